This design comes from an exercise in tuning for small area on the open sky130 flow, not from production work. RTL that was checked went through simulation tests only; none was proved equivalent to the original. The runs stand in the order in which they began. Some may have run side by side, so a run need not build on the results above it, and the first need not be the original design. The series may have gaps, and a smaller design here may also do less where the tests do not look. For runs 3 to 11, 13, 14 and 18, only the layout was checked, not whether the RTL still works. No driver is modelled on the clock port, so clocking that relies on it looks cheaper here than on a real chip. No activity file was given, so power comes from the tool's default toggle rates.

File: flow/design.v
module DataGen(
input             i_clk,
input             i_rst,
input             i_buffon_up,
input             i_buffon_down,
input             i_buffon_left,
input             i_buffon_right,
input      [5:0]  i_color,
output reg [8:0]  o_x,
output reg [7:0]  o_y,
output reg [5:0]  o_data,
output reg        o_done
);
reg done;
reg [8:0]  x_min;
reg [8:0]  x_max;
reg [7:0]  y_min;
reg [7:0]  y_max;
reg [15:0] color_count;
always @(posedge i_clk)
begin
    if(i_rst)
    begin
        o_x     <= 0;
        o_y     <= 0;
		  o_done  <= 0;
    end
    else
    begin 
	 o_x <= (o_x+1) % 400;  
	 if(o_x == 0)
	 o_y <= (o_y+1) % 225;
	 if((o_x == 399) && (o_y == 224))
	 o_done <= 1;
	end			
end
always @(posedge i_clk)
begin
    if(i_rst)
	 begin
	     o_data  <=  6'b111_111;
	 end
	 else
	 begin
	    if(o_x > x_min & o_x < x_max & o_y > y_min & o_y < y_max)
          o_data <= i_color[0]?color_count[15:10]:i_color;
       else
          o_data <= 6'b000000;
	 end
end
always @(posedge i_clk)
begin
    if(i_rst)
	 begin
	     x_min  <=  100;
	     x_max  <=  150;
	     y_min  <=  100;
	     y_max  <=  150;
	 end
	 else
	 begin
		  if(i_buffon_left)
		  begin
		      if(x_min >= 1)
				begin
				    x_min <= x_min - 1;
				    x_max <= x_max - 1;
				end	 
		  end
		  if(i_buffon_right)
		  begin
		      if(x_max <= 398)
				begin
				    x_min <= x_min + 1;
				    x_max <= x_max + 1;
				end	 
		  end
		  if(i_buffon_up)
		  begin
		      if(y_min >= 1)
				begin
				    y_min <= y_min - 1;
				    y_max <= y_max - 1;
				end	 
		  end
		  if(i_buffon_down)
		  begin
		      if(y_max <= 223)
				begin
				    y_min <= y_min + 1;
				    y_max <= y_max + 1;
				end	 
		  end
	 end
end
always @(posedge i_clk)
begin
if(i_rst)
color_count <= 0;
else if(i_color[0])
color_count <= color_count+1;
end
endmodule
module FBCtl(
output        o_rdy,
input         i_enc,
input         i_rst,
input         i_vsync,
output [15:0] o_data,
input         i_clk,
input  [8:0]  i_x,
input  [7:0]  i_y,
input  [5:0]  i_data,
input         i_done,
output        o_fb_we,
output [16:0] o_fb_waddr,
output [5:0]  o_fb_wdata,
output [16:0] o_fb_raddr,
input  [5:0]  i_fb_rdata
);
reg [16:0] rd_addr;
reg [16:0] wr_addr;
reg        frame_buffer_wr_en;
wire[5:0] buff_data;
reg [5:0]  wr_data;
reg [10:0] X;
reg [9:0]  Y;
assign o_rdy   = i_done;
assign o_data     = {buff_data[4],{2{buff_data[5:4]}},{3{buff_data[3:2]}},buff_data[0],{2{buff_data[1:0]}}};
assign o_fb_we    = frame_buffer_wr_en;
assign o_fb_waddr = wr_addr;
assign o_fb_wdata = wr_data;
assign o_fb_raddr = rd_addr;
assign buff_data  = i_fb_rdata;
always @(posedge i_clk)
begin
    if(i_rst|i_vsync)
    begin
        X <= 0;
		  Y <= 0;
    end
    else
    begin
        if(i_enc)
	     begin
		      if (X == 1599)
            begin
                X  <= 0;
                if(Y == 899)
                    Y  <= 0;
                else
                    Y  <= Y + 1;    
            end
            else
                X <= X + 1;
		  rd_addr <= X[10:2]+400*Y[9:2];
		  end		
    end
end
always @(posedge i_clk)
begin
    if(i_rst)
    begin
        frame_buffer_wr_en <= 1'b0;
        wr_addr <= 0;
    end
    else
    begin
        frame_buffer_wr_en <= 1'b1;
        wr_addr  <= i_x + 400*i_y;
		  wr_data  <= i_data;	  
    end
end
endmodule
module debouncer(
input    i_clk,
input    i_rst,
input    i_button,
output   o_pulse
);
reg [9:0] counter;
always @(posedge i_clk)
begin
    if(i_rst)
	     counter <= 0;
    else if(i_button)
	     counter <= counter +1'b1;
end
assign o_pulse = (counter ==100) ? 1'b1 : 1'b0;
endmodule
module lab3_pixgen(
    input         clk,
    input         rst,
    input  [5:0]  color,
    input         btn_left,
    input         btn_right,
    input         btn_up,
    input         btn_down,
    input         enc,
    input         vsync,
    input  [5:0]  fb_rdata,
    output        rdy,
    output        fb_we,
    output [16:0] fb_waddr,
    output [5:0]  fb_wdata,
    output [16:0] fb_raddr,
    output [15:0] rgb
);
wire [8:0]  w_x_coordinate;
wire [7:0]  w_y_coordinate;
wire [5:0]  w_video_data;
wire        w_done;
wire        left_pulse, right_pulse, up_pulse, down_pulse;
FBCtl Inst_FBCtl(
    .o_rdy(rdy),
    .i_enc(enc),
    .i_vsync(vsync),
    .i_rst(rst),
    .o_data(rgb),
    .i_clk(clk),
    .i_x(w_x_coordinate),
    .i_y(w_y_coordinate),
    .i_data(w_video_data),
    .i_done(w_done),
    .o_fb_we(fb_we),
    .o_fb_waddr(fb_waddr),
    .o_fb_wdata(fb_wdata),
    .o_fb_raddr(fb_raddr),
    .i_fb_rdata(fb_rdata)
);
DataGen Inst_DataGen(
    .i_clk(clk),
    .i_rst(rst),
    .i_color(color),
    .i_buffon_up(up_pulse),
    .i_buffon_down(down_pulse),
    .i_buffon_left(left_pulse),
    .i_buffon_right(right_pulse),
    .o_x(w_x_coordinate),
    .o_y(w_y_coordinate),
    .o_data(w_video_data),
    .o_done(w_done)
);
debouncer d1(.i_clk(clk), .i_rst(rst), .i_button(btn_left),  .o_pulse(left_pulse));
debouncer d2(.i_clk(clk), .i_rst(rst), .i_button(btn_right), .o_pulse(right_pulse));
debouncer d3(.i_clk(clk), .i_rst(rst), .i_button(btn_up),    .o_pulse(up_pulse));
debouncer d4(.i_clk(clk), .i_rst(rst), .i_button(btn_down),  .o_pulse(down_pulse));
endmodule
File: flow/run.sh
#!/bin/bash
# synth_recipe.tcl (not shown) runs the flow's synth.tcl, then flattens the netlist and writes it again
# the make line also repeats each setting of config.mk as NAME=value (left out here)
make -C /OpenROAD-flow-scripts/flow DESIGN_CONFIG=/design/flow/config.mk WORK_HOME=/design/flow/orfs CLKGATE_MAP_FILE= SYNTH_SCRIPT=/design/flow/synth_recipe.tcl finish
File: flow/config.mk
export PLATFORM = sky130hd
export DESIGN_NAME = lab3_pixgen
export DESIGN_NICKNAME = lab3_pixgen
export VERILOG_FILES = /design/flow/design.v
export SDC_FILE = /design/flow/constraint.sdc
export NUM_CORES = 4
export LEC_CHECK = 0
export CAP_MARGIN = 20
export CORE_MARGIN = 2
export CORE_UTILIZATION = 40
export SLEW_MARGIN = 20
File: flow/constraint.sdc
create_clock -name core_clock -period 5.0 [get_ports {clk}]
set_input_delay 1.0000 -clock core_clock [delete_from_list [all_inputs] [get_ports {clk}]]
set_output_delay 1.0000 -clock core_clock [all_outputs]
set_load 0.01 [all_outputs]
==> impl_metrics.json, run 1 <==
{
  "outcome": "complete, no violations",
  "fp.dieH_um": 171,
  "yosys.area_share.simple_pct": 19.6,
  "hold_violations": 0,
  "slowest_stage": "dfxtp_1",
  "final_max_slew_viol_count": 0,
  "synth_top_area_share_pct": 27.6,
  "maxCapViolCount": 0,
  "core_mm2": 0.0271,
  "yosys_warnings": 3,
  "cts_resized": 0,
  "ys_types": 76,
  "crit_path_start_kind": "flop",
  "grt_max_degree": 82,
  "rows": 60,
  "timing.final.crit_share_pct": 80.2,
  "rr_startpoint": "Inst_DataGen.o_y[0]",
  "post_drt_via_cell_ratio": 5.01,
  "cts_made_buffers": 17,
  "gr-total-overflow": 0,
  "irDropWorstVdd_mv": 0.220,
  "io_buffers": 55,
  "place_congestion": 0.830,
  "cts_tree": "done",
  "max-slew-margin-rel_pct": 34.4,
  "period_minus_slack_ns": 4.01,
  "synthTopCellsByArea": "dfxtp_1 (28%), ha_1 (15%), xnor2_1 (6.7%), edfxtp_1 (6.2%), nor2_1 (5.6%)",
  "drc_errors": 0,
  "ys_ff_latch": 176,
  "yosys.area.top_type": "dfxtp_1",
  "final_util_pct": 45.9,
  "path_cells": "ha_1, xor2_1, inv_1, ha_1, nor3_1, nand3_4, nand2_1, xnor2_1, ha_1, o2111ai_2, a31oi_4, nor2b_2, xor2_1, a211oi_2",
  "preCtsSetupSlack_ns": 1.08,
  "start_util_pct": 40.9,
  "post_cts_buffers": 0,
  "clockBufferDepth": 2,
  "grt_antenna_before_repair": 0,
  "postRouteAntennaNets": 0,
  "ys_seq_area_share_pct": 33.8,
  "critPathArrivalTime_ns": 4.35,
  "via_count": 8358,
  "synth_top_family_by_area": "simple AND/OR/NAND/NOR gates",
  "p_leak_uw": 0.00530,
  "synth_edf_count": 23,
  "total_power_uw": 3440,
  "seq_area_mm2": 0.00375,
  "drt-pass1-iter-count": 4,
  "synth_compound_area_share_pct": 10.9,
  "fin_cells": 1668,
  "clk_latency_ns": 0.43,
  "post_drt_wl_per_cell_um": 13.1,
  "syn_avg_cell_area_um2": 8.83,
  "worstPathRequired_ns": 5.34,
  "min_path_type": "flop to flop",
  "p_per_area_mw_per_mm2": 276,
  "cts_root_buffer": "clkbuf_16",
  "setup_slack_ns": 0.990,
  "syn_area_mm2": 0.0111,
  "htree_num_levels": 4,
  "routed_wl_um": 21800,
  "grt_pass1_wl_um": 37300,
  "fmaxAchievable_ghz": 0.249,
  "clock_skew_ns": 0.0144,
  "cp_slowest_stage_delay_ns": 0.63,
  "crit_path_end_kind": "flop",
  "synthAdderAreaFrac_pct": 16.9,
  "setup-tns-final_ns": 0,
  "grt_pass1_vias": 8055,
  "io_pins": 78,
  "startpoint": "Inst_DataGen.o_y[0]",
  "cts.sinks": 176,
  "crit_fanout": 12,
  "synth_cells": 1256,
  "hpwlAfterDp_um": 15900,
  "drtIter0Drc": 293,
  "place_inst": 1636,
  "final_nets": 1448,
  "path_class": "flop to flop",
  "n_antenna_cell": 0,
  "fp.dieArea_mm2": 0.0291,
  "holdCritStartpoint": "Inst_DataGen.o_data[3]",
  "drive_above_1_share_pct": 4.40,
  "hold_buffers": 0,
  "multiInputGateArea_mm2": 0.00669,
  "crit_top_cell": "ha_1",
  "die_x_um": 171,
  "path_clk_slew_ns": 0.07,
  "setup-violations-final": 0,
  "synthMuxAreaShare_pct": 1.36,
  "syn_nets": 1421,
  "track_usage_pct": 15.5,
  "rsz0062_at_grt": "false",
  "num-fill-cells": 2631,
  "synth_xor_area_share_pct": 11.5,
  "async_flop_share_pct": 0,
  "synth-main-ff-cell": "dfxtp_1",
  "worst_slew_pin_slew_ns": 0.982,
  "areaGrowthSynthToFinish_pct": 12.1
}
-- metrics by stage --
stage | area (um^2) | hold WS, ns
final | 12400 | 0.403
after global routing | 12400 | 0.417
after CTS | 12400 | 0.404
after detailed placement | 11900 | 0.389
after global placement | 11900 | 0.388
after floorplan | 11100 | 0.386
-- logic make-up (layout without fill, tap and decap cells) --
logic type	after synthesis	count (layout)
fa+ha+maj	145	145
xor+xnor	146	146
buf+inv	157	197
flops	176	176
simple gates	437	437
compound gates	180	180
mux	15	15
-- final cells by class --
class	instances	area share, %
Multi-Input combinational cell	923	53.8
Tap cell	372	3.74
Timing Repair Buffer	57	4.53
Clock inverter	15	1.12
Inverter	108	3.26
Clock buffer	17	3.42
Sequential cell	176	30.2
-- power by group --
group	leakage, uW	internal, uW	switching (uW)
sequential	0.00146	1480	55.4
combinational	0.00355	269	328
clock	0.000280	693	610
-- critical path: cells and delay by family (launching register included) --
family | cells | cell delay (ns)
compound gates | 3 | 0.69
buf+inv | 1 | 0.15
flops | 1 | 0.63
simple gates | 4 | 0.85
fa+ha+maj | 3 | 0.88
xor+xnor | 3 | 0.71
-- registers in the layout (all words and copies together), names as in the netlist --
| register | count |
|---|---|
| Inst_DataGen.color_count | 16 |
| Inst_DataGen.o_data | 6 |
| Inst_DataGen.o_done | 1 |
| Inst_DataGen.o_x | 9 |
| Inst_DataGen.o_y | 8 |
| Inst_DataGen.x_max | 9 |
| Inst_DataGen.x_min | 9 |
| Inst_DataGen.y_max | 8 |
| Inst_DataGen.y_min | 8 |
| Inst_FBCtl.X | 11 |
| Inst_FBCtl.Y | 10 |
| Inst_FBCtl.frame_buffer_wr_en | 1 |
| Inst_FBCtl.rd_addr | 17 |
| Inst_FBCtl.wr_addr | 17 |
| Inst_FBCtl.wr_data | 6 |
| d1.counter | 10 |
| d2.counter | 10 |
| d3.counter | 10 |
| d4.counter | 10 |
-- per-layer routing --
metal  global-route usage [%]  share of wire (%)
met1                     20.0                 49
met2                     26.7                 47
met3                     3.05                2.4
met4                     3.98                1.2
met5                        0                  0
-- worst paths after layout --
path | endpoint | slack (ns) | cells past startpoint
max | Inst_DataGen.o_y[2] | 0.99 | 14
min | Inst_FBCtl.wr_data[3] | 0.40 | 0
max reg2reg | Inst_DataGen.o_y[2] | 0.99 | 14
min reg2reg | Inst_FBCtl.wr_data[3] | 0.40 | 0
-- placed cells by master, fill, tap and decap left out, types with 7 or more instances in the layout --
master,synthesis,routed
a21o_1,21,21
mux2i_1,14,14
nand3_1,40,40
o21ai_0,37,37
nand2_1,81,81
ha_1,137,137
nor3_1,24,24
xnor2_1,85,85
clkbuf_16,0,17
or3_1,7,7
nor2b_1,16,16
inv_1,108,108
clkdlybuf4s50_1,0,54
xor2_1,61,61
nand4_1,32,32
a31oi_1,8,8
a21oi_1,46,46
dfxtp_1,153,153
and3_1,17,17
edfxtp_1,23,23
nor2_1,165,165
fa_1,8,8
-- Yosys cell counts (all sizes together) (8+ instances only) --
cell type / instances
a21oi: 47
xor2: 61
a31oi: 10
ha: 137
clkbuf: 26
edfxtp: 23
a21o: 21
mux2i: 14
nor2: 166
nor3: 26
nand4: 33
buf: 23
nand2: 81
and3: 17
dfxtp: 153
a211oi: 8
nor2b: 18
o21ai: 38
nand3: 41
xnor2: 85
inv: 108
fa: 8
==> inputs of run 2 (changes only) <==
==> flow/design.v (replaced) <==
module DataGen(
input             i_clk,
input             i_rst,
input             i_first,
input             i_buffon_up,
input             i_buffon_down,
input             i_buffon_left,
input             i_buffon_right,
input      [5:0]  i_color,
output reg [8:0]  o_px,
output reg [7:0]  o_py,
output reg [5:0]  o_data,
output reg        o_done
);
reg [8:0]  x_min;
reg [7:0]  y_min;
reg [15:0] color_count;
wire       x_wrap = (o_px == 9'd399);
wire       y_step = (o_px == 9'd0);
wire [8:0] x = (i_first | x_wrap) ? 9'd0 : o_px + 9'd1;
wire [7:0] y = (i_first | (y_step & (o_py == 8'd224))) ? 8'd0 : o_py + y_step;
wire [9:0] dx = {1'b0, x} - {1'b0, x_min} - 10'd1;
wire [8:0] dy = {1'b0, y} - {1'b0, y_min} - 9'd1;
wire       in_rect = (dx < 10'd49) & (dy < 9'd49);
always @(posedge i_clk) begin
    o_px <= x;
    o_py <= y;
    if (i_rst) begin
        o_done <= 1'b0;
        o_data <= 6'b111111;
    end else begin
        if (x == 9'd399 && y == 8'd224)
            o_done <= 1'b1;
        o_data <= in_rect ? (i_color[0] ? color_count[15:10] : i_color) : 6'd0;
    end
end
always @(posedge i_clk) begin
    if (i_rst) begin
        x_min <= 9'd100;
        y_min <= 8'd100;
    end else begin
        if (i_buffon_right & (x_min <= 9'd348))
            x_min <= x_min + 9'd1;
        else if (i_buffon_left & (x_min != 9'd0))
            x_min <= x_min - 9'd1;
        if (i_buffon_down & (y_min <= 8'd173))
            y_min <= y_min + 8'd1;
        else if (i_buffon_up & (y_min != 8'd0))
            y_min <= y_min - 8'd1;
    end
end
always @(posedge i_clk)
    if (i_rst)
        color_count <= 16'd0;
    else
        color_count <= color_count + i_color[0];
endmodule
module FBCtl(
output        o_rdy,
input         i_enc,
input         i_rst,
input         i_vsync,
output [15:0] o_data,
input         i_clk,
input  [8:0]  i_px,
input  [7:0]  i_py,
input  [5:0]  i_data,
input         i_done,
output        o_fb_we,
output [16:0] o_fb_waddr,
output [5:0]  o_fb_wdata,
output [16:0] o_fb_raddr,
input  [5:0]  i_fb_rdata
);
reg        we;
reg [5:0]  wr_data;
reg [10:0] PX;
reg [9:0]  PY;
reg        z;
assign o_rdy      = i_done;
assign o_data     = {i_fb_rdata[4],{2{i_fb_rdata[5:4]}},{3{i_fb_rdata[3:2]}},i_fb_rdata[0],{2{i_fb_rdata[1:0]}}};
assign o_fb_we    = we;
assign o_fb_waddr = i_px + 17'd400 * i_py;
assign o_fb_wdata = wr_data;
assign o_fb_raddr = PX[10:2] + 17'd400 * PY[9:2];
wire        x_wrap = (PX == 11'd1599);
wire [10:0] X = (z | x_wrap) ? 11'd0 : PX + 11'd1;
wire [9:0]  Y = (z | (x_wrap & (PY == 10'd899))) ? 10'd0 : PY + x_wrap;
always @(posedge i_clk) begin
    if (i_rst | i_vsync)
        z <= 1'b1;
    else if (i_enc) begin
        z  <= 1'b0;
        PX <= X;
        PY <= Y;
    end
end
always @(posedge i_clk) begin
    we      <= ~i_rst;
    wr_data <= i_data;
end
endmodule
module debouncer(
input    i_clk,
input    i_rst,
input    i_button,
output   o_pulse
);
reg [9:0] counter;
always @(posedge i_clk)
    if (i_rst)
        counter <= 0;
    else
        counter <= counter + i_button;
assign o_pulse = (counter == 10'd100);
endmodule
module lab3_pixgen(
    input         clk,
    input         rst,
    input  [5:0]  color,
    input         btn_left,
    input         btn_right,
    input         btn_up,
    input         btn_down,
    input         enc,
    input         vsync,
    input  [5:0]  fb_rdata,
    output        rdy,
    output        fb_we,
    output [16:0] fb_waddr,
    output [5:0]  fb_wdata,
    output [16:0] fb_raddr,
    output [15:0] rgb
);
wire [8:0]  w_px;
wire [7:0]  w_py;
wire [5:0]  w_video_data;
wire        w_done;
wire        left_pulse, right_pulse, up_pulse, down_pulse;
FBCtl Inst_FBCtl(
    .o_rdy(rdy),
    .i_enc(enc),
    .i_vsync(vsync),
    .i_rst(rst),
    .o_data(rgb),
    .i_clk(clk),
    .i_px(w_px),
    .i_py(w_py),
    .i_data(w_video_data),
    .i_done(w_done),
    .o_fb_we(fb_we),
    .o_fb_waddr(fb_waddr),
    .o_fb_wdata(fb_wdata),
    .o_fb_raddr(fb_raddr),
    .i_fb_rdata(fb_rdata)
);
DataGen Inst_DataGen(
    .i_clk(clk),
    .i_rst(rst),
    .i_first(~fb_we),
    .i_color(color),
    .i_buffon_up(up_pulse),
    .i_buffon_down(down_pulse),
    .i_buffon_left(left_pulse),
    .i_buffon_right(right_pulse),
    .o_px(w_px),
    .o_py(w_py),
    .o_data(w_video_data),
    .o_done(w_done)
);
debouncer d1(.i_clk(clk), .i_rst(rst), .i_button(btn_left),  .o_pulse(left_pulse));
debouncer d2(.i_clk(clk), .i_rst(rst), .i_button(btn_right), .o_pulse(right_pulse));
debouncer d3(.i_clk(clk), .i_rst(rst), .i_button(btn_up),    .o_pulse(up_pulse));
debouncer d4(.i_clk(clk), .i_rst(rst), .i_button(btn_down),  .o_pulse(down_pulse));
endmodule
==> impl_metrics.json, run 2 <==
{
  "syn_area_mm2": 0.00896,
  "path_clk_slew_ns": 0.06,
  "fin_cells": 1370,
  "hpwlAfterDp_um": 13200,
  "grt_antenna_before_repair": 0,
  "place_congestion": 0.794,
  "crit_path_start_kind": "flop",
  "worst_slew_pin_slew_ns": 0.980,
  "fp.dieH_um": 154,
  "hold_violations": 0,
  "mostFrequentLayoutCell": "nor2_1",
  "seq_power_share_pct": 40.7,
  "synth_top_area_share_pct": 23.5,
  "gr-total-overflow": 0,
  "p_clk_share_pct": 46.1,
  "cts_root_buffer": "clkbuf_16",
  "io_buffers": 55,
  "htree_num_levels": 4,
  "final_cell_mix": "nor2_1 (146), ha_1 (121), dfxtp_1 (103), inv_1 (94), xnor2_1 (65)",
  "grtUsageMet1_pct": 20.4,
  "n_antenna_cell": 0,
  "p_leak_uw": 0.00443,
  "synth-main-ff-cell": "dfxtp_1",
  "max-slew-margin-rel_pct": 34.7,
  "rows": 54,
  "drive_above_1_share_pct": 7.16,
  "total_power_uw": 2650,
  "crit_fanout": 4,
  "fp.dieArea_mm2": 0.0236,
  "critPathArrivalTime_ns": 3.84,
  "period_minus_slack_ns": 4.84,
  "yosys_warnings": 3,
  "ys_ff_latch": 126,
  "grt_pass1_vias": 6491,
  "p_per_area_mw_per_mm2": 255,
  "rr_startpoint": "Inst_DataGen.o_px[5]",
  "top_regs": "Inst_DataGen.color_count x16, Inst_FBCtl.PX x11",
  "grt_max_degree": 45,
  "crit_path_end_kind": "primary output",
  "start_util_pct": 40.9,
  "irDropWorstVdd_mv": 0.227,
  "worst-r2r-setup-slack_ns": 0.83,
  "power_frac_comb_pct": 13.2,
  "post_drt_via_cell_ratio": 5.06,
  "clockBufferDepth": 2,
  "path_class": "flop to primary output",
  "timing.final.crit_share_pct": 96.9,
  "p_sw_share_pct": 24.5,
  "areaGrowthSynthToFinish_pct": 15.7,
  "worstReg2RegEnd": "Inst_DataGen.o_data[0]",
  "ys_top_cells_by_count": "nor2_1 (147), ha_1 (122), dfxtp_1 (105), inv_1 (95), xnor2_1 (65)",
  "post_drt_wl_per_cell_um": 12.6,
  "cts.sinks": 126,
  "drt-pass1-iter-count": 6,
  "routed_wl_um": 17200,
  "outcome": "complete, no violations",
  "clk_latency_ns": 0.41,
  "top_register": "Inst_DataGen.color_count",
  "yosys.area.top_type": "dfxtp_1",
  "async_flop_share_pct": 0,
  "ys_seq_area_share_pct": 30.5,
  "grt_pass1_wl_um": 29400,
  "grt_use_met3_pct": 2.59,
  "yosysMostFrequentCell": "nor2_1",
  "top_usage_layer": "met2",
  "track_usage_pct": 14.7,
  "whs_path_depth": 0,
  "ys_types": 62,
  "via_count": 6929,
  "drtIter0Drc": 237,
  "die_x_um": 154,
  "place_inst": 1332,
  "min_path_type": "flop to flop",
  "syn_nets": 1186,
  "intPower_uw": 2000,
  "hold_end": "Inst_FBCtl.wr_data[3]",
  "drc_errors": 0,
  "setup-violations-final": 0,
  "synth_edf_count": 21,
  "syn_avg_cell_area_um2": 8.68,
  "whs_ns": 0.330,
  "largest_reg_flops": 16,
  "final_max_slew_viol_count": 0,
  "final_nets": 1231,
  "postRouteAntennaNets": 0,
  "synthTopCellsByArea": "dfxtp_1 (23%), ha_1 (17%), edfxtp_1 (7.0%), xnor2_1 (6.4%), nor2_1 (6.2%)",
  "reg2reg_depth": 13,
  "io_pins": 78,
  "met2_usage_pct": 23.7,
  "cts_tree": "done",
  "worstPathRequired_ns": 4.00,
  "core_mm2": 0.0219,
  "synth_cells": 1032,
  "num-fill-cells": 2159,
  "fmaxAchievable_ghz": 0.206,
  "p_switching_uw": 647,
  "clock_skew_ns": 0.00998,
  "holdCritStartpoint": "Inst_DataGen.o_data[3]",
  "maxCapViolCount": 0,
  "cts_made_buffers": 17
}
[run 2: cell count changes in the layout (fill, tap and decap cells not counted), moves of 10 or more]
| cell | before | now |
|---|---|---|
| nand4_1 | 32 | 16 |
| dfxtp_1 | 153 | 103 |
| buf_4 | 3 | 16 |
| nor2_1 | 165 | 146 |
| nor4_1 | 2 | 12 |
| a21o_1 | 21 | 10 |
| inv_1 | 108 | 94 |
| ha_1 | 137 | 121 |
| o21ai_0 | 37 | 22 |
| nand2_1 | 81 | 42 |
| xnor2_1 | 85 | 65 |
[run 2: layout make-up]
| cell class | count | area, um^2 | area share, % |
|---|---|---|---|
| well taps | 280 | 350 | 3.38 |
| clock inverters | 12 | 130 | 1.26 |
| repair buffers | 71 | 646 | 6.23 |
| clock buffers | 20 | 458 | 4.42 |
| flip-flops and latches | 126 | 2740 | 26.4 |
| inverters | 95 | 357 | 3.44 |
| multi-input cells | 766 | 5690 | 54.9 |
[run 2: power groups by stage]
stage | Sequential (uW) | Clock, uW | Combinational (uW)
final | 1080 | 1220 | 350
after global routing | 1080 | 1300 | 393
after detailed placement | 1100 | 0 | 341
after global placement | 1100 | 0 | 340
after CTS | 1080 | 1250 | 345
after floorplan | 1090 | 0 | 229
[run 2: kinds of logic after synthesis]
logic type | synth area share, %
buffers and inverters | 6.98
AOI/OAI and AO/OA | 11.4
xor gates and xnor gates | 11.9
DFF | 30.5
and+or+nand+nor | 18.4
muxes | 1.01
adders and majority gates | 19.7
[run 2: critical path, cell delays in order (launching register included)]
cell and delay, ns:
dfxtp_2 0.36, inv_1 0.07, ha_1 0.28, ha_1 0.28, inv_1 0.05, fa_1 0.49
inv_1 0.04, ha_1 0.33, nor2b_1 0.16, o31a_1 0.28, nor3_2 0.25, buf_4 0.15
o21bai_1 0.06, a21oi_1 0.18, xor2_1 0.19, xnor2_1 0.13, clkbuf_2 0.15
[run 2: how the worst max path moves through the flow]
stage	from	endpoint	slack, ns	depth (start not counted)
6_report	Inst_DataGen.o_py[3]	fb_waddr[16]	0.16	16
5_1_grt	Inst_DataGen.o_py[3]	fb_waddr[16]	-0.02	16
3_5_place_dp	Inst_FBCtl.PY[4]	fb_raddr[16]	0.07	15
2_1_floorplan	Inst_DataGen.o_py[2]	fb_waddr[16]	0.71	14
4_1_cts	Inst_FBCtl.PY[4]	fb_raddr[16]	-0.02	15
3_3_place_gp	Inst_FBCtl.PY[5]	fb_raddr[16]	0.12	15
[run 2: stage by stage]
stage	TNS (ns)	utilization [%]	area (um^2)	worst slack (ns)
after CTS	-0.0185	47.1	10300	-0.0185
after global routing	-0.0197	47.4	10400	-0.0197
after global placement	0	44.1	9660	0.117
after detailed placement	0	44.1	9660	0.0684
final	0	47.4	10400	0.155
after floorplan	0	-	8960	0.710
[run 2: metal layers]
layer	wire (um)	share of wire [%]	up-vias
met4	165	0.96	0
met1	8890	52	3184
li1	-	-	3647
met2	7670	45	82
met5	0	0	-
met3	465	2.7	16
[run 2: what timing repair did]
action / 4_1_cts / 5_1_grt
gates resized for setup: 15 / 21
buffers inserted: 3 / 3
hold buffers: 0 / 0
pin swaps: 1 / 5
setup endpoints to repair: 7 / 8
==> inputs of run 3 (changes only) <==
==> flow/design.v (replaced) <==
module lab3_pixgen(
    input         clk,
    input         rst,
    input  [5:0]  color,
    input         btn_left,
    input         btn_right,
    input         btn_up,
    input         btn_down,
    input         enc,
    input         vsync,
    input  [5:0]  fb_rdata,
    output        rdy,
    output        fb_we,
    output [16:0] fb_waddr,
    output [5:0]  fb_wdata,
    output [16:0] fb_raddr,
    output [15:0] rgb
);
reg  [9:0] cnt_l, cnt_r, cnt_u, cnt_d;
wire       left_pulse  = (cnt_l == 10'd100);
wire       right_pulse = (cnt_r == 10'd100);
wire       up_pulse    = (cnt_u == 10'd100);
wire       down_pulse  = (cnt_d == 10'd100);
always @(posedge clk) begin
    if (rst) begin
        cnt_l <= 10'd0;
        cnt_r <= 10'd0;
        cnt_u <= 10'd0;
        cnt_d <= 10'd0;
    end else begin
        cnt_l <= cnt_l + btn_left;
        cnt_r <= cnt_r + btn_right;
        cnt_u <= cnt_u + btn_up;
        cnt_d <= cnt_d + btn_down;
    end
end
reg  [8:0]  px;
reg  [7:0]  py;
reg         we;
reg         done;
reg  [5:0]  data;
reg  [5:0]  wdata;
reg  [8:0]  x_min;
reg  [7:0]  y_min;
reg  [15:0] cc;
wire       x_wrap = (px == 9'd399);
wire       y_step = (px == 9'd0);
wire [8:0] x = (~we | x_wrap) ? 9'd0 : px + 9'd1;
wire [7:0] y = (~we | (y_step & (py == 8'd224))) ? 8'd0 : py + y_step;
wire [9:0] dx = {1'b0, x} - {1'b0, x_min} - 10'd1;
wire [8:0] dy = {1'b0, y} - {1'b0, y_min} - 9'd1;
wire       in_rect = (dx < 10'd49) & (dy < 9'd49);
always @(posedge clk) begin
    px    <= x;
    py    <= y;
    we    <= ~rst;
    wdata <= data;
    if (rst) begin
        done <= 1'b0;
        data <= 6'b111111;
    end else begin
        if (x == 9'd399 && y == 8'd224)
            done <= 1'b1;
        data <= in_rect ? (color[0] ? cc[15:10] : color) : 6'd0;
    end
end
always @(posedge clk) begin
    if (rst) begin
        x_min <= 9'd100;
        y_min <= 8'd100;
    end else begin
        if (right_pulse & (x_min <= 9'd348))
            x_min <= x_min + 9'd1;
        else if (left_pulse & (x_min != 9'd0))
            x_min <= x_min - 9'd1;
        if (down_pulse & (y_min <= 8'd173))
            y_min <= y_min + 8'd1;
        else if (up_pulse & (y_min != 8'd0))
            y_min <= y_min - 8'd1;
    end
end
always @(posedge clk)
    if (rst)
        cc <= 16'd0;
    else
        cc <= cc + color[0];
reg [10:0] PX;
reg [9:0]  PY;
reg        z;
wire        X_wrap = (PX == 11'd1599);
wire [10:0] X = (z | X_wrap) ? 11'd0 : PX + 11'd1;
wire [9:0]  Y = (z | (X_wrap & (PY == 10'd899))) ? 10'd0 : PY + X_wrap;
always @(posedge clk) begin
    if (rst | vsync)
        z <= 1'b1;
    else if (enc) begin
        z  <= 1'b0;
        PX <= X;
        PY <= Y;
    end
end
assign rdy      = done;
assign fb_we    = we;
assign fb_waddr = px + 17'd400 * py;
assign fb_wdata = wdata;
assign fb_raddr = PX[10:2] + 17'd400 * PY[9:2];
assign rgb      = {fb_rdata[4], {2{fb_rdata[5:4]}}, {3{fb_rdata[3:2]}}, fb_rdata[0], {2{fb_rdata[1:0]}}};
endmodule
==> flow/flow/run.sh (new file) <==
#!/bin/bash
# Own layout flow: the standard layout, with a synthesis script that
# maps all logic with ABC (no half/full adder cell extraction) using an
# area-oriented ABC script. Registers are inferred and mapped exactly as in
# the standard synthesis. Tool output goes to flow_make.log (make) and to
# ORFS's own per-step logs under orfs/logs/.
set -euo pipefail
W=$PWD
sed "s#@FLOWDIR@#$W/flow#g" flow/synth.tcl > my_synth.tcl
sed "s#SYNTH_SCRIPT=[^ ]*#SYNTH_SCRIPT=$W/my_synth.tcl#" standard.sh > my_standard.sh
bash my_standard.sh finish > flow_make.log 2>&1
==> flow/flow/area.abc (new file) <==
strash
&get -n
&deepsyn -T 30
&put
&get -n
&dch -f
&nf -R 1000
&put
==> flow/flow/synth.tcl (new file) <==
# The standard synthesis script (synth_recipe.tcl), with two steps replaced:
# no extraction of half/full adder cells, and the final ABC mapping run
# with flow/area.abc instead of ORFS's speed script.
proc synth {args} { yosys synth -nofsm -noshare {*}$args }
proc extract_fa {args} { puts "extract_fa skipped" }
proc abc {args} {
  set i [lsearch -exact $args -script]
  if { $i >= 0 } {
    set args [lreplace $args $i [expr { $i + 1 }] -script @FLOWDIR@/area.abc]
  }
  yosys abc {*}$args
}
source $::env(SCRIPTS_DIR)/synth.tcl
# left out here: clear keep_hierarchy, flatten, clean up, hide names made inside functions, write 1_2_yosys.v
==> flow/standard.sh (new file) <==
#!/bin/bash
# synth_recipe.tcl (not shown) runs the flow's synth.tcl, then flattens the netlist and writes it again
# the make line also repeats each setting of config.mk as NAME=value (left out here)
make -C /OpenROAD-flow-scripts/flow DESIGN_CONFIG=/design/flow/config.mk WORK_HOME=/design/flow/orfs CLKGATE_MAP_FILE= SYNTH_SCRIPT=/design/flow/synth_recipe.tcl "${@:-finish}"
removed: flow/run.sh
==> impl_metrics.json, run 3 <==
{
  "final_util_pct": 50.5,
  "n_antenna_cell": 0,
  "mostFrequentLayoutCell": "dfxtp_1",
  "synth_cells": 790,
  "period_minus_slack_ns": 4.81,
  "intPower_uw": 1870,
  "worst_slew_pin_slew_ns": 0.948,
  "cp_slowest_stage_delay_ns": 0.45,
  "p_clk_share_pct": 45.7,
  "drive_above_1_share_pct": 10.1,
  "track_usage_pct": 16.2,
  "wl_met3_um": 408,
  "fp.dieH_um": 132,
  "slowest_stage": "edfxtp_1",
  "place_congestion": 0.802,
  "wl_met1_um": 6560,
  "grt_antenna_before_repair": 0,
  "critPathArrivalTime_ns": 3.81,
  "drtIter0Drc": 250,
  "final_cell_mix": "dfxtp_1 (103), a21oi_1 (93), nor2_1 (89), o21ai_0 (61), nor3_1 (48)",
  "start_util_pct": 41.0,
  "post_drt_via_cell_ratio": 5.20,
  "clk_latency_ns": 0.41,
  "setup-violations-final": 0,
  "p_sw_share_pct": 24.0,
  "outcome": "complete, no violations",
  "synthTopCellsByArea": "dfxtp_1 (32%), edfxtp_1 (9.7%), a21oi_1 (7.2%), xnor2_1 (7.0%), nor2_1 (5.4%)",
  "final_nets": 888,
  "cts_tree": "done",
  "clockBufferDepth": 2,
  "num-fill-cells": 1504,
  "wl_met2_um": 6720,
  "cts_made_buffers": 17,
  "hpwlAfterDp_um": 9900,
  "grt_pass1_vias": 5280,
  "rr_startpoint": "py[4]",
  "yosysMostFrequentCell": "dfxtp_1",
  "hold_violations": 0,
  "cp_num_buf_inv": 1,
  "fin_cells": 1096,
  "multiInputGateArea_mm2": 0.00364,
  "maxCapViolCount": 0,
  "top_register": "cc",
  "rows": 46,
  "p_per_area_mw_per_mm2": 307,
  "holdCritStartpoint": "data[5]",
  "path_class": "flop to primary output",
  "final_max_slew_viol_count": 0,
  "whs_path_depth": 0,
  "min_path_type": "flop to flop",
  "ys_ff_latch": 126,
  "largest_reg_flops": 16,
  "path_cells": "xor2_2, a21oi_2, maj3_2, xnor2_2, nand2b_1, a21o_1, and3_1, o21ai_2, and2_4, nor3_2, o21ai_0, nand2_1, nand2b_4, o21ai_1, xnor2_1, and2_1, a21boi_2, clkdlybuf4s15_2",
  "postRouteAntennaNets": 0,
  "ys_types": 46,
  "highest_layer": "met4",
  "power_frac_comb_pct": 10.8,
  "drt-pass1-iter-count": 4,
  "routed_wl_um": 13900,
  "synth-main-ff-cell": "dfxtp_1",
  "synth_edf_count": 21,
  "seq_area_mm2": 0.00274,
  "irDropWorstVdd_mv": 0.265,
  "worstReg2RegEnd": "data[5]",
  "gr-total-overflow": 0,
  "cts_root_buffer": "clkbuf_16",
  "timing.final.crit_share_pct": 96.1,
  "fmaxAchievable_ghz": 0.208,
  "areaGrowthSynthToFinish_pct": 23.1,
  "crit_path_start_kind": "flop",
  "grt_max_degree": 36,
  "rsz0062_at_grt": "true",
  "path_clk_slew_ns": 0.06,
  "htree_num_levels": 4,
  "top_regs": "cc x16, PX x11",
  "syn_avg_cell_area_um2": 8.27,
  "io_pins": 78,
  "cts.sinks": 126,
  "seq_power_share_pct": 43.5,
  "grt_pass1_wl_um": 23400,
  "crit_path_end_kind": "primary output",
  "synth_top_area_share_pct": 32.2,
  "post_drt_wl_per_cell_um": 12.7,
  "setup-tns-final_ns": 0,
  "reg2reg_depth": 28,
  "worst-r2r-setup-slack_ns": 0.47,
  "fp.dieArea_mm2": 0.0174,
  "yosys_warnings": 1,
  "drc_errors": 0,
  "io_buffers": 55,
  "syn_nets": 810,
  "core_mm2": 0.0159,
  "worstPathRequired_ns": 4.00,
  "ys_top_cells_by_count": "dfxtp_1 (105), a21oi_1 (94), nor2_1 (94), o21ai_0 (68), xnor2_1 (52)",
  "async_flop_share_pct": 0,
  "total_power_uw": 2470,
  "hold_end": "wdata[5]",
  "place_inst": 1060,
  "die_x_um": 132,
  "clock_skew_ns": 0.00784,
  "ys_seq_area_share_pct": 41.8,
  "cp_top_family": "simple AND/OR/NAND/NOR gates",
  "p_switching_uw": 593,
  "whs_ns": 0.326,
  "via_count": 5696,
  "syn_area_mm2": 0.00653,
  "max-slew-margin-rel_pct": 36.4,
  "p_leak_uw": 0.00313,
  "crit_fanout": 5,
  "yosys.area.top_type": "dfxtp_1"
}
-- run 3: cell types whose count changed in the layout (fill, tap and decap cells not counted), sizes merged, moves of 31 or more --
cell	change
inv	-98
xor2	-35
ha	-122
nor2	-53
nand3	-31
o21ai	+42
a21oi	+45
-- run 3: routing by layer --
metal / vias to the layer above / track usage, %
li1: 2956 / -
met1: 2657 / 20.1
met2: 68 / 27.3
met3: 15 / 3.34
met4: 0 / 6.94
met5: - / 0
-- run 3: worst reg2reg max path, delay by kind of cell (launching register included) --
kind                       cells  cell delay [ns]
xor gates and xnor gates       2             0.32
adders and majority gates      2             0.57
and+or+nand+nor               11             1.25
DFF                            1             0.33
AOI/OAI and AO/OA              9             1.37
buffers and inverters          4             0.59
-- run 3: worst max path at each step --
stage / from / to / slack [ns] / depth (start not counted)
detailed placement: py[4] / fb_waddr[15] / -0.08 / 22
global placement: py[4] / fb_waddr[15] / 0.09 / 22
floorplan: py[0] / data[1] / 0.17 / 26
finish: PY[3] / fb_raddr[16] / 0.19 / 18
CTS: PX[7] / fb_raddr[16] / 0.01 / 19
global route: PX[7] / fb_raddr[16] / -0.09 / 19
-- run 3: cell families (layout without fill, tap and decap cells) --
group / Yosys count / in the layout / share of synthesized area [%]
AO/OA/AOI/OAI: 207 / 207 / 17.9
multiplexers: 3 / 3 / 0.460
AND/OR/NAND/NOR: 322 / 322 / 24.6
flip-flops: 126 / 126 / 41.8
XOR/XNOR: 74 / 74 / 9.92
buffers and inverters: 52 / 142 / 4.37
adder cells (fa/ha/maj): 6 / 6 / 0.919
-- run 3: repair_timing --
action | in CTS | in global routing
pin swaps | 7 | 14
resized for setup | 28 | 28
hold buffers | 0 | 0
setup buffers | 3 | 2
endpoints found under the setup margin | 8 | 14
cloned | 0 | 0
-- run 3: power groups by stage --
stage	sequential (uW)	clock [uW]	combinational, uW
after floorplan	1090	0	146
after global placement	1090	0	249
after detailed placement	1090	0	253
after CTS	1070	1150	259
after global routing	1080	1200	292
final	1070	1130	266
-- run 3: through the flow --
step	cell area, um^2	setup WS (ns)
detailed placement	7350	-0.0781
finish	8040	0.194
global route	8040	-0.0918
floorplan	6530	0.170
global placement	7350	0.0875
CTS	7970	0.0120
-- run 3: area by class of cell --
| class | count | area share, % |
|---|---|---|
| Clock inverter | 13 | 1.49 |
| Clock buffer | 18 | 5.34 |
| Timing Repair Buffer | 83 | 9.30 |
| Multi-Input combinational cell | 612 | 45.2 |
| Inverter | 28 | 1.31 |
| Sequential cell | 126 | 34.0 |
| Tap cell | 216 | 3.36 |
==> inputs of run 4 (changes only) <==
==> flow/flow/run.sh (replaced) <==
#!/bin/bash
# Own layout flow: the standard layout (standard.sh), with
#  - a synthesis script (flow/synth.tcl) that maps all logic with ABC using
#    flow/area.abc, without extracting half/full adder cells; registers are
#    inferred and mapped exactly as in the standard synthesis;
#  - extra make settings from flow/make_args (one VAR=value per line).
# make's output goes to flow_make.log; ORFS writes each step's log under
# orfs/logs/.
set -euo pipefail
W=$PWD
sed "s#@FLOWDIR@#$W/flow#g" flow/synth.tcl > my_synth.tcl
sed "s#SYNTH_SCRIPT=[^ ]*#SYNTH_SCRIPT=$W/my_synth.tcl#" standard.sh > my_standard.sh
ARGS=()
if [[ -f flow/make_args ]]; then
  while IFS= read -r l; do
    [[ -z "$l" || "$l" == \#* ]] || ARGS+=("$l")
  done < flow/make_args
fi
bash my_standard.sh "${ARGS[@]}" finish > flow_make.log 2>&1
--- a/flow/config.mk
+++ b/flow/config.mk
@@ -9,3 +9,4 @@
 export CORE_MARGIN = 2
 export CORE_UTILIZATION = 40
+export CTS_BUF_LIST = sky130_fd_sc_hd__clkbuf_4
 export SLEW_MARGIN = 20
==> impl_metrics.json, run 4 <==
{
  "critPathArrivalTime_ns": 3.81,
  "path_clk_slew_ns": 0.12,
  "ys_types": 46,
  "async_flop_share_pct": 0,
  "final_max_slew_viol_count": 0,
  "synthTopCellsByArea": "dfxtp_1 (32%), edfxtp_1 (9.7%), a21oi_1 (7.2%), xnor2_1 (7.0%), nor2_1 (5.4%)",
  "worst_slew_pin_slew_ns": 0.912,
  "syn_nets": 810,
  "drc_errors": 0,
  "p_leak_uw": 0.00304,
  "post_drt_wl_per_cell_um": 12.6,
  "setup-violations-final": 0,
  "htree_num_levels": 4,
  "mostFrequentLayoutCell": "dfxtp_1",
  "core_mm2": 0.0159,
  "fp.dieH_um": 132,
  "grt_pass1_wl_um": 23500,
  "grt_max_degree": 36,
  "syn_avg_cell_area_um2": 8.27,
  "final_util_pct": 49.5,
  "worstPathRequired_ns": 4.00,
  "top_register": "cc",
  "synth_cells": 790,
  "clockBufferDepth": 2,
  "timing.final.crit_share_pct": 96.1,
  "p_per_area_mw_per_mm2": 252,
  "power_frac_comb_pct": 14.2,
  "cts_tree": "done",
  "fmaxAchievable_ghz": 0.208,
  "total_power_uw": 1990,
  "die_x_um": 132,
  "areaGrowthSynthToFinish_pct": 20.8,
  "maxCapViolCount": 0,
  "ys_top_cells_by_count": "dfxtp_1 (105), a21oi_1 (94), nor2_1 (94), o21ai_0 (68), xnor2_1 (52)",
  "setup-tns-final_ns": 0,
  "synth_top_area_share_pct": 32.2,
  "place_congestion": 0.802,
  "drtIter0Drc": 262,
  "crit_top_cell": "xnor2_2",
  "slowest_stage": "dfxtp_4",
  "grt_antenna_before_repair": 0,
  "largest_reg_flops": 16,
  "gr-total-overflow": 0,
  "cts.sinks": 126,
  "drt-pass1-iter-count": 4,
  "drive_above_1_share_pct": 12.7,
  "synth-main-ff-cell": "dfxtp_1",
  "crit_fanout": 4,
  "max-slew-margin-rel_pct": 38.8,
  "n_antenna_cell": 0,
  "p_sw_share_pct": 27.0,
  "io_buffers": 55,
  "syn_area_mm2": 0.00653,
  "synth_edf_count": 21,
  "p_clk_share_pct": 31.9,
  "clk_latency_ns": 0.53,
  "post_drt_via_cell_ratio": 5.19,
  "outcome": "complete, no violations",
  "cts_made_buffers": 17,
  "place_inst": 1060,
  "path_cells": "buf_4, nand2b_4, nand3_2, buf_4, or3_4, nand2_2, xnor2_2, nor2_1, maj3_2, nor2_4, xnor2_1, a21oi_1, o21ai_1, nand2_1, xnor2_2, xnor2_2, o21ai_1, and2_1, o22ai_1, a21oi_1, buf_2",
  "rsz0062_at_grt": "true",
  "io_pins": 78,
  "postRouteAntennaNets": 0,
  "min_path_type": "flop to flop",
  "final_cell_mix": "dfxtp_1 (102), a21oi_1 (93), nor2_1 (87), o21ai_0 (59), nor3_1 (48)",
  "yosys.area.top_type": "dfxtp_1",
  "hpwlAfterDp_um": 9900,
  "hold_violations": 0,
  "routed_wl_um": 13900,
  "final_nets": 897,
  "crit_path_end_kind": "primary output",
  "start_util_pct": 41.0,
  "clock_skew_ns": 0.0155,
  "cts_root_buffer": "clkbuf_4",
  "rows": 46,
  "p_switching_uw": 537,
  "via_count": 5735,
  "intPower_uw": 1450,
  "ys_seq_area_share_pct": 41.8,
  "fin_cells": 1105,
  "period_minus_slack_ns": 4.81,
  "top_regs": "cc x16, PX x11",
  "preCtsSetupSlack_ns": -0.0781,
  "path_class": "flop to primary output",
  "ys_ff_latch": 126,
  "yosys_warnings": 1,
  "fp.dieArea_mm2": 0.0174,
  "seq_power_share_pct": 53.9,
  "grt_pass1_vias": 5291,
  "yosysMostFrequentCell": "dfxtp_1",
  "cp_slowest_stage_delay_ns": 0.37,
  "irDropWorstVdd_mv": 0.177,
  "setup_slack_ns": 0.194,
  "track_usage_pct": 16.2,
  "crit_path_start_kind": "flop"
}
## run 4: cell families (layout without fill, tap and decap cells)
group                    after synthesis  count (layout)  share of synthesized area [%]
buffers and inverters                 52             151                           4.37
AND/OR/NAND/NOR                      322             322                           24.6
adder cells (fa/ha/maj)                6               6                          0.919
AO/OA/AOI/OAI                        207             207                           17.9
multiplexers                           3               3                          0.460
XOR/XNOR                              74              74                           9.92
flip-flops                           126             126                           41.8
## run 4: power by group through the flow
stage	logic, uW	clock network, uW	registers [uW]
finish	282	635	1070
global route	308	708	1080
CTS	263	661	1070
detailed placement	253	0	1090
global placement	249	0	1090
floorplan	146	0	1090
## run 4: per-stage QoR
step	hold WS, ns	cell area [um^2]
final	0.340	7890
after global routing	0.350	7890
after CTS	0.342	7720
after detailed placement	0.312	7350
after global placement	0.321	7350
after floorplan	0.310	6530
## run 4: final timing paths
path / to / depth (start not counted) / slack [ns] / startpoint
worst min-delay path: wdata[5] / 0 / 0.34 / data[5]
worst max register to register: data[0] / 27 / 0.45 / py[1]
worst max-delay path: fb_waddr[15] / 21 / 0.19 / py[1]
worst min register to register: wdata[5] / 0 / 0.34 / data[5]
## run 4: critical path, delay by kind of cell, from the launching register on
family / cells / cell delay [ns]
and+or+nand+nor: 8 / 1.05
xor gates and xnor gates: 4 / 0.55
AOI/OAI and AO/OA: 5 / 0.53
DFF: 1 / 0.37
buffers and inverters: 3 / 0.44
adders and majority gates: 1 / 0.33
## run 4: timing repair
action	4_1_cts	5_1_grt
hold buffers	0	0
endpoints found under the setup margin	8	15
pin swaps	8	31
setup buffers	7	7
gates resized for setup	39	44
## run 4: final cells by class
type | instances | area, um^2
clock buffers | 18 | 135
clock inverters | 13 | 120
fillers | 1526 | 8050
inverters | 28 | 105
multi-input cells | 612 | 3720
flip-flops and latches | 126 | 2740
well taps | 216 | 270
repair buffers | 92 | 801
## run 4: metal layers
metal / share of wire (%) / vias to the layer above / global-route usage [%] / wire length [um]
li1: - / 2982 / - / -
met1: 47 / 2679 / 20.0 / 6550
met3: 2.6 / 13 / 3.84 / 362
met2: 49 / 61 / 27.7 / 6880
met5: 0 / - / 0 / 0
met4: 1.1 / 0 / 5.86 / 153
==> inputs of run 5 (changes only) <==
==> flow/flow/make_args (new file) <==
BUFFER_PORTS_ARGS=-buffer_cell sky130_fd_sc_hd__buf_1
--- a/flow/config.mk
+++ b/flow/config.mk
@@ -9,4 +9,3 @@
 export CORE_MARGIN = 2
 export CORE_UTILIZATION = 40
-export CTS_BUF_LIST = sky130_fd_sc_hd__clkbuf_4
 export SLEW_MARGIN = 20
==> impl_metrics.json, run 5 <==
{
  "period_minus_slack_ns": 4.72,
  "start_util_pct": 41.0,
  "ys_ff_latch": 126,
  "core_mm2": 0.0159,
  "cp_slowest_stage_delay_ns": 0.33,
  "clock_skew_ns": 0.00857,
  "path_clk_slew_ns": 0.06,
  "startpoint": "py[0]",
  "post_drt_wl_per_cell_um": 12.2,
  "top_register": "cc",
  "syn_nets": 810,
  "place_congestion": 0.770,
  "largest_reg_flops": 16,
  "p_switching_uw": 579,
  "p_sw_share_pct": 22.7,
  "die_x_um": 132,
  "place_inst": 1051,
  "syn_avg_cell_area_um2": 8.27,
  "cts_made_buffers": 17,
  "crit_fanout": 3,
  "areaGrowthSynthToFinish_pct": 19.2,
  "fp.dieArea_mm2": 0.0174,
  "yosys.area.top_type": "dfxtp_1",
  "async_flop_share_pct": 0,
  "crit_top_cell": "xnor2_2",
  "timing.final.crit_share_pct": 94.5,
  "synth_top_area_share_pct": 32.2,
  "io_pins": 78,
  "via_count": 5573,
  "grt_antenna_before_repair": 0,
  "crit_path_end_kind": "primary output",
  "syn_area_mm2": 0.00653,
  "io_buffers": 55,
  "setup-violations-final": 0,
  "irDropWorstVdd_mv": 0.234,
  "cts_tree": "done",
  "post_drt_via_cell_ratio": 5.09,
  "yosysMostFrequentCell": "dfxtp_1",
  "grt_pass1_vias": 4920,
  "p_clk_share_pct": 49.1,
  "max-slew-margin-rel_pct": 37.8,
  "final_util_pct": 48.8,
  "gr-total-overflow": 0,
  "rr_startpoint": "py[0]",
  "top_regs": "cc x16, PX x11",
  "yosys_warnings": 1,
  "path_class": "flop to primary output",
  "fmaxAchievable_ghz": 0.212,
  "final_max_slew_viol_count": 0,
  "grt_max_degree": 49,
  "clk_latency_ns": 0.41,
  "cts_root_buffer": "clkbuf_16",
  "drtIter0Drc": 258,
  "routed_wl_um": 13400,
  "final_nets": 887,
  "synth_edf_count": 21,
  "critPathArrivalTime_ns": 3.72,
  "crit_path_start_kind": "flop",
  "htree_num_levels": 4,
  "rows": 46,
  "worstPathRequired_ns": 4.00,
  "min_path_type": "flop to flop",
  "p_leak_uw": 0.00300,
  "synth_cells": 790,
  "ys_seq_area_share_pct": 41.8,
  "drc_errors": 0,
  "drt-pass1-iter-count": 4,
  "clockBufferDepth": 2,
  "num-fill-cells": 1591,
  "synth-main-ff-cell": "dfxtp_1",
  "seq_power_share_pct": 42.1,
  "ys_types": 46,
  "p_per_area_mw_per_mm2": 328,
  "drive_above_1_share_pct": 10.1,
  "maxCapViolCount": 0,
  "final_cell_mix": "dfxtp_1 (102), a21oi_1 (92), nor2_1 (92), o21ai_0 (61), buf_1 (51)",
  "worst_slew_pin_slew_ns": 0.928,
  "power_frac_comb_pct": 8.8,
  "mostFrequentLayoutCell": "dfxtp_1",
  "reg2reg_depth": 27,
  "postRouteAntennaNets": 0,
  "hold_violations": 0,
  "intPower_uw": 1970,
  "slowest_stage": "maj3_2",
  "holdCritStartpoint": "data[3]",
  "n_antenna_cell": 0,
  "cts.sinks": 126,
  "fp.dieH_um": 132,
  "path_cells": "clkinv_1, nor2_2, nand2_1, nand3_2, o21ai_2, maj3_2, nand2_2, nand2_2, xnor2_2, nor2_1, maj3_2, nor2_4, xnor2_2, a21oi_1, o21ai_1, nand2_1, xnor2_2, xnor2_1, o21ai_1, and2_1, o22ai_1, a21oi_1, buf_2",
  "fin_cells": 1095,
  "hpwlAfterDp_um": 9210,
  "outcome": "complete, no violations",
  "synthTopCellsByArea": "dfxtp_1 (32%), edfxtp_1 (9.7%), a21oi_1 (7.2%), xnor2_1 (7.0%), nor2_1 (5.4%)",
  "whs_path_depth": 0,
  "track_usage_pct": 15.6,
  "ys_top_cells_by_count": "dfxtp_1 (105), a21oi_1 (94), nor2_1 (94), o21ai_0 (68), xnor2_1 (52)",
  "grt_pass1_wl_um": 22400
}
-- run 5: cell counts after synthesis --
No cell type changed its count.
-- run 5: per-layer routing --
| layer | GRT usage (%) | share of wire, % |
|---|---|---|
| met2 | 25.0 | 46 |
| met1 | 20.5 | 51 |
| met4 | 6.04 | 1.2 |
| met5 | 0 | 0 |
| met3 | 3.42 | 2.4 |
-- run 5: final timing paths --
path	endpoint	slack [ns]
setup / recovery	fb_waddr[15]	0.28
setup reg to reg	data[4]	0.43
hold / removal	wdata[3]	0.32
hold reg to reg	wdata[3]	0.32
-- run 5: final cells by class --
type,instances,area [um^2],share of cell area (%)
Tap cell,216,270,3.47
Sequential cell,126,2740,35.1
Timing Repair Buffer,82,418,5.37
Inverter,28,105,1.35
Multi-Input combinational cell,612,3650,46.8
Clock buffer,23,512,6.57
Clock inverter,8,100,1.29
-- run 5: metrics by stage --
stage | setup TNS, ns | worst slack (ns) | instance area, um^2 | hold WS, ns | power (uW)
global placement | 0 | 0.199 | 6940 | 0.314 | 1290
global route | -0.0488 | -0.0400 | 7790 | 0.328 | 2650
floorplan | 0 | 0.170 | 6530 | 0.310 | 1240
CTS | 0 | 0.00177 | 7610 | 0.327 | 2560
finish | 0 | 0.277 | 7790 | 0.325 | 2550
detailed placement | 0 | 0.145 | 6940 | 0.313 | 1290
-- run 5: timing repair --
| action | CTS | global route |
|---|---|---|
| resized for setup | 12 | 36 |
| pin swaps | 2 | 22 |
| setup buffers | 4 | 9 |
| endpoints found under the setup margin | 4 | 12 |
| hold buffers | 0 | 0 |
-- run 5: worst max-delay path: cells and delay by family, from the launching register on --
| kind | cells | cell delay, ns |
|---|---|---|
| AO/OA/AOI/OAI | 6 | 0.55 |
| XOR/XNOR | 4 | 0.61 |
| adder cells (fa/ha/maj) | 2 | 0.64 |
| buffers and inverters | 2 | 0.25 |
| flip-flops | 1 | 0.32 |
| AND/OR/NAND/NOR | 9 | 0.94 |
-- run 5: power groups by stage --
stage	clock network (uW)	logic, uW	registers (uW)
6_report	1250	225	1070
5_1_grt	1330	252	1080
4_1_cts	1280	204	1070
3_5_place_dp	0	200	1090
3_3_place_gp	0	198	1090
2_1_floorplan	0	146	1090
-- run 5: cell families after synthesis --
kind of cell	count (synthesis)	synth area share, %
AO/OA/AOI/OAI	207	17.9
XOR/XNOR	74	9.92
adder cells (fa/ha/maj)	6	0.919
buffers and inverters	52	4.37
flip-flops	126	41.8
multiplexers	3	0.460
AND/OR/NAND/NOR	322	24.6
==> inputs of run 6 (changes only) <==
==> flow/flow/make_args (replaced) <==
BUFFER_PORTS_ARGS=-buffer_cell sky130_fd_sc_hd__buf_1
MIN_BUF_CELL_AND_PORTS=sky130_fd_sc_hd__buf_1 A X
CTS_ARGS=-sink_clustering_enable -repair_clock_nets -dont_use_dummy_load -sink_clustering_size 30 -buf_list sky130_fd_sc_hd__clkbuf_8
==> impl_metrics.json, run 6 <==
{
  "path_class": "flop to primary output",
  "synth-main-ff-cell": "dfxtp_1",
  "grt_antenna_before_repair": 0,
  "maxCapViolCount": 0,
  "clockBufferDepth": 2,
  "cts_made_buffers": 17,
  "cts.sinks": 126,
  "crit_path_start_kind": "flop",
  "path_clk_slew_ns": 0.08,
  "synthTopCellsByArea": "dfxtp_1 (33%), edfxtp_1 (9.8%), a21oi_1 (7.3%), xnor2_1 (7.1%), nor2_1 (5.5%)",
  "rows": 46,
  "preCtsSetupSlack_ns": 0.165,
  "clock_skew_ns": 0.0313,
  "hpwlAfterDp_um": 9080,
  "p_clk_share_pct": 32.6,
  "setup_slack_ns": 0.213,
  "p_sw_share_pct": 24.5,
  "setup-tns-final_ns": 0,
  "start_util_pct": 40.7,
  "crit_path_end_kind": "primary output",
  "drt-pass1-iter-count": 5,
  "fp.dieArea_mm2": 0.0171,
  "worstPathRequired_ns": 4.00,
  "routed_wl_um": 12900,
  "largest_reg_flops": 16,
  "htree_num_levels": 4,
  "num-fill-cells": 1564,
  "yosys.area.top_type": "dfxtp_1",
  "areaGrowthSynthToFinish_pct": 14.4,
  "fmaxAchievable_ghz": 0.209,
  "fin_cells": 1079,
  "synth_cells": 790,
  "syn_nets": 810,
  "via_count": 5513,
  "min_path_type": "flop to flop",
  "seq_power_share_pct": 56.0,
  "crit_end": "fb_waddr[15]",
  "grt_max_degree": 49,
  "place_inst": 1054,
  "outcome": "complete, no violations",
  "final_util_pct": 46.6,
  "p_switching_uw": 469,
  "top_register": "cc",
  "worst_slew_pin_slew_ns": 0.652,
  "gr-total-overflow": 0,
  "worst-r2r-setup-slack_ns": 0.47,
  "final_cell_mix": "dfxtp_1 (102), a21oi_1 (93), nor2_1 (92), o21ai_0 (62), buf_1 (51)",
  "worstReg2RegEnd": "data[2]",
  "die_x_um": 131,
  "fp.dieH_um": 131,
  "yosys_warnings": 1,
  "crit_fanout": 3,
  "cts_root_buffer": "clkbuf_8",
  "irDropWorstVdd_mv": 0.214,
  "timing.final.crit_share_pct": 95.7,
  "n_antenna_cell": 0,
  "ys_top_cells_by_count": "dfxtp_1 (105), a21oi_1 (94), nor2_1 (94), o21ai_0 (68), xnor2_1 (52)",
  "syn_area_mm2": 0.00644,
  "reg2reg_depth": 26,
  "period_minus_slack_ns": 4.79,
  "power_frac_comb_pct": 11.4,
  "ys_ff_latch": 126,
  "p_per_area_mw_per_mm2": 260,
  "max-slew-margin-rel_pct": 55.9,
  "p_leak_uw": 0.00280,
  "syn_avg_cell_area_um2": 8.15,
  "top_regs": "cc x16, PX x11",
  "mostFrequentLayoutCell": "dfxtp_1",
  "post_drt_via_cell_ratio": 5.11,
  "core_mm2": 0.0158,
  "yosysMostFrequentCell": "dfxtp_1",
  "startpoint": "py[1]",
  "total_power_uw": 1920,
  "post_drt_wl_per_cell_um": 12.0,
  "cts_tree": "done",
  "io_pins": 78,
  "synth_edf_count": 21,
  "drtIter0Drc": 281,
  "critPathArrivalTime_ns": 3.79,
  "drc_errors": 0,
  "synth_top_area_share_pct": 32.6,
  "drive_above_1_share_pct": 8.34,
  "async_flop_share_pct": 0,
  "rr_startpoint": "py[1]",
  "place_congestion": 0.773,
  "grt_pass1_wl_um": 21200,
  "clk_latency_ns": 0.43,
  "track_usage_pct": 15.4,
  "ys_seq_area_share_pct": 42.4,
  "intPower_uw": 1450,
  "ys_types": 46,
  "io_buffers": 55,
  "final_nets": 885,
  "setup-violations-final": 0,
  "postRouteAntennaNets": 0,
  "grt_pass1_vias": 4820,
  "final_max_slew_viol_count": 0,
  "hold_violations": 0
}
run 6: changes by cell type after synthesis:
cell   before  now
buf_4      24    0
buf_1       0   24
run 6: through the flow:
stage	hold slack, ns	area, um^2
2_1_floorplan	0.310	6440
3_3_place_gp	0.312	6960
3_5_place_dp	0.312	6960
4_1_cts	0.324	7260
5_1_grt	0.334	7370
6_report	0.317	7370
run 6: layout make-up:
cell class              instances  area (um^2)  share of cell area [%]
inverters                      28          105                    1.43
multi-input cells             612         3620                    49.1
well taps                     216          270                    3.67
clock buffers                  17          234                    3.17
repair buffers                 80          403                    5.47
flip-flops and latches        126         2740                    37.2
run 6: routing by layer:
metal,track usage (%),wire length [um],share of wire [%],vias up
li1,-,-,-,2945
met1,20.1,6550,51,2498
met2,25.0,5860,45,54
met3,3.87,378,2.9,16
met4,4.69,151,1.2,0
met5,0,0,0,-
run 6: power by group through the flow:
stage               clock network, uW  registers [uW]  logic [uW]
floorplan                           0            1090         139
global placement                    0            1090         199
CTS                               652            1070         204
global route                      691            1080         247
finish                            624            1070         219
detailed placement                  0            1090         200
run 6: worst min-delay path by stage:
stage                  from        to  slack [ns]  cells after the start
floorplan           data[0]  wdata[0]        0.31                      0
global placement    data[5]  wdata[5]        0.31                      0
detailed placement  data[0]  wdata[0]        0.31                      0
CTS                 data[2]  wdata[2]        0.32                      0
global route        data[2]  wdata[2]        0.33                      0
finish              data[2]  wdata[2]        0.32                      0
run 6: what timing repair did:
item,4_1_cts,5_1_grt
cloned,0,0
gates resized for setup,12,30
setup endpoints to repair,4,12
hold endpoints to repair,0,0
hold buffers,0,0
pin swaps,1,20
setup buffers,4,4
run 6: worst max-delay path: stages (launching register included):
cell and delay, ns:
dfxtp_4 0.36, xnor2_2 0.18, nand2_1 0.08, nand3_2 0.08
o21ai_2 0.07, maj3_2 0.30, nand2_1 0.09, nand2_2 0.07
xnor2_2 0.15, nor2_1 0.06, maj3_2 0.34, nor2_4 0.13
xnor2_1 0.12, a21oi_1 0.07, o21ai_1 0.11, nand2_1 0.10
xnor2_1 0.20, xnor2_1 0.17, o21ai_1 0.12, and2_1 0.18
o22ai_1 0.16, a21oi_1 0.06, buf_2 0.14
run 6: cells by family (layout without fill, tap and decap cells):
group,count (synthesis),count (layout),share of synthesized area (%)
AOI/OAI and AO/OA,207,207,18.1
xor gates and xnor gates,74,74,10.1
adders and majority gates,6,6,0.932
buffers and inverters,52,125,3.03
DFF,126,126,42.4
muxes,3,3,0.466
and+or+nand+nor,322,322,25.0
==> inputs of run 7 (changes only) <==
--- a/flow/config.mk
+++ b/flow/config.mk
@@ -8,4 +8,4 @@
 export CAP_MARGIN = 20
 export CORE_MARGIN = 2
-export CORE_UTILIZATION = 40
+export CORE_UTILIZATION = 65
 export SLEW_MARGIN = 20
removed: flow/flow/make_args
==> impl_metrics.json, run 7 <==
{
  "setup_slack_ns": 0.0985,
  "yosys.area.top_type": "dfxtp_1",
  "drc_errors": 0,
  "yosys_warnings": 1,
  "setup-tns-final_ns": 0,
  "grt_pass1_vias": 5667,
  "start_util_pct": 66.8,
  "worst-r2r-setup-slack_ns": 0.19,
  "areaGrowthSynthToFinish_pct": 23.8,
  "ys_ff_latch": 126,
  "htree_num_levels": 4,
  "synthTopCellsByArea": "dfxtp_1 (32%), edfxtp_1 (9.7%), a21oi_1 (7.2%), xnor2_1 (7.0%), nor2_1 (5.4%)",
  "cts.sinks": 126,
  "path_class": "flop to primary output",
  "crit_path_start_kind": "flop",
  "worstPathRequired_ns": 4.00,
  "synth-main-ff-cell": "dfxtp_1",
  "place_congestion": 0.824,
  "drt-pass1-iter-count": 5,
  "fp.dieArea_mm2": 0.0109,
  "hold_violations": 0,
  "mostFrequentLayoutCell": "dfxtp_1",
  "crit_fanout": 3,
  "cts_made_buffers": 17,
  "final_nets": 898,
  "seq_area_mm2": 0.00274,
  "critPathArrivalTime_ns": 3.90,
  "irDropWorstVdd_mv": 0.253,
  "synth_cells": 790,
  "top_regs": "cc x16, PX x11",
  "grt_antenna_before_repair": 0,
  "worst_slew_pin_slew_ns": 0.877,
  "reg2reg_depth": 26,
  "drtIter0Drc": 324,
  "whs_ns": 0.327,
  "preCtsSetupSlack_ns": -0.126,
  "hpwlAfterDp_um": 9460,
  "path_clk_slew_ns": 0.05,
  "fmaxAchievable_ghz": 0.204,
  "via_count": 5996,
  "track_usage_pct": 26.7,
  "drive_above_1_share_pct": 12.5,
  "clock_skew_ns": 0.00809,
  "crit_path_end_kind": "primary output",
  "async_flop_share_pct": 0,
  "clockBufferDepth": 2,
  "syn_nets": 810,
  "num-fill-cells": 593,
  "final_cell_mix": "dfxtp_1 (102), a21oi_1 (91), nor2_1 (88), o21ai_0 (62), nor3_1 (48)",
  "worstReg2RegEnd": "data[1]",
  "io_buffers": 55,
  "grt_pass1_wl_um": 24300,
  "dpl_cell_area_mm2": 0.00722,
  "synth_edf_count": 21,
  "fp.dieH_um": 104,
  "startpoint": "py[4]",
  "post_drt_wl_per_cell_um": 14.6,
  "n_antenna_cell": 0,
  "gr-total-overflow": 0,
  "syn_avg_cell_area_um2": 8.27,
  "multiInputGateArea_mm2": 0.00369,
  "clk_latency_ns": 0.51,
  "final_util_pct": 82.8,
  "post_drt_via_cell_ratio": 5.86,
  "min_path_type": "flop to flop",
  "whs_path_depth": 0,
  "maxCapViolCount": 0,
  "fin_area_mm2": 0.00809,
  "p_per_area_mw_per_mm2": 308,
  "die_x_um": 104,
  "final_max_slew_viol_count": 0,
  "routed_wl_um": 14900,
  "rows": 36,
  "timing.final.crit_share_pct": 98.0,
  "synth_top_area_share_pct": 32.2,
  "grt_max_degree": 49,
  "syn_area_mm2": 0.00653,
  "largest_reg_flops": 16,
  "core_mm2": 0.00977,
  "hold_end": "wdata[2]",
  "ys_top_cells_by_count": "dfxtp_1 (105), a21oi_1 (94), nor2_1 (94), o21ai_0 (68), xnor2_1 (52)",
  "ys_types": 46,
  "max-slew-margin-rel_pct": 41.2,
  "rr_startpoint": "py[3]",
  "outcome": "complete, no violations",
  "period_minus_slack_ns": 4.90,
  "p_leak_uw": 0.00322,
  "cts_tree": "done",
  "ys_seq_area_share_pct": 41.8,
  "cts_root_buffer": "clkbuf_8",
  "yosysMostFrequentCell": "dfxtp_1",
  "postRouteAntennaNets": 0,
  "holdCritStartpoint": "data[2]",
  "setup-violations-final": 0,
  "rsz0062_at_grt": "true",
  "io_pins": 78,
  "top_register": "cc"
}
run 7: changes by cell type in the layout (fill, tap and decap cells not counted), moves of 4 or more:
cell             previous run  this run
nor2_1                     92        88
clkbuf_1                    0         4
buf_4                      24        37
buf_1                      51         0
clkbuf_16                   0        18
clkbuf_8                   17         6
clkdlybuf4s50_1             0        45
run 7: routing by layer:
layer / track usage [%] / vias up / part of all wire (%)
li1: - / 2993 / -
met5: 0 / - / 0
met4: 9.17 / 0 / 1.6
met2: 49.4 / 137 / 52
met3: 5.33 / 29 / 3.8
met1: 30.7 / 2837 / 42
run 7: report_power, final:
group          total, uW  switching, uW  internal [uW]
Sequential          1070           21.2           1050
Clock               1140            411            732
Combinational        278            134            144
run 7: area by class of cell:
cell class,count,share of cell area (%)
multi-input combinational,612,45.7
sequential,126,33.8
timing repair buffer,93,10.1
clock buffer,28,6.77
tap,133,2.06
inverter,28,1.30
clock inverter,3,0.232
run 7: kinds of logic after synthesis:
family                   synth area share, %
AND/OR/NAND/NOR                         24.6
AO/OA/AOI/OAI                           17.9
flip-flops                              41.8
XOR/XNOR                                9.92
buffers and inverters                   4.37
adder cells (fa/ha/maj)                0.919
multiplexers                           0.460
run 7: metrics by stage:
step / std cells / power [uW]
2_1_floorplan: 790 / 1240
3_3_place_gp: 974 / 1330
3_5_place_dp: 974 / 1340
4_1_cts: 1018 / 2480
5_1_grt: 1023 / 2570
6_report: 1023 / 2490
run 7: worst max path at each step:
| stage | slack [ns] | depth (start not counted) | endpoint |
|---|---|---|---|
| after floorplan | 0.17 | 26 | data[1] |
| after global placement | 0.09 | 22 | fb_waddr[15] |
| after detailed placement | -0.13 | 18 | fb_raddr[16] |
| after CTS | -0.12 | 19 | fb_raddr[16] |
| after global routing | -0.16 | 22 | fb_waddr[14] |
| final | 0.1 | 23 | fb_waddr[14] |
run 7: critical path, cell delays in order, from the launching register on:
cell and delay (ns):
dfxtp_2 0.34, xnor2_2 0.18, nand2_1 0.08, nand3_2 0.10, o21ai_2 0.08, maj3_2 0.32
nand2_2 0.09, nand2_2 0.07, xnor2_2 0.18, nor2_1 0.08, maj3_2 0.36, nor2_4 0.18
buf_6 0.11, buf_4 0.08, buf_4 0.10, nand2_1 0.05, nand2_2 0.10, xnor2_2 0.09
xnor2_2 0.15, o21ai_2 0.16, nand2_1 0.08, o21ai_1 0.10, xnor2_1 0.14, buf_2 0.16
run 7: timing repair:
action / in CTS / in global routing
pin swaps: 6 / 21
setup endpoints to repair: 14 / 16
hold buffers: 0 / 0
resized for setup: 27 / 47
setup buffers: 13 / 5
==> inputs of run 8 (changes only) <==
==> flow/design.v (replaced) <==
module lab3_pixgen(
    input         clk,
    input         rst,
    input  [5:0]  color,
    input         btn_left,
    input         btn_right,
    input         btn_up,
    input         btn_down,
    input         enc,
    input         vsync,
    input  [5:0]  fb_rdata,
    output        rdy,
    output        fb_we,
    output [16:0] fb_waddr,
    output [5:0]  fb_wdata,
    output [16:0] fb_raddr,
    output [15:0] rgb
);
reg  [9:0] cnt_l, cnt_r, cnt_u, cnt_d;
wire       left_pulse  = (cnt_l == 10'd100);
wire       right_pulse = (cnt_r == 10'd100);
wire       up_pulse    = (cnt_u == 10'd100);
wire       down_pulse  = (cnt_d == 10'd100);
always @(posedge clk) begin
    if (rst) begin
        cnt_l <= 10'd0;
        cnt_r <= 10'd0;
        cnt_u <= 10'd0;
        cnt_d <= 10'd0;
    end else begin
        cnt_l <= cnt_l + btn_left;
        cnt_r <= cnt_r + btn_right;
        cnt_u <= cnt_u + btn_up;
        cnt_d <= cnt_d + btn_down;
    end
end
reg  [8:0] x_min;
reg  [7:0] y_min;
wire x_inc = right_pulse & (x_min <= 9'd348);
wire x_dec = ~x_inc & left_pulse & (x_min != 9'd0);
wire y_inc = down_pulse & (y_min <= 8'd173);
wire y_dec = ~y_inc & up_pulse & (y_min != 8'd0);
always @(posedge clk) begin
    if (rst) begin
        x_min <= 9'd100;
        y_min <= 8'd100;
    end else begin
        x_min <= x_min + {{8{x_dec}}, x_inc | x_dec};
        y_min <= y_min + {{7{y_dec}}, y_inc | y_dec};
    end
end
reg [15:0] cc;
always @(posedge clk)
    if (rst)
        cc <= 16'd0;
    else
        cc <= cc + color[0];
reg  [8:0] px;
reg  [7:0] py;
reg        we;
reg        done;
reg  [5:0] data;
reg  [5:0] wdata;
wire       x_wrap = (px == 9'd399);
wire       y_step = (px == 9'd0);
wire [8:0] x = (~we | x_wrap) ? 9'd0 : px + 9'd1;
wire [7:0] y = (~we | (y_step & (py == 8'd224))) ? 8'd0 : py + y_step;
wire [8:0] dx = px - x_min;
wire [7:0] dy = py + ~y_min + y_step;
wire       in_rect = we & (dx < 9'd49) & (dy < 8'd49);
always @(posedge clk) begin
    px    <= x;
    py    <= y;
    we    <= ~rst;
    wdata <= data;
    if (rst) begin
        done <= 1'b0;
        data <= 6'b111111;
    end else begin
        if (we & (px == 9'd398) & (py == 8'd224))
            done <= 1'b1;
        data <= in_rect ? (color[0] ? cc[15:10] : color) : 6'd0;
    end
end
reg [10:0] PX;
reg [1:0]  Yl;
reg [12:0] T;
reg        z;
wire        X_wrap  = (PX == 11'd1599);
wire        Yl_wrap = X_wrap & (Yl == 2'd3);
wire        Y_wrap  = Yl_wrap & (T == 13'd5624);
wire        c16     = (PX[5:0] == 6'd63);
wire [10:0] X   = (z | X_wrap) ? 11'd0 : PX + 11'd1;
wire [1:0]  Yln = (z | Yl_wrap) ? 2'd0 : Yl + X_wrap;
wire [12:0] Tn  = (z | Y_wrap) ? 13'd0 : T + ((X_wrap & ~Yl_wrap) ? -13'd24 : {12'd0, c16});
always @(posedge clk) begin
    if (rst | vsync)
        z <= 1'b1;
    else if (enc) begin
        z  <= 1'b0;
        PX <= X;
        Yl <= Yln;
        T  <= Tn;
    end
end
assign rdy      = done;
assign fb_we    = we;
assign fb_waddr = px + 17'd400 * py;
assign fb_wdata = wdata;
assign fb_raddr = {T, PX[5:2]};
assign rgb      = {fb_rdata[4], {2{fb_rdata[5:4]}}, {3{fb_rdata[3:2]}}, fb_rdata[0], {2{fb_rdata[1:0]}}};
endmodule
==> flow/flow/make_args (new file) <==
BUFFER_PORTS_ARGS=-buffer_cell sky130_fd_sc_hd__buf_1
MIN_BUF_CELL_AND_PORTS=sky130_fd_sc_hd__buf_1 A X
CTS_ARGS=-sink_clustering_enable -repair_clock_nets -dont_use_dummy_load -sink_clustering_size 30 -buf_list sky130_fd_sc_hd__clkbuf_8
--- a/flow/config.mk
+++ b/flow/config.mk
@@ -8,4 +8,4 @@
 export CAP_MARGIN = 20
 export CORE_MARGIN = 2
-export CORE_UTILIZATION = 65
+export CORE_UTILIZATION = 40
 export SLEW_MARGIN = 20
==> impl_metrics.json, run 8 <==
{
  "via_count": 5399,
  "syn_avg_cell_area_um2": 8.52,
  "yosys.area.top_type": "dfxtp_1",
  "p_switching_uw": 460,
  "synth-main-ff-cell": "dfxtp_1",
  "irDropWorstVdd_mv": 0.136,
  "place_congestion": 0.773,
  "clock_skew_ns": 0.0293,
  "drc_errors": 0,
  "post_drt_via_cell_ratio": 5.41,
  "mostFrequentLayoutCell": "dfxtp_1",
  "met2_usage_pct": 26.6,
  "final_max_slew_viol_count": 0,
  "fmaxAchievable_ghz": 0.214,
  "n_antenna_cell": 0,
  "ys_types": 48,
  "max-slew-margin-rel_pct": 42.4,
  "clockBufferDepth": 2,
  "worstPathRequired_ns": 4.00,
  "crit_path_end_kind": "primary output",
  "synthTopCellsByArea": "dfxtp_1 (34%), edfxtp_1 (12%), a21oi_1 (7.0%), o21ai_0 (5.0%), xnor2_1 (4.8%)",
  "hold_buffers": 0,
  "crit_path_start_kind": "flop",
  "synth_cells": 734,
  "grt_max_degree": 44,
  "clk_latency_ns": 0.45,
  "critPathArrivalTime_ns": 3.67,
  "largest_reg_flops": 16,
  "outcome": "complete, no violations",
  "path_class": "flop to primary output",
  "hold_violations": 0,
  "cts_made_buffers": 17,
  "ys_seq_area_share_pct": 46.1,
  "hpwlAfterDp_um": 9220,
  "synth_top_family_by_area": "simple AND/OR/NAND/NOR gates",
  "async_flop_share_pct": 0,
  "p_per_area_mw_per_mm2": 276,
  "fp.dieH_um": 129,
  "ys_ff_latch": 131,
  "top_usage_layer": "met2",
  "synth_compound_area_share_pct": 18.8,
  "path_clk_slew_ns": 0.06,
  "intPower_uw": 1460,
  "syn_area_mm2": 0.00625,
  "yosysMostFrequentCell": "dfxtp_1",
  "io_pins": 78,
  "syn_nets": 754,
  "top_register": "cc",
  "grt_antenna_before_repair": 0,
  "post_drt_wl_per_cell_um": 13.2,
  "grt_use_met3_pct": 3.51,
  "whs_ns": 0.328,
  "min_path_type": "flop to flop",
  "cts_tree": "done",
  "period_minus_slack_ns": 4.67,
  "cts.sinks": 131,
  "routed_wl_um": 13200,
  "postRouteAntennaNets": 0,
  "total_power_uw": 1920,
  "synth_xor_area_share_pct": 6.72,
  "fp.dieArea_mm2": 0.0167,
  "final_nets": 809,
  "worst_slew_pin_slew_ns": 0.854,
  "final_util_pct": 45.8,
  "final_cell_mix": "dfxtp_1 (100), a21oi_1 (87), nor2_1 (76), o21ai_0 (61), nor3_1 (55)",
  "p_leak_uw": 0.00250,
  "htree_num_levels": 4,
  "synth_edf_count": 26,
  "yosys_warnings": 1,
  "start_util_pct": 41.0,
  "rows": 45,
  "die_x_um": 129,
  "synth_top_area_share_pct": 33.6,
  "setup-violations-final": 0,
  "track_usage_pct": 16.3,
  "crit_fanout": 8,
  "power_frac_comb_pct": 8.2,
  "areaGrowthSynthToFinish_pct": 11.6,
  "core_mm2": 0.0153,
  "synthMuxAreaShare_pct": 0.660,
  "ys_top_cells_by_count": "dfxtp_1 (105), a21oi_1 (88), nor2_1 (76), o21ai_0 (62), nor3_1 (57)",
  "timing.final.crit_share_pct": 93.3,
  "cts_root_buffer": "clkbuf_8",
  "maxCapViolCount": 0,
  "drtIter0Drc": 222,
  "grt_pass1_wl_um": 22100,
  "io_buffers": 55,
  "grt_pass1_vias": 4915,
  "gr-total-overflow": 0,
  "p_clk_share_pct": 33.3,
  "setup-tns-final_ns": 0,
  "top_regs": "cc x16, T x13, PX x11",
  "grtUsageMet1_pct": 20.8,
  "drt-pass1-iter-count": 5,
  "synthAdderAreaFrac_pct": 0.160,
  "seq_power_share_pct": 58.5,
  "p_sw_share_pct": 23.9,
  "yosys.area_share.simple_pct": 25.1,
  "drive_above_1_share_pct": 4.45
}
## run 8: cell count changes in the layout (fill, tap and decap cells not counted), sizes merged, moves of 10 or more
cell	previous run	this run
buf	42	59
clkbuf	28	18
clkdlybuf4s50	45	0
clkinv	30	18
nor2	94	76
xnor2	52	34
## run 8: power groups by stage
stage | combinational (uW) | clock [uW] | sequential [uW]
floorplan | 107 | 0 | 1150
global placement | 150 | 0 | 1150
detailed placement | 154 | 0 | 1150
CTS | 154 | 663 | 1130
global route | 180 | 706 | 1130
finish | 159 | 640 | 1130
## run 8: repair_timing
| item | in CTS | in global routing |
|---|---|---|
| buffers inserted | 0 | 1 |
| setup endpoints to repair | 2 | 3 |
| pin swaps | 0 | 3 |
| resized for setup | 3 | 12 |
## run 8: path summary, 6_finish.rpt
kind | slack (ns) | cells past startpoint | from | end
setup / recovery | 0.33 | 17 | px[4] | fb_waddr[15]
setup reg to reg | 1.31 | 13 | py[4] | py[6]
hold reg to reg | 0.33 | 0 | data[3] | wdata[3]
hold / removal | 0.33 | 0 | data[3] | wdata[3]
## run 8: layer usage
layer	routed length (um)	part of all wire, %
met1	6420	49
met2	6050	46
met3	554	4.2
met4	197	1.5
met5	0	0
## run 8: cells by family after synthesis
group | Yosys count
buf+inv | 42
simple gates | 304
fa+ha+maj | 1
mux | 4
flops | 131
compound gates | 204
xor+xnor | 48
## run 8: final cells by class
| class | instances | area, um^2 |
|---|---|---|
| fillers | 1469 | 8280 |
| multi-input cells | 561 | 3260 |
| flip-flops and latches | 131 | 2890 |
| repair buffers | 60 | 265 |
| well taps | 211 | 264 |
| clock buffers | 17 | 234 |
| inverters | 18 | 67.6 |
## run 8: stage by stage
| step | std cells | area (um^2) | setup WS (ns) |
|---|---|---|---|
| global route | 998 | 6980 | -0.00451 |
| global placement | 979 | 6660 | 0.561 |
| CTS | 996 | 6910 | 0.111 |
| finish | 998 | 6980 | 0.334 |
| floorplan | 734 | 6250 | 0.724 |
| detailed placement | 979 | 6660 | 0.426 |
## run 8: critical path, cell delays in order, from the launching register on
cell	delay, ns
dfxtp_2	0.41
nand2_1	0.10
o21ai_1	0.20
nor2b_2	0.19
o21ai_0	0.10
a211oi_1	0.32
a21oi_1	0.09
xnor2_1	0.17
buf_4	0.15
a21oi_1	0.12
o21ai_0	0.11
nand2b_2	0.24
nor3_4	0.26
a31oi_4	0.15
a21oi_2	0.19
nor2_1	0.07
a22o_1	0.24
buf_1	0.12
==> inputs of run 9 (changes only) <==
--- a/flow/design.v
+++ b/flow/design.v
@@ -62,8 +62,12 @@
 reg  [5:0] data;
 reg  [5:0] wdata;
+reg  [12:0] Tw;
 wire       x_wrap = (px == 9'd399);
 wire       y_step = (px == 9'd0);
 wire [8:0] x = (~we | x_wrap) ? 9'd0 : px + 9'd1;
-wire [7:0] y = (~we | (y_step & (py == 8'd224))) ? 8'd0 : py + y_step;
+wire       y_wrap = y_step & (py == 8'd224);
+wire [7:0] y = (~we | y_wrap) ? 8'd0 : py + y_step;
+wire [12:0] Twn = (~we | y_wrap) ? 13'd0 :
+                  Tw + (x_wrap ? -13'd24 : y_step ? 13'd25 : {12'd0, &px[3:0]});
 wire [8:0] dx = px - x_min;
 wire [7:0] dy = py + ~y_min + y_step;
@@ -72,4 +76,5 @@
     px    <= x;
     py    <= y;
+    Tw    <= Twn;
     we    <= ~rst;
     wdata <= data;
@@ -106,5 +111,5 @@
 assign rdy      = done;
 assign fb_we    = we;
-assign fb_waddr = px + 17'd400 * py;
+assign fb_waddr = {Tw, px[3:0]};
 assign fb_wdata = wdata;
 assign fb_raddr = {T, PX[5:2]};
==> impl_metrics.json, run 9 <==
{
  "outcome": "complete, no violations",
  "synth_top_area_share_pct": 37.2,
  "cp_top_family": "simple AND/OR/NAND/NOR gates",
  "syn_nets": 748,
  "grt_use_met3_pct": 4.63,
  "cp_slowest_stage_delay_ns": 0.36,
  "routed_wl_um": 13100,
  "synth_edf_count": 26,
  "syn_area_mm2": 0.00634,
  "top_usage_layer": "met2",
  "setup-tns-final_ns": 0,
  "grtUsageMet1_pct": 20.0,
  "final_cell_mix": "dfxtp_1 (118), a21oi_1 (107), nor2_1 (71), o21ai_0 (66), nor3_1 (56)",
  "slowest_stage": "dfxtp_1",
  "gr-total-overflow": 0,
  "track_usage_pct": 16.0,
  "path_class": "flop to flop",
  "final_nets": 802,
  "place_inst": 979,
  "setup-violations-final": 0,
  "drc_errors": 0,
  "timing.final.crit_share_pct": 72.0,
  "clk_latency_ns": 0.45,
  "rows": 46,
  "hpwlAfterDp_um": 9340,
  "io_buffers": 55,
  "fmaxAchievable_ghz": 0.278,
  "irDropWorstVdd_mv": 0.146,
  "crit_path_start_kind": "flop",
  "cts.sinks": 144,
  "yosys.area_share.simple_pct": 24.2,
  "top_register": "cc",
  "syn_avg_cell_area_um2": 8.72,
  "path_clk_slew_ns": 0.07,
  "clockBufferDepth": 2,
  "place_congestion": 0.813,
  "grt_pass1_wl_um": 21900,
  "n_antenna_cell": 0,
  "core_mm2": 0.0157,
  "clock_skew_ns": 0.0332,
  "drive_above_1_share_pct": 2.82,
  "fin_area_mm2": 0.00700,
  "mostFrequentLayoutCell": "dfxtp_1",
  "min_path_type": "flop to flop",
  "yosys.area.top_type": "dfxtp_1",
  "whs_ns": 0.331,
  "fp.dieH_um": 130,
  "fin_cells": 996,
  "critPathArrivalTime_ns": 3.96,
  "period_minus_slack_ns": 3.60,
  "grt_pass1_vias": 4923,
  "grt_antenna_before_repair": 0,
  "yosysMostFrequentCell": "dfxtp_1",
  "htree_num_levels": 4,
  "max-slew-margin-rel_pct": 39.7,
  "synth_compound_area_share_pct": 20.9,
  "grt_max_degree": 46,
  "synth_top_family_by_area": "simple AND/OR/NAND/NOR gates",
  "post_cts_buffers": 0,
  "cts_tree": "done",
  "postRouteAntennaNets": 0,
  "post_drt_via_cell_ratio": 5.42,
  "cts_root_buffer": "clkbuf_8",
  "synthMuxAreaShare_pct": 0.316,
  "top_regs": "cc x16, T x13, Tw x13",
  "ys_seq_area_share_pct": 49.5,
  "ys_top_cells_by_count": "dfxtp_1 (118), a21oi_1 (107), nor2_1 (71), o21ai_0 (67), nor3_1 (56)",
  "post_drt_wl_per_cell_um": 13.1,
  "ys_types": 49,
  "start_util_pct": 40.4,
  "crit_top_cell": "nor2_1",
  "hold_violations": 0,
  "final_max_slew_viol_count": 0,
  "maxCapViolCount": 0,
  "fp.dieArea_mm2": 0.0169,
  "synth-main-ff-cell": "dfxtp_1",
  "path_cells": "nor2_1, nand3_1, nor4_1, nand2_1, clkinv_1, a21oi_1, and3_1, and2_0, o211ai_1, o21ai_0, nor3_1, nand2b_1, nor2_1, nor2_1, a21oi_1, nand3_1, mux2i_1, nor2_1, a211oi_1",
  "cts_resized": 0,
  "worst_slew_pin_slew_ns": 0.892,
  "dpl_cell_area_mm2": 0.00676,
  "die_x_um": 130,
  "rsz0062_at_grt": "false",
  "via_count": 5397,
  "async_flop_share_pct": 0,
  "synthTopCellsByArea": "dfxtp_1 (37%), edfxtp_1 (12%), a21oi_1 (8.4%), o21ai_0 (5.3%), nor3_1 (4.4%)",
  "crit_path_end_kind": "flop",
  "met2_usage_pct": 26.1,
  "preCtsSetupSlack_ns": 1.38,
  "crit_fanout": 7,
  "cts_made_buffers": 17,
  "drt-pass1-iter-count": 4,
  "drtIter0Drc": 231,
  "synthAdderAreaFrac_pct": 0,
  "yosys_warnings": 1,
  "p_leak_uw": 0.00254,
  "io_pins": 78,
  "ys_ff_latch": 144,
  "setup_slack_ns": 1.40,
  "synth_xor_area_share_pct": 2.76,
  "areaGrowthSynthToFinish_pct": 10.3,
  "worstPathRequired_ns": 5.36,
  "cp_num_buf_inv": 1,
  "num-fill-cells": 1508,
  "largest_reg_flops": 16,
  "p_per_area_mw_per_mm2": 294,
  "hold_buffers": 0,
  "synth_cells": 728
}
run 9: cell families after synthesis:
group	Yosys count
AND/OR/NAND/NOR	293
XOR/XNOR	20
AO/OA/AOI/OAI	231
buffers and inverters	38
multiplexers	2
flip-flops	144
run 9: through the flow:
step	utilization [%]	total power, uW
after floorplan	-	1380
after global placement	43.0	1420
after detailed placement	43.0	1430
after CTS	44.5	2090
after global routing	44.5	2150
final	44.5	2060
run 9: report_power, final:
part / switching, uW / internal, uW / leakage [uW]
clock: 361 / 299 / 0.000122
combinational: 89.2 / 57.6 / 0.00121
sequential: 36.8 / 1220 / 0.00121
total: 487 / 1570 / 0.00254
run 9: path summary, 6_finish.rpt:
| check | slack [ns] | cells after the start | start | endpoint |
|---|---|---|---|---|
| max reg2reg | 1.40 | 19 | px[6] | Tw[12] |
| max | 1.40 | 19 | px[6] | Tw[12] |
| min reg2reg | 0.33 | 0 | data[0] | wdata[0] |
| min | 0.33 | 0 | data[0] | wdata[0] |
run 9: final cells by class:
class	count	area (um^2)	share of cell area (%)
Clock buffer	17	234	3.34
Inverter	14	52.6	0.751
Multi-Input combinational cell	546	3060	43.7
Sequential cell	144	3140	44.9
Tap cell	216	270	3.86
Timing Repair Buffer	59	238	3.40
run 9: metal layers:
layer	wire length [um]	vias up
li1	-	2777
met1	6240	2477
met2	6050	122
met3	547	21
met4	214	0
met5	0	-
==> inputs of run 10 (changes only) <==
--- a/flow/config.mk
+++ b/flow/config.mk
@@ -8,4 +8,4 @@
 export CAP_MARGIN = 20
 export CORE_MARGIN = 2
-export CORE_UTILIZATION = 40
+export CORE_UTILIZATION = 70
 export SLEW_MARGIN = 20
==> impl_metrics.json, run 10 <==
{
  "cts_tree": "done",
  "drc_errors": 0,
  "ys_ff_latch": 144,
  "path_class": "flop to flop",
  "n_antenna_cell": 0,
  "core_mm2": 0.00876,
  "cts_root_buffer": "clkbuf_8",
  "yosysMostFrequentCell": "dfxtp_1",
  "yosys_warnings": 1,
  "setup-violations-final": 0,
  "synth_top_family_by_area": "simple AND/OR/NAND/NOR gates",
  "syn_avg_cell_area_um2": 8.72,
  "synthMuxAreaShare_pct": 0.316,
  "fmaxAchievable_ghz": 0.270,
  "hold_end": "wdata[5]",
  "hpwlAfterDp_um": 8980,
  "rr_startpoint": "PX[0]",
  "clock_skew_ns": 0.0303,
  "io_buffers": 55,
  "die_x_um": 99.2,
  "maxCapViolCount": 0,
  "post_drt_via_cell_ratio": 6.19,
  "holdCritStartpoint": "data[5]",
  "rsz0062_at_grt": "false",
  "ys_top_cells_by_count": "dfxtp_1 (118), a21oi_1 (107), nor2_1 (71), o21ai_0 (67), nor3_1 (56)",
  "clockBufferDepth": 2,
  "largest_reg_flops": 16,
  "drive_above_1_share_pct": 2.82,
  "drtIter0Drc": 222,
  "whs_path_depth": 0,
  "p_leak_uw": 0.00254,
  "grt_max_degree": 26,
  "synth_cells": 728,
  "setup-tns-final_ns": 0,
  "cts.sinks": 144,
  "p_per_area_mw_per_mm2": 299,
  "final_cell_mix": "dfxtp_1 (118), a21oi_1 (107), nor2_1 (71), o21ai_0 (66), nor3_1 (56)",
  "synth_xor_area_share_pct": 2.76,
  "fp.dieArea_mm2": 0.00984,
  "synth_top_area_share_pct": 37.2,
  "top_regs": "cc x16, T x13, Tw x13",
  "ys_types": 49,
  "crit_path_start_kind": "flop",
  "drt-pass1-iter-count": 5,
  "areaGrowthSynthToFinish_pct": 8.14,
  "yosys.area_share.simple_pct": 24.2,
  "cts_resized": 0,
  "syn_area_mm2": 0.00634,
  "grt_pass1_vias": 5026,
  "worst-r2r-setup-slack_ns": 1.30,
  "worstPathRequired_ns": 5.17,
  "htree_num_levels": 4,
  "clk_latency_ns": 0.43,
  "top_register": "cc",
  "post_cts_buffers": 0,
  "grt_pass1_wl_um": 21400,
  "path_clk_slew_ns": 0.08,
  "synthAdderAreaFrac_pct": 0,
  "place_congestion": 0.843,
  "cts_made_buffers": 17,
  "synth_compound_area_share_pct": 20.9,
  "io_pins": 78,
  "syn_nets": 748,
  "async_flop_share_pct": 0,
  "min_path_type": "flop to flop",
  "worst_slew_pin_slew_ns": 0.916,
  "crit_path_end_kind": "flop",
  "rows": 34,
  "final_max_slew_viol_count": 0,
  "synth_edf_count": 26,
  "mostFrequentLayoutCell": "dfxtp_1",
  "crit_fanout": 8,
  "synthTopCellsByArea": "dfxtp_1 (37%), edfxtp_1 (12%), a21oi_1 (8.4%), o21ai_0 (5.3%), nor3_1 (4.4%)",
  "routed_wl_um": 12700,
  "via_count": 5501,
  "timing.final.crit_share_pct": 74.0,
  "hold_buffers": 0,
  "outcome": "complete, no violations",
  "whs_ns": 0.314,
  "grt_antenna_before_repair": 0,
  "reg2reg_depth": 14,
  "worstReg2RegEnd": "T[12]",
  "yosys.area.top_type": "dfxtp_1",
  "ys_seq_area_share_pct": 49.5,
  "track_usage_pct": 26.3,
  "postRouteAntennaNets": 0,
  "final_nets": 802,
  "irDropWorstVdd_mv": 0.194,
  "num-fill-cells": 636,
  "hold_violations": 0,
  "critPathArrivalTime_ns": 3.87,
  "synth-main-ff-cell": "dfxtp_1",
  "start_util_pct": 72.4,
  "max-slew-margin-rel_pct": 38.1,
  "gr-total-overflow": 0,
  "period_minus_slack_ns": 3.70,
  "fp.dieH_um": 99.2,
  "post_drt_wl_per_cell_um": 14.3
}
-- run 10: per-stage QoR --
| stage | total power [uW] | setup slack (ns) | instances | util [%] | cell area [um^2] |
|---|---|---|---|---|---|
| after global placement | 1410 | 1.56 | 871 | 75.6 | 6630 |
| after global routing | 2130 | 0.948 | 888 | 78.3 | 6860 |
| after detailed placement | 1420 | 1.40 | 871 | 75.6 | 6630 |
| final | 2050 | 1.30 | 888 | 78.3 | 6860 |
| after floorplan | 1380 | 1.84 | 728 | - | 6340 |
| after CTS | 2060 | 1.36 | 888 | 78.3 | 6860 |
-- run 10: logic make-up (layout without fill, tap and decap cells) --
kind of cell,Yosys count,count (layout)
buffers and inverters,38,90
DFF,144,144
muxes,2,2
and+or+nand+nor,293,293
AOI/OAI and AO/OA,231,231
xor gates and xnor gates,20,20
-- run 10: layout make-up --
type	instances	area, um^2	share of cell area, %
flip-flops and latches	144	3140	45.8
clock buffers	17	234	3.41
well taps	108	135	1.97
repair buffers	59	238	3.46
multi-input cells	546	3060	44.6
inverters	14	52.6	0.766
-- run 10: worst max-delay path by stage --
stage / startpoint / to / slack, ns / cells after the start
2_1_floorplan: PX[0] / T[12] / 1.84 / 14
3_3_place_gp: color[0] / cc[15] / 1.56 / 12
3_5_place_dp: PX[0] / T[12] / 1.40 / 14
4_1_cts: PX[0] / T[12] / 1.36 / 14
5_1_grt: px[6] / Tw[12] / 0.95 / 19
6_report: PX[0] / T[12] / 1.30 / 14
-- run 10: worst max-delay path, cell delays in order (launching register included) --
cell	delay [ns]
edfxtp_1	0.45
and3_1	0.26
and3_1	0.22
and2_0	0.28
and4_1	0.31
nand2_1	0.15
and3_1	0.26
and3_1	0.23
and2_0	0.25
and3_1	0.25
and3_1	0.19
nand3_1	0.10
mux2i_1	0.22
a21oi_1	0.11
o21a_1	0.15
-- run 10: layer usage --
| metal | routed length (um) | track usage [%] |
|---|---|---|
| met5 | 0 | 0 |
| met4 | 146 | 9.17 |
| met3 | 581 | 5.48 |
| met2 | 6390 | 46.7 |
| met1 | 5580 | 31.8 |
-- run 10: report_power, final --
group,switching [uW],internal [uW],total [uW]
Clock,353,299,652
Combinational,87.9,57.6,145
Sequential,36.8,1220,1250
Total,477,1570,2050
==> inputs of run 11 (changes only) <==
--- a/flow/config.mk
+++ b/flow/config.mk
@@ -8,4 +8,5 @@
 export CAP_MARGIN = 20
 export CORE_MARGIN = 2
-export CORE_UTILIZATION = 70
+export CORE_UTILIZATION = 60
+export GPL_TIMING_DRIVEN = 0
 export SLEW_MARGIN = 20
==> impl_metrics.json, run 11 <==
{
  "max-slew-margin-rel_pct": 32.3,
  "slowest_stage": "nor4_1",
  "synth_top_family_by_area": "simple AND/OR/NAND/NOR gates",
  "cts.sinks": 144,
  "clock_skew_ns": 0.0204,
  "setup-tns-final_ns": 0,
  "hpwlAfterDp_um": 9050,
  "post_drt_via_cell_ratio": 5.87,
  "hold_violations": 0,
  "top_register": "cc",
  "n_antenna_cell": 0,
  "cts_resized": 0,
  "crit_path_end_kind": "flop",
  "core_mm2": 0.0103,
  "irDropWorstVdd_mv": 0.199,
  "io_buffers": 71,
  "period_minus_slack_ns": 3.78,
  "crit_fanout": 5,
  "hold_buffers": 0,
  "post_cts_buffers": 0,
  "async_flop_share_pct": 0,
  "synthTopCellsByArea": "dfxtp_1 (37%), edfxtp_1 (12%), a21oi_1 (8.4%), o21ai_0 (5.3%), nor3_1 (4.4%)",
  "timing.final.crit_share_pct": 75.7,
  "synthAdderAreaFrac_pct": 0,
  "min_path_type": "flop to flop",
  "maxCapViolCount": 0,
  "ys_types": 49,
  "largest_reg_flops": 16,
  "synth_top_area_share_pct": 37.2,
  "synthMuxAreaShare_pct": 0.316,
  "die_x_um": 107,
  "post_drt_wl_per_cell_um": 13.6,
  "crit_path_start_kind": "flop",
  "critPathArrivalTime_ns": 4.13,
  "syn_area_mm2": 0.00634,
  "postRouteAntennaNets": 0,
  "yosys.area_share.simple_pct": 24.2,
  "mostFrequentLayoutCell": "dfxtp_1",
  "p_per_area_mw_per_mm2": 293,
  "start_util_pct": 61.7,
  "htree_num_levels": 4,
  "clockBufferDepth": 2,
  "crit_top_cell": "nor2_1",
  "final_cell_mix": "dfxtp_1 (118), a21oi_1 (107), buf_1 (94), nor2_1 (71), o21ai_0 (66)",
  "areaGrowthSynthToFinish_pct": 11.6,
  "path_class": "flop to flop",
  "drive_above_1_share_pct": 2.69,
  "io_pins": 78,
  "path_cells": "clkinv_1, nor4_1, nand2_1, clkinv_1, a21oi_1, and3_1, and2_0, o211ai_1, o21ai_0, nor3_1, nand2b_1, nor2_1, nor2_1, a21oi_1, nand3_1, mux2i_1, nor2_1, a211oi_1",
  "p_leak_uw": 0.00260,
  "synth_compound_area_share_pct": 20.9,
  "fmaxAchievable_ghz": 0.264,
  "synth_cells": 728,
  "total_power_uw": 2070,
  "outcome": "complete, no violations",
  "setup-violations-final": 0,
  "cts_tree": "done",
  "yosysMostFrequentCell": "dfxtp_1",
  "drtIter0Drc": 332,
  "syn_avg_cell_area_um2": 8.72,
  "drc_errors": 0,
  "fp.dieH_um": 107,
  "yosys_warnings": 1,
  "ys_top_cells_by_count": "dfxtp_1 (118), a21oi_1 (107), nor2_1 (71), o21ai_0 (67), nor3_1 (56)",
  "clk_latency_ns": 0.42,
  "rows": 37,
  "grt_max_degree": 38,
  "cts_root_buffer": "clkbuf_8",
  "via_count": 5606,
  "final_max_slew_viol_count": 0,
  "worstPathRequired_ns": 5.34,
  "final_nets": 841,
  "fp.dieArea_mm2": 0.0114,
  "top_regs": "cc x16, T x13, Tw x13",
  "drt-pass1-iter-count": 5,
  "yosys.area.top_type": "dfxtp_1",
  "track_usage_pct": 23.6,
  "ys_ff_latch": 144,
  "synth_edf_count": 26,
  "path_clk_slew_ns": 0.08,
  "grt_antenna_before_repair": 0,
  "place_congestion": 0.815,
  "grt_pass1_wl_um": 22000,
  "gr-total-overflow": 0,
  "cp_slowest_stage_delay_ns": 0.50,
  "synth_xor_area_share_pct": 2.76,
  "ys_seq_area_share_pct": 49.5,
  "syn_nets": 748,
  "grt_pass1_vias": 5091,
  "rsz0062_at_grt": "false",
  "routed_wl_um": 13000,
  "cts_made_buffers": 17,
  "synth-main-ff-cell": "dfxtp_1",
  "worst_slew_pin_slew_ns": 1.00
}
[run 11: final timing paths]
check | start | endpoint | slack, ns | cells after the start
setup / recovery | px[2] | Tw[12] | 1.22 | 18
hold reg to reg | data[3] | wdata[3] | 0.32 | 0
setup reg to reg | px[2] | Tw[12] | 1.22 | 18
hold / removal | data[3] | wdata[3] | 0.32 | 0
[run 11: final cells by class]
cell class | count | area (um^2)
buffer | 24 | 90.1
sequential | 144 | 3140
multi-input combinational | 546 | 3060
inverter | 14 | 52.6
fill | 864 | 3200
tap | 136 | 170
timing repair buffer | 74 | 327
clock buffer | 17 | 234
[run 11: per-layer routing]
metal  GRT usage (%)  part of all wire (%)  vias to the layer above
met2            41.2                    49                      127
met1            29.4                    46                     2620
met3            5.11                   4.3                        7
met4            6.86                  0.65                        0
li1                -                     -                     2852
met5               0                     0                        -
[run 11: worst max-delay path, delay by kind of cell, from the launching register on]
kind                   cells  cell delay [ns]
AO/OA/AOI/OAI              5             0.90
buffers and inverters      2             0.26
flip-flops                 1             0.40
multiplexers               1             0.19
AND/OR/NAND/NOR           10             1.97
[run 11: power by group]
| part | total (uW) | switching (uW) | internal [uW] |
|---|---|---|---|
| combinational | 163 | 96.4 | 66.1 |
| clock | 657 | 357 | 300 |
| sequential | 1250 | 37.5 | 1220 |
| total | 2070 | 491 | 1580 |
[run 11: logic make-up (layout without fill, tap and decap cells)]
family | Yosys count | count (layout)
multiplexers | 2 | 2
buffers and inverters | 38 | 129
XOR/XNOR | 20 | 20
flip-flops | 144 | 144
AO/OA/AOI/OAI | 231 | 231
AND/OR/NAND/NOR | 293 | 293
[run 11: metrics by stage]
| stage | std cells | cell area (um^2) | utilization, % | hold slack (ns) | setup slack, ns |
|---|---|---|---|---|---|
| 5_1_grt | 955 | 7080 | 68.9 | 0.327 | 0.623 |
| 3_3_place_gp | 935 | 6780 | 66.0 | 0.313 | 0.375 |
| 3_5_place_dp | 938 | 6850 | 66.6 | 0.313 | 1.22 |
| 6_report | 955 | 7080 | 68.9 | 0.325 | 1.22 |
| 4_1_cts | 955 | 7080 | 68.9 | 0.328 | 1.18 |
| 2_1_floorplan | 728 | 6340 | - | 0.310 | 1.84 |
==> inputs of run 12 (changes only) <==
--- a/flow/design.v
+++ b/flow/design.v
@@ -37,8 +37,21 @@
 reg  [8:0] x_min;
 reg  [7:0] y_min;
-wire x_inc = right_pulse & (x_min <= 9'd348);
+wire x_inc = right_pulse & (x_min != 9'd349);
 wire x_dec = ~x_inc & left_pulse & (x_min != 9'd0);
-wire y_inc = down_pulse & (y_min <= 8'd173);
+wire y_inc = down_pulse & (y_min != 8'd174);
 wire y_dec = ~y_inc & up_pulse & (y_min != 8'd0);
+wire [8:0] x_tog;
+wire [7:0] y_tog;
+assign x_tog[0] = x_inc | x_dec;
+assign y_tog[0] = y_inc | y_dec;
+genvar i;
+generate
+    for (i = 1; i < 9; i = i + 1) begin : g_xt
+        assign x_tog[i] = x_tog[i-1] & (x_min[i-1] ^ x_dec);
+    end
+    for (i = 1; i < 8; i = i + 1) begin : g_yt
+        assign y_tog[i] = y_tog[i-1] & (y_min[i-1] ^ y_dec);
+    end
+endgenerate
 always @(posedge clk) begin
     if (rst) begin
@@ -46,6 +59,6 @@
         y_min <= 8'd100;
     end else begin
-        x_min <= x_min + {{8{x_dec}}, x_inc | x_dec};
-        y_min <= y_min + {{7{y_dec}}, y_inc | y_dec};
+        x_min <= x_min ^ x_tog;
+        y_min <= y_min ^ y_tog;
     end
 end
@@ -92,20 +105,15 @@
 reg [12:0] T;
 reg        z;
+wire        en      = enc & ~vsync & ~rst;
 wire        X_wrap  = (PX == 11'd1599);
 wire        Yl_wrap = X_wrap & (Yl == 2'd3);
 wire        Y_wrap  = Yl_wrap & (T == 13'd5624);
 wire        c16     = (PX[5:0] == 6'd63);
-wire [10:0] X   = (z | X_wrap) ? 11'd0 : PX + 11'd1;
-wire [1:0]  Yln = (z | Yl_wrap) ? 2'd0 : Yl + X_wrap;
-wire [12:0] Tn  = (z | Y_wrap) ? 13'd0 : T + ((X_wrap & ~Yl_wrap) ? -13'd24 : {12'd0, c16});
 always @(posedge clk) begin
-    if (rst | vsync)
-        z <= 1'b1;
-    else if (enc) begin
-        z  <= 1'b0;
-        PX <= X;
-        Yl <= Yln;
-        T  <= Tn;
-    end
+    z  <= rst | vsync | (z & ~enc);
+    PX <= (en & (z | X_wrap)) ? 11'd0 : PX + en;
+    Yl <= (en & (z | Yl_wrap)) ? 2'd0 : Yl + (en & X_wrap);
+    T  <= (en & (z | Y_wrap)) ? 13'd0 :
+          T + (~en ? 13'd0 : (X_wrap & ~Yl_wrap) ? -13'd24 : {12'd0, c16});
 end
 assign rdy      = done;
--- a/flow/config.mk
+++ b/flow/config.mk
@@ -8,5 +8,4 @@
 export CAP_MARGIN = 20
 export CORE_MARGIN = 2
-export CORE_UTILIZATION = 60
-export GPL_TIMING_DRIVEN = 0
+export CORE_UTILIZATION = 40
 export SLEW_MARGIN = 20
==> impl_metrics.json, run 12 <==
{
  "slowest_stage": "and3_1",
  "irDropWorstVdd_mv": 0.175,
  "path_cells": "clkbuf_2, nor2_1, and3_1, and2_0, and3_1, and3_1, a21oi_1, and3_1, nand2_1, and3_1, and2_0, nand4_1, nor2_1, a21oi_1, nor2b_1, o21ai_0, nor2_1, nor2_1, a211oi_1",
  "fmaxAchievable_ghz": 0.243,
  "yosys.area.top_type": "dfxtp_1",
  "final_cell_mix": "dfxtp_1 (144), a21oi_1 (100), nor2_1 (78), o21ai_0 (64), nor3_1 (57)",
  "num-fill-cells": 1444,
  "p_per_area_mw_per_mm2": 299,
  "synth_edf_count": 0,
  "min_path_type": "flop to flop",
  "ys_ff_latch": 144,
  "post_cts_buffers": 0,
  "fin_area_mm2": 0.00662,
  "async_flop_share_pct": 0,
  "p_sw_share_pct": 23.3,
  "cts.sinks": 144,
  "power_frac_comb_pct": 5.5,
  "hold_violations": 0,
  "setup-tns-final_ns": 0,
  "ys_top_cells_by_count": "dfxtp_1 (144), a21oi_1 (100), nor2_1 (78), o21ai_0 (65), nor3_1 (57)",
  "fp.dieH_um": 127,
  "crit_top_cell": "and3_1",
  "worst_slew_pin_slew_ns": 0.776,
  "grt_pass1_vias": 4834,
  "seq_area_mm2": 0.00288,
  "syn_nets": 748,
  "gr-total-overflow": 0,
  "grt_antenna_before_repair": 1,
  "max-slew-margin-rel_pct": 47.8,
  "die_x_um": 127,
  "crit_path_end_kind": "flop",
  "synth_cells": 728,
  "grt_pass1_wl_um": 21200,
  "fp.dieArea_mm2": 0.0160,
  "final_util_pct": 45.4,
  "drtIter0Drc": 269,
  "cts_resized": 0,
  "via_count": 5198,
  "total_power_uw": 1980,
  "p_clk_share_pct": 33.6,
  "syn_area_mm2": 0.00602,
  "rsz0062_at_grt": "false",
  "mostFrequentLayoutCell": "dfxtp_1",
  "outcome": "complete, no violations",
  "hpwlAfterDp_um": 8660,
  "place_congestion": 0.797,
  "worstPathRequired_ns": 5.35,
  "post_drt_via_cell_ratio": 5.40,
  "clock_skew_ns": 0.0207,
  "post_drt_wl_per_cell_um": 12.9,
  "critPathArrivalTime_ns": 4.46,
  "final_max_slew_viol_count": 0,
  "seq_power_share_pct": 60.9,
  "synth-main-ff-cell": "dfxtp_1",
  "path_clk_slew_ns": 0.07,
  "p_switching_uw": 462,
  "period_minus_slack_ns": 4.11,
  "clk_latency_ns": 0.43,
  "drt-pass1-iter-count": 4,
  "synth_top_area_share_pct": 47.9,
  "io_buffers": 55,
  "postRouteAntennaNets": 0,
  "drc_errors": 0,
  "maxCapViolCount": 0,
  "ys_seq_area_share_pct": 47.9,
  "syn_avg_cell_area_um2": 8.27,
  "routed_wl_um": 12400,
  "yosys_warnings": 1,
  "crit_fanout": 7,
  "yosysMostFrequentCell": "dfxtp_1",
  "largest_reg_flops": 16,
  "final_nets": 800,
  "ys_types": 42,
  "n_antenna_cell": 0,
  "crit_path_start_kind": "input pin",
  "cts_root_buffer": "clkbuf_8",
  "start_util_pct": 41.2,
  "cts_tree": "done",
  "track_usage_pct": 15.9,
  "synthTopCellsByArea": "dfxtp_1 (48%), a21oi_1 (8.3%), o21ai_0 (5.4%), nor2_1 (4.9%), nor3_1 (4.7%)",
  "htree_num_levels": 4,
  "rows": 44,
  "clockBufferDepth": 2,
  "areaGrowthSynthToFinish_pct": 10.0,
  "multiInputGateArea_mm2": 0.00300,
  "path_class": "input pin to flop",
  "cp_slowest_stage_delay_ns": 0.29,
  "io_pins": 78,
  "setup-violations-final": 0,
  "intPower_uw": 1520,
  "drive_above_1_share_pct": 2.83,
  "cts_made_buffers": 17,
  "dpl_cell_area_mm2": 0.00638,
  "top_regs": "cc x16, T x13, Tw x13",
  "timing.final.crit_share_pct": 82.3,
  "grt_max_degree": 42,
  "hold_buffers": 0,
  "core_mm2": 0.0146,
  "p_leak_uw": 0.00251,
  "top_register": "cc"
}
[run 12: logic make-up after synthesis]
family | synth area share, %
buf+inv | 2.37
simple gates | 26.9
compound gates | 18.2
mux | 0.499
flops | 47.9
xor+xnor | 4.08
[run 12: worst paths after layout]
kind,slack (ns),start,end,depth (start not counted)
max reg2reg,1.53,PX[0],T[12],17
min reg2reg,0.32,data[0],wdata[0],0
max,0.89,rst,T[12],19
min,0.32,data[0],wdata[0],0
[run 12: worst max-delay path, delay by kind of cell]
family                 cells  cell delay, ns
and+or+nand+nor           14            2.87
buffers and inverters      1            0.09
AOI/OAI and AO/OA          4            0.52
[run 12: metal layers]
layer  routed length [um]  GRT usage [%]
met4                  185           5.43
met5                   12              0
met1                 5900           19.3
met2                 5720           26.2
met3                  539           5.40
[run 12: metrics by stage]
step,cells,hold WS [ns],setup slack (ns)
floorplan,728,0.310,1.04
global placement,945,0.311,0.600
detailed placement,945,0.313,0.470
CTS,962,0.322,0.925
global route,962,0.335,0.416
finish,962,0.319,0.886
[run 12: power by group through the flow]
| stage | registers [uW] | logic, uW | clock network [uW] |
|---|---|---|---|
| after CTS | 1210 | 110 | 699 |
| final | 1210 | 109 | 665 |
| after global placement | 1230 | 107 | 0 |
| after floorplan | 1230 | 77.8 | 0 |
| after detailed placement | 1230 | 110 | 0 |
| after global routing | 1210 | 125 | 739 |
[run 12: cell type report]
| class | instances | area share (%) |
|---|---|---|
| Clock buffer | 17 | 3.53 |
| Tap cell | 184 | 3.48 |
| Multi-Input combinational cell | 546 | 45.3 |
| Inverter | 14 | 0.794 |
| Sequential cell | 144 | 43.5 |
| Timing Repair Buffer | 57 | 3.36 |
==> inputs of run 13 (changes only) <==
--- a/flow/design.v
+++ b/flow/design.v
@@ -75,5 +75,4 @@
 reg  [5:0] data;
 reg  [5:0] wdata;
-reg  [12:0] Tw;
 wire       x_wrap = (px == 9'd399);
 wire       y_step = (px == 9'd0);
@@ -81,6 +80,4 @@
 wire       y_wrap = y_step & (py == 8'd224);
 wire [7:0] y = (~we | y_wrap) ? 8'd0 : py + y_step;
-wire [12:0] Twn = (~we | y_wrap) ? 13'd0 :
-                  Tw + (x_wrap ? -13'd24 : y_step ? 13'd25 : {12'd0, &px[3:0]});
 wire [8:0] dx = px - x_min;
 wire [7:0] dy = py + ~y_min + y_step;
@@ -89,5 +86,4 @@
     px    <= x;
     py    <= y;
-    Tw    <= Twn;
     we    <= ~rst;
     wdata <= data;
@@ -119,5 +115,5 @@
 assign rdy      = done;
 assign fb_we    = we;
-assign fb_waddr = {Tw, px[3:0]};
+assign fb_waddr = {{py, 4'b0} + {py, 3'b0} + py + px[8:4], px[3:0]};
 assign fb_wdata = wdata;
 assign fb_raddr = {T, PX[5:2]};
==> impl_metrics.json, run 13 <==
{
  "hold_end": "wdata[5]",
  "whs_path_depth": 0,
  "place_inst": 960,
  "cts_tree": "done",
  "synth_cells": 741,
  "via_count": 5322,
  "path_clk_slew_ns": 0.08,
  "async_flop_share_pct": 0,
  "top_register": "cc",
  "drive_above_1_share_pct": 6.37,
  "seq_area_mm2": 0.00263,
  "rows": 44,
  "top_regs": "cc x16, T x13, PX x11",
  "ys_types": 45,
  "fin_area_mm2": 0.00672,
  "yosysMostFrequentCell": "dfxtp_1",
  "maxCapViolCount": 0,
  "fmaxAchievable_ghz": 0.209,
  "fp.dieArea_mm2": 0.0158,
  "seq_power_share_pct": 58.9,
  "grt_antenna_before_repair": 0,
  "intPower_uw": 1410,
  "p_clk_share_pct": 34.5,
  "htree_num_levels": 4,
  "cts.sinks": 131,
  "irDropWorstVdd_mv": 0.138,
  "rsz0062_at_grt": "true",
  "p_sw_share_pct": 23.0,
  "drc_errors": 0,
  "syn_area_mm2": 0.00594,
  "areaGrowthSynthToFinish_pct": 13.0,
  "ys_top_cells_by_count": "dfxtp_1 (131), a21oi_1 (91), nor2_1 (74), o21ai_0 (69), nand2_1 (54)",
  "power_frac_comb_pct": 6.6,
  "worstReg2RegEnd": "T[12]",
  "crit_fanout": 8,
  "mostFrequentLayoutCell": "dfxtp_1",
  "syn_nets": 761,
  "path_class": "flop to primary output",
  "synth_top_area_share_pct": 44.1,
  "grt_pass1_wl_um": 21900,
  "outcome": "complete, no violations",
  "critPathArrivalTime_ns": 3.79,
  "fin_cells": 985,
  "min_path_type": "flop to flop",
  "cts_made_buffers": 17,
  "n_antenna_cell": 0,
  "core_mm2": 0.0145,
  "io_buffers": 54,
  "start_util_pct": 40.9,
  "io_pins": 78,
  "dpl_cell_area_mm2": 0.00633,
  "crit_path_end_kind": "primary output",
  "post_drt_wl_per_cell_um": 13.2,
  "syn_avg_cell_area_um2": 8.02,
  "hpwlAfterDp_um": 9150,
  "timing.final.crit_share_pct": 95.8,
  "clk_latency_ns": 0.44,
  "drtIter0Drc": 261,
  "p_leak_uw": 0.00252,
  "hold_violations": 0,
  "final_max_slew_viol_count": 0,
  "place_congestion": 0.848,
  "p_per_area_mw_per_mm2": 274,
  "setup-violations-final": 0,
  "num-fill-cells": 1429,
  "routed_wl_um": 13000,
  "post_drt_via_cell_ratio": 5.40,
  "final_util_pct": 46.2,
  "synthTopCellsByArea": "dfxtp_1 (44%), a21oi_1 (7.7%), o21ai_0 (5.8%), nor2_1 (4.7%), nor3_1 (4.4%)",
  "yosys_warnings": 1,
  "worst_slew_pin_slew_ns": 0.879,
  "clockBufferDepth": 2,
  "grt_pass1_vias": 4946,
  "max-slew-margin-rel_pct": 40.8,
  "grt_max_degree": 42,
  "ys_seq_area_share_pct": 44.1,
  "yosys.area.top_type": "dfxtp_1",
  "postRouteAntennaNets": 0,
  "multiInputGateArea_mm2": 0.00322,
  "worstPathRequired_ns": 4.00,
  "synth-main-ff-cell": "dfxtp_1",
  "ys_ff_latch": 131,
  "p_switching_uw": 423,
  "reg2reg_depth": 17,
  "crit_path_start_kind": "flop",
  "largest_reg_flops": 16,
  "gr-total-overflow": 0,
  "rr_startpoint": "PX[0]",
  "cts_root_buffer": "clkbuf_8",
  "period_minus_slack_ns": 4.79,
  "clock_skew_ns": 0.0291,
  "total_power_uw": 1840,
  "worst-r2r-setup-slack_ns": 1.33,
  "drt-pass1-iter-count": 5,
  "die_x_um": 126,
  "fp.dieH_um": 126,
  "final_cell_mix": "dfxtp_1 (129), a21oi_1 (88), nor2_1 (72), o21ai_0 (66), nand2_1 (52)",
  "holdCritStartpoint": "data[5]",
  "synth_edf_count": 0,
  "setup-tns-final_ns": 0,
  "track_usage_pct": 16.5,
  "final_nets": 823
}
[run 13: per-layer routing]
metal	vias to the layer above	track usage [%]	part of all wire (%)	wire (um)
li1	2747	-	-	-
met1	2442	20.7	46	6030
met2	114	27.5	48	6200
met3	19	4.12	4.3	559
met4	0	5.88	1.4	184
met5	-	0	0	0
[run 13: kinds of logic (layout without fill, tap and decap cells)]
group | count (synthesis) | count (layout) | share of synthesized area (%)
and+or+nand+nor | 319 | 319 | 27.4
AOI/OAI and AO/OA | 201 | 201 | 18.9
DFF | 131 | 131 | 44.1
buffers and inverters | 44 | 104 | 2.78
adders and majority gates | 1 | 1 | 0.168
muxes | 1 | 1 | 0.168
xor gates and xnor gates | 43 | 43 | 6.34
other | 1 | 1 | 0.0631
[run 13: how the worst max path moves through the flow]
stage | startpoint | end | slack (ns)
2_1_floorplan | py[1] | fb_waddr[14] | 0.50
3_3_place_gp | py[1] | fb_waddr[15] | 0.45
3_5_place_dp | py[1] | fb_waddr[15] | 0.14
4_1_cts | px[5] | fb_waddr[14] | 0.003
5_1_grt | py[1] | fb_waddr[15] | -0.11
6_report | px[5] | fb_waddr[14] | 0.21
[run 13: metrics by stage]
step	worst slack [ns]	hold slack (ns)
global placement	0.446	0.314
detailed placement	0.144	0.318
CTS	0.00345	0.336
global route	-0.105	0.331
floorplan	0.498	0.310
finish	0.209	0.332
[run 13: power groups by stage]
stage          clock network, uW  logic [uW]  registers, uW
2_1_floorplan                  0        74.5           1110
3_3_place_gp                   0         106           1100
3_5_place_dp                   0         109           1100
4_1_cts                      662         113           1080
5_1_grt                      707         136           1080
6_report                     634         122           1080
[run 13: layout make-up]
class                   count  area share (%)
clock buffers              17            3.48
inverters                  19            1.06
multi-input cells         566            48.0
flip-flops and latches    131            39.1
well taps                 184            3.43
repair buffers             68            4.94
[run 13: worst max-delay path, stage by stage, from the launching register on]
cell	delay (ns)
dfxtp_1	0.32
buf_4	0.16
nor2_1	0.13
a21oi_2	0.05
nor2b_1	0.14
a21oi_2	0.23
nand2_2	0.10
nand3_2	0.11
o21ai_2	0.08
o311ai_2	0.26
and3_1	0.25
nor2_2	0.06
maj3_2	0.32
nor2_1	0.13
a41oi_2	0.07
and3_4	0.24
or3_1	0.35
nand2_1	0.10
xnor2_1	0.11
clkbuf_2	0.14
[run 13: repair_timing]
item                       4_1_cts  5_1_grt
hold buffers                     0        0
setup buffers                    2        5
pin swaps                        3        4
setup endpoints to repair        3        3
gates resized for setup          6       18
==> inputs of run 14 (changes only) <==
--- a/flow/design.v
+++ b/flow/design.v
@@ -18,8 +18,12 @@
 );
 reg  [9:0] cnt_l, cnt_r, cnt_u, cnt_d;
-wire       left_pulse  = (cnt_l == 10'd100);
-wire       right_pulse = (cnt_r == 10'd100);
-wire       up_pulse    = (cnt_u == 10'd100);
-wire       down_pulse  = (cnt_d == 10'd100);
+function [9:0] db_next;
+    input [9:0] c;
+    db_next = {c[8:0], c[9] ^ c[6] ^ (c[8:0] == 9'd0)};
+endfunction
+wire       left_pulse  = (cnt_l == 10'd778);
+wire       right_pulse = (cnt_r == 10'd778);
+wire       up_pulse    = (cnt_u == 10'd778);
+wire       down_pulse  = (cnt_d == 10'd778);
 always @(posedge clk) begin
     if (rst) begin
@@ -29,8 +33,8 @@
         cnt_d <= 10'd0;
     end else begin
-        cnt_l <= cnt_l + btn_left;
-        cnt_r <= cnt_r + btn_right;
-        cnt_u <= cnt_u + btn_up;
-        cnt_d <= cnt_d + btn_down;
+        if (btn_left)  cnt_l <= db_next(cnt_l);
+        if (btn_right) cnt_r <= db_next(cnt_r);
+        if (btn_up)    cnt_u <= db_next(cnt_u);
+        if (btn_down)  cnt_d <= db_next(cnt_d);
     end
 end
@@ -75,4 +79,5 @@
 reg  [5:0] data;
 reg  [5:0] wdata;
+reg  [12:0] Tw;
 wire       x_wrap = (px == 9'd399);
 wire       y_step = (px == 9'd0);
@@ -80,4 +85,6 @@
 wire       y_wrap = y_step & (py == 8'd224);
 wire [7:0] y = (~we | y_wrap) ? 8'd0 : py + y_step;
+wire [12:0] Twn = (~we | y_wrap) ? 13'd0 :
+                  Tw + (x_wrap ? -13'd24 : y_step ? 13'd25 : {12'd0, &px[3:0]});
 wire [8:0] dx = px - x_min;
 wire [7:0] dy = py + ~y_min + y_step;
@@ -86,4 +93,5 @@
     px    <= x;
     py    <= y;
+    Tw    <= Twn;
     we    <= ~rst;
     wdata <= data;
@@ -115,5 +123,5 @@
 assign rdy      = done;
 assign fb_we    = we;
-assign fb_waddr = {{py, 4'b0} + {py, 3'b0} + py + px[8:4], px[3:0]};
+assign fb_waddr = {Tw, px[3:0]};
 assign fb_wdata = wdata;
 assign fb_raddr = {T, PX[5:2]};
==> impl_metrics.json, run 14 <==
{
  "outcome": "complete, no violations",
  "cts_tree": "done",
  "ys_seq_area_share_pct": 48.3,
  "hold_buffers": 0,
  "final_nets": 764,
  "via_count": 4975,
  "drive_above_1_share_pct": 2.70,
  "n_antenna_cell": 0,
  "final_util_pct": 45.2,
  "clk_latency_ns": 0.44,
  "fp.dieH_um": 126,
  "p_sw_share_pct": 22.7,
  "p_clk_share_pct": 33.0,
  "ys_top_cells_by_count": "dfxtp_1 (144), nor2_1 (81), a21oi_1 (65), o21ai_0 (46), nor3_1 (41)",
  "die_x_um": 126,
  "track_usage_pct": 15.6,
  "drc_errors": 0,
  "io_pins": 78,
  "crit_path_start_kind": "input pin",
  "grt_antenna_before_repair": 0,
  "hold_violations": 0,
  "maxCapViolCount": 0,
  "post_drt_via_cell_ratio": 5.37,
  "clockBufferDepth": 2,
  "gr-total-overflow": 0,
  "fmaxAchievable_ghz": 0.244,
  "postRouteAntennaNets": 0,
  "crit_fanout": 8,
  "yosysMostFrequentCell": "dfxtp_1",
  "irDropWorstVdd_mv": 0.149,
  "p_switching_uw": 448,
  "min_path_type": "flop to flop",
  "grt_pass1_wl_um": 20800,
  "cts_root_buffer": "clkbuf_8",
  "final_cell_mix": "dfxtp_1 (144), nor2_1 (81), a21oi_1 (65), buf_1 (55), o21ai_0 (45)",
  "syn_nets": 711,
  "worst-r2r-setup-slack_ns": 1.16,
  "mostFrequentLayoutCell": "dfxtp_1",
  "syn_avg_cell_area_um2": 8.64,
  "intPower_uw": 1520,
  "period_minus_slack_ns": 4.11,
  "top_regs": "cc x16, T x13, Tw x13",
  "worstPathRequired_ns": 5.35,
  "power_frac_comb_pct": 5.8,
  "rsz0062_at_grt": "false",
  "synth_top_area_share_pct": 48.3,
  "setup-violations-final": 0,
  "synth_cells": 691,
  "grt_max_degree": 32,
  "post_drt_wl_per_cell_um": 13.0,
  "place_congestion": 0.828,
  "setup_slack_ns": 0.894,
  "cts.sinks": 144,
  "htree_num_levels": 4,
  "hpwlAfterDp_um": 8560,
  "synthTopCellsByArea": "dfxtp_1 (48%), a21oi_1 (5.4%), a22o_1 (5.3%), nor2_1 (5.1%), o21ai_0 (3.9%)",
  "drtIter0Drc": 187,
  "timing.final.crit_share_pct": 82.1,
  "ys_ff_latch": 144,
  "yosys.area.top_type": "dfxtp_1",
  "p_per_area_mw_per_mm2": 300,
  "io_buffers": 55,
  "rows": 44,
  "cts_resized": 0,
  "syn_area_mm2": 0.00597,
  "total_power_uw": 1970,
  "start_util_pct": 41.1,
  "whs_ns": 0.321,
  "fp.dieArea_mm2": 0.0159,
  "clock_skew_ns": 0.0290,
  "p_leak_uw": 0.00257,
  "core_mm2": 0.0145,
  "crit_path_end_kind": "flop",
  "ys_types": 47,
  "routed_wl_um": 12100,
  "yosys_warnings": 1,
  "seq_power_share_pct": 61.1,
  "final_max_slew_viol_count": 0,
  "setup-tns-final_ns": 0,
  "drt-pass1-iter-count": 4,
  "path_class": "input pin to flop",
  "critPathArrivalTime_ns": 4.45,
  "synth-main-ff-cell": "dfxtp_1",
  "post_cts_buffers": 0,
  "cts_made_buffers": 17,
  "async_flop_share_pct": 0,
  "synth_edf_count": 0,
  "preCtsSetupSlack_ns": 0.469,
  "max-slew-margin-rel_pct": 44.6,
  "largest_reg_flops": 16,
  "grt_pass1_vias": 4630,
  "top_register": "cc",
  "path_clk_slew_ns": 0.07,
  "worst_slew_pin_slew_ns": 0.820,
  "areaGrowthSynthToFinish_pct": 10.1
}
[run 14: cell count changes in the layout (fill, tap and decap cells not counted), sizes merged, moves of 9 or more]
cell	delta
a22o	+34
a21oi	-26
o21ai	-23
nand2	-17
and3	-13
dfxtp	+13
nor3	-11
nand2b	-9
[run 14: path summary, 6_finish.rpt]
path / start / end / cells past startpoint
max: rst / T[12] / 17
min: data[3] / wdata[3] / 0
max reg2reg: px[3] / Tw[12] / 18
min reg2reg: data[3] / wdata[3] / 0
[run 14: kinds of logic (layout without fill, tap and decap cells)]
kind of cell,after synthesis,after routing,synth area share [%]
mux,1,1,0.168
buf+inv,48,99,3.02
fa+ha+maj,1,1,0.168
flops,144,144,48.3
simple gates,267,267,22.1
xor+xnor,35,35,5.13
compound gates,195,195,21.1
[run 14: worst max-delay path, stage by stage]
cell and delay [ns]:
buf_1 0.08, nor2_1 0.21, and3_1 0.24, and2_0 0.25, and3_1 0.24, and3_1 0.32, a21oi_1 0.14, and3_1 0.24
nand2_1 0.12, and3_1 0.23, and3_1 0.23, and3_1 0.23, nand3_1 0.11, a21oi_1 0.25, and2_0 0.24, a21oi_1 0.09
a311oi_1 0.24
[run 14: metal layers]
metal | track usage [%] | vias up | share of wire [%]
met2 | 25.4 | 87 | 47
met3 | 4.29 | 13 | 3.8
met5 | 0 | - | 0
li1 | - | 2585 | -
met4 | 6.85 | 0 | 1.5
met1 | 19.3 | 2290 | 48
[run 14: power groups by stage]
stage,registers (uW),clock network [uW],logic (uW)
finish,1200,650,115
global route,1210,726,131
CTS,1200,681,116
detailed placement,1230,0,116
global placement,1230,0,112
floorplan,1230,0,84.4
[run 14: cell type report]
type                    instances  area [um^2]
flip-flops and latches        144         2880
repair buffers                 58          229
fillers                      1433         7960
well taps                     184          230
clock buffers                  17          234
multi-input cells             499         2910
inverters                      24         90.1
[run 14: stage by stage]
step / cells / area (um^2)
4_1_cts: 926 / 6570
5_1_grt: 926 / 6570
2_1_floorplan: 691 / 5970
3_3_place_gp: 909 / 6340
3_5_place_dp: 909 / 6340
6_report: 926 / 6570
==> inputs of run 15 (changes only) <==
--- a/flow/design.v
+++ b/flow/design.v
@@ -41,7 +41,7 @@
 reg  [8:0] x_min;
 reg  [7:0] y_min;
-wire x_inc = right_pulse & (x_min != 9'd349);
+wire x_inc = right_pulse & ~(x_min[8] & x_min[6] & (&x_min[4:2]) & x_min[0]);    
 wire x_dec = ~x_inc & left_pulse & (x_min != 9'd0);
-wire y_inc = down_pulse & (y_min != 8'd174);
+wire y_inc = down_pulse & ~(y_min[7] & y_min[5] & (&y_min[3:1]));                
 wire y_dec = ~y_inc & up_pulse & (y_min != 8'd0);
 wire [8:0] x_tog;
@@ -80,8 +80,8 @@
 reg  [5:0] wdata;
 reg  [12:0] Tw;
-wire       x_wrap = (px == 9'd399);
+wire       x_wrap = px[8] & px[7] & (&px[3:0]);                
 wire       y_step = (px == 9'd0);
 wire [8:0] x = (~we | x_wrap) ? 9'd0 : px + 9'd1;
-wire       y_wrap = y_step & (py == 8'd224);
+wire       y_wrap = y_step & (&py[7:5]);                        
 wire [7:0] y = (~we | y_wrap) ? 8'd0 : py + y_step;
 wire [12:0] Twn = (~we | y_wrap) ? 13'd0 :
@@ -100,5 +100,5 @@
         data <= 6'b111111;
     end else begin
-        if (we & (px == 9'd398) & (py == 8'd224))
+        if (we & px[8] & px[7] & (&px[3:1]) & ~px[0] & (&py[7:5]))    
             done <= 1'b1;
         data <= in_rect ? (color[0] ? cc[15:10] : color) : 6'd0;
@@ -110,8 +110,8 @@
 reg        z;
 wire        en      = enc & ~vsync & ~rst;
-wire        X_wrap  = (PX == 11'd1599);
+wire        c16     = &PX[5:0];
+wire        X_wrap  = PX[10] & PX[9] & c16;                     
 wire        Yl_wrap = X_wrap & (Yl == 2'd3);
-wire        Y_wrap  = Yl_wrap & (T == 13'd5624);
-wire        c16     = (PX[5:0] == 6'd63);
+wire        Y_wrap  = Yl_wrap & T[12] & T[10] & (&T[8:5]);      
 always @(posedge clk) begin
     z  <= rst | vsync | (z & ~enc);
==> flow/flow/area.abc (replaced) <==
strash
&get -n
&deepsyn -I 3 -J 200
&put
&get -n
&dch -f
&nf -R 1000
&put
==> impl_metrics.json, run 15 <==
{
  "outcome": "complete, no violations",
  "ys_ff_latch": 144,
  "crit_top_cell": "and3_1",
  "post_drt_wl_per_cell_um": 12.7,
  "path_clk_slew_ns": 0.08,
  "path_class": "input pin to flop",
  "drtIter0Drc": 229,
  "mostFrequentLayoutCell": "dfxtp_1",
  "final_nets": 742,
  "worstReg2RegEnd": "T[12]",
  "hold_end": "wdata[1]",
  "final_cell_mix": "dfxtp_1 (144), a21oi_1 (72), nor2_1 (68), buf_1 (55), o21ai_0 (42)",
  "hold_buffers": 0,
  "clk_latency_ns": 0.44,
  "cts_resized": 0,
  "setup-violations-final": 0,
  "setup-tns-final_ns": 0,
  "grt_max_degree": 34,
  "clock_skew_ns": 0.0247,
  "p_sw_share_pct": 23.2,
  "post_cts_buffers": 0,
  "p_switching_uw": 461,
  "power_frac_comb_pct": 6.1,
  "num-fill-cells": 1417,
  "max-slew-margin-rel_pct": 57.5,
  "synth_xor_area_share_pct": 3.16,
  "clockBufferDepth": 2,
  "crit_path_end_kind": "flop",
  "fp.dieArea_mm2": 0.0155,
  "critPathArrivalTime_ns": 4.96,
  "min_path_type": "flop to flop",
  "cts_made_buffers": 17,
  "postRouteAntennaNets": 0,
  "top_register": "cc",
  "synth_edf_count": 0,
  "core_mm2": 0.0144,
  "async_flop_share_pct": 0,
  "maxCapViolCount": 0,
  "final_max_slew_viol_count": 0,
  "cp_top_family": "simple AND/OR/NAND/NOR gates",
  "synthAdderAreaFrac_pct": 0,
  "synth_top_family_by_area": "compound AO/OA/AOI/OAI gates",
  "intPower_uw": 1520,
  "worst_slew_pin_slew_ns": 0.637,
  "synth_compound_area_share_pct": 22.7,
  "grt_pass1_vias": 4357,
  "areaGrowthSynthToFinish_pct": 10.4,
  "ys_types": 42,
  "hold_violations": 0,
  "synth-main-ff-cell": "dfxtp_1",
  "grt_antenna_before_repair": 0,
  "post_drt_via_cell_ratio": 5.37,
  "crit_fanout": 6,
  "largest_reg_flops": 16,
  "slowest_stage": "or3_1",
  "yosys.area_share.simple_pct": 21.5,
  "cts_root_buffer": "clkbuf_8",
  "p_leak_uw": 0.00243,
  "rows": 44,
  "holdCritStartpoint": "data[1]",
  "synthTopCellsByArea": "dfxtp_1 (50%), a21oi_1 (6.2%), a22o_1 (5.4%), nor2_1 (4.4%), o21ai_0 (3.7%)",
  "top_regs": "cc x16, T x13, Tw x13",
  "cts.sinks": 144,
  "grt_pass1_wl_um": 19600,
  "gr-total-overflow": 0,
  "fin_cells": 904,
  "syn_area_mm2": 0.00582,
  "period_minus_slack_ns": 4.57,
  "track_usage_pct": 15.1,
  "cp_slowest_stage_delay_ns": 0.34,
  "yosys_warnings": 1,
  "place_congestion": 0.798,
  "rsz0062_at_grt": "false",
  "irDropWorstVdd_mv": 0.159,
  "routed_wl_um": 11500,
  "p_per_area_mw_per_mm2": 309,
  "synthMuxAreaShare_pct": 0,
  "place_inst": 887,
  "syn_avg_cell_area_um2": 8.70,
  "htree_num_levels": 4,
  "io_buffers": 55,
  "via_count": 4853,
  "yosysMostFrequentCell": "dfxtp_1",
  "fp.dieH_um": 125,
  "synth_cells": 669,
  "total_power_uw": 1990,
  "crit_path_start_kind": "input pin",
  "start_util_pct": 40.5,
  "timing.final.crit_share_pct": 91.4,
  "multiInputGateArea_mm2": 0.00276,
  "drive_above_1_share_pct": 2.78,
  "seq_area_mm2": 0.00288,
  "fmaxAchievable_ghz": 0.219,
  "path_cells": "buf_1, nor2_1, and3_1, and2_0, and3_1, and3_1, nand3_1, a21oi_1, nor2b_1, and2_0, and3_1, o21a_1, nand2_1, and3b_1, nor2b_1, nand2_1, or3_1, nor2_1, o21ai_0, a21oi_1, o21a_1",
  "io_pins": 78,
  "n_antenna_cell": 0,
  "worst-r2r-setup-slack_ns": 1.11,
  "worst-path-stages": 21,
  "cts_tree": "done",
  "synth_top_area_share_pct": 49.5,
  "syn_nets": 689,
  "p_clk_share_pct": 33.4,
  "worstPathRequired_ns": 5.39,
  "drc_errors": 0,
  "seq_power_share_pct": 60.6,
  "reg2reg_depth": 19,
  "yosys.area.top_type": "dfxtp_1",
  "ys_top_cells_by_count": "dfxtp_1 (144), a21oi_1 (72), nor2_1 (68), o21ai_0 (43), nand2_1 (38)",
  "die_x_um": 125,
  "hpwlAfterDp_um": 8120,
  "cp_num_buf_inv": 1,
  "ys_seq_area_share_pct": 49.5,
  "drt-pass1-iter-count": 6,
  "whs_path_depth": 0,
  "whs_ns": 0.322,
  "rr_startpoint": "PX[0]"
}
==> run 15: cell types whose count changed after synthesis, moves of 4 or more <==
cell     previous run  this run
nor2_1             81        68
xor2_1             13         4
a21oi_1            65        72
o21a_1              9        14
xnor2_1            22        17
nand3_1            15        19
nor3_1             41        37
nor4_1             10         6
==> run 15: routing by layer <==
layer	vias to the layer above	global-route usage [%]	wire length (um)
met5	-	0	0
met4	0	7.40	284
met3	33	3.87	515
met2	70	23.9	5110
met1	2239	19.3	5610
li1	2511	-	-
==> run 15: logic make-up (layout without fill, tap and decap cells) <==
| group | after synthesis | in the layout |
|---|---|---|
| flip-flops | 144 | 144 |
| XOR/XNOR | 21 | 21 |
| AND/OR/NAND/NOR | 251 | 251 |
| AO/OA/AOI/OAI | 206 | 206 |
| buffers and inverters | 47 | 98 |
==> run 15: layout make-up <==
| class | count | share of cell area [%] |
|---|---|---|
| clock buffer | 17 | 3.64 |
| multi-input combinational | 478 | 43.0 |
| timing repair buffer | 58 | 3.57 |
| sequential | 144 | 44.9 |
| tap | 184 | 3.58 |
| inverter | 23 | 1.34 |
==> run 15: metrics by stage <==
stage | setup WS [ns] | utilization, % | instance area [um^2]
CTS | 0.447 | 44.7 | 6420
global route | 0.0185 | 44.7 | 6420
floorplan | 0.399 | - | 5820
global placement | 0.149 | 43.1 | 6190
finish | 0.428 | 44.7 | 6420
detailed placement | 0.00546 | 43.1 | 6190
==> run 15: how the worst max path moves through the flow <==
stage	start	end	slack, ns
2_1_floorplan	rst	T[12]	0.40
3_3_place_gp	rst	T[12]	0.15
3_5_place_dp	rst	T[12]	0.005
4_1_cts	rst	T[12]	0.45
5_1_grt	rst	T[12]	0.02
6_report	rst	T[12]	0.43
==> run 15: power by group through the flow <==
stage | Combinational, uW | Sequential, uW | Clock, uW
after floorplan | 89.1 | 1230 | 0
after global placement | 118 | 1230 | 0
after detailed placement | 121 | 1230 | 0
after CTS | 122 | 1200 | 690
after global routing | 138 | 1210 | 728
final | 121 | 1200 | 662
==> inputs of run 16 (changes only) <==
--- a/flow/flow/run.sh
+++ b/flow/flow/run.sh
@@ -4,5 +4,6 @@
 #    flow/area.abc, without extracting half/full adder cells; registers are
 #    inferred and mapped exactly as in the standard synthesis;
-#  - extra make settings from flow/make_args (one VAR=value per line).
+#  - extra make settings from flow/make_args (one VAR=value per line;
+#    @FLOWDIR@ stands for this flow folder).
 # make's output goes to flow_make.log; ORFS writes each step's log under
 # orfs/logs/.
@@ -14,5 +15,5 @@
 if [[ -f flow/make_args ]]; then
   while IFS= read -r l; do
-    [[ -z "$l" || "$l" == \#* ]] || ARGS+=("$l")
+    [[ -z "$l" || "$l" == \#* ]] || ARGS+=("${l//@FLOWDIR@/$W/flow}")
   done < flow/make_args
 fi
==> flow/flow/make_args (replaced) <==
BUFFER_PORTS_ARGS=-buffer_cell sky130_fd_sc_hd__buf_1
MIN_BUF_CELL_AND_PORTS=sky130_fd_sc_hd__buf_1 A X
CTS_ARGS=-sink_clustering_enable -repair_clock_nets -dont_use_dummy_load -sink_clustering_size 30 -root_buf sky130_fd_sc_hd__clkbuf_16 -buf_list sky130_fd_sc_hd__clkbuf_4
POST_CTS_TCL=@FLOWDIR@/post_cts.tcl
==> flow/flow/post_cts.tcl (new file) <==
estimate_parasitics -placement
set block [ord::get_db_block]
set up 0
foreach inst [$block getInsts] {
  if {[[$inst getMaster] getName] ne "sky130_fd_sc_hd__clkbuf_4"} { continue }
  set net [[$inst findITerm X] getNet]
  if {$net eq "NULL"} { continue }
  set mx 0
  foreach it [$net getITerms] {
    if {[$it isInputSignal]} {
      set s [get_property [get_pins "[[$it getInst] getName]/[[$it getMTerm] getName]"] slew_max]
      if {$s > $mx} { set mx $s }
    }
  }
  if {$mx > 0.095} {
    replace_cell [get_cells [$inst getName]] sky130_fd_sc_hd__clkbuf_8
    incr up
  }
  puts "post_cts: [$inst getName] max clock pin slew $mx"
}
puts "post_cts: upsized $up leaf buffers"
if {$up > 0} {
  detailed_placement
  check_placement -verbose
  estimate_parasitics -placement
}
==> impl_metrics.json, run 16 <==
{
  "outcome": "complete, no violations",
  "grt_antenna_before_repair": 0,
  "met2_usage_pct": 23.8,
  "final_cell_mix": "dfxtp_1 (144), a21oi_1 (72), nor2_1 (67), buf_1 (55), o21ai_0 (42)",
  "p_per_area_mw_per_mm2": 303,
  "fin_cells": 904,
  "grt_use_met3_pct": 4.64,
  "areaGrowthSynthToFinish_pct": 9.87,
  "rows": 44,
  "clk_latency_ns": 0.37,
  "synthTopCellsByArea": "dfxtp_1 (50%), a21oi_1 (6.2%), a22o_1 (5.4%), nor2_1 (4.4%), o21ai_0 (3.7%)",
  "startpoint": "rst",
  "critPathArrivalTime_ns": 4.89,
  "clock_skew_ns": 0.0282,
  "setup-violations-final": 0,
  "drt-pass1-iter-count": 5,
  "grt_max_degree": 34,
  "p_sw_share_pct": 23.3,
  "top_register": "cc",
  "syn_nets": 689,
  "die_x_um": 125,
  "largest_reg_flops": 16,
  "yosysMostFrequentCell": "dfxtp_1",
  "top_usage_layer": "met2",
  "yosys_warnings": 1,
  "reg2reg_depth": 19,
  "p_leak_uw": 0.00241,
  "drc_errors": 0,
  "gr-total-overflow": 0,
  "place_congestion": 0.798,
  "start_util_pct": 40.5,
  "yosys.area.top_type": "dfxtp_1",
  "fp.dieArea_mm2": 0.0155,
  "drtIter0Drc": 218,
  "p_clk_share_pct": 31.8,
  "io_buffers": 55,
  "hold_end": "wdata[1]",
  "syn_area_mm2": 0.00582,
  "worstReg2RegEnd": "T[12]",
  "post_drt_via_cell_ratio": 5.36,
  "async_flop_share_pct": 0,
  "final_nets": 742,
  "worst-r2r-setup-slack_ns": 1.15,
  "maxCapViolCount": 0,
  "intPower_uw": 1490,
  "p_switching_uw": 451,
  "crit_fanout": 6,
  "grtUsageMet1_pct": 19.4,
  "grt_pass1_vias": 4357,
  "place_inst": 887,
  "track_usage_pct": 15.1,
  "hold_violations": 0,
  "synth_cells": 669,
  "power_frac_comb_pct": 6.2,
  "max-slew-margin-rel_pct": 58.0,
  "io_pins": 78,
  "crit_path_start_kind": "input pin",
  "n_antenna_cell": 0,
  "worstPathRequired_ns": 5.30,
  "routed_wl_um": 11500,
  "top_regs": "cc x16, T x13, Tw x13",
  "fmaxAchievable_ghz": 0.218,
  "ys_types": 42,
  "holdCritStartpoint": "data[1]",
  "ys_top_cells_by_count": "dfxtp_1 (144), a21oi_1 (72), nor2_1 (68), o21ai_0 (43), nand2_1 (38)",
  "final_max_slew_viol_count": 0,
  "whs_path_depth": 0,
  "path_class": "input pin to flop",
  "worst_slew_pin_slew_ns": 0.629,
  "path_clk_slew_ns": 0.08,
  "postRouteAntennaNets": 0,
  "fp.dieH_um": 125,
  "crit_path_end_kind": "flop",
  "final_util_pct": 44.5,
  "synth_edf_count": 0,
  "irDropWorstVdd_mv": 0.171,
  "syn_avg_cell_area_um2": 8.70,
  "setup-tns-final_ns": 0,
  "post_drt_wl_per_cell_um": 12.8,
  "core_mm2": 0.0144,
  "min_path_type": "flop to flop",
  "rsz0062_at_grt": "false",
  "cts_tree": "done",
  "synth_top_area_share_pct": 49.5,
  "whs_ns": 0.322,
  "timing.final.crit_share_pct": 91.8,
  "num-fill-cells": 1412,
  "drive_above_1_share_pct": 3.06,
  "seq_power_share_pct": 62.0,
  "hpwlAfterDp_um": 8120,
  "rr_startpoint": "PX[0]",
  "period_minus_slack_ns": 4.59,
  "via_count": 4845,
  "ys_ff_latch": 144,
  "cts.sinks": 144,
  "synth-main-ff-cell": "dfxtp_1",
  "grt_pass1_wl_um": 19600,
  "ys_seq_area_share_pct": 49.5,
  "mostFrequentLayoutCell": "dfxtp_1"
}
## run 16: cell counts after synthesis
No cell type changed its count.
## run 16: cell families (layout without fill, tap and decap cells)
| group | Yosys count | after routing | share of synthesized area, % |
|---|---|---|---|
| and+or+nand+nor | 251 | 251 | 21.5 |
| AOI/OAI and AO/OA | 206 | 206 | 22.7 |
| DFF | 144 | 144 | 49.5 |
| buffers and inverters | 47 | 98 | 3.03 |
| xor gates and xnor gates | 21 | 21 | 3.16 |
## run 16: worst max-delay path, stage by stage
cell and delay [ns]:
buf_1 0.17, nor2_2 0.22, and3_1 0.22, and2_0 0.24, and3_1 0.24, and3_2 0.26
nand3_1 0.16, a21oi_1 0.19, nor2b_1 0.08, and2_0 0.21, and3_1 0.24, o21a_1 0.20
nand2_1 0.13, and3b_1 0.21, nor2b_1 0.18, nand2_1 0.10, or3_1 0.34, nor2_1 0.09
o21ai_0 0.10, a21oi_1 0.16, o21a_1 0.13
## run 16: layout make-up
class | count | area [um^2] | area share, %
repair buffers | 58 | 229 | 3.58
clock buffers | 17 | 201 | 3.15
multi-input cells | 478 | 2760 | 43.2
well taps | 184 | 230 | 3.60
inverters | 23 | 86.3 | 1.35
flip-flops and latches | 144 | 2880 | 45.1
## run 16: how the worst max path moves through the flow
stage,cells after the start,endpoint
2_1_floorplan,20,T[12]
3_3_place_gp,21,T[12]
3_5_place_dp,21,T[12]
5_1_grt,21,T[12]
6_report,21,T[12]
## run 16: routing by layer
layer	part of all wire (%)	vias up	wire, um
met2	44	91	5120
li1	-	2512	-
met1	49	2213	5690
met5	0	-	0
met4	2.0	0	228
met3	4.3	29	497
## run 16: per-stage QoR
stage / power [uW] / setup WS [ns] / cell area, um^2
finish: 1940 / 0.411 / 6390
global route: 2030 / 0.0548 / 6390
detailed placement: 1350 / 0.00546 / 6190
global placement: 1340 / 0.149 / 6190
floorplan: 1320 / 0.399 / 5820
## run 16: power groups by stage
| stage | Combinational, uW | Clock, uW | Sequential (uW) |
|---|---|---|---|
| after global routing | 139 | 684 | 1210 |
| after detailed placement | 121 | 0 | 1230 |
| after floorplan | 89.1 | 0 | 1230 |
| after global placement | 118 | 0 | 1230 |
| final | 121 | 616 | 1200 |
==> inputs of run 17 (changes only) <==
--- a/flow/config.mk
+++ b/flow/config.mk
@@ -8,4 +8,4 @@
 export CAP_MARGIN = 20
 export CORE_MARGIN = 2
-export CORE_UTILIZATION = 40
+export CORE_UTILIZATION = 70
 export SLEW_MARGIN = 20
==> impl_metrics.json, run 17 <==
{
  "dpl_cell_area_mm2": 0.00609,
  "start_util_pct": 71.5,
  "fp.dieH_um": 95.2,
  "synth-main-ff-cell": "dfxtp_1",
  "holdCritStartpoint": "data[5]",
  "largest_reg_flops": 16,
  "max-slew-margin-rel_pct": 57.3,
  "areaGrowthSynthToFinish_pct": 7.96,
  "min_path_type": "flop to flop",
  "drt-pass1-iter-count": 4,
  "path_clk_slew_ns": 0.09,
  "crit_fanout": 6,
  "mostFrequentLayoutCell": "dfxtp_1",
  "cts.sinks": 144,
  "place_inst": 808,
  "rsz0062_at_grt": "false",
  "io_buffers": 55,
  "top_register": "cc",
  "timing.final.crit_share_pct": 93.0,
  "grt_use_met3_pct": 6.72,
  "final_max_slew_viol_count": 0,
  "n_antenna_cell": 0,
  "outcome": "complete, no violations",
  "top_regs": "cc x16, T x13, Tw x13",
  "fin_area_mm2": 0.00628,
  "seq_area_mm2": 0.00288,
  "final_cell_mix": "dfxtp_1 (144), a21oi_1 (72), nor2_1 (67), buf_1 (55), o21ai_0 (42)",
  "postRouteAntennaNets": 0,
  "grt_pass1_wl_um": 18200,
  "routed_wl_um": 10900,
  "p_per_area_mw_per_mm2": 302,
  "fin_cells": 825,
  "grt_antenna_before_repair": 0,
  "async_flop_share_pct": 0,
  "ys_seq_area_share_pct": 49.5,
  "drc_errors": 0,
  "syn_avg_cell_area_um2": 8.70,
  "hold_end": "wdata[5]",
  "core_mm2": 0.00813,
  "worst-r2r-setup-slack_ns": 1.10,
  "clock_skew_ns": 0.0266,
  "syn_nets": 689,
  "num-fill-cells": 608,
  "final_nets": 742,
  "gr-total-overflow": 0,
  "yosysMostFrequentCell": "dfxtp_1",
  "path_class": "input pin to flop",
  "yosys.area.top_type": "dfxtp_1",
  "cts_tree": "done",
  "multiInputGateArea_mm2": 0.00276,
  "period_minus_slack_ns": 4.65,
  "top_usage_layer": "met2",
  "synth_top_area_share_pct": 49.5,
  "crit_path_end_kind": "flop",
  "place_congestion": 0.858,
  "fmaxAchievable_ghz": 0.215,
  "startpoint": "rst",
  "critPathArrivalTime_ns": 4.93,
  "clk_latency_ns": 0.35,
  "die_x_um": 95.2,
  "via_count": 4914,
  "grtUsageMet1_pct": 31.1,
  "hold_violations": 0,
  "worstReg2RegEnd": "T[12]",
  "grt_pass1_vias": 4259,
  "hpwlAfterDp_um": 7720,
  "p_leak_uw": 0.00241,
  "grt_max_degree": 34,
  "fp.dieArea_mm2": 0.00906,
  "ys_ff_latch": 144,
  "synth_cells": 669,
  "synth_edf_count": 0,
  "irDropWorstVdd_mv": 0.191,
  "worst_slew_pin_slew_ns": 0.639,
  "drive_above_1_share_pct": 3.06,
  "met2_usage_pct": 43.1,
  "worstPathRequired_ns": 5.28,
  "io_pins": 78,
  "crit_path_start_kind": "input pin",
  "post_drt_wl_per_cell_um": 13.3,
  "post_drt_via_cell_ratio": 5.96,
  "syn_area_mm2": 0.00582,
  "rows": 33,
  "ys_top_cells_by_count": "dfxtp_1 (144), a21oi_1 (72), nor2_1 (68), o21ai_0 (43), nand2_1 (38)",
  "rr_startpoint": "PX[0]",
  "yosys_warnings": 1,
  "reg2reg_depth": 19,
  "track_usage_pct": 25.0,
  "synthTopCellsByArea": "dfxtp_1 (50%), a21oi_1 (6.2%), a22o_1 (5.4%), nor2_1 (4.4%), o21ai_0 (3.7%)",
  "whs_path_depth": 0,
  "setup-violations-final": 0,
  "drtIter0Drc": 205,
  "ys_types": 42,
  "maxCapViolCount": 0
}
==> run 17: cell counts after synthesis <==
No cell type changed its count.
==> run 17: metal layers <==
layer	part of all wire [%]	wire, um
met2	50	5470
met5	0	0
met4	0.77	84
met3	3.8	418
met1	45	4980
==> run 17: cell type report <==
cell class,instances,area share (%)
sequential,144,45.9
multi-input combinational,478,44.0
timing repair buffer,58,3.64
clock buffer,17,3.01
tap,105,2.09
inverter,23,1.37
==> run 17: through the flow <==
step	utilization [%]	setup TNS (ns)	worst slack [ns]	hold WS, ns	total power (uW)
2_1_floorplan	-	0	0.399	0.310	1320
3_3_place_gp	74.9	0	0.165	0.313	1340
3_5_place_dp	74.9	-0.0698	-0.0561	0.315	1350
5_1_grt	77.2	0	0.0175	0.310	1990
6_report	77.2	0	0.350	0.305	1900
==> run 17: critical path, cell delays in order <==
cell     delay [ns]
buf_1          0.17
nor2_2         0.22
and3_1         0.23
and2_1         0.22
and3_1         0.24
and3_2         0.26
nand3_1        0.14
a21oi_1        0.20
nor2b_1        0.08
and2_0         0.22
and3_1         0.24
o21a_1         0.21
nand2_1        0.15
and3b_1        0.23
nor2b_1        0.19
nand2_1        0.10
or3_1          0.34
nor2_1         0.09
o21ai_0        0.10
a21oi_1        0.16
o21a_1         0.13
==> run 17: logic make-up (layout without fill, tap and decap cells) <==
family	Yosys count	in the layout	share of synthesized area [%]
compound gates	206	206	22.7
xor+xnor	21	21	3.16
buf+inv	47	98	3.03
flops	144	144	49.5
simple gates	251	251	21.5
==> run 17: how the worst max path moves through the flow <==
stage          slack [ns]  depth (start not counted)    end
2_1_floorplan        0.40                         20  T[12]
3_3_place_gp         0.16                         21  T[12]
3_5_place_dp        -0.06                         21  T[12]
5_1_grt              0.02                         21  T[12]
6_report             0.35                         21  T[12]
==> run 17: report_power, final <==
group / internal [uW] / total, uW / switching (uW) / leakage (uW)
combinational: 48.0 / 121 / 73.4 / 0.00114
clock: 245 / 572 / 327 / 0.000104
sequential: 1180 / 1200 / 25.5 / 0.00117
==> inputs of run 18 (changes only) <==
--- a/flow/design.v
+++ b/flow/design.v
@@ -74,5 +74,5 @@
         cc <= cc + color[0];
 reg  [8:0] px;
-reg  [7:0] py;
+reg  [7:0] Dy;       
 reg        we;
 reg        done;
@@ -83,14 +83,16 @@
 wire       y_step = (px == 9'd0);
 wire [8:0] x = (~we | x_wrap) ? 9'd0 : px + 9'd1;
-wire       y_wrap = y_step & (&py[7:5]);                        
-wire [7:0] y = (~we | y_wrap) ? 8'd0 : py + y_step;
+wire       y_wrap = y_step & Tw[12] & Tw[10] & (&Tw[8:5]);     
+wire [7:0] Dyn = ~we ? 8'd156 :
+                 Dy + (y_step ? (y_wrap ? 8'd32 : 8'd1) : 8'd0)
+                    - {{7{y_dec}}, y_inc | y_dec};
 wire [12:0] Twn = (~we | y_wrap) ? 13'd0 :
                   Tw + (x_wrap ? -13'd24 : y_step ? 13'd25 : {12'd0, &px[3:0]});
 wire [8:0] dx = px - x_min;
-wire [7:0] dy = py + ~y_min + y_step;
+wire [7:0] dy = Dy - {7'd0, ~y_step};
 wire       in_rect = we & (dx < 9'd49) & (dy < 8'd49);
 always @(posedge clk) begin
     px    <= x;
-    py    <= y;
+    Dy    <= Dyn;
     Tw    <= Twn;
     we    <= ~rst;
@@ -100,5 +102,5 @@
         data <= 6'b111111;
     end else begin
-        if (we & px[8] & px[7] & (&px[3:1]) & ~px[0] & (&py[7:5]))    
+        if (we & (&px[3:1]) & ~px[0] & Tw[12] & Tw[10] & (&Tw[8:3]))    
             done <= 1'b1;
         data <= in_rect ? (color[0] ? cc[15:10] : color) : 6'd0;
--- a/flow/config.mk
+++ b/flow/config.mk
@@ -8,4 +8,4 @@
 export CAP_MARGIN = 20
 export CORE_MARGIN = 2
-export CORE_UTILIZATION = 70
+export CORE_UTILIZATION = 40
 export SLEW_MARGIN = 20
==> impl_metrics.json, run 18 <==
{
  "outcome": "complete, no violations",
  "intPower_uw": 1510,
  "cts_tree": "done",
  "rsz0062_at_grt": "false",
  "seq_power_share_pct": 61.6,
  "p_per_area_mw_per_mm2": 312,
  "synth_top_family_by_area": "compound AO/OA/AOI/OAI gates",
  "p_leak_uw": 0.00240,
  "fin_cells": 891,
  "fp.dieH_um": 124,
  "top_register": "cc",
  "multiInputGateArea_mm2": 0.00277,
  "yosys.area.top_type": "dfxtp_1",
  "synth_cells": 656,
  "hold_violations": 0,
  "io_pins": 78,
  "total_power_uw": 1990,
  "syn_avg_cell_area_um2": 8.80,
  "final_util_pct": 45.7,
  "critPathArrivalTime_ns": 5.00,
  "drive_above_1_share_pct": 3.94,
  "crit_fanout": 5,
  "fmaxAchievable_ghz": 0.213,
  "setup-violations-final": 0,
  "routed_wl_um": 11600,
  "max-slew-margin-rel_pct": 54.9,
  "period_minus_slack_ns": 4.69,
  "via_count": 4848,
  "worstPathRequired_ns": 5.31,
  "gr-total-overflow": 0,
  "n_antenna_cell": 0,
  "min_path_type": "flop to flop",
  "fin_area_mm2": 0.00639,
  "crit_path_end_kind": "flop",
  "yosys_warnings": 1,
  "synth_compound_area_share_pct": 22.0,
  "place_congestion": 0.830,
  "maxCapViolCount": 0,
  "track_usage_pct": 15.5,
  "top_regs": "cc x16, T x13, Tw x13",
  "synthAdderAreaFrac_pct": 0,
  "drt-pass1-iter-count": 4,
  "synthTopCellsByArea": "dfxtp_1 (50%), a21oi_1 (5.9%), a22o_1 (5.5%), o21ai_0 (4.9%), nor2_1 (4.2%)",
  "timing.final.crit_share_pct": 93.8,
  "final_cell_mix": "dfxtp_1 (144), a21oi_1 (66), nor2_1 (64), o21ai_0 (57), buf_1 (55)",
  "fp.dieArea_mm2": 0.0154,
  "preCtsSetupSlack_ns": -0.0853,
  "synth_xor_area_share_pct": 3.64,
  "synth_edf_count": 0,
  "irDropWorstVdd_mv": 0.164,
  "clock_skew_ns": 0.0288,
  "ys_types": 43,
  "p_switching_uw": 482,
  "synth_top_area_share_pct": 49.9,
  "mostFrequentLayoutCell": "dfxtp_1",
  "post_drt_via_cell_ratio": 5.44,
  "ys_top_cells_by_count": "dfxtp_1 (144), a21oi_1 (68), nor2_1 (64), o21ai_0 (57), nand2_1 (38)",
  "syn_area_mm2": 0.00577,
  "seq_area_mm2": 0.00288,
  "final_max_slew_viol_count": 0,
  "async_flop_share_pct": 0,
  "largest_reg_flops": 16,
  "synthMuxAreaShare_pct": 0.564,
  "die_x_um": 124,
  "grt_pass1_vias": 4288,
  "power_frac_comb_pct": 7.7,
  "setup_slack_ns": 0.309,
  "clk_latency_ns": 0.37,
  "dpl_cell_area_mm2": 0.00618,
  "p_sw_share_pct": 24.2,
  "cts.sinks": 144,
  "grt_antenna_before_repair": 0,
  "num-fill-cells": 1393,
  "post_drt_wl_per_cell_um": 13.0,
  "start_util_pct": 41.3,
  "path_class": "input pin to flop",
  "ys_ff_latch": 144,
  "hpwlAfterDp_um": 8200,
  "worst_slew_pin_slew_ns": 0.675,
  "grt_pass1_wl_um": 19000,
  "grt_max_degree": 29,
  "final_nets": 733,
  "drc_errors": 0,
  "drtIter0Drc": 255,
  "crit_path_start_kind": "input pin",
  "ys_seq_area_share_pct": 49.9,
  "path_clk_slew_ns": 0.09,
  "core_mm2": 0.0140,
  "p_clk_share_pct": 30.7,
  "rows": 43,
  "yosys.area_share.simple_pct": 21.3,
  "place_inst": 874,
  "areaGrowthSynthToFinish_pct": 10.7,
  "io_buffers": 55,
  "postRouteAntennaNets": 0,
  "syn_nets": 676,
  "synth-main-ff-cell": "dfxtp_1",
  "yosysMostFrequentCell": "dfxtp_1"
}
==> run 18: changes by cell type in the layout (fill, tap and decap cells not counted), moves of 4 or more <==
cell      before  now
nor4_1         6   10
a21oi_1       72   66
o21a_1        14    5
and3_1        24   19
and2_0        13   18
clkinv_1      23   14
buf_4          3    7
o22ai_1        4    0
or3_1          5   11
o21ai_0       42   57
==> run 18: kinds of logic (layout without fill, tap and decap cells) <==
group                     after synthesis  in the layout
and+or+nand+nor                       245            245
AOI/OAI and AO/OA                     202            202
DFF                                   144            144
buffers and inverters                  38             93
xor gates and xnor gates               24             24
muxes                                   3              3
==> run 18: cell type report <==
cell class	instances	share of cell area, %
clock buffer	17	3.15
inverter	14	0.822
tap	180	3.52
multi-input combinational	474	43.4
timing repair buffer	62	4.05
sequential	144	45.1
==> run 18: final timing paths <==
path                               from        to  slack [ns]  depth (start not counted)
worst max-delay path                rst     T[12]        0.31                         22
worst max register to register    PX[0]     T[12]        1.00                         20
worst min-delay path            data[0]  wdata[0]        0.33                          0
worst min register to register  data[0]  wdata[0]        0.33                          0
==> run 18: per-stage QoR <==
stage	hold slack (ns)	setup TNS (ns)
floorplan	0.310	0
global placement	0.312	0
detailed placement	0.316	-0.106
global route	0.339	0
finish	0.329	0
==> run 18: metal layers <==
| layer | wire, um | vias to the layer above | GRT usage (%) |
|---|---|---|---|
| met1 | 5720 | 2252 | 19.6 |
| met5 | 0 | - | 0 |
| met3 | 470 | 13 | 4.21 |
| met4 | 185 | 0 | 6.53 |
| met2 | 5230 | 97 | 25.1 |
| li1 | - | 2486 | - |
==> run 18: power groups by stage <==
stage / logic (uW) / registers, uW / clock network [uW]
after floorplan: 108 / 1250 / 0
after global placement: 149 / 1250 / 0
after detailed placement: 154 / 1250 / 0
after global routing: 175 / 1230 / 684
final: 154 / 1230 / 612
==> run 18: critical path: stages <==
cell	delay, ns
buf_1	0.16
nor2_1	0.17
and3_1	0.21
and2_0	0.16
and3_1	0.18
and3_1	0.21
nand3_1	0.17
a21oi_2	0.16
nor2b_1	0.07
and2_0	0.17
and3_1	0.21
o21a_1	0.20
and2_0	0.22
or3b_1	0.45
or3_1	0.36
nor2_1	0.10
nor2_1	0.06
a21oi_2	0.17
nor3b_4	0.24
mux2_1	0.17
o21bai_1	0.06
a21oi_1	0.10

static timing again, ports no longer ideal:
Ports are ideal in the flow. The routed layouts listed here were re-timed in OpenROAD. Step 1: set_driving_cell puts a clkbuf_16 on clk and a buf_2 on each other input, an assumption about the parent block. Step 2, shift: input delay + t, output delay - t, t = (earliest + latest rising clock arrival at the registers) / 2. This alone moves slack from input paths to output paths. a / b / c = no drivers / after step 1 / after step 2; a / b = the first two.
| run | t (ns) | setup slack, ns | worst register clock-pin slew, ns |
|---|---|---|---|
| run 1 | 0.472 | 0.990 / 0.990 / 0.990 | 0.08 / 0.08 |
| run 2 | 0.451 | 0.155 / 0.114 / 0.565 | 0.06 / 0.06 |
| run 3 | 0.451 | 0.194 / 0.154 / 0.468 | 0.06 / 0.06 |
| run 4 | 0.555 | 0.194 / 0.160 / 0.451 | 0.12 / 0.12 |
| run 5 | 0.448 | 0.277 / 0.236 / 0.430 | 0.06 / 0.06 |
| run 6 | 0.451 | 0.213 / 0.181 / 0.475 | 0.08 / 0.08 |
| run 7 | 0.540 | 0.098 / 0.068 / 0.187 | 0.06 / 0.06 |
| run 8 | 0.468 | 0.334 / 0.297 / 0.765 | 0.08 / 0.08 |
| run 9 | 0.467 | 1.399 / 1.399 / 1.338 | 0.08 / 0.08 |
| run 10 | 0.452 | 1.302 / 1.302 / 1.302 | 0.08 / 0.08 |
| run 11 | 0.450 | 1.217 / 1.217 / 1.217 | 0.08 / 0.08 |
| run 12 | 0.462 | 0.886 / 0.867 / 0.405 | 0.08 / 0.08 |
| run 13 | 0.456 | 0.209 / 0.175 / 0.254 | 0.08 / 0.08 |
| run 14 | 0.458 | 0.894 / 0.907 / 0.449 | 0.08 / 0.08 |
| run 15 | 0.467 | 0.428 / 0.441 / -0.025 | 0.08 / 0.08 |
| run 16 | 0.394 | 0.411 / 0.428 / 0.033 | 0.09 / 0.09 |
| run 17 | 0.372 | 0.350 / 0.368 / -0.004 | 0.09 / 0.09 |
| run 18 | 0.394 | 0.309 / 0.327 / -0.067 | 0.09 / 0.09 |
With both steps, setup timing fails in run 15, run 17 and run 18, where it was met with ideal ports. For run 12, which loses most, drivers alone change the setup slack by -0.019 ns; drivers and shift together by -0.481 ns.
